Source: an optimization exercise on an open RTL-to-GDS flow (aim: small area). Production flows keep margins and buffers that such runs may drop. RTL that was checked went through simulation tests only; none was proved equivalent to the original. The runs stand in the order in which they began. Some may have run side by side, so a run need not build on the results above it, and the first need not be the original design. Not every run is shown, and edits may drop behaviour that the tests do not exercise. Only the layout flow was run in runs 3 to 6 and 17; the RTL was not checked for function there. The clock input has no modelled driver; a real chip could not lean on it and would need a root buffer or a full tree. Power and IR drop assume default switching activity.

$ cat run.sh
#!/bin/bash
# synth_recipe.tcl (not shown) runs the flow's synth.tcl, then flattens the netlist and writes it again
# the make line also repeats each setting of config.mk as NAME=value (left out here)
make -C /OpenROAD-flow-scripts/flow DESIGN_CONFIG=/design/flow/config.mk WORK_HOME=/design/flow/orfs CLKGATE_MAP_FILE= SYNTH_SCRIPT=/design/flow/synth_recipe.tcl finish
$ cat config.mk
export PLATFORM = sky130hd
export DESIGN_NAME = aFinalP
export DESIGN_NICKNAME = aFinalP
export VERILOG_FILES = /design/flow/design.v
export SDC_FILE = /design/flow/constraint.sdc
export NUM_CORES = 4
export LEC_CHECK = 0
export ABC_AREA = 1
export CAP_MARGIN = 20
export CORE_MARGIN = 2
export CORE_UTILIZATION = 40
export SLEW_MARGIN = 20
$ cat constraint.sdc
create_clock -name core_clock -period 8.0 [get_ports {clk}]
set_input_delay 1.6000 -clock core_clock [delete_from_list [all_inputs] [get_ports {clk}]]
set_output_delay 1.6000 -clock core_clock [all_outputs]
set_load 0.01 [all_outputs]
$ cat design.v
module aFinalP(
    output [7:0] dr, dg,
    output [7:0] db,
    output [3:0] comm,
    input clk,
    input rst,  
    input [3:0] btn,
    output [7:0] seg,
    output [7:0] score_out
);
    reg [9:0] e;
    reg [5:0] flag;
    reg [7:0] score;
    reg [3:0] pressed;
    reg [3:0] deb;  
    wire pre = &flag;
    wire tick1 = &e[3:0];
    wire [2:0] row = e[6:4];
    reg [3:0] lit;
    always @(*) begin
        case ({flag, row})
        9'd7: lit = 4'd1;
        9'd14: lit = 4'd1;
        9'd21: lit = 4'd1;
        9'd23: lit = 4'd2;
        9'd28: lit = 4'd1;
        9'd30: lit = 4'd2;
        9'd35: lit = 4'd1;
        9'd37: lit = 4'd2;
        9'd39: lit = 4'd4;
        9'd42: lit = 4'd1;
        9'd44: lit = 4'd2;
        9'd46: lit = 4'd4;
        9'd49: lit = 4'd1;
        9'd51: lit = 4'd2;
        9'd53: lit = 4'd4;
        9'd55: lit = 4'd8;
        9'd56: lit = 4'd1;
        9'd58: lit = 4'd2;
        9'd60: lit = 4'd4;
        9'd62: lit = 4'd8;
        9'd65: lit = 4'd2;
        9'd67: lit = 4'd4;
        9'd69: lit = 4'd8;
        9'd72: lit = 4'd2;
        9'd74: lit = 4'd4;
        9'd76: lit = 4'd8;
        9'd81: lit = 4'd4;
        9'd83: lit = 4'd8;
        9'd87: lit = 4'd4;
        9'd88: lit = 4'd4;
        9'd90: lit = 4'd8;
        9'd94: lit = 4'd4;
        9'd97: lit = 4'd8;
        9'd101: lit = 4'd4;
        9'd103: lit = 4'd1;
        9'd104: lit = 4'd8;
        9'd108: lit = 4'd4;
        9'd110: lit = 4'd1;
        9'd115: lit = 4'd4;
        9'd117: lit = 4'd1;
        9'd119: lit = 4'd2;
        9'd122: lit = 4'd4;
        9'd124: lit = 4'd1;
        9'd126: lit = 4'd2;
        9'd129: lit = 4'd4;
        9'd131: lit = 4'd1;
        9'd133: lit = 4'd2;
        9'd135: lit = 4'd8;
        9'd136: lit = 4'd4;
        9'd138: lit = 4'd1;
        9'd140: lit = 4'd2;
        9'd142: lit = 4'd8;
        9'd145: lit = 4'd1;
        9'd147: lit = 4'd2;
        9'd149: lit = 4'd8;
        9'd151: lit = 4'd4;
        9'd152: lit = 4'd1;
        9'd154: lit = 4'd2;
        9'd156: lit = 4'd8;
        9'd158: lit = 4'd4;
        9'd161: lit = 4'd2;
        9'd163: lit = 4'd8;
        9'd165: lit = 4'd4;
        9'd167: lit = 4'd4;
        9'd168: lit = 4'd2;
        9'd170: lit = 4'd8;
        9'd172: lit = 4'd4;
        9'd174: lit = 4'd4;
        9'd175: lit = 4'd8;
        9'd177: lit = 4'd8;
        9'd179: lit = 4'd4;
        9'd181: lit = 4'd4;
        9'd182: lit = 4'd8;
        9'd183: lit = 4'd2;
        9'd184: lit = 4'd8;
        9'd186: lit = 4'd4;
        9'd188: lit = 4'd4;
        9'd189: lit = 4'd8;
        9'd190: lit = 4'd2;
        9'd191: lit = 4'd1;
        9'd193: lit = 4'd4;
        9'd195: lit = 4'd4;
        9'd196: lit = 4'd8;
        9'd197: lit = 4'd2;
        9'd198: lit = 4'd1;
        9'd199: lit = 4'd2;
        9'd200: lit = 4'd4;
        9'd202: lit = 4'd4;
        9'd203: lit = 4'd8;
        9'd204: lit = 4'd2;
        9'd205: lit = 4'd1;
        9'd207: lit = 4'd2;
        9'd209: lit = 4'd4;
        9'd210: lit = 4'd8;
        9'd211: lit = 4'd2;
        9'd212: lit = 4'd1;
        9'd214: lit = 4'd2;
        9'd215: lit = 4'd4;
        9'd216: lit = 4'd4;
        9'd217: lit = 4'd8;
        9'd218: lit = 4'd2;
        9'd219: lit = 4'd1;
        9'd221: lit = 4'd2;
        9'd222: lit = 4'd4;
        9'd223: lit = 4'd1;
        9'd224: lit = 4'd8;
        9'd225: lit = 4'd2;
        9'd226: lit = 4'd1;
        9'd228: lit = 4'd2;
        9'd229: lit = 4'd4;
        9'd230: lit = 4'd1;
        9'd231: lit = 4'd8;
        9'd232: lit = 4'd2;
        9'd233: lit = 4'd1;
        9'd235: lit = 4'd2;
        9'd236: lit = 4'd4;
        9'd237: lit = 4'd1;
        9'd238: lit = 4'd8;
        9'd240: lit = 4'd1;
        9'd242: lit = 4'd2;
        9'd243: lit = 4'd4;
        9'd244: lit = 4'd1;
        9'd245: lit = 4'd8;
        9'd249: lit = 4'd2;
        9'd250: lit = 4'd4;
        9'd251: lit = 4'd1;
        9'd252: lit = 4'd8;
        9'd255: lit = 4'd1;
        9'd256: lit = 4'd2;
        9'd257: lit = 4'd4;
        9'd258: lit = 4'd1;
        9'd259: lit = 4'd8;
        9'd262: lit = 4'd1;
        9'd263: lit = 4'd2;
        9'd264: lit = 4'd4;
        9'd265: lit = 4'd1;
        9'd266: lit = 4'd8;
        9'd269: lit = 4'd1;
        9'd270: lit = 4'd2;
        9'd272: lit = 4'd1;
        9'd273: lit = 4'd8;
        9'd276: lit = 4'd1;
        9'd277: lit = 4'd2;
        9'd279: lit = 4'd4;
        9'd280: lit = 4'd8;
        9'd283: lit = 4'd1;
        9'd284: lit = 4'd2;
        9'd286: lit = 4'd4;
        9'd287: lit = 4'd8;
        9'd290: lit = 4'd1;
        9'd291: lit = 4'd2;
        9'd293: lit = 4'd4;
        9'd294: lit = 4'd8;
        9'd297: lit = 4'd1;
        9'd298: lit = 4'd2;
        9'd300: lit = 4'd4;
        9'd301: lit = 4'd8;
        9'd303: lit = 4'd2;
        9'd304: lit = 4'd1;
        9'd305: lit = 4'd2;
        9'd307: lit = 4'd4;
        9'd308: lit = 4'd8;
        9'd310: lit = 4'd2;
        9'd312: lit = 4'd2;
        9'd314: lit = 4'd4;
        9'd315: lit = 4'd8;
        9'd317: lit = 4'd2;
        9'd319: lit = 4'd1;
        9'd321: lit = 4'd4;
        9'd322: lit = 4'd8;
        9'd324: lit = 4'd2;
        9'd326: lit = 4'd1;
        9'd327: lit = 4'd8;
        9'd328: lit = 4'd4;
        9'd329: lit = 4'd8;
        9'd331: lit = 4'd2;
        9'd333: lit = 4'd1;
        9'd334: lit = 4'd8;
        9'd336: lit = 4'd8;
        9'd338: lit = 4'd2;
        9'd340: lit = 4'd1;
        9'd341: lit = 4'd8;
        9'd345: lit = 4'd2;
        9'd347: lit = 4'd1;
        9'd348: lit = 4'd8;
        9'd352: lit = 4'd2;
        9'd354: lit = 4'd1;
        9'd355: lit = 4'd8;
        9'd359: lit = 4'd2;
        9'd361: lit = 4'd1;
        9'd362: lit = 4'd8;
        9'd366: lit = 4'd2;
        9'd368: lit = 4'd1;
        9'd369: lit = 4'd8;
        9'd373: lit = 4'd2;
        9'd376: lit = 4'd8;
        9'd381: lit = 4'd2;
        9'd388: lit = 4'd2;
        9'd395: lit = 4'd2;
        9'd402: lit = 4'd2;
        9'd409: lit = 4'd2;
        9'd416: lit = 4'd2;
        default: lit = 4'd0;
        endcase
    end
    reg [7:0] endpic;
    always @(*) begin
        case ({flag[1:0], row})
        5'd16: endpic = 8'b11000011;
        5'd17: endpic = 8'b10111101;
        5'd18: endpic = 8'b01111110;
        5'd19: endpic = 8'b01111110;
        5'd20: endpic = 8'b01111110;
        5'd21: endpic = 8'b01111110;
        5'd22: endpic = 8'b10111101;
        5'd23: endpic = 8'b11000011;
        5'd24: endpic = 8'b11000011;
        5'd25: endpic = 8'b10111101;
        5'd26: endpic = 8'b01011010;
        5'd27: endpic = 8'b01101110;
        5'd28: endpic = 8'b01101110;
        5'd29: endpic = 8'b01011010;
        5'd30: endpic = 8'b10111101;
        5'd31: endpic = 8'b11000011;
        5'd0: endpic = 8'b11000011;
        5'd1: endpic = 8'b10111101;
        5'd2: endpic = 8'b01101010;
        5'd3: endpic = 8'b01011110;
        5'd4: endpic = 8'b01011110;
        5'd5: endpic = 8'b01101010;
        5'd6: endpic = 8'b10111101;
        5'd7: endpic = 8'b11000011;
        default: endpic = 8'hFF;
        endcase
    end
    wire chart = (flag <= 6'd53);
    wire [7:0] chart_dr = ~{lit[0], lit[0], lit[1], lit[1], lit[2], lit[2], lit[3], lit[3]};
    assign dr = chart ? chart_dr : (flag == 6'd55 || flag == 6'd56) ? endpic : 8'hFF;
    assign dg = (flag == 6'd54 || flag == 6'd56) ? endpic : 8'hFF;
    assign comm = {1'b1, row & {3{~pre}}};
    assign db = 8'hFF;
    assign score_out = score;
    reg [6:0] segments;
    always @(*) begin
        if (score <= 8'd4) segments = 7'b1000110;        
        else if (score <= 8'd14) segments = 7'b0000011;  
        else if (score <= 8'd20) segments = 7'b0001000;  
        else if (score <= 8'd25) segments = 7'b0010010;  
        else segments = 7'b1111111;
    end
    assign seg = {1'b0, segments};
    reg [3:0] act;
    always @(*) begin
        act[0] = (flag == 6'd8 || flag == 6'd20 || flag == 6'd30 || flag == 6'd15 ||
                  flag == 6'd35 || flag == 6'd39 || flag == 6'd47);
        act[1] = (flag == 6'd10 || flag == 6'd22 || flag == 6'd28 || flag == 6'd33 ||
                  flag == 6'd40 || flag == 6'd45 || flag == 6'd53);
        act[2] = (flag == 6'd12 || flag == 6'd18 || flag == 6'd26 || flag == 6'd28 ||
                  flag == 6'd34 || flag == 6'd42);
        act[3] = (flag == 6'd14 || flag == 6'd24 || flag == 6'd29 || flag == 6'd36 ||
                  flag == 6'd43 || flag == 6'd48);
    end
    always @(posedge clk) begin
        if (rst) begin
            e <= 10'd1016;
            flag <= 6'd63;
            score <= 8'd0;
            pressed <= 4'd0;
            deb <= 4'd0;
        end else begin
            e <= e + 10'd1;
            if (pre) begin
                if (tick1) flag <= 6'd0;
            end else if (e == 10'd511) begin
                if (flag == 6'd53) begin
                    if (score >= 8'd21 && score <= 8'd25) flag <= 6'd56;
                    else if (score >= 8'd15 && score <= 8'd20) flag <= 6'd54;
                    else if (score <= 8'd14) flag <= 6'd55;
                end else if (flag < 6'd53)
                    flag <= flag + 6'd1;
            end
            if (e[6:0] == 7'd92) deb <= btn;
            if (e[6:0] == 7'd93) deb <= deb & btn;
            if (e[6:0] == 7'd111) begin
                if (|(deb & ~pressed & act)) score <= score + 8'd1;
                pressed <= deb & (pressed | act);
            end
        end
    end
endmodule
==> qor.txt, run 1 <==
Util after Layout: 47.03%
crit-path max FO: 22
DP HPWL: 7743 µm
CP Launch Type: flip-flop
critical path's slowest cell: dfxtp_1
Area Growth Syn to Fin: 13.24%
multi-input logic area: 0.002425 mm²
Diodes inserted: 0
Synth area leaders: nand2_1 20%, dfxtp_1 19%, nand3_1 9.8%
largest net degree at the start of global routing: 27
clock-pin slew on the worst setup and hold paths: 0.07 ns
Buffers on Ports: 39
met1 layer usage reported by global route: 30.64%
Hold Violations, Final: 0
Worst Hold Class: reg2reg
Post-Syn Area: 0.003430 mm²
GR Util met3: 2.793%
Post-synth EDFFs: 0
post-cts resize count: 0
CTS Buf Count: 5
crit path time final: 5.153 ns
required time of the worst setup path: 6.40 ns
CP max stage delay: 0.78 ns
routability cong.: 1.072
Die Area: 0.009331 mm²
share of the synthesized area in the top cell type: 19.70%
DRT antenna net count: 0
Die Y: 96.60 µm
outcome: no timing/DRC/antenna violations
Most used DFF post-synth: dfxtp_1
Setup CP Type: reg2out
Post-Syn Instances: 571
CTS tree: yes
Avg Inst Size Synth: 6.006 µm²
vias in the first global route: 3341
Rel. slew slack: 35.59%
Max clock buf depth: 2
global-route wire length before repair: 16060 µm
drt total wl: 9972 µm
drt pass-1 iters: 4
Post-CTS Setup Bufs: 0
grt met2 use: 34.78%
crit path cell chain: clkinv_1, ha_1, nand3_2, nor2_1, a31oi_1, o21ai_0, nand2_1, clkdlybuf4s50_1
Critical Path AT: 3.55 ns
Row Count: 33
most used routing layer in global routing: met2
largest area contributor in the netlist: nand2_1
Reg area: 640.6 µm²
DRC: 0
Yosys reg bits: 32
Worst setup EP type: output port
layout cells sized above 1: 9.244%
Tot Pwr: 326.4 µW
hold_buf cts: 0
H-tree level count: 2
initial drt markers: 304
Max Cap Viol: 0
IO Pins: 50
GRT overflow: 0
Core Area: 0.008258 mm²
WL/cell: 14.25 µm
detailed-route via count: 3722
static leakage: 1.855 nW
initial antenna violation count: 0
number of fill cells: 906
yosys synthesis warning count: 1
VDD IR max: 100.5 µV
Setup TNS: 0 ns
RSZ-0062 raised after global routing: no
share of the clock period used by the worst path: 64.41%
nets@finish: 623
Chip Width: 96.60 µm
async set-reset flop share out of synthesis: 0%
measured slew at the worst slew-check pin: 0.9632 ns
pwr dens: 84.05 mW/mm²
CTS root buffer: clkbuf_8
Final Skew: 0.01135 ns
# clock sinks: 32
final-report setup violation count: 0
Peak Freq: 194.1 MHz
Slew Limit Fails: 0
sequential-to-total area share from yosys stat: 18.68%
worst-skew pair later-pin latency: 0.28 ns
Total Routing Usage GR: 21.87%
Netlist cell types: 43
starting density of the core: 41.53%
DR vias/cell: 5.317
## metrics by stage
stage                     instance area [µm²]  setup slack [ns]  std cells  hold slack, ns
final                                    3884             2.847        700          0.4764
after floorplan                          3460             4.531        579          0.4449
after CTS                                3884             2.839        700          0.4745
after global routing                     3884             2.503        700          0.4982
after detailed placement                 3794             3.158        692          0.4705
after global placement                   3794             3.253        692          0.4630
## logic make-up after synthesis
kind of cell / share of synthesized area, %
simple gates: 42.50
compound gates: 16.16
flops: 18.68
other cells: 0.2190
xor+xnor: 2.554
fa+ha+maj: 8.391
buf+inv: 11.49
## final cells by class
class                      instances  share of cell area, %
multi-input combinational        461                  62.44
inverter                          55                  5.316
sequential                        32                  16.49
clock buffer                       8                  2.320
timing repair buffer              39                  10.05
tap                              105                  3.383
## cells in the mapped netlist, types with 5 or more instances
cell / number
buf_2: 6
a21oi_1: 25
o21ai_0: 34
dfxtp_1: 32
buf_4: 15
a31oi_1: 5
nand4_1: 7
ha_1: 23
inv_2: 12
a21oi_2: 9
clkbuf_1: 5
nand2_1: 180
inv_1: 42
nand2_2: 12
nor2_1: 40
nand3_1: 67
xor2_1: 8
## worst paths after layout
check	startpoint	cells past startpoint	slack (ns)	end
setup / recovery	flag[1]	8	2.85	dr[7]
hold / removal	pressed[2]	2	0.48	pressed[2]
setup reg to reg	flag[1]	11	4.86	score[6]
hold reg to reg	pressed[2]	2	0.48	pressed[2]
## state kept, by name, indices dropped and copies added (netlist names)
name / cells
pressed: 4
score: 8
deb: 4
e: 10
flag: 6
## power by group
part	internal [mW]	switching, mW
combinational	0.0122	0.0216
sequential	0.161	0.00309
clock	0.0702	0.0582
## worst max-delay path, delay by kind of cell, from the launching register on
kind / cells / cell delay, ns
flip-flops: 1 / 0.78
buffers and inverters: 2 / 1.17
adder cells (fa/ha/maj): 1 / 0.48
AO/OA/AOI/OAI: 2 / 0.56
AND/OR/NAND/NOR: 3 / 0.29
## cell usage in the layout, fill, tap and decap left out, types with 4 or more instances in the layout
cell,Yosys,routed
a21oi_2,9,9
o221a_2,4,4
clkdlybuf4s50_1,0,39
conb_1,2,10
xor2_1,8,8
o21ai_0,34,34
dfxtp_1,32,32
inv_1,42,42
ha_1,23,23
nand3_2,4,4
nor3_1,4,4
nand2_1,180,180
inv_2,12,12
nand4_1,7,7
a21oi_1,25,25
a211oi_1,4,4
nand2_2,12,12
nand3_1,67,67
clkbuf_8,0,6
nor2_1,40,40
a31oi_1,5,5
## per-layer routing
metal,vias to the layer above,share of wire [%]
met5,-,0
li1,1897,-
met3,21,5.3
met4,0,2.2
met1,1676,48
met2,128,44
==> run 2, diff against run 1 <==
==> design.v (replaced) <==
module aFinalP(
    output [7:0] dr, dg,
    output [7:0] db,
    output [3:0] comm,
    input clk,
    input rst,  
    input [3:0] btn,
    output [7:0] seg,
    output [7:0] score_out
);
    reg [9:0] e;
    reg [5:0] flag;
    reg [7:0] score;
    reg [3:0] pressed;
    reg [3:0] deb;  
    wire pre = &flag;
    wire tick1 = &e[3:0];
    wire [2:0] row = e[6:4];
    wire [5:0] s = flag + row;
    reg [3:0] seq;
    always @(*) begin
        case (s)
        6'd7: seq = 4'd1;
        6'd9: seq = 4'd2;
        6'd11: seq = 4'd4;
        6'd13: seq = 4'd8;
        6'd17: seq = 4'd4;
        6'd19: seq = 4'd1;
        6'd21: seq = 4'd2;
        6'd23: seq = 4'd8;
        6'd25: seq = 4'd4;
        6'd27: seq = 4'd4;
        6'd28: seq = 4'd8;
        6'd29: seq = 4'd2;
        6'd30: seq = 4'd1;
        6'd32: seq = 4'd2;
        6'd33: seq = 4'd4;
        6'd34: seq = 4'd1;
        6'd35: seq = 4'd8;
        6'd38: seq = 4'd1;
        6'd39: seq = 4'd2;
        6'd41: seq = 4'd4;
        6'd42: seq = 4'd8;
        6'd44: seq = 4'd2;
        6'd46: seq = 4'd1;
        6'd47: seq = 4'd8;
        default: seq = 4'd0;
        endcase
    end
    wire lane1 = seq[1] | (flag == 6'd24 && row == 3'd7) |
                 (s == 6'd51 && flag < 6'd47) | (s == 6'd52 && flag >= 6'd47);
    wire [3:0] lit = {seq[3:2], lane1, seq[0]};
    reg [7:0] endpic;
    always @(*) begin
        case ({flag[1:0], row})
        5'd16: endpic = 8'b11000011;
        5'd17: endpic = 8'b10111101;
        5'd18: endpic = 8'b01111110;
        5'd19: endpic = 8'b01111110;
        5'd20: endpic = 8'b01111110;
        5'd21: endpic = 8'b01111110;
        5'd22: endpic = 8'b10111101;
        5'd23: endpic = 8'b11000011;
        5'd24: endpic = 8'b11000011;
        5'd25: endpic = 8'b10111101;
        5'd26: endpic = 8'b01011010;
        5'd27: endpic = 8'b01101110;
        5'd28: endpic = 8'b01101110;
        5'd29: endpic = 8'b01011010;
        5'd30: endpic = 8'b10111101;
        5'd31: endpic = 8'b11000011;
        5'd0: endpic = 8'b11000011;
        5'd1: endpic = 8'b10111101;
        5'd2: endpic = 8'b01101010;
        5'd3: endpic = 8'b01011110;
        5'd4: endpic = 8'b01011110;
        5'd5: endpic = 8'b01101010;
        5'd6: endpic = 8'b10111101;
        5'd7: endpic = 8'b11000011;
        default: endpic = 8'hFF;
        endcase
    end
    wire chart = (flag <= 6'd53);
    wire [7:0] chart_dr = ~{lit[0], lit[0], lit[1], lit[1], lit[2], lit[2], lit[3], lit[3]};
    assign dr = chart ? chart_dr : (flag == 6'd55 || flag == 6'd56) ? endpic : 8'hFF;
    assign dg = (flag == 6'd54 || flag == 6'd56) ? endpic : 8'hFF;
    assign comm = {1'b1, row & {3{~pre}}};
    assign db = 8'hFF;
    assign score_out = score;
    reg [6:0] segments;
    always @(*) begin
        if (score <= 8'd4) segments = 7'b1000110;        
        else if (score <= 8'd14) segments = 7'b0000011;  
        else if (score <= 8'd20) segments = 7'b0001000;  
        else if (score <= 8'd25) segments = 7'b0010010;  
        else segments = 7'b1111111;
    end
    assign seg = {1'b0, segments};
    reg [3:0] act;
    always @(*) begin
        act[0] = (flag == 6'd8 || flag == 6'd20 || flag == 6'd30 || flag == 6'd15 ||
                  flag == 6'd35 || flag == 6'd39 || flag == 6'd47);
        act[1] = (flag == 6'd10 || flag == 6'd22 || flag == 6'd28 || flag == 6'd33 ||
                  flag == 6'd40 || flag == 6'd45 || flag == 6'd53);
        act[2] = (flag == 6'd12 || flag == 6'd18 || flag == 6'd26 || flag == 6'd28 ||
                  flag == 6'd34 || flag == 6'd42);
        act[3] = (flag == 6'd14 || flag == 6'd24 || flag == 6'd29 || flag == 6'd36 ||
                  flag == 6'd43 || flag == 6'd48);
    end
    always @(posedge clk) begin
        if (e[6:0] == 7'd92) deb <= btn;
        if (e[6:0] == 7'd93) deb <= deb & btn;
    end
    always @(posedge clk) begin
        if (rst) begin
            e <= 10'd1016;
            flag <= 6'd63;
            score <= 8'd0;
            pressed <= 4'd0;
        end else begin
            e <= e + 10'd1;
            if (pre) begin
                if (tick1) flag <= 6'd0;
            end else if (e == 10'd511) begin
                if (flag == 6'd53) begin
                    if (score >= 8'd21 && score <= 8'd25) flag <= 6'd56;
                    else if (score >= 8'd15 && score <= 8'd20) flag <= 6'd54;
                    else if (score <= 8'd14) flag <= 6'd55;
                end else if (flag < 6'd53)
                    flag <= flag + 6'd1;
            end
            if (e[6:0] == 7'd111) begin
                if (|(deb & ~pressed & act)) score <= score + 8'd1;
                pressed <= deb & (pressed | act);
            end
        end
    end
endmodule
==> run 2 against run 1 <==
  * Still clean on timing, DRC and antenna
  * Worst setup slack improved by 0.39 ns
  * Hold slack better by 0.0058 ns
  * Die area fell by 15%
  * Fmax rose by 8.3%
  * Register-to-register slack improved by 0.83 ns
  * Sequential cell count unchanged
  * Largest cell class unchanged
==> qor.txt, run 2 <==
outcome: no timing/DRC/antenna violations (unchanged)
Diodes inserted: 0 (unchanged)
nets@finish: 514 (was 623)
Hold Violations, Final: 0 (unchanged)
Rel. slew slack: 47.32% (was 35.59%)
Slew Limit Fails: 0 (unchanged)
CP Launch Type: flip-flop (unchanged)
largest reg by FF count: e (unchanged)
most used routing layer in global routing: met2 (unchanged)
routability cong.: 0.9546 (was 1.072)
Core Area: 0.007137 mm² (was 0.008258 mm²)
async set-reset flop share out of synthesis: 0% (unchanged)
VDD IR max: 88.42 µV (was 100.5 µV)
CTS Buf Count: 5 (unchanged)
sw frac: 24.30% (was 25.40%)
CP max stage delay: 0.53 ns (was 0.78 ns)
CP Launch Point: e[5] (was flag[1])
largest area contributor in the netlist: dfxtp_1 (was nand2_1)
grt met2 use: 30.12% (was 34.78%)
Netlist cell types: 40 (was 43)
starting density of the core: 40.57% (was 41.53%)
Most used DFF post-synth: dfxtp_1 (unchanged)
Power Internal: 235.9 µW (was 243.5 µW)
Row Count: 31 (was 33)
r2r endpoint: flag[5] (was score[6])
Worst Hold End: e[0] (was pressed[2])
Tot Pwr: 311.6 µW (was 326.4 µW)
sequential-to-total area share from yosys stat: 23.51% (was 18.68%)
Peak Freq: 210.1 MHz (was 194.1 MHz)
number of fill cells: 763 (was 906)
share of the synthesized area in the top cell type: 19.36% (was 19.70%)
Avg Inst Size Synth: 6.363 µm² (was 6.006 µm²)
Clk network pwr share: 37.4% (was 39.3%)
crit path time final: 4.760 ns (was 5.153 ns)
DRT antenna net count: 0 (unchanged)
Post-Syn Area: 0.002895 mm² (was 0.003430 mm²)
global-route wire length before repair: 11740 µm (was 16060 µm)
DP HPWL: 5628 µm (was 7743 µm)
Synth area leaders: dfxtp_1 19%, nand2_1 14%, nand3_1 10% (was nand2_1 20%, dfxtp_1 19%, nand3_1 9.8%)
placed inst area: 0.003284 mm² (was 0.003794 mm²)
post-route cell area: 0.003366 mm² (was 0.003884 mm²)
Switch Pwr: 75.73 µW (was 82.91 µW)
CTS root buffer: clkbuf_8 (unchanged)
Total Routing Usage GR: 18.57% (was 21.87%)
top-count cell post-synth: nand2_1 (unchanged)
Worst setup EP type: output port (unchanged)
CTS tree: yes (unchanged)
Post-Syn Instances: 455 (was 571)
drt total wl: 7063 µm (was 9972 µm)
worst min-delay path startpoint: e[0] (was pressed[2])
Largest register FFs: 10 (unchanged)
Final Skew: 0.007400 ns (was 0.01135 ns)
met1 layer usage reported by global route: 25.90% (was 30.64%)
Post-synth EDFFs: 4 (was 0)
DR vias/cell: 4.896 (was 5.317)
most frequent cells in the layout: 107 x nand2_1, 59 x nand3_1, 56 x inv_1, 42 x nor2_1, 39 x clkdlybuf4s50_1 (was 180 x nand2_1, 67 x nand3_1, 42 x inv_1, 40 x nor2_1, 39 x clkdlybuf4s50_1)
Reg power frac: 53.4% (was 50.3%)
hold_buf cts: 0 (unchanged)
GR Util met3: 2.770% (was 2.793%)
H-tree level count: 2 (unchanged)
R2R Path Start: flag[1] (unchanged)
Setup TNS: 0 ns (unchanged)
most common cell after layout, fill and taps aside: nand2_1 (unchanged)
Area Growth Syn to Fin: 16.25% (was 13.24%)
delay-heaviest family, CP: buffers and inverters (unchanged)
final-report setup violation count: 0 (unchanged)
IO Pins: 50 (unchanged)
clock-pin slew on the worst setup and hold paths: 0.06 ns (was 0.07 ns)
Buffers on Ports: 39 (unchanged)
Max clock buf depth: 2 (unchanged)
DRC: 0 (unchanged)
Yosys reg bits: 32 (unchanged)
Crit path top cell by count: nand2_1
initial antenna violation count: 0 (unchanged)
Chip Width: 89.08 µm (was 96.60 µm)
Critical path buffers and inverters: 4 (was 2)
slack of the worst reg-to-reg path: 5.69 ns (was 4.86 ns)
Critical Path AT: 3.16 ns (was 3.55 ns)
measured slew at the worst slew-check pin: 0.7878 ns (was 0.9632 ns)
static leakage: 1.621 nW (was 1.855 nW)
Max Cap Viol: 0 (unchanged)
drt pass-1 iters: 4 (unchanged)
initial drt markers: 158 (was 304)
Setup CP Type: reg2out (unchanged)
detailed-route via count: 2869 (was 3722)
yosys synthesis warning count: 1 (unchanged)
vias in the first global route: 2546 (was 3341)
WL/cell: 12.05 µm (was 14.25 µm)
worst-skew pair later-pin latency: 0.28 ns (about the same)
most frequent cells after synthesis: 107 x nand2_1, 59 x nand3_1, 56 x inv_1 (was 180 x nand2_1, 67 x nand3_1, 42 x inv_1)
layout cells sized above 1: 4.312% (was 9.244%)
Post-CTS Setup Bufs: 0 (unchanged)
Worst Hold Class: reg2reg (unchanged)
r2r worst-path depth: 10 (was 11)
Die Area: 0.007934 mm² (was 0.009331 mm²)
# clock sinks: 32 (unchanged)
required time of the worst setup path: 6.40 ns (about the same)
post-cts resize count: 0 (unchanged)
share of the clock period used by the worst path: 59.50% (was 64.41%)
Min-Delay Path Depth: 1 (was 2)
Top Registers: e (10), score (8), flag (6) (unchanged)
Logic pwr share: 9.2% (was 10.4%)
Die Y: 89.08 µm (was 96.60 µm)
GRT overflow: 0 (unchanged)
crit path cell chain: inv_1, fa_1, inv_1, nand2_1, a21oi_1, xor2_1, inv_1, a21oi_1, nand2_1, nand2_1, nand2_1, nand2_1, clkdlybuf4s50_1 (was clkinv_1, ha_1, nand3_2, nor2_1, a31oi_1, o21ai_0, nand2_1, clkdlybuf4s50_1)
RSZ-0062 raised after global routing: no (unchanged)
largest net degree at the start of global routing: 21 (was 27)
crit-path max FO: 8 (was 22)
critical path's slowest cell: clkdlybuf4s50_1 (was dfxtp_1)
pwr dens: 92.59 mW/mm² (was 84.05 mW/mm²)
## run 2: layout make-up
cell class / instances / area (µm²) / area share, %
Clock buffer: 7 / 76.32 / 2.268
Inverter: 60 / 225.2 / 6.691
Clock inverter: 1 / 5.005 / 0.1487
Multi-Input combinational cell: 348 / 1864 / 55.39
Sequential cell: 32 / 680.7 / 20.22
Timing Repair Buffer: 39 / 390.4 / 11.60
Tap cell: 99 / 123.9 / 3.680
## run 2: worst max path at each step
stage	slack, ns	end	cells after the start
after floorplan	4.32	dr[6]	12
after global placement	3.65	dr[0]	13
after detailed placement	3.55	dr[1]	13
after CTS	3.23	dr[1]	13
after global routing	2.97	dr[1]	13
final	3.24	dr[1]	13
## run 2: worst reg2reg max path, cell delays in order (launching register included)
cell and delay (ns):
dfxtp_1 0.39, inv_1 0.20, ha_1 0.27, nand3_2 0.13, nor2_4 0.22, or2_1 0.30, nand2_2 0.12, a21oi_4 0.24
nand2_2 0.14, nand2_1 0.10, nand3_1 0.07
## run 2: kinds of logic (layout without fill, tap and decap cells)
family | Yosys count | count (layout) | synth area share, %
AOI/OAI and AO/OA | 73 | 73 | 15.17
xor gates and xnor gates | 11 | 11 | 3.327
adders and majority gates | 22 | 22 | 9.767
buffers and inverters | 83 | 107 | 13.14
DFF | 32 | 32 | 23.51
other | 2 | 10 | 0.2594
and+or+nand+nor | 232 | 232 | 34.83
## run 2: per-layer routing
metal / share of wire (%) / up-vias
li1: - / 1523
met2: 47 / 68
met3: 4.3 / 2
met1: 48 / 1276
met5: 0 / -
met4: 0.41 / 0
## run 2: power by group through the flow
stage | registers [mW] | logic, mW | clock network, mW
final | 0.166 | 0.0287 | 0.117
after global routing | 0.167 | 0.0326 | 0.128
after CTS | 0.166 | 0.0287 | 0.122
after detailed placement | 0.170 | 0.0286 | 0
after global placement | 0.170 | 0.0286 | 0
after floorplan | 0.169 | 0.0236 | 0
## run 2: stage by stage
stage / hold WS, ns / worst slack [ns] / std cells / utilization, %
floorplan: 0.4449 / 4.322 / 463 / -
global placement: 0.4676 / 3.647 / 578 / 46.02
detailed placement: 0.4745 / 3.548 / 578 / 46.02
CTS: 0.4886 / 3.233 / 586 / 47.16
global route: 0.5130 / 2.965 / 586 / 47.16
finish: 0.4821 / 3.240 / 586 / 47.16
==> run 3, diff against run 2 <==
--- a/design.v
+++ b/design.v
@@ -15,4 +15,3 @@
     reg [3:0] deb;  
-    wire pre = &flag;
-    wire tick1 = &e[3:0];
+    wire pre = (flag == 6'd0) && !e[9];
     wire [2:0] row = e[6:4];
@@ -51,3 +50,3 @@
                  (s == 6'd51 && flag < 6'd47) | (s == 6'd52 && flag >= 6'd47);
-    wire [3:0] lit = {seq[3:2], lane1, seq[0]};
+    wire [3:0] lit = {seq[3:2], lane1, seq[0]} & {4{~pre}};
     reg [7:0] endpic;
@@ -113,6 +112,7 @@
     end
+    wire [16:0] k = {1'b0, flag, e} + 17'd1;
     always @(posedge clk) begin
         if (rst) begin
-            e <= 10'd1016;
-            flag <= 6'd63;
+            e <= 10'd504;
+            flag <= 6'd0;
             score <= 8'd0;
@@ -120,12 +120,9 @@
         end else begin
-            e <= e + 10'd1;
-            if (pre) begin
-                if (tick1) flag <= 6'd0;
-            end else if (e == 10'd511) begin
-                if (flag == 6'd53) begin
-                    if (score >= 8'd21 && score <= 8'd25) flag <= 6'd56;
-                    else if (score >= 8'd15 && score <= 8'd20) flag <= 6'd54;
-                    else if (score <= 8'd14) flag <= 6'd55;
-                end else if (flag < 6'd53)
-                    flag <= flag + 6'd1;
+            e <= k[9:0];
+            if (flag < 6'd53)
+                flag <= k[15:10];
+            else if (flag == 6'd53 && &e) begin
+                if (score >= 8'd21 && score <= 8'd25) flag <= 6'd56;
+                else if (score >= 8'd15 && score <= 8'd20) flag <= 6'd54;
+                else if (score <= 8'd14) flag <= 6'd55;
             end
==> flow/run.sh (new file) <==
#!/bin/bash
# Standard ORFS layout, with two changes: ABC maps the logic for area only
# (flow/area.abc, no buffering or upsizing for a 8 ps target), and the port
# buffers are the smallest buffer cell.
set -euo pipefail
here=$(pwd)
cat > "$here/mysynth.tcl" <<EOT
rename abc my_orig_abc
proc abc {args} {
  set i [lsearch -exact \$args -script]
  if {\$i >= 0} { lset args [expr {\$i + 1}] $here/flow/area.abc }
  my_orig_abc {*}\$args
}
source $here/synth_recipe.tcl
EOT
bash standard.sh SYNTH_SCRIPT="$here/mysynth.tcl" \
  "BUFFER_PORTS_ARGS=-buffer_cell sky130_fd_sc_hd__buf_1" finish > "$here/standard.log" 2>&1
==> flow/area.abc (new file) <==
strash
dch
map -a
topo
==> standard.sh (new file) <==
#!/bin/bash
# synth_recipe.tcl (not shown) runs the flow's synth.tcl, then flattens the netlist and writes it again
# the make line also repeats each setting of config.mk as NAME=value (left out here)
make -C /OpenROAD-flow-scripts/flow DESIGN_CONFIG=/design/flow/config.mk WORK_HOME=/design/flow/orfs CLKGATE_MAP_FILE= SYNTH_SCRIPT=/design/flow/synth_recipe.tcl "${@:-finish}"
--- a/config.mk
+++ b/config.mk
@@ -7,3 +7,2 @@
 export LEC_CHECK = 0
-export ABC_AREA = 1
 export CAP_MARGIN = 20
removed: run.sh
==> run 3 against run 2 <==
  * The run now fails in synthesis
==> qor.txt, run 3 <==
outcome: stopped before the end (was no timing/DRC/antenna violations)
yosys synthesis warning count: 1 (unchanged)
Stopped at: synthesis
Error: ERROR: TCL interpreter returned an error: can't rename "abc": command doesn't exist
==> run 4, diff against run 3 <==
--- a/flow/run.sh
+++ b/flow/run.sh
@@ -7,2 +7,3 @@
 cat > "$here/mysynth.tcl" <<EOT
+yosys -import
 rename abc my_orig_abc
==> run 4 against run 3 <==
  * Now clean on timing, DRC and antenna
==> qor.txt, run 4 <==
Peak Freq: 200.8 MHz
Power Internal: 237.2 µW
Netlist cell types: 31
nets@finish: 461
GRT overflow: 0
crit-path max FO: 8
r2r endpoint: score[7]
Rel. slew slack: 45.28%
Die Y: 84.06 µm
Tot Pwr: 309.7 µW
VDD IR max: 107.1 µV
yosys synthesis warning count: 1 (unchanged)
Largest register FFs: 10
RSZ-0062 raised after global routing: no
Chip Width: 84.06 µm
Diodes inserted: 0
Reg area: 680.7 µm²
Slew Limit Fails: 0
Logic pwr share: 5.0%
pwr dens: 109.2 mW/mm²
CP Launch Point: e[5]
Clk network pwr share: 41.6%
Synth area leaders: dfxtp_1 22%, clkinv_1 10%, nor2_1 8.8%
Top Registers: e (10), score (8), flag (6)
largest net degree at the start of global routing: 23
final worst slack: 3.021 ns
share of the synthesized area in the top cell type: 21.86%
Die Area: 0.007065 mm²
r2r worst-path depth: 12
Area Growth Syn to Fin: 10.59%
worst-skew pair later-pin latency: 0.28 ns
CTS tree: yes
DR vias/cell: 5.243
crit path time final: 4.979 ns
drt total wl: 6734 µm
WL/cell: 13.08 µm
R2R Path Start: flag[1]
Switch Pwr: 72.44 µW
most frequent cells in the layout: 69 x clkinv_1, 60 x nor2_1, 53 x nand2_1, 39 x buf_1, 38 x a21oi_1
DRT antenna net count: 0
initial drt markers: 101
Avg Inst Size Synth: 6.474 µm²
drt pass-1 iters: 5
static leakage: 1.052 nW
Worst Hold Class: reg2reg
top-count cell post-synth: clkinv_1
Buffers on Ports: 39
layout cells sized above 1: 2.740%
DP HPWL: 5387 µm
Max Cap Viol: 0
CP Launch Type: flip-flop
Post-Syn Area: 0.002564 mm²
number of fill cells: 684
Hold Violations, Final: 0
measured slew at the worst slew-check pin: 0.8105 ns
IO Pins: 50
DRC: 0
routability cong.: 0.8762
outcome: no timing/DRC/antenna violations (was stopped before the end)
sw frac: 23.39%
sequential-to-total area share from yosys stat: 26.55%
Worst setup EP type: output port
final-report setup violation count: 0
clock-pin slew on the worst setup and hold paths: 0.07 ns
# clock sinks: 32
hold_buf cts: 0
Post-synth EDFFs: 4
Max clock buf depth: 2
largest area contributor in the netlist: dfxtp_1
Post-Syn Instances: 396
share of the clock period used by the worst path: 62.24%
Final Skew: 0.003482 ns
Most used DFF post-synth: dfxtp_1
H-tree level count: 2
CTS Buf Count: 5
required time of the worst setup path: 6.40 ns
CTS root buffer: clkbuf_8
initial antenna violation count: 0
multi-input logic area: 0.001553 mm²
detailed-route via count: 2700
async set-reset flop share out of synthesis: 0%
vias in the first global route: 2342
Total Routing Usage GR: 19.30%
post-cts resize count: 0
largest reg by FF count: e
Post-Place Setup Slack: 3.339 ns
Row Count: 29
Setup CP Type: reg2out
Worst Setup EP: dr[6]
most common cell after layout, fill and taps aside: clkinv_1
Core Area: 0.006277 mm²
Critical Path AT: 3.38 ns
starting density of the core: 40.84%
Reg power frac: 53.3%
Yosys reg bits: 32
most frequent cells after synthesis: 69 x clkinv_1, 60 x nor2_1, 53 x nand2_1
Setup TNS: 0 ns
slack of the worst reg-to-reg path: 4.70 ns
Post-CTS Setup Bufs: 0
global-route wire length before repair: 11150 µm
run 4: worst min-delay path by stage:
stage	startpoint	end	slack [ns]	cells past startpoint
after detailed placement	e[0]	e[0]	0.47	1
after global routing	e[0]	e[0]	0.52	1
after global placement	e[0]	e[0]	0.46	1
after floorplan	e[0]	e[0]	0.44	1
final	e[0]	e[0]	0.48	1
after CTS	e[0]	e[0]	0.49	1
run 4: critical path, stage by stage (launching register included):
cell and delay, ns:
dfxtp_1 0.43, clkinv_1 0.29, fa_1 0.52, nor2_1 0.16
o21ai_0 0.16, or2_2 0.31, nand2_1 0.21, clkinv_1 0.17
nand2_1 0.11, a21oi_1 0.07, o41ai_1 0.42, nand2_1 0.10
buf_1 0.14
run 4: metrics by stage:
step	hold WS (ns)	cells	area [µm²]	utilization (%)
floorplan	0.4366	404	2594	-
global placement	0.4559	507	2743	43.69
detailed placement	0.4695	507	2743	43.69
CTS	0.4856	515	2835	45.17
global route	0.5155	515	2835	45.17
finish	0.4765	515	2835	45.17
run 4: cell type report:
type	count	area share [%]
tap	77	3.398
inverter	69	9.135
sequential	32	24.01
clock inverter	2	0.3530
multi-input combinational	289	54.77
clock buffer	6	2.913
timing repair buffer	40	5.428
run 4: power groups by stage:
stage	Combinational (mW)	Clock, mW	Sequential (mW)
3_5_place_dp	0.0155	0	0.169
4_1_cts	0.0157	0.133	0.165
6_report	0.0156	0.129	0.165
3_3_place_gp	0.0156	0	0.169
5_1_grt	0.0180	0.140	0.165
2_1_floorplan	0.0141	0	0.169
run 4: per-layer routing:
metal  GRT usage (%)  up-vias  share of wire, %  wire length (µm)
li1                -     1399                 -                 -
met4           8.504        0               2.7               182
met2           30.95       87                46              3129
met5               0        -                 0                 0
met3           3.264       11               4.8               325
met1           25.33     1203                46              3097
run 4: kinds of logic after synthesis:
family                   count (synthesis)  synth area share, %
AND/OR/NAND/NOR                        152                24.50
AO/OA/AOI/OAI                          105                24.16
buffers and inverters                   83                14.06
flip-flops                              32                26.55
adder cells (fa/ha/maj)                 18                9.077
XOR/XNOR                                 4                1.366
other                                    2               0.2929
==> run 5, diff against run 4 <==
--- a/design.v
+++ b/design.v
@@ -51,2 +51,3 @@
     wire [3:0] lit = {seq[3:2], lane1, seq[0]} & {4{~pre}};
+    wire fin = &flag[5:3];  
     reg [7:0] endpic;
@@ -62,18 +63,18 @@
         5'd23: endpic = 8'b11000011;
+        5'd8: endpic = 8'b11000011;
+        5'd9: endpic = 8'b10111101;
+        5'd10: endpic = 8'b01011010;
+        5'd11: endpic = 8'b01101110;
+        5'd12: endpic = 8'b01101110;
+        5'd13: endpic = 8'b01011010;
+        5'd14: endpic = 8'b10111101;
+        5'd15: endpic = 8'b11000011;
         5'd24: endpic = 8'b11000011;
         5'd25: endpic = 8'b10111101;
-        5'd26: endpic = 8'b01011010;
-        5'd27: endpic = 8'b01101110;
-        5'd28: endpic = 8'b01101110;
-        5'd29: endpic = 8'b01011010;
+        5'd26: endpic = 8'b01101010;
+        5'd27: endpic = 8'b01011110;
+        5'd28: endpic = 8'b01011110;
+        5'd29: endpic = 8'b01101010;
         5'd30: endpic = 8'b10111101;
         5'd31: endpic = 8'b11000011;
-        5'd0: endpic = 8'b11000011;
-        5'd1: endpic = 8'b10111101;
-        5'd2: endpic = 8'b01101010;
-        5'd3: endpic = 8'b01011110;
-        5'd4: endpic = 8'b01011110;
-        5'd5: endpic = 8'b01101010;
-        5'd6: endpic = 8'b10111101;
-        5'd7: endpic = 8'b11000011;
         default: endpic = 8'hFF;
@@ -81,6 +82,5 @@
     end
-    wire chart = (flag <= 6'd53);
     wire [7:0] chart_dr = ~{lit[0], lit[0], lit[1], lit[1], lit[2], lit[2], lit[3], lit[3]};
-    assign dr = chart ? chart_dr : (flag == 6'd55 || flag == 6'd56) ? endpic : 8'hFF;
-    assign dg = (flag == 6'd54 || flag == 6'd56) ? endpic : 8'hFF;
+    assign dr = !fin ? chart_dr : flag[0] ? endpic : 8'hFF;
+    assign dg = (fin && flag[1]) ? endpic : 8'hFF;
     assign comm = {1'b1, row & {3{~pre}}};
@@ -121,9 +121,10 @@
             e <= k[9:0];
-            if (flag < 6'd53)
+            if (flag == 6'd53) begin
+                if (&e) begin
+                    if (score >= 8'd21 && score <= 8'd25) flag <= 6'd59;
+                    else if (score >= 8'd15 && score <= 8'd20) flag <= 6'd58;
+                    else if (score <= 8'd14) flag <= 6'd57;
+                end
+            end else if (!fin)
                 flag <= k[15:10];
-            else if (flag == 6'd53 && &e) begin
-                if (score >= 8'd21 && score <= 8'd25) flag <= 6'd56;
-                else if (score >= 8'd15 && score <= 8'd20) flag <= 6'd54;
-                else if (score <= 8'd14) flag <= 6'd55;
-            end
             if (e[6:0] == 7'd111) begin
--- a/flow/run.sh
+++ b/flow/run.sh
@@ -17,2 +17,2 @@
 bash standard.sh SYNTH_SCRIPT="$here/mysynth.tcl" \
-  "BUFFER_PORTS_ARGS=-buffer_cell sky130_fd_sc_hd__buf_1" finish > "$here/standard.log" 2>&1
+  "BUFFER_PORTS_ARGS=-buffer_cell sky130_fd_sc_hd__buf_1" ADDER_MAP_FILE= finish > "$here/standard.log" 2>&1
==> flow/area.abc (replaced) <==
strash
 dch -f
 amap
 topo
==> run 5 against run 4 <==
  * Still clean
  * Synthesized cell count down 19%
  * Critical path depth is 4 higher
  * Worst setup slack worse by 0.37 ns
  * Critical endpoint is now dr[4]
  * Largest cell class unchanged
  * Largest power group unchanged
==> qor.txt, run 5 <==
slack of the worst reg-to-reg path: 4.19 ns (was 4.70 ns)
top-count cell post-synth: nor2_1 (was clkinv_1)
Post-Syn Area: 0.002166 mm² (was 0.002564 mm²)
CTS tree: yes (unchanged)
crit-path max FO: 11 (was 8)
Worst Hold End: e[0] (unchanged)
Buffers on Ports: 39 (unchanged)
RSZ-0062 raised after global routing: no (unchanged)
Min-Delay Path Depth: 1 (unchanged)
drt total wl: 5653 µm (was 6734 µm)
Most used DFF post-synth: dfxtp_1 (unchanged)
R2R Path Start: flag[0] (was flag[1])
WL/cell: 13.12 µm (was 13.08 µm)
Avg Inst Size Synth: 6.789 µm² (was 6.474 µm²)
starting density of the core: 41.87% (was 40.84%)
Yosys reg bits: 32 (unchanged)
Diodes inserted: 0 (unchanged)
Synth area leaders: dfxtp_1 26%, nor2_1 12%, clkinv_1 6.2% (was dfxtp_1 22%, clkinv_1 10%, nor2_1 8.8%)
Die Y: 77.59 µm (was 84.06 µm)
largest net degree at the start of global routing: 22 (was 23)
required time of the worst setup path: 6.40 ns (about the same)
Cells after DPL: 423 (was 507)
worst min-delay path startpoint: e[0] (unchanged)
Rel. slew slack: 47.93% (was 45.28%)
# clock sinks: 32 (unchanged)
CTS root buffer: clkbuf_8 (unchanged)
async set-reset flop share out of synthesis: 0% (unchanged)
Final Skew: 0.005273 ns (was 0.003482 ns)
Worst setup EP type: output port (unchanged)
final-report setup violation count: 0 (unchanged)
Netlist cell types: 41 (was 31)
Hold Violations, Final: 0 (unchanged)
global-route wire length before repair: 9839 µm (was 11150 µm)
initial antenna violation count: 0 (unchanged)
GRT overflow: 0 (unchanged)
pwr dens: 124.0 mW/mm² (was 109.2 mW/mm²)
most common cell after layout, fill and taps aside: nor2_1 (was clkinv_1)
vias in the first global route: 2181 (was 2342)
detailed-route via count: 2363 (was 2700)
Setup CP Type: reg2out (unchanged)
fin cells: 431 (was 515)
layout cells sized above 1: 2.770% (was 2.740%)
Core Area: 0.005172 mm² (was 0.006277 mm²)
post-cts resize count: 0 (unchanged)
Post-CTS Setup Bufs: 0 (unchanged)
Critical Path AT: 3.75 ns (was 3.38 ns)
share of the clock period used by the worst path: 66.91% (was 62.24%)
Area Growth Syn to Fin: 12.19% (was 10.59%)
Chip Width: 77.59 µm (was 84.06 µm)
Top Registers: e (10), score (8), flag (6) (unchanged)
largest area contributor in the netlist: dfxtp_1 (unchanged)
DR vias/cell: 5.483 (was 5.243)
number of fill cells: 539 (was 684)
DRC: 0 (unchanged)
initial drt markers: 202 (was 101)
routability cong.: 0.8994 (was 0.8762)
Worst Hold Class: reg2reg (unchanged)
CP Launch Type: flip-flop (unchanged)
H-tree level count: 2 (unchanged)
Total Routing Usage GR: 19.67% (was 19.30%)
multi-input logic area: 0.001285 mm² (was 0.001553 mm²)
crit path time final: 5.353 ns (was 4.979 ns)
most frequent cells in the layout: 67 x nor2_1, 39 x buf_1, 36 x clkinv_1, 29 x nand2_1, 28 x dfxtp_1 (was 69 x clkinv_1, 60 x nor2_1, 53 x nand2_1, 39 x buf_1, 38 x a21oi_1)
worst-skew pair later-pin latency: 0.29 ns (was 0.28 ns)
Max clock buf depth: 2 (unchanged)
hold_buf cts: 0 (unchanged)
drt pass-1 iters: 4 (was 5)
Max Cap Viol: 0 (unchanged)
yosys synthesis warning count: 1 (unchanged)
IO Pins: 50 (unchanged)
Slew Limit Fails: 0 (unchanged)
Row Count: 26 (was 29)
static leakage: 0.7627 nW (was 1.052 nW)
sequential-to-total area share from yosys stat: 31.43% (was 26.55%)
DRT antenna net count: 0 (unchanged)
Reg area: 680.7 µm² (unchanged)
largest reg by FF count: e (unchanged)
outcome: no timing/DRC/antenna violations (unchanged)
Post-synth EDFFs: 4 (unchanged)
Post-Syn Instances: 319 (was 396)
CTS Buf Count: 5 (unchanged)
measured slew at the worst slew-check pin: 0.7614 ns (was 0.8105 ns)
share of the synthesized area in the top cell type: 25.88% (was 21.86%)
VDD IR max: 103.4 µV (was 107.1 µV)
r2r worst-path depth: 11 (was 12)
DP HPWL: 4317 µm (was 5387 µm)
r2r endpoint: score[7] (unchanged)
nets@finish: 366 (was 461)
most frequent cells after synthesis: 67 x nor2_1, 36 x clkinv_1, 29 x nand2_1 (was 69 x clkinv_1, 60 x nor2_1, 53 x nand2_1)
Peak Freq: 186.8 MHz (was 200.8 MHz)
Largest register FFs: 10 (unchanged)
clock-pin slew on the worst setup and hold paths: 0.07 ns (about the same)
Setup TNS: 0 ns (unchanged)
Die Area: 0.006019 mm² (was 0.007065 mm²)
-- run 5: power by group --
part	leakage, nW	switching [mW]	internal [mW]
logic	0.452	0.00773	0.00330
clock network	0.0479	0.0644	0.0606
registers	0.262	0.00160	0.164
total	0.763	0.0737	0.228
-- run 5: worst max-delay path by stage --
| stage | from | to | cells past startpoint | slack (ns) |
|---|---|---|---|---|
| finish | flag[1] | dr[4] | 16 | 2.65 |
| global placement | flag[1] | dr[4] | 16 | 3.13 |
| global route | flag[1] | dr[4] | 17 | 2.13 |
| floorplan | flag[1] | dr[4] | 16 | 3.58 |
| detailed placement | flag[1] | dr[4] | 16 | 3.01 |
| CTS | flag[1] | dr[4] | 16 | 2.69 |
-- run 5: through the flow --
step / hold WS (ns) / total power [mW] / setup WS, ns / area (µm²) / utilization (%)
floorplan: 0.4305 / 0.1788 / 3.577 / 2196 / -
global placement: 0.4483 / 0.1795 / 3.130 / 2336 / 45.16
finish: 0.4964 / 0.3013 / 2.647 / 2430 / 46.98
detailed placement: 0.4810 / 0.1797 / 3.014 / 2336 / 45.16
CTS: 0.4988 / 0.3043 / 2.695 / 2424 / 46.86
global route: 0.5291 / 0.3116 / 2.125 / 2430 / 46.98
-- run 5: cell type report --
cell class | instances | area share [%]
Clock buffer | 5 | 2.832
Multi-Input combinational cell | 245 | 52.88
Inverter | 36 | 5.561
Sequential cell | 32 | 28.01
Timing Repair Buffer | 40 | 6.334
Clock inverter | 3 | 0.7724
Tap cell | 70 | 3.605
-- run 5: kinds of logic (layout without fill, tap and decap cells) --
group / Yosys count / in the layout / synth area share [%]
AOI/OAI and AO/OA: 91 / 91 / 27.85
other: 2 / 10 / 0.3467
DFF: 32 / 32 / 31.43
buffers and inverters: 50 / 84 / 10.92
and+or+nand+nor: 144 / 144 / 29.46
-- run 5: worst max-delay path, cell delays in order, from the launching register on --
cell and delay, ns:
dfxtp_1 0.51, clkinv_1 0.29, nor2_1 0.21, clkinv_1 0.09, nand2_1 0.06, nor2_1 0.04, a21oi_1 0.21, nand2_1 0.12
nor2_1 0.14, nor2_1 0.06, a21oi_1 0.39, clkinv_1 0.27, a311oi_1 0.33, a31oi_1 0.07, a311oi_1 0.34, o21bai_1 0.16
buf_1 0.17
-- run 5: routing by layer --
| metal | GRT usage [%] | share of wire (%) | vias to the layer above |
|---|---|---|---|
| met5 | 0 | 0 | - |
| met4 | 5.357 | 0.83 | 0 |
| met3 | 3.721 | 4.5 | 8 |
| met2 | 33.02 | 47 | 71 |
| met1 | 25.72 | 47 | 1071 |
| li1 | - | - | 1213 |
==> run 6, diff against run 5 <==
--- a/config.mk
+++ b/config.mk
@@ -10,2 +10,3 @@
 export CORE_UTILIZATION = 40
+export CTS_BUF_LIST = sky130_fd_sc_hd__clkbuf_2 sky130_fd_sc_hd__clkbuf_4
 export SLEW_MARGIN = 20
==> run 6 against run 5 <==
  * Count of clock-buffer cells in the layout is the same
  * Clock skew rose by 0.0017 ns
  * Worst setup slack got worse by 0.072 ns
  * Wire length shrank 0.27%
  * Largest power group unchanged
  * Global-route usage increased by 0.15 points
  * Cell count did not move
==> qor.txt, run 6 <==
outcome: no timing/DRC/antenna violations (unchanged)
CTS root buffer: clkbuf_4 (was clkbuf_8)
Post-synth EDFFs: 4 (unchanged)
drt total wl: 5638 µm (was 5653 µm)
Max Cap Viol: 0 (unchanged)
Hold Violations, Final: 0 (unchanged)
crit path time final: 5.425 ns (was 5.353 ns)
Final Skew: 0.006967 ns (was 0.005273 ns)
most frequent cells after synthesis: 67 x nor2_1, 36 x clkinv_1, 29 x nand2_1 (unchanged)
post-cts resize count: 0 (unchanged)
Crit path top cell by count: nor2_1 (unchanged)
final-report setup violation count: 0 (unchanged)
DRC: 0 (unchanged)
Rel. slew slack: 48.69% (was 47.93%)
Slew Limit Fails: 0 (unchanged)
Top Registers: e (10), score (8), flag (6) (unchanged)
initial antenna violation count: 0 (unchanged)
Yosys reg bits: 32 (unchanged)
static leakage: 0.7497 nW (was 0.7627 nW)
crit path cell chain: clkinv_1, nor2_1, clkinv_1, nand2_1, nor2_1, a21oi_1, nand2_1, nor2_1, nor2_1, a21oi_1, clkinv_1, a311oi_1, a31oi_1, a311oi_1, o21bai_1, buf_1 (unchanged)
Critical Path AT: 3.82 ns (was 3.75 ns)
critical path's slowest cell: dfxtp_1 (unchanged)
vias in the first global route: 2181 (unchanged)
hold_buf cts: 0 (unchanged)
most used routing layer in global routing: met2 (unchanged)
Die Y: 77.59 µm (unchanged)
Worst Hold Class: reg2reg (unchanged)
Core Area: 0.005172 mm² (unchanged)
GRT overflow: 0 (unchanged)
Critical path buffers and inverters: 4 (unchanged)
worst-skew pair later-pin latency: 0.34 ns (was 0.29 ns)
Die Area: 0.006019 mm² (unchanged)
CP max stage delay: 0.52 ns (was 0.51 ns)
measured slew at the worst slew-check pin: 0.7503 ns (was 0.7614 ns)
Setup CP Type: reg2out (unchanged)
Peak Freq: 184.3 MHz (was 186.8 MHz)
Largest register FFs: 10 (unchanged)
pwr dens: 113.1 mW/mm² (was 124.0 mW/mm²)
WL/cell: 13.08 µm (was 13.12 µm)
Diodes inserted: 0 (unchanged)
Worst setup EP type: output port (unchanged)
initial drt markers: 210 (was 202)
met1 layer usage reported by global route: 25.65% (was 25.72%)
IO Pins: 50 (unchanged)
drt pass-1 iters: 4 (unchanged)
CTS tree: yes (unchanged)
Setup TNS: 0 ns (unchanged)
Row Count: 26 (unchanged)
Total Routing Usage GR: 19.82% (was 19.67%)
layout cells sized above 1: 2.770% (unchanged)
CP Launch Type: flip-flop (unchanged)
sequential-to-total area share from yosys stat: 31.43% (unchanged)
detailed-route via count: 2383 (was 2363)
DRT antenna net count: 0 (unchanged)
Most used DFF post-synth: dfxtp_1 (unchanged)
CTS Buf Count: 5 (unchanged)
Netlist cell types: 41 (unchanged)
Post-Syn Instances: 319 (unchanged)
largest net degree at the start of global routing: 22 (unchanged)
grt met2 use: 32.84% (was 33.02%)
DP HPWL: 4317 µm (unchanged)
GR Util met3: 5.116% (was 3.721%)
most common cell after layout, fill and taps aside: nor2_1 (unchanged)
H-tree level count: 2 (unchanged)
Avg Inst Size Synth: 6.789 µm² (unchanged)
most frequent cells in the layout: 67 x nor2_1, 39 x buf_1, 36 x clkinv_1, 29 x nand2_1, 28 x dfxtp_1 (unchanged)
yosys synthesis warning count: 1 (unchanged)
delay-heaviest family, CP: compound AO/OA/AOI/OAI gates (unchanged)
clock-pin slew on the worst setup and hold paths: 0.11 ns (was 0.07 ns)
top-count cell post-synth: nor2_1 (unchanged)
VDD IR max: 99.98 µV (was 103.4 µV)
crit-path max FO: 11 (unchanged)
nets@finish: 366 (unchanged)
largest area contributor in the netlist: dfxtp_1 (unchanged)
Post-Syn Area: 0.002166 mm² (unchanged)
async set-reset flop share out of synthesis: 0% (unchanged)
Chip Width: 77.59 µm (unchanged)
Post-CTS Setup Bufs: 0 (unchanged)
largest reg by FF count: e (unchanged)
required time of the worst setup path: 6.40 ns (about the same)
share of the clock period used by the worst path: 67.81% (was 66.91%)
Util after Layout: 46.37% (was 46.98%)
RSZ-0062 raised after global routing: no (unchanged)
# clock sinks: 32 (unchanged)
Synth area leaders: dfxtp_1 26%, nor2_1 12%, clkinv_1 6.2% (unchanged)
starting density of the core: 41.87% (unchanged)
Buffers on Ports: 39 (unchanged)
Area Growth Syn to Fin: 10.75% (was 12.19%)
share of the synthesized area in the top cell type: 25.88% (unchanged)
DR vias/cell: 5.529 (was 5.483)
routability cong.: 0.8994 (unchanged)
global-route wire length before repair: 9832 µm (was 9839 µm)
Max clock buf depth: 2 (unchanged)
## run 6: final timing paths
kind,from,endpoint,slack [ns],cells after the start
max,flag[1],dr[4],2.58,16
min,score[7],score[7],0.51,1
max reg2reg,flag[0],score[7],4.17,11
min reg2reg,score[7],score[7],0.51,1
## run 6: where the power goes
group / internal [mW] / switching, mW / leakage [nW]
Clock: 0.0337 / 0.0613 / 0.0349
Combinational: 0.00330 / 0.00766 / 0.452
Sequential: 0.164 / 0.00160 / 0.262
## run 6: layout make-up
class,instances,area (µm²)
repair buffers,40,153.9
inverters,36,135.1
flip-flops and latches,32,680.7
clock inverters,3,18.77
fillers,543,2774
well taps,70,87.58
clock buffers,5,37.54
multi-input cells,245,1285
## run 6: per-layer routing
metal,vias up,routed length [µm]
met5,-,0
met4,0,44
met3,8,294
met2,86,2656
met1,1072,2643
li1,1217,-
## run 6: per-stage QoR
step | cell area (µm²) | worst slack, ns | hold WS, ns | power [mW] | cells
6_report | 2399 | 2.575 | 0.5054 | 0.2713 | 431
2_1_floorplan | 2196 | 3.577 | 0.4305 | 0.1788 | 327
3_3_place_gp | 2336 | 3.130 | 0.4483 | 0.1795 | 423
3_5_place_dp | 2336 | 3.014 | 0.4810 | 0.1797 | 423
4_1_cts | 2392 | 2.619 | 0.5085 | 0.2742 | 431
5_1_grt | 2399 | 2.037 | 0.5392 | 0.2826 | 431
## run 6: cell families after synthesis
family	count (synthesis)	synth area share, %
simple gates	144	29.46
compound gates	91	27.85
buf+inv	50	10.92
flops	32	31.43
other cells	2	0.3467
==> run 7, diff against run 6 <==
--- a/design.v
+++ b/design.v
@@ -83,3 +83,3 @@
     wire [7:0] chart_dr = ~{lit[0], lit[0], lit[1], lit[1], lit[2], lit[2], lit[3], lit[3]};
-    assign dr = !fin ? chart_dr : flag[0] ? endpic : 8'hFF;
+    assign dr = chart_dr & ((fin && flag[0]) ? endpic : 8'hFF);
     assign dg = (fin && flag[1]) ? endpic : 8'hFF;
--- a/flow/run.sh
+++ b/flow/run.sh
@@ -1,5 +1,8 @@
 #!/bin/bash
-# Standard ORFS layout, with two changes: ABC maps the logic for area only
-# (flow/area.abc, no buffering or upsizing for a 8 ps target), and the port
-# buffers are the smallest buffer cell.
+# The standard ORFS layout (standard.sh), with three changes:
+# - ABC maps the logic with flow/area.abc (AIG optimisation, then area-only
+#   mapping, no buffering or upsizing) instead of abc_area/abc_speed;
+# - no half/full adder cells from ADDER_MAP_FILE: adders are left to ABC;
+# - the port buffers are the smallest buffer cell, buf_1.
+# Every tool's output is in standard.log and ORFS's own logs under orfs/logs.
 set -euo pipefail
==> flow/area.abc (replaced) <==
strash
&get -n
&deepsyn -I 2 -J 20
&put
dch -f
amap
topo
--- a/config.mk
+++ b/config.mk
@@ -10,3 +10,3 @@
 export CORE_UTILIZATION = 40
-export CTS_BUF_LIST = sky130_fd_sc_hd__clkbuf_2 sky130_fd_sc_hd__clkbuf_4
+export CTS_BUF_LIST = sky130_fd_sc_hd__clkbuf_4
 export SLEW_MARGIN = 20
==> run 7 against run 6 <==
  * Critical path depth stayed put
  * Hold slack worse by 0.033 ns
  * Cell area is 8.1% lower
  * Area after synthesis is 7.6% lower
  * Via count is 11% lower
  * Register-to-register slack better by 0.79 ns
  * First-iteration DRC count is 30% lower
  * Sequential cell count stayed put
  * Fmax is 8.4% higher
  * Sequential share of layout area is 2.5 points higher
  * Synthesized cell count is 6.6% lower
  * Sequential power hardly changed
==> qor.txt, run 7 <==
outcome: no timing/DRC/antenna violations (unchanged)
Post-synth EDFFs: 4 (unchanged)
DR vias/cell: 5.227 (was 5.529)
Chip Width: 74.72 µm (was 77.59 µm)
Netlist cell types: 33 (was 41)
yosys synthesis warning count: 1 (unchanged)
vias in the first global route: 1813 (was 2181)
static leakage: 0.7151 nW (was 0.7497 nW)
largest family of logic cells by synthesized area: simple AND/OR/NAND/NOR gates (unchanged)
share of the synthesized area in the top cell type: 28.02% (was 25.88%)
Synth Area in Adders: 0% (unchanged)
Top Registers: e (10), score (8), flag (6) (unchanged)
# clock sinks: 32 (unchanged)
post-cts resize count: 0 (unchanged)
routability cong.: 0.9168 (was 0.8994)
final-report setup violation count: 0 (unchanged)
Clk network pwr share: 31.1% (was 35.0%)
measured slew at the worst slew-check pin: 0.9483 ns (was 0.7503 ns)
Max clock buf depth: 2 (unchanged)
Die Y: 74.72 µm (was 77.59 µm)
largest area contributor in the netlist: dfxtp_1 (unchanged)
share of the clock period used by the worst path: 62.56% (was 67.81%)
Post-CTS Setup Bufs: 0 (unchanged)
Avg Inst Size Synth: 6.714 µm² (was 6.789 µm²)
Reg power frac: 61.6% (was 60.9%)
clock-pin slew on the worst setup and hold paths: 0.10 ns (was 0.11 ns)
Yosys reg bits: 32 (unchanged)
layout cells sized above 1: 1.479% (was 2.770%)
Setup TNS: 0 ns (unchanged)
Most used DFF post-synth: dfxtp_1 (unchanged)
Switch Pwr: 68.98 µW (was 70.60 µW)
sw frac: 25.59% (was 26.02%)
simple-gate share of the synthesized area: 29.14% (was 29.46%)
CTS tree: yes (unchanged)
DP HPWL: 3923 µm (was 4317 µm)
worst-skew pair later-pin latency: 0.33 ns (was 0.34 ns)
Worst setup EP type: output port (unchanged)
top-count cell post-synth: nor2_1 (unchanged)
post-route cell area: 0.002205 mm² (was 0.002399 mm²)
async set-reset flop share out of synthesis: 0% (unchanged)
DRT antenna net count: 0 (unchanged)
drt total wl: 5161 µm (was 5638 µm)
Peak Freq: 199.8 MHz (was 184.3 MHz)
number of fill cells: 524 (was 543)
global-route wire length before repair: 8342 µm (was 9832 µm)
Setup CP Type: reg2out (unchanged)
placed inst area: 0.002160 mm² (was 0.002336 mm²)
initial drt markers: 147 (was 210)
required time of the worst setup path: 6.40 ns (about the same)
Total Routing Usage GR: 19.40% (was 19.82%)
IO Pins: 50 (unchanged)
slack of the worst reg-to-reg path: 4.96 ns (was 4.17 ns)
Worst Hold Slack: 0.4726 ns (was 0.5054 ns)
CP Launch Type: flip-flop (unchanged)
most frequent cells after synthesis: 64 x nor2_1, 34 x clkinv_1, 30 x nand2_1 (was 67 x nor2_1, 36 x clkinv_1, 29 x nand2_1)
crit-path max FO: 11 (unchanged)
Final Skew: 0.007264 ns (was 0.006967 ns)
GRT overflow: 0 (unchanged)
Core Area: 0.004786 mm² (was 0.005172 mm²)
Power Internal: 200.6 µW (was 200.7 µW)
Synth area leaders: dfxtp_1 28%, nor2_1 12%, o21ai_0 6.8% (was dfxtp_1 26%, nor2_1 12%, clkinv_1 6.2%)
detailed-route via count: 2117 (was 2383)
VDD IR max: 80.08 µV (was 99.98 µV)
CTS Buf Count: 5 (unchanged)
initial antenna violation count: 0 (unchanged)
Critical Path AT: 3.41 ns (was 3.82 ns)
Die Area: 0.005583 mm² (was 0.006019 mm²)
most common cell after layout, fill and taps aside: nor2_1 (unchanged)
drt pass-1 iters: 4 (unchanged)
Max Cap Viol: 0 (unchanged)
largest reg by FF count: e (unchanged)
starting density of the core: 41.80% (was 41.87%)
Largest register FFs: 10 (unchanged)
DRC: 0 (unchanged)
RSZ-0062 raised after global routing: no (unchanged)
post-synthesis compound-gate area fraction: 25.02% (was 27.85%)
pwr dens: 122.3 mW/mm² (was 113.1 mW/mm²)
Rel. slew slack: 35.89% (was 48.69%)
mux contribution to synthesized area: 0% (unchanged)
WL/cell: 12.74 µm (was 13.08 µm)
hold_buf cts: 0 (unchanged)
most frequent cells in the layout: 64 x nor2_1, 39 x buf_1, 36 x clkinv_1, 30 x nand2_1, 28 x dfxtp_1 (was 67 x nor2_1, 39 x buf_1, 36 x clkinv_1, 29 x nand2_1, 28 x dfxtp_1)
Buffers on Ports: 39 (unchanged)
Synth Area in XOR/XNOR: 0% (unchanged)
Post-Syn Area: 0.002001 mm² (was 0.002166 mm²)
largest net degree at the start of global routing: 17 (was 22)
Area Growth Syn to Fin: 10.19% (was 10.75%)
Post-Syn Instances: 298 (was 319)
sequential-to-total area share from yosys stat: 34.02% (was 31.43%)
H-tree level count: 2 (unchanged)
crit path time final: 5.005 ns (was 5.425 ns)
Worst Hold Class: reg2reg (unchanged)
CTS root buffer: clkbuf_4 (unchanged)
Row Count: 25 (was 26)
nets@finish: 344 (was 366)
Hold Violations, Final: 0 (unchanged)
Logic pwr share: 7.4% (was 4.0%)
Slew Limit Fails: 0 (unchanged)
Diodes inserted: 0 (unchanged)
run 7: worst max-delay path, cell delays in order, from the launching register on:
cell	delay (ns)
dfxtp_1	0.42
clkinv_1	0.28
nor2_1	0.21
nor2_1	0.06
a21oi_1	0.15
nand2_1	0.09
o21ai_0	0.10
nand2_1	0.10
o21ai_0	0.16
clkinv_1	0.23
o21ai_0	0.26
o22ai_1	0.14
nor2_1	0.11
a31oi_1	0.04
a2111oi_0	0.46
nor2_1	0.11
buf_1	0.15
run 7: layout make-up:
cell class	count	area [µm²]	share of cell area [%]
multi-input cells	226	1121	50.85
well taps	67	83.83	3.803
clock inverters	2	7.507	0.3405
repair buffers	39	146.4	6.640
flip-flops and latches	32	680.7	30.87
clock buffers	5	37.54	1.703
inverters	34	127.6	5.789
run 7: cells by family (layout without fill, tap and decap cells):
| kind of cell | count (synthesis) | in the layout |
|---|---|---|
| simple gates | 135 | 135 |
| compound gates | 81 | 81 |
| buf+inv | 48 | 80 |
| flops | 32 | 32 |
| other cells | 2 | 10 |
run 7: power by group through the flow:
stage                     clock [mW]  sequential (mW)  combinational (mW)
after floorplan                    0            0.169              0.0171
after global placement             0            0.170              0.0198
after detailed placement           0            0.170              0.0196
after CTS                     0.0874            0.166              0.0198
after global routing          0.0944            0.166              0.0227
final                         0.0837            0.166              0.0199
run 7: final timing paths:
| path | endpoint | cells past startpoint | startpoint |
|---|---|---|---|
| max | dr[7] | 16 | flag[1] |
| max reg2reg | score[7] | 12 | flag[4] |
| min | e[2] | 2 | e[2] |
| min reg2reg | e[2] | 2 | e[2] |
run 7: metal layers:
layer / part of all wire [%] / vias up / routed length, µm / GRT usage (%)
li1: - / 1111 / - / -
met5: 0 / - / 0 / 0
met4: 1.9 / 0 / 99 / 8.135
met2: 43 / 68 / 2211 / 28.91
met1: 49 / 927 / 2526 / 27.42
met3: 6.3 / 11 / 324 / 3.882
run 7: through the flow:
stage / util [%] / power, mW / setup slack, ns / std cells
3_5_place_dp: 45.12 / 0.1892 / 3.406 / 398
2_1_floorplan: - / 0.1862 / 3.888 / 306
6_report: 46.07 / 0.2696 / 2.995 / 405
4_1_cts: 46.07 / 0.2731 / 2.997 / 405
5_1_grt: 46.07 / 0.2834 / 2.596 / 405
3_3_place_gp: 45.12 / 0.1894 / 3.535 / 398
==> run 8, diff against run 7 <==
--- a/config.mk
+++ b/config.mk
@@ -10,3 +10,5 @@
 export CORE_UTILIZATION = 40
-export CTS_BUF_LIST = sky130_fd_sc_hd__clkbuf_4
+export CTS_BUF_LIST = sky130_fd_sc_hd__clkbuf_8
+export CTS_CLUSTER_DIAMETER = 100
+export CTS_CLUSTER_SIZE = 40
 export SLEW_MARGIN = 20
==> run 8 against run 7 <==
  * Still clean on timing, DRC and antenna
  * Wire length is 0.52% higher
  * First-iteration DRC count is 12% higher
  * Worst setup slack better by 0.044 ns
  * Sequential share of layout area is 0.70 points lower
  * Fmax is 0.88% higher
  * Core utilization is 1.1 points higher
  * Sequential power hardly changed
  * Critical path type unchanged
  * Largest cell class unchanged
==> qor.txt, run 8 <==
WL/cell: 12.81 µm (was 12.74 µm)
share of the synthesized area in the top cell type: 28.02% (unchanged)
Rel. slew slack: 41.37% (was 35.89%)
starting density of the core: 41.80% (unchanged)
post-cts resize count: 0 (unchanged)
Min-Delay Path Depth: 2 (unchanged)
CP Launch Type: flip-flop (unchanged)
Largest register FFs: 10 (unchanged)
Post-Syn Area: 0.002001 mm² (unchanged)
Total Routing Usage GR: 19.38% (was 19.40%)
routability cong.: 0.9168 (unchanged)
nets@finish: 344 (unchanged)
detailed-route via count: 2135 (was 2117)
Worst Hold End: e[2] (unchanged)
Setup TNS: 0 ns (unchanged)
DRC: 0 (unchanged)
Critical Path AT: 3.36 ns (was 3.41 ns)
Worst setup EP type: output port (unchanged)
number of fill cells: 522 (was 524)
measured slew at the worst slew-check pin: 0.8673 ns (was 0.9483 ns)
largest family of logic cells by synthesized area: simple AND/OR/NAND/NOR gates (unchanged)
outcome: no timing/DRC/antenna violations (unchanged)
Synth Area in Adders: 0% (unchanged)
most frequent cells in the layout: 64 x nor2_1, 39 x buf_1, 34 x clkinv_1, 30 x nand2_1, 28 x dfxtp_1 (was 64 x nor2_1, 39 x buf_1, 36 x clkinv_1, 30 x nand2_1, 28 x dfxtp_1)
most common cell after layout, fill and taps aside: nor2_1 (unchanged)
Core Area: 0.004786 mm² (unchanged)
r2r worst-path depth: 14 (was 12)
drt total wl: 5188 µm (was 5161 µm)
Netlist cell types: 33 (unchanged)
Die Area: 0.005583 mm² (unchanged)
share of the clock period used by the worst path: 62.02% (was 62.56%)
Max Cap Viol: 0 (unchanged)
GRT overflow: 0 (unchanged)
layout cells sized above 1: 2.071% (was 1.479%)
Most used DFF post-synth: dfxtp_1 (unchanged)
# clock sinks: 32 (unchanged)
yosys synthesis warning count: 1 (unchanged)
Post-synth EDFFs: 4 (unchanged)
Util after Layout: 47.14% (was 46.07%)
post-synthesis compound-gate area fraction: 25.02% (unchanged)
worst min-delay path startpoint: e[2] (unchanged)
CTS tree: yes (unchanged)
crit-path max FO: 8 (was 11)
crit path time final: 4.961 ns (was 5.005 ns)
Top Registers: e (10), score (8), flag (6) (unchanged)
worst-skew pair later-pin latency: 0.28 ns (was 0.33 ns)
CTS root buffer: clkbuf_8 (was clkbuf_4)
Final Skew: 0.003657 ns (was 0.007264 ns)
clock-pin slew on the worst setup and hold paths: 0.07 ns (was 0.10 ns)
DRT antenna net count: 0 (unchanged)
R2R Path Start: flag[2] (was flag[4])
largest net degree at the start of global routing: 17 (unchanged)
Chip Width: 74.72 µm (unchanged)
Reg area: 680.7 µm² (unchanged)
slack of the worst reg-to-reg path: 4.96 ns (about the same)
r2r endpoint: score[7] (unchanged)
hold_buf cts: 0 (unchanged)
Synth Area in XOR/XNOR: 0% (unchanged)
required time of the worst setup path: 6.40 ns (about the same)
vias in the first global route: 1809 (was 1813)
H-tree level count: 2 (unchanged)
Max clock buf depth: 2 (unchanged)
most frequent cells after synthesis: 64 x nor2_1, 34 x clkinv_1, 30 x nand2_1 (unchanged)
Yosys reg bits: 32 (unchanged)
Worst Hold Class: reg2reg (unchanged)
multi-input logic area: 0.001121 mm² (unchanged)
largest area contributor in the netlist: dfxtp_1 (unchanged)
global-route wire length before repair: 8355 µm (was 8342 µm)
IO Pins: 50 (unchanged)
Die Y: 74.72 µm (unchanged)
Synth area leaders: dfxtp_1 28%, nor2_1 12%, o21ai_0 6.8% (unchanged)
Diodes inserted: 0 (unchanged)
RSZ-0062 raised after global routing: no (unchanged)
Setup CP Type: reg2out (unchanged)
Area Growth Syn to Fin: 12.76% (was 10.19%)
Slew Limit Fails: 0 (unchanged)
Hold Violations, Final: 0 (unchanged)
initial antenna violation count: 0 (unchanged)
top-count cell post-synth: nor2_1 (unchanged)
async set-reset flop share out of synthesis: 0% (unchanged)
DP HPWL: 3923 µm (unchanged)
simple-gate share of the synthesized area: 29.14% (unchanged)
CTS Buf Count: 5 (unchanged)
Row Count: 25 (unchanged)
final-report setup violation count: 0 (unchanged)
static leakage: 0.7393 nW (was 0.7151 nW)
pwr dens: 142.1 mW/mm² (was 122.3 mW/mm²)
Post-CTS Setup Bufs: 0 (unchanged)
Peak Freq: 201.6 MHz (was 199.8 MHz)
DR vias/cell: 5.272 (was 5.227)
sequential-to-total area share from yosys stat: 34.02% (unchanged)
Post-Syn Instances: 298 (unchanged)
Avg Inst Size Synth: 6.714 µm² (unchanged)
VDD IR max: 118.1 µV (was 80.08 µV)
Buffers on Ports: 39 (unchanged)
largest reg by FF count: e (unchanged)
mux contribution to synthesized area: 0% (unchanged)
drt pass-1 iters: 4 (unchanged)
initial drt markers: 164 (was 147)
## run 8: cell count changes in the layout (fill, tap and decap cells not counted), sizes merged
cell	before	now
clkbuf	5	7
clkinv	36	34
## run 8: worst max path at each step
stage | from | endpoint | slack, ns | cells after the start
after floorplan | flag[1] | dr[6] | 3.89 | 15
after global placement | flag[1] | dr[6] | 3.53 | 16
after detailed placement | flag[1] | dr[7] | 3.41 | 16
after CTS | flag[1] | dr[7] | 3.07 | 16
after global routing | flag[0] | dr[7] | 2.68 | 16
final | flag[0] | dr[7] | 3.04 | 16
## run 8: area by class of cell
type	instances	share of cell area [%]
clock buffers	7	4.271
inverters	34	5.657
multi-input cells	226	49.70
flip-flops and latches	32	30.17
well taps	67	3.716
repair buffers	39	6.489
## run 8: power breakdown
part	internal, mW	switching, mW
sequential	0.164	0.00192
clock	0.0765	0.0580
combinational	0.00594	0.0140
## run 8: stage by stage
| stage | worst slack [ns] | hold WS (ns) | std cells | cell area [µm²] | power [mW] |
|---|---|---|---|---|---|
| 2_1_floorplan | 3.888 | 0.4349 | 306 | 2031 | 0.1862 |
| 3_3_place_gp | 3.535 | 0.4548 | 398 | 2160 | 0.1894 |
| 3_5_place_dp | 3.406 | 0.4599 | 398 | 2160 | 0.1892 |
| 4_1_cts | 3.067 | 0.4705 | 405 | 2256 | 0.3249 |
| 5_1_grt | 2.677 | 0.4917 | 405 | 2256 | 0.3334 |
| 6_report | 3.039 | 0.4676 | 405 | 2256 | 0.3206 |
## run 8: worst max-delay path: stages (launching register included)
cell       delay, ns
dfxtp_1         0.47
clkinv_1        0.20
nor2_1          0.23
nor2_1          0.06
a21oi_1         0.15
nand2_1         0.09
o21ai_0         0.10
nand2_1         0.10
o21ai_0         0.17
clkinv_1        0.23
o21ai_0         0.26
o22ai_1         0.14
nor2_1          0.11
a31oi_1         0.04
a2111oi_0       0.47
nor2_1          0.11
buf_1           0.15
## run 8: per-layer routing
layer  track usage (%)  part of all wire (%)  routed length, µm
met4             7.937                   1.4                 74
met5                 0                     0                  0
met3             3.481                   5.4                278
met2             28.91                    44               2290
met1             27.66                    49               2544
## run 8: logic make-up (layout without fill, tap and decap cells)
family | after synthesis | after routing
AOI/OAI and AO/OA | 81 | 81
buffers and inverters | 48 | 80
DFF | 32 | 32
other | 2 | 10
and+or+nand+nor | 135 | 135
==> run 9, diff against run 8 <==
--- a/config.mk
+++ b/config.mk
@@ -10,3 +10,3 @@
 export CORE_UTILIZATION = 40
-export CTS_BUF_LIST = sky130_fd_sc_hd__clkbuf_8
+export CTS_BUF_LIST = sky130_fd_sc_hd__clkbuf_4
 export CTS_CLUSTER_DIAMETER = 100
==> run 9 against run 8 <==
  * Cell count unchanged
  * Critical path depth unchanged
  * Global-route usage about the same
  * Worst setup slack got worse by 0.044 ns
  * First-iteration DRC count decreased by 10%
  * Combinational power about the same
  * Clock skew increased by 0.0036 ns
  * Largest cell class unchanged
  * Highest routed layer unchanged
==> qor.txt, run 9 <==
CP Launch Point: flag[1] (was flag[0])
H-tree level count: 2 (unchanged)
Max Cap Viol: 0 (unchanged)
yosys synthesis warning count: 1 (unchanged)
GR Util met3: 3.882% (was 3.481%)
Die Area: 0.005583 mm² (unchanged)
CP Launch Type: flip-flop (unchanged)
Post-Syn Instances: 298 (unchanged)
RSZ-0062 raised after global routing: no (unchanged)
share of the clock period used by the worst path: 62.56% (was 62.02%)
drt total wl: 5161 µm (was 5188 µm)
Max clock buf depth: 2 (unchanged)
IO Pins: 50 (unchanged)
Slew Limit Fails: 0 (unchanged)
DR vias/cell: 5.227 (was 5.272)
measured slew at the worst slew-check pin: 0.9483 ns (was 0.8673 ns)
Largest register FFs: 10 (unchanged)
Area Growth Syn to Fin: 10.19% (was 12.76%)
number of fill cells: 524 (was 522)
DRT antenna net count: 0 (unchanged)
most frequent cells after synthesis: 64 x nor2_1, 34 x clkinv_1, 30 x nand2_1 (unchanged)
final-report setup violation count: 0 (unchanged)
r2r worst-path depth: 12 (was 14)
GRT overflow: 0 (unchanged)
starting density of the core: 41.80% (unchanged)
drt pass-1 iters: 4 (unchanged)
vias in the first global route: 1813 (was 1809)
worst-skew pair later-pin latency: 0.33 ns (was 0.28 ns)
Total Routing Usage GR: 19.40% (was 19.38%)
fin cells: 405 (unchanged)
DRC: 0 (unchanged)
Die Y: 74.72 µm (unchanged)
largest reg by FF count: e (unchanged)
met1 layer usage reported by global route: 27.42% (was 27.66%)
largest area contributor in the netlist: dfxtp_1 (unchanged)
grt met2 use: 28.91% (unchanged)
Synth area leaders: dfxtp_1 28%, nor2_1 12%, o21ai_0 6.8% (unchanged)
R2R Path Start: flag[4] (was flag[2])
pwr dens: 122.3 mW/mm² (was 142.1 mW/mm²)
post-route cell area: 0.002205 mm² (was 0.002256 mm²)
CTS root buffer: clkbuf_4 (was clkbuf_8)
Setup TNS: 0 ns (unchanged)
r2r endpoint: score[7] (unchanged)
crit path time final: 5.005 ns (was 4.961 ns)
Critical Path AT: 3.41 ns (was 3.36 ns)
required time of the worst setup path: 6.40 ns (about the same)
nets@finish: 344 (unchanged)
# clock sinks: 32 (unchanged)
largest net degree at the start of global routing: 17 (unchanged)
Netlist cell types: 33 (unchanged)
Worst Hold Class: reg2reg (unchanged)
layout cells sized above 1: 1.479% (was 2.071%)
global-route wire length before repair: 8342 µm (was 8355 µm)
Worst Setup EP: dr[7] (unchanged)
static leakage: 0.7151 nW (was 0.7393 nW)
CTS tree: yes (unchanged)
Post-synth EDFFs: 4 (unchanged)
outcome: no timing/DRC/antenna violations (unchanged)
Min-Delay Path Depth: 2 (unchanged)
Row Count: 25 (unchanged)
routability cong.: 0.9168 (unchanged)
initial drt markers: 147 (was 164)
Post-CTS Setup Bufs: 0 (unchanged)
Buffers on Ports: 39 (unchanged)
most used routing layer in global routing: met2 (unchanged)
hold_buf cts: 0 (unchanged)
Cells after DPL: 398 (unchanged)
sequential-to-total area share from yosys stat: 34.02% (unchanged)
Rel. slew slack: 35.89% (was 41.37%)
Avg Inst Size Synth: 6.714 µm² (unchanged)
initial antenna violation count: 0 (unchanged)
placed inst area: 0.002160 mm² (unchanged)
Diodes inserted: 0 (unchanged)
most frequent cells in the layout: 64 x nor2_1, 39 x buf_1, 36 x clkinv_1, 30 x nand2_1, 28 x dfxtp_1 (was 64 x nor2_1, 39 x buf_1, 34 x clkinv_1, 30 x nand2_1, 28 x dfxtp_1)
most common cell after layout, fill and taps aside: nor2_1 (unchanged)
Peak Freq: 199.8 MHz (was 201.6 MHz)
VDD IR max: 80.08 µV (was 118.1 µV)
CTS Buf Count: 5 (unchanged)
Setup CP Type: reg2out (unchanged)
async set-reset flop share out of synthesis: 0% (unchanged)
share of the synthesized area in the top cell type: 28.02% (unchanged)
Hold Violations, Final: 0 (unchanged)
Post-Syn Area: 0.002001 mm² (unchanged)
Final Skew: 0.007264 ns (was 0.003657 ns)
detailed-route via count: 2117 (was 2135)
Yosys reg bits: 32 (unchanged)
clock-pin slew on the worst setup and hold paths: 0.10 ns (was 0.07 ns)
Top Registers: e (10), score (8), flag (6) (unchanged)
Core Area: 0.004786 mm² (unchanged)
slack of the worst reg-to-reg path: 4.96 ns (about the same)
top-count cell post-synth: nor2_1 (unchanged)
WL/cell: 12.74 µm (was 12.81 µm)
Chip Width: 74.72 µm (unchanged)
crit-path max FO: 11 (was 8)
Worst setup EP type: output port (unchanged)
Most used DFF post-synth: dfxtp_1 (unchanged)
post-cts resize count: 0 (unchanged)
DP HPWL: 3923 µm (unchanged)
==> run 9: changes by cell type in the layout (fill, tap and decap cells not counted), sizes merged <==
cell	before	now
clkbuf	7	5
clkinv	34	36
==> run 9: layout make-up <==
cell class                      count  area, µm²  share of cell area, %
Clock buffer                        5      37.54                  1.703
Clock inverter                      2      7.507                 0.3405
Tap cell                           67      83.83                  3.803
Timing Repair Buffer               39      146.4                  6.640
Multi-Input combinational cell    226       1121                  50.85
Inverter                           34      127.6                  5.789
Sequential cell                    32      680.7                  30.87
==> run 9: routing by layer <==
metal | part of all wire [%] | vias to the layer above
li1 | - | 1111
met1 | 49 | 927
met2 | 43 | 68
met3 | 6.3 | 11
met4 | 1.9 | 0
met5 | 0 | -
==> run 9: worst min-delay path by stage <==
| stage | from | endpoint | slack, ns |
|---|---|---|---|
| final | e[2] | e[2] | 0.47 |
| after floorplan | e[0] | e[0] | 0.43 |
| after global routing | e[2] | e[2] | 0.50 |
| after CTS | e[2] | e[2] | 0.48 |
| after global placement | e[2] | e[2] | 0.45 |
| after detailed placement | e[2] | e[2] | 0.46 |
==> run 9: logic make-up after synthesis <==
family	count (synthesis)	share of synthesized area (%)
DFF	32	34.02
AOI/OAI and AO/OA	81	25.02
other	2	0.3754
and+or+nand+nor	135	29.14
buffers and inverters	48	11.44
==> run 9: power by group <==
group	switching [mW]	total, mW	internal [mW]
Sequential	0.00193	0.166	0.164
Combinational	0.0139	0.0199	0.00594
Clock	0.0531	0.0837	0.0306
Total	0.0690	0.270	0.201
==> run 9: critical path, cell delays in order (launching register included) <==
cell and delay [ns]:
dfxtp_1 0.42, clkinv_1 0.28, nor2_1 0.21, nor2_1 0.06, a21oi_1 0.15, nand2_1 0.09, o21ai_0 0.10, nand2_1 0.10
o21ai_0 0.16, clkinv_1 0.23, o21ai_0 0.26, o22ai_1 0.14, nor2_1 0.11, a31oi_1 0.04, a2111oi_0 0.46, nor2_1 0.11
buf_1 0.15
==> run 9: stage by stage <==
| stage | hold WS [ns] | utilization [%] | setup WS, ns | power (mW) |
|---|---|---|---|---|
| 2_1_floorplan | 0.4349 | - | 3.888 | 0.1862 |
| 3_3_place_gp | 0.4548 | 45.12 | 3.535 | 0.1894 |
| 3_5_place_dp | 0.4599 | 45.12 | 3.406 | 0.1892 |
| 4_1_cts | 0.4754 | 46.07 | 2.997 | 0.2731 |
| 5_1_grt | 0.4973 | 46.07 | 2.596 | 0.2834 |
| 6_report | 0.4726 | 46.07 | 2.995 | 0.2696 |
==> run 10, diff against run 9 <==
--- a/design.v
+++ b/design.v
@@ -52,35 +52,13 @@
     wire fin = &flag[5:3];  
-    reg [7:0] endpic;
-    always @(*) begin
-        case ({flag[1:0], row})
-        5'd16: endpic = 8'b11000011;
-        5'd17: endpic = 8'b10111101;
-        5'd18: endpic = 8'b01111110;
-        5'd19: endpic = 8'b01111110;
-        5'd20: endpic = 8'b01111110;
-        5'd21: endpic = 8'b01111110;
-        5'd22: endpic = 8'b10111101;
-        5'd23: endpic = 8'b11000011;
-        5'd8: endpic = 8'b11000011;
-        5'd9: endpic = 8'b10111101;
-        5'd10: endpic = 8'b01011010;
-        5'd11: endpic = 8'b01101110;
-        5'd12: endpic = 8'b01101110;
-        5'd13: endpic = 8'b01011010;
-        5'd14: endpic = 8'b10111101;
-        5'd15: endpic = 8'b11000011;
-        5'd24: endpic = 8'b11000011;
-        5'd25: endpic = 8'b10111101;
-        5'd26: endpic = 8'b01101010;
-        5'd27: endpic = 8'b01011110;
-        5'd28: endpic = 8'b01011110;
-        5'd29: endpic = 8'b01101010;
-        5'd30: endpic = 8'b10111101;
-        5'd31: endpic = 8'b11000011;
-        default: endpic = 8'hFF;
-        endcase
-    end
+    wire f1 = row[1] ^ row[2], f0 = row[0] ^ row[2];
+    wire e_edge = ~f1;        
+    wire e_ring = f1 | ~f0;   
+    wire e_b3 = f1 | f0;
+    wire [7:0] end_r = {e_edge, e_ring, f0 ^ (f1 & flag[1]), f0 ^ (f1 & ~flag[1]),
+                        e_b3, f0, e_ring, e_edge};
+    wire [7:0] end_g = {e_edge, e_ring, f1 ? ~(f0 & flag[0]) : f0, f1 ? (f0 | ~flag[0]) : f0,
+                        e_b3, f1 ? (f0 | ~flag[0]) : f0, e_ring, e_edge};
     wire [7:0] chart_dr = ~{lit[0], lit[0], lit[1], lit[1], lit[2], lit[2], lit[3], lit[3]};
-    assign dr = chart_dr & ((fin && flag[0]) ? endpic : 8'hFF);
-    assign dg = (fin && flag[1]) ? endpic : 8'hFF;
+    assign dr = chart_dr & ((fin && flag[0]) ? end_r : 8'hFF);
+    assign dg = (fin && flag[1]) ? end_g : 8'hFF;
     assign comm = {1'b1, row & {3{~pre}}};
==> flow/run.sh (replaced) <==
#!/bin/bash
# The standard ORFS layout (standard.sh), with these changes:
# - ABC maps the logic with flow/multi_abc.tcl (best of several &deepsyn
#   seeds, area-only mapping, no buffering or upsizing) instead of
#   abc_area/abc_speed;
# - no half/full adder cells from ADDER_MAP_FILE: adders are left to ABC;
# - the port buffers are the smallest buffer cell, buf_1;
# - the constant outputs share the synthesis's tie cell instead of one tie
#   cell per output.
# Every tool's output is in standard.log and ORFS's own logs under orfs/logs.
set -euo pipefail
here=$(pwd)
mkdir -p "$here/abc_runs"
export MULTI_ABC_DIR="$here/abc_runs" MULTI_ABC_N=8
cat > "$here/mysynth.tcl" <<EOT
source $here/flow/multi_abc.tcl
source $here/synth_recipe.tcl
EOT
bash standard.sh SYNTH_SCRIPT="$here/mysynth.tcl" \
  "BUFFER_PORTS_ARGS=-buffer_cell sky130_fd_sc_hd__buf_1" ADDER_MAP_FILE= \
  SKIP_REPAIR_TIE_FANOUT=1 finish > "$here/standard.log" 2>&1
==> flow/multi_abc.tcl (new file) <==
# Sourced by flow/run.sh's synthesis script before synth_recipe.tcl. It wraps
# yosys's abc command: the technology mapping is run with several ABC scripts
# (AIG optimisation by &deepsyn with different seeds, then area-only mapping,
# no buffering or upsizing) and the smallest result is kept.
yosys -import
rename abc my_orig_abc
proc abc {args} {
  set i [lsearch -exact $args -script]
  if {$i < 0} { return [my_orig_abc {*}$args] }
  set li [lsearch -exact $args -liberty]
  set lib [lindex $args [expr {$li + 1}]]
  set dir $::env(MULTI_ABC_DIR)
  design -save multiabc_pre
  set best -1
  set bestarea 1e18
  for {set s 0} {$s < $::env(MULTI_ABC_N)} {incr s} {
    design -load multiabc_pre
    set f [open $dir/abc_$s.script w]
    puts $f "strash\n&get -n\n&deepsyn -I 2 -J 20 -S [expr {2 * $s}]\n&put\ndch -f\namap\ntopo"
    close $f
    lset args [expr {$i + 1}] $dir/abc_$s.script
    my_orig_abc {*}$args
    tee -q -o $dir/abc_$s.stat stat -liberty $lib
    set fh [open $dir/abc_$s.stat r]
    set txt [read $fh]
    close $fh
    regexp {Chip area for module[^:]*:\s*([0-9.]+)} $txt -> area
    puts "MULTIABC seed $s area $area"
    if {$area < $bestarea} {
      set bestarea $area
      set best $s
      design -save multiabc_best
    }
  }
  design -load multiabc_best
  puts "MULTIABC best seed $best area $bestarea"
}
--- a/config.mk
+++ b/config.mk
@@ -11,4 +11,2 @@
 export CTS_BUF_LIST = sky130_fd_sc_hd__clkbuf_4
-export CTS_CLUSTER_DIAMETER = 100
-export CTS_CLUSTER_SIZE = 40
 export SLEW_MARGIN = 20
removed: flow/area.abc
==> run 10 against run 9 <==
  * Critical path type unchanged
  * Synthesized cell count down 1.3%
  * Largest cell class unchanged
  * Non-clock buffer count unchanged
  * Via count down 1.9%
  * Area after synthesis up 0.63%
  * Sequential power about the same
  * Global-route usage down 0.43 points
  * Fmax down 8.1%
  * Still clean on timing, DRC and antenna
  * Combinational power down 48%
  * Die area up 0.60%
  * Register-to-register slack worse by 0.12 ns
==> qor.txt, run 10 <==
outcome: no timing/DRC/antenna violations (unchanged)
Clk network pwr share: 34.5% (was 31.1%)
largest area contributor in the netlist: dfxtp_1 (unchanged)
global-route wire length before repair: 8252 µm (was 8342 µm)
share of the clock period used by the worst path: 68.08% (was 62.56%)
Util after Layout: 45.86% (was 46.07%)
sw frac: 22.63% (was 25.59%)
yosys synthesis warning count: 1 (unchanged)
Post-synth EDFFs: 4 (unchanged)
Reg power frac: 61.6% (about the same)
slack of the worst reg-to-reg path: 4.84 ns (was 4.96 ns)
final-report setup violation count: 0 (unchanged)
Tot Pwr: 267.7 µW (was 269.6 µW)
Min-Delay Path Depth: 1 (was 2)
Max Cap Viol: 0 (unchanged)
Row Count: 25 (unchanged)
clock-pin slew on the worst setup and hold paths: 0.09 ns (was 0.10 ns)
Buffers on Ports: 39 (unchanged)
layout cells sized above 1: 2.141% (was 1.479%)
Worst Hold Class: reg2reg (unchanged)
Yosys reg bits: 32 (unchanged)
CTS Buf Count: 5 (unchanged)
crit-path max FO: 15 (was 11)
WL/cell: 12.67 µm (was 12.74 µm)
Critical Path AT: 3.85 ns (was 3.41 ns)
Avg Inst Size Synth: 6.848 µm² (was 6.714 µm²)
Power Internal: 207.1 µW (was 200.6 µW)
Final Skew: 0.009777 ns (was 0.007264 ns)
DR vias/cell: 5.269 (was 5.227)
Largest register FFs: 10 (unchanged)
VDD IR max: 91.34 µV (was 80.08 µV)
most frequent cells in the layout: 63 x nor2_1, 39 x buf_1, 35 x clkinv_1, 28 x nand2_1, 28 x dfxtp_1 (was 64 x nor2_1, 39 x buf_1, 36 x clkinv_1, 30 x nand2_1, 28 x dfxtp_1)
measured slew at the worst slew-check pin: 0.7197 ns (was 0.9483 ns)
drt pass-1 iters: 6 (was 4)
Max clock buf depth: 2 (unchanged)
Most used DFF post-synth: dfxtp_1 (unchanged)
vias in the first global route: 1760 (was 1813)
drt total wl: 4992 µm (was 5161 µm)
GRT overflow: 0 (unchanged)
Die Y: 74.95 µm (was 74.72 µm)
static leakage: 0.7411 nW (was 0.7151 nW)
Die Area: 0.005617 mm² (was 0.005583 mm²)
placed inst area: 0.002138 mm² (was 0.002160 mm²)
CTS tree: yes (unchanged)
worst min-delay path startpoint: e[0] (was e[2])
initial drt markers: 102 (was 147)
# clock sinks: 32 (unchanged)
Worst Hold End: e[0] (was e[2])
DRC: 0 (unchanged)
Post-CTS Setup Bufs: 0 (unchanged)
Worst setup EP type: output port (unchanged)
Setup TNS: 0 ns (unchanged)
DRT antenna net count: 0 (unchanged)
Chip Width: 74.95 µm (was 74.72 µm)
Worst Hold Slack: 0.4791 ns (was 0.4726 ns)
largest net degree at the start of global routing: 17 (unchanged)
async set-reset flop share out of synthesis: 0% (unchanged)
r2r endpoint: score[7] (unchanged)
Peak Freq: 183.6 MHz (was 199.8 MHz)
R2R Path Start: flag[0] (was flag[4])
most frequent cells after synthesis: 63 x nor2_1, 34 x clkinv_1, 28 x dfxtp_1, 28 x nand2_1, 27 x o21ai_0 (was 64 x nor2_1, 34 x clkinv_1, 30 x nand2_1)
required time of the worst setup path: 6.40 ns (about the same)
Total Routing Usage GR: 18.97% (was 19.40%)
Diodes inserted: 0 (unchanged)
post-cts resize count: 0 (unchanged)
number of fill cells: 501 (was 524)
routability cong.: 0.9083 (was 0.9168)
Setup CP Type: reg2out (unchanged)
H-tree level count: 2 (unchanged)
crit path time final: 5.446 ns (was 5.005 ns)
worst-skew pair later-pin latency: 0.33 ns (about the same)
Netlist cell types: 37 (was 33)
Rel. slew slack: 51.51% (was 35.89%)
CTS root buffer: clkbuf_4 (unchanged)
share of the synthesized area in the top cell type: 27.84% (was 28.02%)
Slew Limit Fails: 0 (unchanged)
Switch Pwr: 60.58 µW (was 68.98 µW)
Top Registers: e (10), score (8), flag (6) (unchanged)
top-count cell post-synth: nor2_1 (unchanged)
starting density of the core: 42.07% (was 41.80%)
initial antenna violation count: 0 (unchanged)
Synth area leaders: dfxtp_1 28%, nor2_1 12%, o21ai_0 6.7% (was dfxtp_1 28%, nor2_1 12%, o21ai_0 6.8%)
sequential-to-total area share from yosys stat: 33.81% (was 34.02%)
Hold Violations, Final: 0 (unchanged)
Post-Syn Area: 0.002013 mm² (was 0.002001 mm²)
nets@finish: 332 (was 344)
Logic pwr share: 3.9% (was 7.4%)
detailed-route via count: 2076 (was 2117)
RSZ-0062 raised after global routing: no (unchanged)
Post-Syn Instances: 294 (was 298)
pwr dens: 122.0 mW/mm² (was 122.3 mW/mm²)
most common cell after layout, fill and taps aside: nor2_1 (unchanged)
CP Launch Type: flip-flop (unchanged)
hold_buf cts: 0 (unchanged)
DP HPWL: 3854 µm (was 3923 µm)
largest reg by FF count: e (unchanged)
post-route cell area: 0.002195 mm² (was 0.002205 mm²)
r2r worst-path depth: 14 (was 12)
IO Pins: 50 (unchanged)
Area Growth Syn to Fin: 9.012% (was 10.19%)
Core Area: 0.004786 mm² (unchanged)
==> run 10: cells by family (layout without fill, tap and decap cells) <==
logic type      Yosys count  count (layout)  synth area share (%)
buf+inv                  48              81                 11.56
simple gates            130             130                 27.91
compound gates           82              82                 26.35
other cells               2               2                0.3730
flops                    32              32                 33.81
==> run 10: final cells by class <==
cell class / count / area, µm² / share of cell area (%)
clock inverters: 1 / 3.754 / 0.1710
repair buffers: 39 / 146.4 / 6.670
well taps: 67 / 83.83 / 3.820
clock buffers: 7 / 52.55 / 2.395
inverters: 34 / 127.6 / 5.815
flip-flops and latches: 32 / 680.7 / 31.01
multi-input cells: 214 / 1100 / 50.11
==> run 10: how the worst max path moves through the flow <==
| stage | from | to | slack [ns] | cells after the start |
|---|---|---|---|---|
| final | flag[1] | dg[5] | 2.55 | 19 |
| after global routing | flag[1] | dg[5] | 2.08 | 19 |
| after CTS | flag[1] | dg[5] | 2.56 | 19 |
| after detailed placement | flag[1] | dg[5] | 2.93 | 19 |
| after global placement | flag[1] | dg[5] | 3.05 | 19 |
| after floorplan | flag[1] | dg[5] | 3.37 | 18 |
==> run 10: metal layers <==
| metal | part of all wire [%] | wire length, µm | global-route usage, % | vias to the layer above |
|---|---|---|---|---|
| met1 | 48 | 2399 | 26.28 | 903 |
| li1 | - | - | - | 1096 |
| met5 | 0 | 0 | 0 | - |
| met3 | 6.7 | 332 | 3.882 | 7 |
| met2 | 44 | 2213 | 29.14 | 70 |
| met4 | 0.92 | 46 | 7.143 | 0 |
==> run 10: stage by stage <==
| stage | instances | worst slack (ns) |
|---|---|---|
| after floorplan | 294 | 3.367 |
| after global placement | 386 | 3.050 |
| after global routing | 394 | 2.084 |
| final | 394 | 2.554 |
| after detailed placement | 386 | 2.932 |
| after CTS | 394 | 2.565 |
==> run 10: power by group through the flow <==
| stage | Clock [mW] | Sequential, mW | Combinational (mW) |
|---|---|---|---|
| global placement | 0 | 0.169 | 0.0102 |
| detailed placement | 0 | 0.169 | 0.0103 |
| CTS | 0.0969 | 0.165 | 0.0103 |
| floorplan | 0 | 0.168 | 0.0107 |
| global route | 0.103 | 0.165 | 0.0119 |
| finish | 0.0923 | 0.165 | 0.0104 |
==> run 10: critical path: stages, from the launching register on <==
cell and delay [ns]:
dfxtp_1 0.63, clkinv_1 0.37, nor2_1 0.21, nor2_1 0.06, a21oi_1 0.15, nand2_1 0.08
o21ai_0 0.10, nand2_1 0.12, o21ai_0 0.21, nor2b_1 0.22, nor2_1 0.07, a21oi_1 0.14
nor2_1 0.07, and3_1 0.17, a2111oi_0 0.28, o31ai_1 0.16, nor2_1 0.17, nor2_1 0.06
nor2_1 0.09, buf_1 0.16
==> run 11, diff against run 10 <==
--- a/flow/run.sh
+++ b/flow/run.sh
@@ -20,2 +20,3 @@
   "BUFFER_PORTS_ARGS=-buffer_cell sky130_fd_sc_hd__buf_1" ADDER_MAP_FILE= \
-  SKIP_REPAIR_TIE_FANOUT=1 finish > "$here/standard.log" 2>&1
+  SKIP_REPAIR_TIE_FANOUT=1 \
+  "CTS_ARGS=-sink_clustering_enable -repair_clock_nets -buf_list sky130_fd_sc_hd__clkbuf_4 -dont_use_dummy_load" finish > "$here/standard.log" 2>&1
==> run 11 against run 10 <==
  * Total power is 5.4% lower
  * Critical path type unchanged
  * Still clean
  * Global-route usage decreased by 0.056 points
  * Wire length rose by 0.22%
  * Count of clock-buffer cells in the layout down 2
  * Highest routed layer unchanged
==> qor.txt, run 11 <==
outcome: no timing/DRC/antenna violations (unchanged)
share of the synthesized area in the top cell type: 27.84% (unchanged)
Critical Path AT: 3.83 ns (was 3.85 ns)
post-synthesis compound-gate area fraction: 26.35% (unchanged)
WL/cell: 12.80 µm (was 12.67 µm)
post-cts resize count: 0 (unchanged)
Post-Syn Area: 0.002013 mm² (unchanged)
Largest register FFs: 10 (unchanged)
Die Y: 74.95 µm (unchanged)
Synth Area in XOR/XNOR: 0% (unchanged)
most common cell after layout, fill and taps aside: nor2_1 (unchanged)
final-report setup violation count: 0 (unchanged)
mux contribution to synthesized area: 0% (unchanged)
CTS Buf Count: 5 (unchanged)
Setup CP Type: reg2out (unchanged)
Core Area: 0.004786 mm² (unchanged)
vias in the first global route: 1774 (was 1760)
worst-skew pair later-pin latency: 0.33 ns (about the same)
async set-reset flop share out of synthesis: 0% (unchanged)
Hold Violations, Final: 0 (unchanged)
Row Count: 25 (unchanged)
share of the clock period used by the worst path: 67.87% (was 68.08%)
clock-pin slew on the worst setup and hold paths: 0.08 ns (was 0.09 ns)
drt pass-1 iters: 6 (unchanged)
Final Skew: 0.01699 ns (was 0.009777 ns)
pwr dens: 116.3 mW/mm² (was 122.0 mW/mm²)
Worst Setup EP: dg[5] (unchanged)
required time of the worst setup path: 6.40 ns (about the same)
CTS root buffer: clkbuf_4 (unchanged)
Max clock buf depth: 2 (unchanged)
r2r worst-path depth: 14 (unchanged)
Avg Inst Size Synth: 6.848 µm² (unchanged)
Worst Hold Class: reg2reg (unchanged)
# clock sinks: 32 (unchanged)
top-count cell post-synth: nor2_1 (unchanged)
yosys synthesis warning count: 1 (unchanged)
Setup TNS: 0 ns (unchanged)
Post-Syn Instances: 294 (unchanged)
Area Growth Syn to Fin: 8.080% (was 9.012%)
DR vias/cell: 5.335 (was 5.269)
layout cells sized above 1: 1.543% (was 2.141%)
DRC: 0 (unchanged)
CP Launch Type: flip-flop (unchanged)
crit path time final: 5.430 ns (was 5.446 ns)
global-route wire length before repair: 8252 µm (unchanged)
Max Cap Viol: 0 (unchanged)
routability cong.: 0.9083 (unchanged)
most frequent cells after synthesis: 63 x nor2_1, 34 x clkinv_1, 28 x dfxtp_1, 28 x nand2_1, 27 x o21ai_0 (unchanged)
starting density of the core: 42.07% (unchanged)
Top Registers: e (10), score (8), flag (6) (unchanged)
R2R Path Start: flag[0] (unchanged)
Total Routing Usage GR: 18.92% (was 18.97%)
nets@finish: 332 (unchanged)
Peak Freq: 184.2 MHz (was 183.6 MHz)
CP Launch Point: flag[1] (unchanged)
H-tree level count: 2 (unchanged)
drt total wl: 5003 µm (was 4992 µm)
Yosys reg bits: 32 (unchanged)
largest area contributor in the netlist: dfxtp_1 (unchanged)
measured slew at the worst slew-check pin: 0.7177 ns (was 0.7197 ns)
VDD IR max: 86.28 µV (was 91.34 µV)
static leakage: 0.7303 nW (was 0.7411 nW)
Synth area leaders: dfxtp_1 28%, nor2_1 12%, o21ai_0 6.7% (unchanged)
GRT overflow: 0 (unchanged)
Chip Width: 74.95 µm (unchanged)
Die Area: 0.005617 mm² (unchanged)
Rel. slew slack: 51.78% (was 51.51%)
Worst setup EP type: output port (unchanged)
Diodes inserted: 0 (unchanged)
Slew Limit Fails: 0 (unchanged)
largest family of logic cells by synthesized area: simple AND/OR/NAND/NOR gates (unchanged)
Tot Pwr: 253.1 µW (was 267.7 µW)
simple-gate share of the synthesized area: 27.91% (unchanged)
IO Pins: 50 (unchanged)
sequential-to-total area share from yosys stat: 33.81% (unchanged)
CTS tree: yes (unchanged)
DP HPWL: 3854 µm (unchanged)
largest net degree at the start of global routing: 17 (unchanged)
Most used DFF post-synth: dfxtp_1 (unchanged)
Netlist cell types: 37 (unchanged)
crit-path max FO: 15 (unchanged)
Buffers on Ports: 39 (unchanged)
detailed-route via count: 2086 (was 2076)
largest reg by FF count: e (unchanged)
DRT antenna net count: 0 (unchanged)
Post-CTS Setup Bufs: 0 (unchanged)
r2r endpoint: score[7] (unchanged)
most frequent cells in the layout: 63 x nor2_1, 39 x buf_1, 34 x clkinv_1, 28 x nand2_1, 28 x dfxtp_1 (was 63 x nor2_1, 39 x buf_1, 35 x clkinv_1, 28 x nand2_1, 28 x dfxtp_1)
Util after Layout: 45.46% (was 45.86%)
RSZ-0062 raised after global routing: no (unchanged)
Post-synth EDFFs: 4 (unchanged)
slack of the worst reg-to-reg path: 4.87 ns (was 4.84 ns)
initial drt markers: 133 (was 102)
hold_buf cts: 0 (unchanged)
Synth Area in Adders: 0% (unchanged)
initial antenna violation count: 0 (unchanged)
## run 11: final cells by class
type	count	area, µm²
Multi-Input combinational cell	214	1100
Fill cell	504	2610
Clock buffer	5	37.54
Timing Repair Buffer	39	146.4
Inverter	34	127.6
Tap cell	67	83.83
Sequential cell	32	680.7
## run 11: worst min-delay path by stage
| stage | startpoint | endpoint | slack (ns) | depth (start not counted) |
|---|---|---|---|---|
| 3_5_place_dp | e[0] | e[0] | 0.46 | 1 |
| 5_1_grt | e[0] | e[0] | 0.50 | 1 |
| 6_report | e[0] | e[0] | 0.48 | 1 |
| 3_3_place_gp | e[0] | e[0] | 0.45 | 1 |
| 2_1_floorplan | e[0] | e[0] | 0.43 | 1 |
| 4_1_cts | e[0] | e[0] | 0.48 | 1 |
## run 11: layer usage
layer | wire (µm) | share of wire [%] | GRT usage, %
met1 | 2423 | 48 | 26.20
met2 | 2222 | 44 | 29.34
met3 | 305 | 6.1 | 3.882
met4 | 51 | 1.0 | 6.548
met5 | 0 | 0 | 0
## run 11: where the power goes
part | switching, mW | internal [mW]
Combinational | 0.00749 | 0.00294
Clock | 0.0484 | 0.0293
Sequential | 0.00134 | 0.164
## run 11: worst max-delay path, stage by stage (launching register included)
cell and delay (ns):
dfxtp_1 0.63, clkinv_1 0.36, nor2_1 0.21, nor2_1 0.06, a21oi_1 0.15, nand2_1 0.08
o21ai_0 0.10, nand2_1 0.12, o21ai_0 0.21, nor2b_1 0.22, nor2_1 0.06, a21oi_1 0.14
nor2_1 0.07, and3_1 0.18, a2111oi_0 0.28, o31ai_1 0.16, nor2_1 0.17, nor2_1 0.06
nor2_1 0.09, buf_1 0.16
## run 11: stage by stage
step	hold slack (ns)	setup WS, ns	area, µm²	cells
floorplan	0.4302	3.367	2013	294
global placement	0.4499	3.050	2138	386
detailed placement	0.4601	2.932	2138	386
CTS	0.4792	2.574	2176	391
global route	0.5027	2.096	2176	391
finish	0.4769	2.570	2176	391
## run 11: kinds of logic after synthesis
group / Yosys count
other: 2
AND/OR/NAND/NOR: 130
buffers and inverters: 48
AO/OA/AOI/OAI: 82
flip-flops: 32
==> run 12, diff against run 11 <==
--- a/flow/run.sh
+++ b/flow/run.sh
@@ -21,2 +21,2 @@
   SKIP_REPAIR_TIE_FANOUT=1 \
-  "CTS_ARGS=-sink_clustering_enable -repair_clock_nets -buf_list sky130_fd_sc_hd__clkbuf_4 -dont_use_dummy_load" finish > "$here/standard.log" 2>&1
+  "CTS_ARGS=-sink_clustering_enable -repair_clock_nets -buf_list sky130_fd_sc_hd__clkbuf_4 -dont_use_dummy_load -sink_clustering_size 16 -sink_clustering_max_diameter 200" finish > "$here/standard.log" 2>&1
==> run 12 against run 11 <==
  * Count of clock-buffer cells in the layout did not move
  * Combinational power barely moved
  * Critical path type unchanged
  * Worst setup slack did not move
  * Fmax did not move
  * Clock power barely moved
  * Largest cell class unchanged
  * Cell area did not move
  * Highest routed layer unchanged
  * Total power did not move
==> qor.txt, run 12 <==
most frequent cells in the layout: 63 x nor2_1, 39 x buf_1, 34 x clkinv_1, 28 x nand2_1, 28 x dfxtp_1 (unchanged)
global-route wire length before repair: 8252 µm (unchanged)
DRC: 0 (unchanged)
number of fill cells: 504 (unchanged)
Setup TNS: 0 ns (unchanged)
largest reg by FF count: e (unchanged)
fin cells: 391 (unchanged)
CP max stage delay: 0.63 ns (about the same)
most frequent cells after synthesis: 63 x nor2_1, 34 x clkinv_1, 28 x dfxtp_1, 28 x nand2_1, 27 x o21ai_0 (unchanged)
# clock sinks: 32 (unchanged)
Critical path buffers and inverters: 2 (unchanged)
crit path cell chain: clkinv_1, nor2_1, nor2_1, a21oi_1, nand2_1, o21ai_0, nand2_1, o21ai_0, nor2b_1, nor2_1, a21oi_1, nor2_1, and3_1, a2111oi_0, o31ai_1, nor2_1, nor2_1, nor2_1, buf_1 (unchanged)
post-route cell area: 0.002176 mm² (unchanged)
nets@finish: 332 (unchanged)
Netlist cell types: 37 (unchanged)
Max clock buf depth: 2 (unchanged)
Die Area: 0.005617 mm² (unchanged)
initial drt markers: 133 (unchanged)
Row Count: 25 (unchanged)
Die Y: 74.95 µm (unchanged)
Tot Pwr: 253.1 µW (unchanged)
Post-CTS Setup Bufs: 0 (unchanged)
mux contribution to synthesized area: 0% (unchanged)
drt pass-1 iters: 6 (unchanged)
Post-Syn Instances: 294 (unchanged)
yosys synthesis warning count: 1 (unchanged)
RSZ-0062 raised after global routing: no (unchanged)
layout cells sized above 1: 1.543% (unchanged)
DR vias/cell: 5.335 (unchanged)
share of the clock period used by the worst path: 67.87% (unchanged)
CTS root buffer: clkbuf_4 (unchanged)
share of the synthesized area in the top cell type: 27.84% (unchanged)
Avg Inst Size Synth: 6.848 µm² (unchanged)
Total Routing Usage GR: 18.92% (unchanged)
worst-skew pair later-pin latency: 0.33 ns (about the same)
delay-heaviest family, CP: simple AND/OR/NAND/NOR gates (unchanged)
Post-synth EDFFs: 4 (unchanged)
final-report setup violation count: 0 (unchanged)
hold_buf cts: 0 (unchanged)
Synth Area in Adders: 0% (unchanged)
sequential-to-total area share from yosys stat: 33.81% (unchanged)
Buffers on Ports: 39 (unchanged)
pwr dens: 116.3 mW/mm² (unchanged)
drt total wl: 5003 µm (unchanged)
largest family of logic cells by synthesized area: simple AND/OR/NAND/NOR gates (unchanged)
Cells after DPL: 386 (unchanged)
Most used DFF post-synth: dfxtp_1 (unchanged)
largest net degree at the start of global routing: 17 (unchanged)
Worst Hold Class: reg2reg (unchanged)
static leakage: 0.7303 nW (unchanged)
Core Area: 0.004786 mm² (unchanged)
crit path time final: 5.430 ns (unchanged)
Worst setup EP type: output port (unchanged)
Slew Limit Fails: 0 (unchanged)
Yosys reg bits: 32 (unchanged)
DRT antenna net count: 0 (unchanged)
Max Cap Viol: 0 (unchanged)
Critical Path AT: 3.83 ns (about the same)
Chip Width: 74.95 µm (unchanged)
CP Launch Type: flip-flop (unchanged)
IO Pins: 50 (unchanged)
initial antenna violation count: 0 (unchanged)
Largest register FFs: 10 (unchanged)
vias in the first global route: 1774 (unchanged)
most common cell after layout, fill and taps aside: nor2_1 (unchanged)
Crit path top cell by count: nor2_1 (unchanged)
placed inst area: 0.002138 mm² (unchanged)
Hold Violations, Final: 0 (unchanged)
Area Growth Syn to Fin: 8.080% (unchanged)
Synth area leaders: dfxtp_1 28%, nor2_1 12%, o21ai_0 6.7% (unchanged)
Peak Freq: 184.2 MHz (unchanged)
Rel. slew slack: 51.78% (unchanged)
largest area contributor in the netlist: dfxtp_1 (unchanged)
required time of the worst setup path: 6.40 ns (about the same)
H-tree level count: 2 (unchanged)
post-synthesis compound-gate area fraction: 26.35% (unchanged)
routability cong.: 0.9083 (unchanged)
async set-reset flop share out of synthesis: 0% (unchanged)
CTS tree: yes (unchanged)
GRT overflow: 0 (unchanged)
Synth Area in XOR/XNOR: 0% (unchanged)
detailed-route via count: 2086 (unchanged)
measured slew at the worst slew-check pin: 0.7177 ns (unchanged)
CTS Buf Count: 5 (unchanged)
Final Skew: 0.01699 ns (unchanged)
critical path's slowest cell: dfxtp_1 (unchanged)
Top Registers: e (10), score (8), flag (6) (unchanged)
Setup CP Type: reg2out (unchanged)
simple-gate share of the synthesized area: 27.91% (unchanged)
WL/cell: 12.80 µm (unchanged)
VDD IR max: 86.28 µV (unchanged)
DP HPWL: 3854 µm (unchanged)
starting density of the core: 42.07% (unchanged)
crit-path max FO: 15 (unchanged)
post-cts resize count: 0 (unchanged)
Diodes inserted: 0 (unchanged)
outcome: no timing/DRC/antenna violations (unchanged)
top-count cell post-synth: nor2_1 (unchanged)
clock-pin slew on the worst setup and hold paths: 0.08 ns (about the same)
Post-Syn Area: 0.002013 mm² (unchanged)
-- run 12: per-layer routing --
metal,global-route usage (%),vias to the layer above,wire (µm)
met3,3.882,9,305
li1,-,1091,-
met4,6.548,0,51
met2,29.34,69,2222
met1,26.20,917,2423
met5,0,-,0
-- run 12: power by group --
part	internal [mW]	leakage, nW	switching [mW]	total (mW)
logic	0.00294	0.445	0.00749	0.0104
registers	0.164	0.262	0.00134	0.165
clock network	0.0293	0.0230	0.0484	0.0777
-- run 12: area by class of cell --
type,instances,area [µm²],share of cell area [%]
Clock buffer,5,37.54,1.725
Tap cell,67,83.83,3.853
Multi-Input combinational cell,214,1100,50.55
Inverter,34,127.6,5.865
Sequential cell,32,680.7,31.28
Timing Repair Buffer,39,146.4,6.728
-- run 12: per-stage QoR --
stage	util [%]	setup slack (ns)	hold WS, ns
2_1_floorplan	-	3.367	0.4302
3_3_place_gp	44.68	3.050	0.4499
3_5_place_dp	44.68	2.932	0.4601
4_1_cts	45.46	2.574	0.4792
5_1_grt	45.46	2.096	0.5027
6_report	45.46	2.570	0.4769
-- run 12: final timing paths --
| kind | slack (ns) | end | from | cells past startpoint |
|---|---|---|---|---|
| worst max-delay path | 2.57 | dg[5] | flag[1] | 19 |
| worst min-delay path | 0.48 | e[0] | e[0] | 1 |
| worst max register to register | 4.87 | score[7] | flag[0] | 14 |
| worst min register to register | 0.48 | e[0] | e[0] | 1 |
-- run 12: cell families after synthesis --
| logic type | count (synthesis) |
|---|---|
| other cells | 2 |
| compound gates | 82 |
| buf+inv | 48 |
| flops | 32 |
| simple gates | 130 |
==> run 13, diff against run 12 <==
--- a/flow/run.sh
+++ b/flow/run.sh
@@ -8,3 +8,4 @@
 # - the constant outputs share the synthesis's tie cell instead of one tie
-#   cell per output.
+#   cell per output;
+# - clock tree synthesis adds no dummy load cells (-dont_use_dummy_load).
 # Every tool's output is in standard.log and ORFS's own logs under orfs/logs.
@@ -21,2 +22,2 @@
   SKIP_REPAIR_TIE_FANOUT=1 \
-  "CTS_ARGS=-sink_clustering_enable -repair_clock_nets -buf_list sky130_fd_sc_hd__clkbuf_4 -dont_use_dummy_load -sink_clustering_size 16 -sink_clustering_max_diameter 200" finish > "$here/standard.log" 2>&1
+  "CTS_ARGS=-sink_clustering_enable -repair_clock_nets -buf_list sky130_fd_sc_hd__clkbuf_4 -dont_use_dummy_load" finish > "$here/standard.log" 2>&1
==> run 13 against run 12 <==
  * Largest power group unchanged
  * First-iteration DRC count stayed put
  * Die area stayed put
  * Sequential cell count stayed put
  * Still clean
  * Total power is the same
  * Synthesized cell count unchanged
  * Core utilization unchanged
  * Count of clock-buffer cells in the layout unchanged
  * Sequential power about the same
  * Register-to-register slack hardly changed
  * Clock power is essentially flat
  * Cell count unchanged
==> qor.txt, run 13 <==
async set-reset flop share out of synthesis: 0% (unchanged)
r2r worst-path depth: 14 (unchanged)
Max Cap Viol: 0 (unchanged)
Slew Limit Fails: 0 (unchanged)
CTS root buffer: clkbuf_4 (unchanged)
hold_buf cts: 0 (unchanged)
Min-Delay Path Depth: 1 (unchanged)
Post-Syn Instances: 294 (unchanged)
Most used DFF post-synth: dfxtp_1 (unchanged)
Total Routing Usage GR: 18.92% (unchanged)
global-route wire length before repair: 8252 µm (unchanged)
most common cell after layout, fill and taps aside: nor2_1 (unchanged)
Post-CTS Setup Bufs: 0 (unchanged)
Diodes inserted: 0 (unchanged)
R2R Path Start: flag[0] (unchanged)
Yosys reg bits: 32 (unchanged)
post-cts resize count: 0 (unchanged)
Largest register FFs: 10 (unchanged)
Buffers on Ports: 39 (unchanged)
CP Launch Type: flip-flop (unchanged)
sw frac: 22.62% (unchanged)
DRC: 0 (unchanged)
RSZ-0062 raised after global routing: no (unchanged)
initial antenna violation count: 0 (unchanged)
static leakage: 0.7303 nW (unchanged)
IO Pins: 50 (unchanged)
Chip Width: 74.95 µm (unchanged)
DR vias/cell: 5.335 (unchanged)
DRT antenna net count: 0 (unchanged)
top-count cell post-synth: nor2_1 (unchanged)
Max clock buf depth: 2 (unchanged)
final-report setup violation count: 0 (unchanged)
Setup TNS: 0 ns (unchanged)
Util after Layout: 45.46% (unchanged)
slack of the worst reg-to-reg path: 4.87 ns (about the same)
worst-skew pair later-pin latency: 0.33 ns (about the same)
layout cells sized above 1: 1.543% (unchanged)
r2r endpoint: score[7] (unchanged)
crit path time final: 5.430 ns (unchanged)
number of fill cells: 504 (unchanged)
Core Area: 0.004786 mm² (unchanged)
outcome: no timing/DRC/antenna violations (unchanged)
Worst Hold Slack: 0.4769 ns (unchanged)
GRT overflow: 0 (unchanged)
VDD IR max: 86.28 µV (unchanged)
Area Growth Syn to Fin: 8.080% (unchanged)
required time of the worst setup path: 6.40 ns (about the same)
crit-path max FO: 15 (unchanged)
starting density of the core: 42.07% (unchanged)
Worst Hold End: e[0] (unchanged)
measured slew at the worst slew-check pin: 0.7177 ns (unchanged)
share of the synthesized area in the top cell type: 27.84% (unchanged)
# clock sinks: 32 (unchanged)
Netlist cell types: 37 (unchanged)
DP HPWL: 3854 µm (unchanged)
Rel. slew slack: 51.78% (unchanged)
CTS Buf Count: 5 (unchanged)
Final Skew: 0.01699 ns (unchanged)
vias in the first global route: 1774 (unchanged)
nets@finish: 332 (unchanged)
largest reg by FF count: e (unchanged)
Die Y: 74.95 µm (unchanged)
drt pass-1 iters: 6 (unchanged)
Avg Inst Size Synth: 6.848 µm² (unchanged)
most frequent cells after synthesis: 63 x nor2_1, 34 x clkinv_1, 28 x dfxtp_1, 28 x nand2_1, 27 x o21ai_0 (unchanged)
share of the clock period used by the worst path: 67.87% (unchanged)
yosys synthesis warning count: 1 (unchanged)
pwr dens: 116.3 mW/mm² (unchanged)
Clk network pwr share: 30.7% (about the same)
Worst setup EP type: output port (unchanged)
largest area contributor in the netlist: dfxtp_1 (unchanged)
routability cong.: 0.9083 (unchanged)
largest net degree at the start of global routing: 17 (unchanged)
Row Count: 25 (unchanged)
clock-pin slew on the worst setup and hold paths: 0.08 ns (about the same)
most frequent cells in the layout: 63 x nor2_1, 39 x buf_1, 34 x clkinv_1, 28 x nand2_1, 28 x dfxtp_1 (unchanged)
WL/cell: 12.80 µm (unchanged)
initial drt markers: 133 (unchanged)
drt total wl: 5003 µm (unchanged)
Worst Hold Class: reg2reg (unchanged)
Switch Pwr: 57.26 µW (unchanged)
Synth area leaders: dfxtp_1 28%, nor2_1 12%, o21ai_0 6.7% (unchanged)
H-tree level count: 2 (unchanged)
Power Internal: 195.9 µW (unchanged)
Setup CP Type: reg2out (unchanged)
CTS tree: yes (unchanged)
Hold Violations, Final: 0 (unchanged)
Post-synth EDFFs: 4 (unchanged)
Post-Syn Area: 0.002013 mm² (unchanged)
detailed-route via count: 2086 (unchanged)
Peak Freq: 184.2 MHz (unchanged)
Reg power frac: 65.2% (about the same)
Top Registers: e (10), score (8), flag (6) (unchanged)
Critical Path AT: 3.83 ns (about the same)
worst min-delay path startpoint: e[0] (unchanged)
sequential-to-total area share from yosys stat: 33.81% (unchanged)
Die Area: 0.005617 mm² (unchanged)
Logic pwr share: 4.1% (about the same)
run 13: worst max-delay path by stage:
stage | cells past startpoint | slack [ns] | start | to
after floorplan | 18 | 3.37 | flag[1] | dg[5]
after global placement | 19 | 3.05 | flag[1] | dg[5]
after detailed placement | 19 | 2.93 | flag[1] | dg[5]
after CTS | 19 | 2.57 | flag[1] | dg[5]
after global routing | 19 | 2.10 | flag[1] | dg[5]
final | 19 | 2.57 | flag[1] | dg[5]
run 13: kinds of logic (layout without fill, tap and decap cells):
family | Yosys count | count (layout) | synth area share [%]
other cells | 2 | 2 | 0.3730
buf+inv | 48 | 78 | 11.56
simple gates | 130 | 130 | 27.91
flops | 32 | 32 | 33.81
compound gates | 82 | 82 | 26.35
run 13: area by class of cell:
cell class	instances	area [µm²]	share of cell area, %
clock buffer	5	37.54	1.725
tap	67	83.83	3.853
sequential	32	680.7	31.28
timing repair buffer	39	146.4	6.728
inverter	34	127.6	5.865
multi-input combinational	214	1100	50.55
run 13: power groups by stage:
stage | clock network, mW | logic (mW) | registers, mW
global placement | 0 | 0.0102 | 0.169
finish | 0.0777 | 0.0104 | 0.165
global route | 0.0866 | 0.0119 | 0.165
CTS | 0.0821 | 0.0103 | 0.165
detailed placement | 0 | 0.0103 | 0.169
floorplan | 0 | 0.0107 | 0.168
run 13: critical path, stage by stage, from the launching register on:
cell       delay, ns
dfxtp_1         0.63
clkinv_1        0.36
nor2_1          0.21
nor2_1          0.06
a21oi_1         0.15
nand2_1         0.08
o21ai_0         0.10
nand2_1         0.12
o21ai_0         0.21
nor2b_1         0.22
nor2_1          0.06
a21oi_1         0.14
nor2_1          0.07
and3_1          0.18
a2111oi_0       0.28
o31ai_1         0.16
nor2_1          0.17
nor2_1          0.06
nor2_1          0.09
buf_1           0.16
run 13: stage by stage:
stage,area (µm²),power (mW),setup slack (ns),std cells
global placement,2138,0.1788,3.050,386
CTS,2176,0.2574,2.574,391
detailed placement,2138,0.1791,2.932,386
finish,2176,0.2531,2.570,391
global route,2176,0.2638,2.096,391
floorplan,2013,0.1790,3.367,294
run 13: per-layer routing:
| layer | GRT usage, % | up-vias | part of all wire [%] |
|---|---|---|---|
| met2 | 29.34 | 69 | 44 |
| met3 | 3.882 | 9 | 6.1 |
| met4 | 6.548 | 0 | 1.0 |
| li1 | - | 1091 | - |
| met1 | 26.20 | 917 | 48 |
| met5 | 0 | - | 0 |
==> run 14, diff against run 13 <==
--- a/design.v
+++ b/design.v
@@ -66,10 +66,6 @@
     assign score_out = score;
-    reg [6:0] segments;
-    always @(*) begin
-        if (score <= 8'd4) segments = 7'b1000110;        
-        else if (score <= 8'd14) segments = 7'b0000011;  
-        else if (score <= 8'd20) segments = 7'b0001000;  
-        else if (score <= 8'd25) segments = 7'b0010010;  
-        else segments = 7'b1111111;
-    end
+    wire ge5 = score >= 8'd5, ge15 = score >= 8'd15, ge21 = score >= 8'd21, ge26 = score >= 8'd26;
+    wire gA = ge15 & ~ge21;
+    wire [6:0] segments = {~ge5 | ge26, ge26, ge21, gA | ge26, ~ge5 | ge26, ~gA,
+                           (ge5 & ~ge15) | ge26};
     assign seg = {1'b0, segments};
@@ -87,4 +83,3 @@
     always @(posedge clk) begin
-        if (e[6:0] == 7'd92) deb <= btn;
-        if (e[6:0] == 7'd93) deb <= deb & btn;
+        if (e[6:1] == 6'd46) deb <= btn & (deb | {4{~e[0]}});
     end
@@ -101,5 +96,3 @@
                 if (&e) begin
-                    if (score >= 8'd21 && score <= 8'd25) flag <= 6'd59;
-                    else if (score >= 8'd15 && score <= 8'd20) flag <= 6'd58;
-                    else if (score <= 8'd14) flag <= 6'd57;
+                    if (!ge26) flag <= {4'b1110, ge15, ~gA};
                 end
==> run 14 against run 13 <==
  * Worst setup slack worse by 0.13 ns
  * Fmax down 2.3%
  * Global-route usage up 0.95 points
  * Non-clock buffer count unchanged
  * Core utilization down 0.29 points
==> qor.txt, run 14 <==
drt total wl: 5246 µm (was 5003 µm)
vias in the first global route: 1811 (was 1774)
initial drt markers: 93 (was 133)
CTS Buf Count: 5 (unchanged)
Row Count: 25 (unchanged)
Hold Violations, Final: 0 (unchanged)
VDD IR max: 110.5 µV (was 86.28 µV)
worst-skew pair later-pin latency: 0.33 ns (about the same)
Slew Limit Fails: 0 (unchanged)
most frequent cells after synthesis: 79 x nor2_1, 33 x clkinv_1, 28 x dfxtp_1 (was 63 x nor2_1, 34 x clkinv_1, 28 x dfxtp_1, 28 x nand2_1, 27 x o21ai_0)
IO Pins: 50 (unchanged)
DRT antenna net count: 0 (unchanged)
global-route wire length before repair: 8487 µm (was 8252 µm)
Chip Width: 74.97 µm (was 74.95 µm)
largest area contributor in the netlist: dfxtp_1 (unchanged)
Top Registers: e (10), score (8), flag (6) (unchanged)
Post-synth EDFFs: 4 (unchanged)
final worst slack: 2.441 ns (was 2.570 ns)
Setup CP Type: reg2out (unchanged)
DRC: 0 (unchanged)
outcome: no timing/DRC/antenna violations (unchanged)
CTS tree: yes (unchanged)
Yosys reg bits: 32 (unchanged)
final-report setup violation count: 0 (unchanged)
CP Launch Type: flip-flop (unchanged)
Diodes inserted: 0 (unchanged)
share of the synthesized area in the top cell type: 27.83% (was 27.84%)
Critical Path AT: 3.96 ns (was 3.83 ns)
CTS root buffer: clkbuf_4 (unchanged)
drt pass-1 iters: 4 (was 6)
detailed-route via count: 2117 (was 2086)
# clock sinks: 32 (unchanged)
WL/cell: 13.45 µm (was 12.80 µm)
crit path time final: 5.559 ns (was 5.430 ns)
Avg Inst Size Synth: 6.829 µm² (was 6.848 µm²)
hold_buf cts: 0 (unchanged)
largest net degree at the start of global routing: 18 (was 17)
placed inst area: 0.002125 mm² (was 0.002138 mm²)
Setup TNS: 0 ns (unchanged)
Synth area leaders: dfxtp_1 28%, nor2_1 15%, o21ai_0 6.7% (was dfxtp_1 28%, nor2_1 12%, o21ai_0 6.7%)
Util after Layout: 45.18% (was 45.46%)
Peak Freq: 179.9 MHz (was 184.2 MHz)
async set-reset flop share out of synthesis: 0% (unchanged)
layout cells sized above 1: 1.548% (was 1.543%)
Total Routing Usage GR: 19.87% (was 18.92%)
Post-CTS Setup Bufs: 0 (unchanged)
multi-input logic area: 0.001090 mm² (was 0.001100 mm²)
most common cell after layout, fill and taps aside: nor2_1 (unchanged)
crit-path max FO: 13 (was 15)
Core Area: 0.004786 mm² (unchanged)
DP HPWL: 4161 µm (was 3854 µm)
routability cong.: 0.9181 (was 0.9083)
Final Skew: 0.01498 ns (was 0.01699 ns)
Post-Syn Instances: 295 (was 294)
top-count cell post-synth: nor2_1 (unchanged)
Reg area: 680.7 µm² (unchanged)
required time of the worst setup path: 6.40 ns (about the same)
yosys synthesis warning count: 1 (unchanged)
post-route cell area: 0.002162 mm² (was 0.002176 mm²)
measured slew at the worst slew-check pin: 0.8195 ns (was 0.7177 ns)
Most used DFF post-synth: dfxtp_1 (unchanged)
share of the clock period used by the worst path: 69.49% (was 67.87%)
Die Area: 0.005620 mm² (was 0.005617 mm²)
H-tree level count: 2 (unchanged)
GRT overflow: 0 (unchanged)
sequential-to-total area share from yosys stat: 33.79% (was 33.81%)
static leakage: 0.7390 nW (was 0.7303 nW)
Post-Syn Area: 0.002014 mm² (was 0.002013 mm²)
clock-pin slew on the worst setup and hold paths: 0.10 ns (was 0.08 ns)
Buffers on Ports: 39 (unchanged)
Area Growth Syn to Fin: 7.329% (was 8.080%)
post-cts resize count: 0 (unchanged)
Largest register FFs: 10 (unchanged)
pwr dens: 118.5 mW/mm² (was 116.3 mW/mm²)
largest reg by FF count: e (unchanged)
RSZ-0062 raised after global routing: no (unchanged)
Worst Hold Class: reg2reg (unchanged)
Worst setup EP type: output port (unchanged)
Max clock buf depth: 2 (unchanged)
starting density of the core: 42.09% (was 42.07%)
Max Cap Viol: 0 (unchanged)
DR vias/cell: 5.428 (was 5.335)
nets@finish: 331 (was 332)
most frequent cells in the layout: 79 x nor2_1, 39 x buf_1, 33 x clkinv_1, 28 x dfxtp_1, 27 x o21ai_0 (was 63 x nor2_1, 39 x buf_1, 34 x clkinv_1, 28 x nand2_1, 28 x dfxtp_1)
number of fill cells: 527 (was 504)
Post-Place Setup Slack: 2.873 ns (was 2.932 ns)
Netlist cell types: 34 (was 37)
initial antenna violation count: 0 (unchanged)
Die Y: 74.97 µm (was 74.95 µm)
Rel. slew slack: 45.36% (was 51.78%)
run 14: critical path: stages, from the launching register on:
cell and delay, ns:
dfxtp_1 0.57, clkinv_1 0.43, nor2_1 0.34, o22ai_1 0.17
nand2_1 0.10, o21ai_0 0.13, nor2_1 0.16, nor2_1 0.08
nor2_1 0.20, clkinv_1 0.14, nand2_1 0.12, o21ai_0 0.12
clkinv_1 0.08, nor2_1 0.05, o221a_1 0.25, o22a_1 0.20
nor4_1 0.26, nor2_1 0.09, buf_1 0.14
run 14: worst paths after layout:
check	startpoint	end	slack (ns)	cells past startpoint
worst min-delay path	e[2]	e[2]	0.47	2
worst min register to register	e[2]	e[2]	0.47	2
worst max-delay path	flag[1]	dr[6]	2.44	18
worst max register to register	flag[1]	score[3]	3.75	20
run 14: final cells by class:
cell class	count	share of cell area, %
Multi-Input combinational cell	214	50.41
Sequential cell	32	31.48
Inverter	33	5.729
Timing Repair Buffer	39	6.771
Tap cell	67	3.877
Clock buffer	5	1.736
run 14: power by group:
| group | leakage [nW] | switching, mW | total (mW) | internal (mW) |
|---|---|---|---|---|
| sequential | 0.263 | 0.00137 | 0.165 | 0.164 |
| combinational | 0.453 | 0.00829 | 0.0117 | 0.00337 |
| clock | 0.0230 | 0.0501 | 0.0795 | 0.0293 |
| total | 0.739 | 0.0598 | 0.256 | 0.196 |
run 14: per-layer routing:
layer	global-route usage (%)	part of all wire (%)	vias up
met5	0	0	-
met4	7.937	1.9	0
met3	3.481	4.7	10
met2	33.72	46	58
met1	24.98	47	965
li1	-	-	1084
run 14: kinds of logic (layout without fill, tap and decap cells):
logic type / Yosys count / count (layout) / share of synthesized area [%]
simple gates: 135 / 135 / 28.32
compound gates: 77 / 77 / 25.40
buf+inv: 49 / 77 / 12.11
flops: 32 / 32 / 33.79
other cells: 2 / 2 / 0.3728
run 14: metrics by stage:
step	instances	hold WS (ns)	total power, mW
final	390	0.4695	0.2562
after global routing	390	0.4994	0.2671
after CTS	390	0.4701	0.2595
after detailed placement	385	0.4575	0.1805
after global placement	385	0.4528	0.1804
after floorplan	295	0.4361	0.1798
==> run 15, diff against run 14 <==
--- a/flow/run.sh
+++ b/flow/run.sh
@@ -9,3 +9,5 @@
 #   cell per output;
-# - clock tree synthesis adds no dummy load cells (-dont_use_dummy_load).
+# - clock tree synthesis adds no dummy load cells (-dont_use_dummy_load);
+# - before global routing, flow/drop_root.tcl removes the root clock buffer
+#   so the clock port drives the four leaf clock buffers directly.
 # Every tool's output is in standard.log and ORFS's own logs under orfs/logs.
@@ -22,2 +24,3 @@
   SKIP_REPAIR_TIE_FANOUT=1 \
-  "CTS_ARGS=-sink_clustering_enable -repair_clock_nets -buf_list sky130_fd_sc_hd__clkbuf_4 -dont_use_dummy_load" finish > "$here/standard.log" 2>&1
+  "CTS_ARGS=-sink_clustering_enable -repair_clock_nets -buf_list sky130_fd_sc_hd__clkbuf_4 -dont_use_dummy_load" \
+  PRE_GLOBAL_ROUTE_TCL="$here/flow/drop_root.tcl" finish > "$here/standard.log" 2>&1
==> flow/drop_root.tcl (new file) <==
proc drop_clock_root_buffer {} {
  set block [ord::get_db_block]
  set root [$block findInst clkbuf_0_clk]
  if { $root == "NULL" } { puts "DROPROOT: no root buffer"; return }
  set in_net [[$root findITerm A] getNet]
  set out_net [[$root findITerm X] getNet]
  set loads {}
  foreach it [$out_net getITerms] {
    if { [$it getInst] != $root } { lappend loads $it }
  }
  if { [llength $loads] > 4 || [llength [$out_net getBTerms]] > 0 } {
    puts "DROPROOT: [llength $loads] loads, root buffer kept"
    return
  }
  foreach it $loads {
    $it disconnect
    $it connect $in_net
  }
  [$root findITerm A] disconnect
  [$root findITerm X] disconnect
  odb::dbInst_destroy $root
  odb::dbNet_destroy $out_net
  puts "DROPROOT: removed [$in_net getName] root buffer, [llength $loads] leaf buffers on the port"
}
drop_clock_root_buffer
==> run 15 against run 14 <==
  * First-iteration DRC count down 5.4%
  * Highest routed layer unchanged
  * Critical path type unchanged
  * Cell area down 0.35%
  * Area after synthesis unchanged
  * Cell count down 0.26%
==> qor.txt, run 15 <==
CP Launch Type: flip-flop (unchanged)
post-cts resize count: 0 (unchanged)
largest net degree at the start of global routing: 18 (unchanged)
starting density of the core: 42.09% (unchanged)
Buffers on Ports: 39 (unchanged)
Post-synth EDFFs: 4 (unchanged)
outcome: no timing/DRC/antenna violations (unchanged)
GRT overflow: 0 (unchanged)
Post-Place Setup Slack: 2.873 ns (unchanged)
detailed-route via count: 2104 (was 2117)
r2r worst-path depth: 19 (was 20)
Netlist cell types: 34 (unchanged)
Top Registers: e (10), score (8), flag (6) (unchanged)
crit path time final: 5.368 ns (was 5.559 ns)
sequential-to-total area share from yosys stat: 33.79% (unchanged)
DRC: 0 (unchanged)
drt pass-1 iters: 4 (unchanged)
Die Y: 74.97 µm (unchanged)
RSZ-0062 raised after global routing: no (unchanged)
worst-skew pair later-pin latency: 0.16 ns (was 0.33 ns)
CP Launch Point: flag[1] (unchanged)
IO Pins: 50 (unchanged)
Reg area: 680.7 µm² (unchanged)
R2R Path Start: flag[1] (unchanged)
Most used DFF post-synth: dfxtp_1 (unchanged)
Rel. slew slack: 44.97% (was 45.36%)
number of fill cells: 526 (was 527)
Worst Setup EP: dr[6] (unchanged)
most frequent cells in the layout: 79 x nor2_1, 39 x buf_1, 33 x clkinv_1, 28 x dfxtp_1, 27 x o21ai_0 (unchanged)
yosys synthesis warning count: 1 (unchanged)
static leakage: 0.7344 nW (was 0.7390 nW)
DP HPWL: 4161 µm (unchanged)
Chip Width: 74.97 µm (unchanged)
final worst slack: 2.632 ns (was 2.441 ns)
Worst Hold Class: reg2reg (unchanged)
nets@finish: 330 (was 331)
vias in the first global route: 1802 (was 1811)
measured slew at the worst slew-check pin: 0.8255 ns (was 0.8195 ns)
routability cong.: 0.9181 (unchanged)
# clock sinks: 32 (unchanged)
global-route wire length before repair: 8438 µm (was 8487 µm)
slack of the worst reg-to-reg path: 3.77 ns (was 3.75 ns)
initial antenna violation count: 0 (unchanged)
VDD IR max: 110.3 µV (was 110.5 µV)
async set-reset flop share out of synthesis: 0% (unchanged)
WL/cell: 13.38 µm (was 13.45 µm)
Core Area: 0.004786 mm² (unchanged)
initial drt markers: 88 (was 93)
Yosys reg bits: 32 (unchanged)
Hold Violations, Final: 0 (unchanged)
Row Count: 25 (unchanged)
multi-input logic area: 0.001090 mm² (unchanged)
drt total wl: 5204 µm (was 5246 µm)
Slew Limit Fails: 0 (unchanged)
Avg Inst Size Synth: 6.829 µm² (unchanged)
r2r endpoint: score[7] (was score[3])
Diodes inserted: 0 (unchanged)
Peak Freq: 186.3 MHz (was 179.9 MHz)
Critical Path AT: 3.77 ns (was 3.96 ns)
Area Growth Syn to Fin: 6.957% (was 7.329%)
Largest register FFs: 10 (unchanged)
top-count cell post-synth: nor2_1 (unchanged)
Die Area: 0.005620 mm² (unchanged)
hold_buf cts: 0 (unchanged)
DRT antenna net count: 0 (unchanged)
Setup CP Type: reg2out (unchanged)
Setup TNS: 0 ns (unchanged)
share of the clock period used by the worst path: 67.10% (was 69.49%)
required time of the worst setup path: 6.40 ns (about the same)
Worst setup EP type: output port (unchanged)
Final Skew: 0.01484 ns (was 0.01498 ns)
pwr dens: 112.1 mW/mm² (was 118.5 mW/mm²)
Synth area leaders: dfxtp_1 28%, nor2_1 15%, o21ai_0 6.7% (unchanged)
Post-CTS Setup Bufs: 0 (unchanged)
Total Routing Usage GR: 19.45% (was 19.87%)
largest reg by FF count: e (unchanged)
Post-Syn Area: 0.002014 mm² (unchanged)
crit-path max FO: 13 (unchanged)
Post-Syn Instances: 295 (unchanged)
share of the synthesized area in the top cell type: 27.83% (unchanged)
largest area contributor in the netlist: dfxtp_1 (unchanged)
DR vias/cell: 5.409 (was 5.428)
most common cell after layout, fill and taps aside: nor2_1 (unchanged)
layout cells sized above 1: 1.242% (was 1.548%)
final-report setup violation count: 0 (unchanged)
most frequent cells after synthesis: 79 x nor2_1, 33 x clkinv_1, 28 x dfxtp_1 (unchanged)
clock-pin slew on the worst setup and hold paths: 0.10 ns (about the same)
Max Cap Viol: 0 (unchanged)
[run 15: worst max-delay path, cell delays in order, from the launching register on]
cell	delay (ns)
dfxtp_1	0.57
clkinv_1	0.43
nor2_1	0.34
o22ai_1	0.17
nand2_1	0.10
o21ai_0	0.12
nor2_1	0.15
nor2_1	0.08
nor2_1	0.20
clkinv_1	0.13
nand2_1	0.12
o21ai_0	0.12
clkinv_1	0.08
nor2_1	0.05
o221a_1	0.25
o22a_1	0.20
nor4_1	0.26
nor2_1	0.09
buf_1	0.14
[run 15: metal layers]
| layer | global-route usage, % | part of all wire [%] | routed length [µm] | vias to the layer above |
|---|---|---|---|---|
| li1 | - | - | - | 1081 |
| met1 | 24.98 | 47 | 2458 | 964 |
| met2 | 33.72 | 47 | 2434 | 52 |
| met3 | 3.079 | 4.5 | 233 | 7 |
| met4 | 5.556 | 1.5 | 78 | 0 |
| met5 | 0 | 0 | 0 | - |
[run 15: cell families after synthesis]
| family | share of synthesized area, % |
|---|---|
| compound gates | 25.40 |
| flops | 33.79 |
| simple gates | 28.32 |
| other cells | 0.3728 |
| buf+inv | 12.11 |
[run 15: where the power goes]
| group | internal (mW) | leakage, nW | switching (mW) | total, mW |
|---|---|---|---|---|
| Clock | 0.0239 | 0.0184 | 0.0409 | 0.0648 |
| Combinational | 0.00337 | 0.453 | 0.00827 | 0.0116 |
| Sequential | 0.164 | 0.263 | 0.00138 | 0.165 |
| Total | 0.191 | 0.734 | 0.0506 | 0.242 |
[run 15: layout make-up]
| class | instances | share of cell area (%) |
|---|---|---|
| Sequential cell | 32 | 31.59 |
| Inverter | 33 | 5.749 |
| Clock buffer | 4 | 1.394 |
| Multi-Input combinational cell | 214 | 50.58 |
| Tap cell | 67 | 3.891 |
| Timing Repair Buffer | 39 | 6.794 |
[run 15: worst min path at each step]
stage,startpoint,to,slack (ns),cells past startpoint
after floorplan,e[2],e[2],0.44,2
after global placement,e[1],e[1],0.45,1
after detailed placement,e[2],e[2],0.46,2
after CTS,e[2],e[2],0.47,2
after global routing,e[0],e[0],0.50,1
final,e[2],e[2],0.47,2
[run 15: per-stage QoR]
step                      power, mW  hold slack, ns  instances  util, %  cell area, µm²
final                        0.2416          0.4695        389    45.02            2155
after global routing         0.2509          0.4994        389    45.02            2155
after CTS                    0.2595          0.4701        390    45.18            2162
after detailed placement     0.1805          0.4575        385    44.39            2125
after global placement       0.1804          0.4528        385    44.39            2125
after floorplan              0.1798          0.4361        295        -            2014
==> run 16, diff against run 15 <==
--- a/design.v
+++ b/design.v
@@ -18,32 +18,27 @@
     wire [5:0] s = flag + row;
-    reg [3:0] seq;
-    always @(*) begin
-        case (s)
-        6'd7: seq = 4'd1;
-        6'd9: seq = 4'd2;
-        6'd11: seq = 4'd4;
-        6'd13: seq = 4'd8;
-        6'd17: seq = 4'd4;
-        6'd19: seq = 4'd1;
-        6'd21: seq = 4'd2;
-        6'd23: seq = 4'd8;
-        6'd25: seq = 4'd4;
-        6'd27: seq = 4'd4;
-        6'd28: seq = 4'd8;
-        6'd29: seq = 4'd2;
-        6'd30: seq = 4'd1;
-        6'd32: seq = 4'd2;
-        6'd33: seq = 4'd4;
-        6'd34: seq = 4'd1;
-        6'd35: seq = 4'd8;
-        6'd38: seq = 4'd1;
-        6'd39: seq = 4'd2;
-        6'd41: seq = 4'd4;
-        6'd42: seq = 4'd8;
-        6'd44: seq = 4'd2;
-        6'd46: seq = 4'd1;
-        6'd47: seq = 4'd8;
-        default: seq = 4'd0;
-        endcase
-    end
+    wire [3:0] seq;
+    assign seq[0] = (s == 6'd7) |
+                    (s == 6'd19) |
+                    (s == 6'd30) |
+                    (s == 6'd34) |
+                    (s == 6'd38) |
+                    (s == 6'd46);
+    assign seq[1] = (s == 6'd9) |
+                    (s == 6'd21) |
+                    (s == 6'd29) |
+                    (s == 6'd32) |
+                    (s == 6'd39) |
+                    (s == 6'd44);
+    assign seq[2] = (s == 6'd11) |
+                    (s == 6'd17) |
+                    (s == 6'd25) |
+                    (s == 6'd27) |
+                    (s == 6'd33) |
+                    (s == 6'd41);
+    assign seq[3] = (s == 6'd13) |
+                    (s == 6'd23) |
+                    (s == 6'd28) |
+                    (s == 6'd35) |
+                    (s == 6'd42) |
+                    (s == 6'd47);
     wire lane1 = seq[1] | (flag == 6'd24 && row == 3'd7) |
--- a/flow/run.sh
+++ b/flow/run.sh
@@ -16,3 +16,3 @@
 mkdir -p "$here/abc_runs"
-export MULTI_ABC_DIR="$here/abc_runs" MULTI_ABC_N=8
+export MULTI_ABC_DIR="$here/abc_runs" MULTI_ABC_N=12
 cat > "$here/mysynth.tcl" <<EOT
--- a/flow/multi_abc.tcl
+++ b/flow/multi_abc.tcl
@@ -2,4 +2,4 @@
 # yosys's abc command: the technology mapping is run with several ABC scripts
-# (AIG optimisation by &deepsyn with different seeds, then area-only mapping,
-# no buffering or upsizing) and the smallest result is kept.
+# (AIG optimisation by &deepsyn with different seeds, then area-only mapping
+# by amap or map -a, no buffering or upsizing) and the smallest result is kept.
 yosys -import
@@ -15,6 +15,13 @@
   set bestarea 1e18
+  set scripts {}
   for {set s 0} {$s < $::env(MULTI_ABC_N)} {incr s} {
+    foreach mapper {amap {map -a}} {
+      lappend scripts "strash\n&get -n\n&deepsyn -I 2 -J 20 -S [expr {2 * $s}]\n&put\ndch -f\n$mapper\ntopo"
+    }
+  }
+  set s 0
+  foreach body $scripts {
     design -load multiabc_pre
     set f [open $dir/abc_$s.script w]
-    puts $f "strash\n&get -n\n&deepsyn -I 2 -J 20 -S [expr {2 * $s}]\n&put\ndch -f\namap\ntopo"
+    puts $f $body
     close $f
@@ -27,3 +34,3 @@
     regexp {Chip area for module[^:]*:\s*([0-9.]+)} $txt -> area
-    puts "MULTIABC seed $s area $area"
+    puts "MULTIABC script $s area $area"
     if {$area < $bestarea} {
@@ -33,5 +40,6 @@
     }
+    incr s
   }
   design -load multiabc_best
-  puts "MULTIABC best seed $best area $bestarea"
+  puts "MULTIABC best script $best area $bestarea"
 }
==> run 16 against run 15 <==
  * Still clean on timing, DRC and antenna
  * Clock power is 3.7% lower
  * Synthesized cell count shrank 0.68%
  * Critical path depth shrank 2
  * Clock skew grew 0.0054 ns
  * Sequential power about the same
  * Total power is 0.90% lower
  * Count of clock-buffer cells in the layout did not move
  * Cell area shrank 0.87%
  * First-iteration DRC count grew 130%
  * Fmax grew 14%
  * Critical endpoint is now dr[1]
==> qor.txt, run 16 <==
Worst setup EP type: output port (unchanged)
Setup TNS: 0 ns (unchanged)
Top Registers: e (10), score (8), flag (6) (unchanged)
static leakage: 0.7124 nW (was 0.7344 nW)
Netlist cell types: 35 (was 34)
initial antenna violation count: 0 (unchanged)
Power Internal: 191.0 µW (about the same)
Synth area leaders: dfxtp_1 28%, nor2_1 14%, o21ai_0 6.5% (was dfxtp_1 28%, nor2_1 15%, o21ai_0 6.7%)
most common cell after layout, fill and taps aside: nor2_1 (unchanged)
most frequent cells in the layout: 74 x nor2_1, 39 x buf_1, 28 x clkinv_1, 28 x dfxtp_1, 26 x o21ai_0 (was 79 x nor2_1, 39 x buf_1, 33 x clkinv_1, 28 x dfxtp_1, 27 x o21ai_0)
Hold Violations, Final: 0 (unchanged)
Max Cap Viol: 0 (unchanged)
Largest register FFs: 10 (unchanged)
Final Skew: 0.02026 ns (was 0.01484 ns)
Post-Syn Instances: 293 (was 295)
outcome: no timing/DRC/antenna violations (unchanged)
sequential-to-total area share from yosys stat: 34.11% (was 33.79%)
Core Area: 0.004755 mm² (was 0.004786 mm²)
required time of the worst setup path: 6.40 ns (about the same)
slack of the worst reg-to-reg path: 4.94 ns (was 3.77 ns)
critical path's slowest cell: dfxtp_1 (unchanged)
post-cts resize count: 0 (unchanged)
routability cong.: 0.9064 (was 0.9181)
Switch Pwr: 48.40 µW (was 50.58 µW)
# clock sinks: 32 (unchanged)
initial drt markers: 203 (was 88)
top-count cell post-synth: nor2_1 (unchanged)
detailed-route via count: 2043 (was 2104)
Chip Width: 74.64 µm (was 74.97 µm)
VDD IR max: 96.81 µV (was 110.3 µV)
Setup CP Type: reg2out (unchanged)
DRT antenna net count: 0 (unchanged)
largest reg by FF count: e (unchanged)
Slew Limit Fails: 0 (unchanged)
RSZ-0062 raised after global routing: no (unchanged)
number of fill cells: 513 (was 526)
crit path time final: 4.693 ns (was 5.368 ns)
multi-input logic area: 0.001090 mm² (unchanged)
largest net degree at the start of global routing: 16 (was 18)
Area Growth Syn to Fin: 7.022% (was 6.957%)
worst-skew pair later-pin latency: 0.16 ns (about the same)
pwr dens: 112.1 mW/mm² (about the same)
async set-reset flop share out of synthesis: 0% (unchanged)
Clk network pwr share: 26.1% (was 26.8%)
CP max stage delay: 0.46 ns (was 0.57 ns)
vias in the first global route: 1751 (was 1802)
global-route wire length before repair: 7838 µm (was 8438 µm)
crit-path max FO: 12 (was 13)
Rel. slew slack: 44.03% (was 44.97%)
starting density of the core: 41.97% (was 42.09%)
share of the clock period used by the worst path: 58.67% (was 67.10%)
drt total wl: 4772 µm (was 5204 µm)
share of the synthesized area in the top cell type: 28.09% (was 27.83%)
final-report setup violation count: 0 (unchanged)
GRT overflow: 0 (unchanged)
Total Routing Usage GR: 17.89% (was 19.45%)
Reg area: 680.7 µm² (unchanged)
clock-pin slew on the worst setup and hold paths: 0.10 ns (about the same)
Row Count: 25 (unchanged)
CP Launch Type: flip-flop (unchanged)
Post-synth EDFFs: 4 (unchanged)
Avg Inst Size Synth: 6.811 µm² (was 6.829 µm²)
Most used DFF post-synth: dfxtp_1 (unchanged)
drt pass-1 iters: 4 (unchanged)
placed inst area: 0.002106 mm² (was 0.002125 mm²)
Worst Hold Slack: 0.4783 ns (was 0.4695 ns)
nets@finish: 328 (was 330)
largest area contributor in the netlist: dfxtp_1 (unchanged)
yosys synthesis warning count: 1 (unchanged)
Post-CTS Setup Bufs: 0 (unchanged)
DR vias/cell: 5.279 (was 5.409)
Yosys reg bits: 32 (unchanged)
Post-Syn Area: 0.001996 mm² (was 0.002014 mm²)
Crit path top cell by count: nor2_1 (unchanged)
layout cells sized above 1: 1.250% (was 1.242%)
crit path cell chain: clkinv_1, nor2_1, nor2_1, a21oi_1, nand2_1, o21ai_0, nand2_1, o21ai_0, or2_0, nand2_1, o22a_1, nor2_1, nor2_1, o32ai_1, nor2_1, buf_1 (was clkinv_1, nor2_1, o22ai_1, nand2_1, o21ai_0, nor2_1, nor2_1, nor2_1, clkinv_1, nand2_1, o21ai_0, clkinv_1, nor2_1, o221a_1, o22a_1, nor4_1, nor2_1, buf_1)
fin cells: 387 (was 389)
hold_buf cts: 0 (unchanged)
DP HPWL: 3751 µm (was 4161 µm)
Reg power frac: 69.0% (was 68.3%)
DRC: 0 (unchanged)
Die Area: 0.005570 mm² (was 0.005620 mm²)
Worst Hold Class: reg2reg (unchanged)
delay-heaviest family, CP: simple AND/OR/NAND/NOR gates (unchanged)
Critical Path AT: 3.09 ns (was 3.77 ns)
Peak Freq: 213.1 MHz (was 186.3 MHz)
Diodes inserted: 0 (unchanged)
IO Pins: 50 (unchanged)
Cells after DPL: 383 (was 385)
Logic pwr share: 4.9% (was 4.8%)
most frequent cells after synthesis: 74 x nor2_1, 28 x clkinv_1, 28 x dfxtp_1 (was 79 x nor2_1, 33 x clkinv_1, 28 x dfxtp_1)
WL/cell: 12.33 µm (was 13.38 µm)
Critical path buffers and inverters: 2 (was 4)
Util after Layout: 44.92% (was 45.02%)
measured slew at the worst slew-check pin: 0.8318 ns (was 0.8255 ns)
sw frac: 20.22% (was 20.94%)
post-route cell area: 0.002136 mm² (was 0.002155 mm²)
Die Y: 74.64 µm (was 74.97 µm)
Buffers on Ports: 39 (unchanged)
==> run 16: cell types whose count changed after synthesis, moves of 5 or more <==
cell / change
nor2_1: -5
clkinv_1: -5
nand3_1: +5
o211ai_1: +6
==> run 16: area by class of cell <==
cell class	count	share of cell area [%]
Clock buffer	4	1.406
Tap cell	67	3.925
Sequential cell	32	31.87
Inverter	28	4.921
Timing Repair Buffer	39	6.854
Multi-Input combinational cell	217	51.03
==> run 16: logic make-up (layout without fill, tap and decap cells) <==
logic type / after synthesis / count (layout) / share of synthesized area (%)
flip-flops: 32 / 32 / 34.11
buffers and inverters: 44 / 71 / 11.29
AND/OR/NAND/NOR: 139 / 139 / 29.72
AO/OA/AOI/OAI: 76 / 76 / 24.51
other: 2 / 2 / 0.3763
==> run 16: tightest hold or removal path, cell delays in order (launching register included) <==
cell,delay [ns]
dfxtp_1,0.32
clkinv_1,0.05
a211oi_1,0.06
==> run 16: per-stage QoR <==
stage | setup slack, ns | power [mW]
floorplan | 3.985 | 0.1804
global placement | 3.671 | 0.1807
detailed placement | 3.534 | 0.1809
CTS | 3.157 | 0.2581
global route | 2.935 | 0.2502
finish | 3.307 | 0.2394
==> run 16: power by group through the flow <==
stage / registers (mW) / logic (mW) / clock network, mW
2_1_floorplan: 0.169 / 0.0119 / 0
3_3_place_gp: 0.169 / 0.0118 / 0
3_5_place_dp: 0.169 / 0.0120 / 0
4_1_cts: 0.165 / 0.0120 / 0.0810
5_1_grt: 0.165 / 0.0136 / 0.0712
6_report: 0.165 / 0.0118 / 0.0624
==> run 16: final timing paths <==
kind | startpoint | end | cells after the start
min reg2reg | e[2] | e[2] | 2
min | e[2] | e[2] | 2
max | flag[1] | dr[1] | 16
max reg2reg | flag[3] | score[7] | 15
==> run 16: layer usage <==
metal / vias up / GRT usage (%) / part of all wire [%]
met5: - / 0 / 0
met4: 0 / 6.548 / 1.8
met3: 10 / 3.481 / 3.9
met2: 47 / 28.02 / 47
met1: 907 / 24.65 / 47
li1: 1079 / - / -
==> run 17, diff against run 16 <==
--- a/design.v
+++ b/design.v
@@ -80,3 +80,2 @@
     end
-    wire [16:0] k = {1'b0, flag, e} + 17'd1;
     always @(posedge clk) begin
@@ -88,3 +87,3 @@
         end else begin
-            e <= k[9:0];
+            e <= e + 10'd1;
             if (flag == 6'd53) begin
@@ -94,3 +93,3 @@
             end else if (!fin)
-                flag <= k[15:10];
+                flag <= flag + {5'd0, &e};
             if (e[6:0] == 7'd111) begin
==> run 17 against run 16 <==
  * Critical endpoint is now dr[6]
  * Sequential power barely moved
  * Cell count rose by 0.52%
  * Cell area barely moved
  * Via count rose by 1.6%
==> qor.txt, run 17 <==
worst-skew pair later-pin latency: 0.16 ns (about the same)
Post-Syn Instances: 295 (was 293)
Top Registers: e (10), score (8), flag (6) (unchanged)
routability cong.: 0.9001 (was 0.9064)
Post-CTS Setup Bufs: 0 (unchanged)
sequential-to-total area share from yosys stat: 34.13% (was 34.11%)
required time of the worst setup path: 6.40 ns (about the same)
Diodes inserted: 0 (unchanged)
IO Pins: 50 (unchanged)
starting density of the core: 41.95% (was 41.97%)
Worst Hold End: e[2] (unchanged)
CP Launch Type: flip-flop (unchanged)
Chip Width: 74.61 µm (was 74.64 µm)
Max Cap Viol: 0 (unchanged)
r2r worst-path depth: 14 (was 15)
slack of the worst reg-to-reg path: 4.96 ns (was 4.94 ns)
Most used DFF post-synth: dfxtp_1 (unchanged)
share of the synthesized area in the top cell type: 28.11% (was 28.09%)
VDD IR max: 73.65 µV (was 96.81 µV)
Critical Path AT: 3.07 ns (was 3.09 ns)
Worst setup EP type: output port (unchanged)
drt pass-1 iters: 4 (unchanged)
detailed-route via count: 2076 (was 2043)
final-report setup violation count: 0 (unchanged)
RSZ-0062 raised after global routing: no (unchanged)
worst min-delay path startpoint: e[2] (unchanged)
Rel. slew slack: 43.13% (was 44.03%)
Cells after DPL: 385 (was 383)
Buffers on Ports: 39 (unchanged)
yosys synthesis warning count: 1 (unchanged)
async set-reset flop share out of synthesis: 0% (unchanged)
Synth Area in Adders: 0% (unchanged)
most common cell after layout, fill and taps aside: nor2_1 (unchanged)
initial drt markers: 118 (was 203)
Min-Delay Path Depth: 2 (unchanged)
Largest register FFs: 10 (unchanged)
DP HPWL: 3947 µm (was 3751 µm)
layout cells sized above 1: 1.242% (was 1.250%)
Setup TNS: 0 ns (unchanged)
Die Y: 74.61 µm (was 74.64 µm)
hold_buf cts: 0 (unchanged)
crit path time final: 4.674 ns (was 4.693 ns)
Total Routing Usage GR: 18.93% (was 17.89%)
Setup CP Type: reg2out (unchanged)
Netlist cell types: 35 (unchanged)
measured slew at the worst slew-check pin: 0.8453 ns (was 0.8318 ns)
# clock sinks: 32 (unchanged)
WL/cell: 12.77 µm (was 12.33 µm)
Worst Hold Class: reg2reg (unchanged)
largest net degree at the start of global routing: 18 (was 16)
clock-pin slew on the worst setup and hold paths: 0.09 ns (was 0.10 ns)
Area Growth Syn to Fin: 7.026% (was 7.022%)
simple-gate share of the synthesized area: 28.54% (was 29.72%)
Hold Violations, Final: 0 (unchanged)
fin cells: 389 (was 387)
drt total wl: 4969 µm (was 4772 µm)
DR vias/cell: 5.337 (was 5.279)
Post-Place Setup Slack: 3.531 ns (was 3.534 ns)
Synth Area in XOR/XNOR: 0% (unchanged)
DRC: 0 (unchanged)
post-cts resize count: 0 (unchanged)
final worst slack: 3.326 ns (was 3.307 ns)
Row Count: 25 (unchanged)
Tot Pwr: 239.9 µW (was 239.4 µW)
outcome: no timing/DRC/antenna violations (unchanged)
most frequent cells in the layout: 71 x nor2_1, 39 x buf_1, 31 x clkinv_1, 31 x nand2_1, 30 x o21ai_0 (was 74 x nor2_1, 39 x buf_1, 28 x clkinv_1, 28 x dfxtp_1, 26 x o21ai_0)
Slew Limit Fails: 0 (unchanged)
Core Area: 0.004755 mm² (unchanged)
post-synthesis compound-gate area fraction: 25.09% (was 24.51%)
GRT overflow: 0 (unchanged)
largest reg by FF count: e (unchanged)
Post-synth EDFFs: 4 (unchanged)
share of the clock period used by the worst path: 58.42% (was 58.67%)
Post-Syn Area: 0.001994 mm² (was 0.001996 mm²)
Avg Inst Size Synth: 6.761 µm² (was 6.811 µm²)
top-count cell post-synth: nor2_1 (unchanged)
pwr dens: 112.4 mW/mm² (was 112.1 mW/mm²)
R2R Path Start: flag[3] (unchanged)
crit-path max FO: 12 (unchanged)
largest family of logic cells by synthesized area: simple AND/OR/NAND/NOR gates (unchanged)
nets@finish: 330 (was 328)
vias in the first global route: 1783 (was 1751)
Peak Freq: 214.0 MHz (was 213.1 MHz)
Final Skew: 0.01472 ns (was 0.02026 ns)
Synth area leaders: dfxtp_1 28%, nor2_1 13%, o21ai_0 7.5% (was dfxtp_1 28%, nor2_1 14%, o21ai_0 6.5%)
largest area contributor in the netlist: dfxtp_1 (unchanged)
Die Area: 0.005567 mm² (was 0.005570 mm²)
DRT antenna net count: 0 (unchanged)
global-route wire length before repair: 8114 µm (was 7838 µm)
mux contribution to synthesized area: 0% (unchanged)
most frequent cells after synthesis: 71 x nor2_1, 31 x clkinv_1, 31 x nand2_1 (was 74 x nor2_1, 28 x clkinv_1, 28 x dfxtp_1)
r2r endpoint: score[7] (unchanged)
static leakage: 0.7312 nW (was 0.7124 nW)
Util after Layout: 44.89% (was 44.92%)
Yosys reg bits: 32 (unchanged)
initial antenna violation count: 0 (unchanged)
[run 17: cell count changes after synthesis, moves of 2 or more]
cell,previous run,this run
nand3_1,7,4
nand2_1,25,31
nor2_1,74,71
o211ai_1,7,5
a22oi_1,3,1
nor2b_1,2,0
or3_1,1,4
o21ai_0,26,30
o32a_1,0,2
nor3_1,17,13
clkinv_1,28,31
o32ai_1,3,1
[run 17: logic make-up (layout without fill, tap and decap cells)]
group	Yosys count	in the layout
flip-flops	32	32
buffers and inverters	47	74
AND/OR/NAND/NOR	135	135
other	2	2
AO/OA/AOI/OAI	79	79
[run 17: worst max-delay path, cell delays in order (launching register included)]
cell and delay (ns):
dfxtp_1 0.48, clkinv_1 0.33, nor2_1 0.22, nor2_1 0.06
a21oi_1 0.15, nand2_1 0.08, o21ai_0 0.11, nand2_1 0.12
o22ai_1 0.24, o21ai_0 0.20, clkinv_1 0.09, o21ai_0 0.10
or3_1 0.33, a31oi_1 0.21, nor2_1 0.07, buf_1 0.13
[run 17: layer usage]
metal  routed length, µm  track usage, %
met1                2392           26.39
met4                  48           4.365
met3                 295           3.213
met5                   0               0
met2                2233           30.88
[run 17: worst max path at each step]
stage	startpoint	end	slack, ns	depth (start not counted)
floorplan	flag[1]	dr[5]	3.96	14
global placement	flag[1]	dr[6]	3.63	15
detailed placement	flag[1]	dr[6]	3.53	15
CTS	flag[1]	dr[6]	3.19	15
global route	flag[1]	dr[7]	2.96	15
finish	flag[1]	dr[6]	3.33	15
[run 17: cell type report]
cell class / instances / area [µm²]
fill: 518 / 2620
tap: 67 / 83.83
sequential: 32 / 680.7
inverter: 31 / 116.4
timing repair buffer: 39 / 146.4
clock buffer: 4 / 30.03
multi-input combinational: 216 / 1077
[run 17: power breakdown]
group          switching (mW)  internal (mW)
registers             0.00135          0.164
logic                 0.00777        0.00291
clock network          0.0403         0.0239
[run 17: per-stage QoR]
stage / hold WS (ns) / area (µm²)
after floorplan: 0.4365 / 1994
after global placement: 0.4554 / 2105
after detailed placement: 0.4569 / 2105
after CTS: 0.4716 / 2142
after global routing: 0.5168 / 2135
final: 0.4681 / 2135
==> run 18, diff against run 17 <==
--- a/design.v
+++ b/design.v
@@ -80,2 +80,3 @@
     end
+    wire [16:0] k = {1'b0, flag, e} + 17'd1;
     always @(posedge clk) begin
@@ -87,3 +88,3 @@
         end else begin
-            e <= e + 10'd1;
+            e <= k[9:0];
             if (flag == 6'd53) begin
@@ -93,3 +94,3 @@
             end else if (!fin)
-                flag <= flag + {5'd0, &e};
+                flag <= k[15:10];
             if (e[6:0] == 7'd111) begin
--- a/flow/run.sh
+++ b/flow/run.sh
@@ -10,4 +10,5 @@
 # - clock tree synthesis adds no dummy load cells (-dont_use_dummy_load);
-# - before global routing, flow/drop_root.tcl removes the root clock buffer
-#   so the clock port drives the four leaf clock buffers directly.
+# - before global routing (flow/pre_grt.tcl), drop_root.tcl removes the root
+#   clock buffer so the clock port drives the four leaf clock buffers
+#   directly, and merge_ties.tcl drives both constant nets from one tie cell.
 # Every tool's output is in standard.log and ORFS's own logs under orfs/logs.
@@ -25,2 +26,2 @@
   "CTS_ARGS=-sink_clustering_enable -repair_clock_nets -buf_list sky130_fd_sc_hd__clkbuf_4 -dont_use_dummy_load" \
-  PRE_GLOBAL_ROUTE_TCL="$here/flow/drop_root.tcl" finish > "$here/standard.log" 2>&1
+  PRE_GLOBAL_ROUTE_TCL="$here/flow/pre_grt.tcl" finish > "$here/standard.log" 2>&1
==> flow/merge_ties.tcl (new file) <==
# PRE_GLOBAL_ROUTE hook: the constant outputs are driven by two tie cells,
# one using only its HI pin and one only its LO pin; drive both nets from
# the first cell's HI and LO pins and remove the second.
proc merge_tie_cells {} {
  set block [ord::get_db_block]
  set hi_only {}
  set lo_only {}
  foreach inst [$block getInsts] {
    if { [[$inst getMaster] getName] != "sky130_fd_sc_hd__conb_1" } { continue }
    set hn [[$inst findITerm HI] getNet]
    set ln [[$inst findITerm LO] getNet]
    if { $hn != "NULL" && $ln == "NULL" } { lappend hi_only $inst }
    if { $hn == "NULL" && $ln != "NULL" } { lappend lo_only $inst }
  }
  if { [llength $hi_only] != 1 || [llength $lo_only] != 1 } {
    puts "MERGETIES: [llength $hi_only] HI-only and [llength $lo_only] LO-only tie cells, left as they are"
    return
  }
  set keep [lindex $hi_only 0]
  set drop [lindex $lo_only 0]
  set net [[$drop findITerm LO] getNet]
  [$drop findITerm LO] disconnect
  [$keep findITerm LO] connect $net
  odb::dbInst_destroy $drop
  puts "MERGETIES: [$net getName] moved to [$keep getName], [$drop getName] removed"
}
merge_tie_cells
==> flow/pre_grt.tcl (new file) <==
# PRE_GLOBAL_ROUTE hook (flow/run.sh): edits to the placed, clock-tree-built
# design before global routing.
set flow_dir [file dirname [info script]]
source $flow_dir/drop_root.tcl
source $flow_dir/merge_ties.tcl
==> run 18 against run 17 <==
  * Sequential power about the same
  * Via count fell by 0.96%
  * First-iteration DRC count increased by 97%
  * Fmax fell by 0.79%
  * Clock skew rose by 0.0070 ns
  * Cell area shrank 0.12%
  * Hold slack better by 0.010 ns
  * Total power is 0.11% lower
  * Critical path type unchanged
==> qor.txt, run 18 <==
outcome: no timing/DRC/antenna violations (unchanged)
most frequent cells in the layout: 74 x nor2_1, 39 x buf_1, 28 x clkinv_1, 28 x dfxtp_1, 26 x o21ai_0 (was 71 x nor2_1, 39 x buf_1, 31 x clkinv_1, 31 x nand2_1, 30 x o21ai_0)
hold_buf cts: 0 (unchanged)
vias in the first global route: 1754 (was 1783)
most common cell after layout, fill and taps aside: nor2_1 (unchanged)
initial drt markers: 232 (was 118)
DR vias/cell: 5.326 (was 5.337)
placed inst area: 0.002106 mm² (was 0.002105 mm²)
Rel. slew slack: 43.88% (was 43.13%)
share of the synthesized area in the top cell type: 28.09% (was 28.11%)
Yosys reg bits: 32 (unchanged)
routability cong.: 0.9064 (was 0.9001)
slack of the worst reg-to-reg path: 4.95 ns (was 4.96 ns)
Post-Syn Instances: 293 (was 295)
top-count cell post-synth: nor2_1 (unchanged)
Buffers on Ports: 39 (unchanged)
IO Pins: 50 (unchanged)
drt pass-1 iters: 4 (unchanged)
drt total wl: 4818 µm (was 4969 µm)
largest net degree at the start of global routing: 16 (was 18)
measured slew at the worst slew-check pin: 0.8341 ns (was 0.8453 ns)
post-cts resize count: 0 (unchanged)
worst-skew pair later-pin latency: 0.16 ns (about the same)
Avg Inst Size Synth: 6.811 µm² (was 6.761 µm²)
DP HPWL: 3751 µm (was 3947 µm)
DRT antenna net count: 0 (unchanged)
crit path time final: 4.711 ns (was 4.674 ns)
Area Growth Syn to Fin: 6.834% (was 7.026%)
Core Area: 0.004755 mm² (unchanged)
post-route cell area: 0.002132 mm² (was 0.002135 mm²)
CP Launch Type: flip-flop (unchanged)
sequential-to-total area share from yosys stat: 34.11% (was 34.13%)
Critical path buffers and inverters: 2 (was 3)
CP max stage delay: 0.47 ns (was 0.48 ns)
layout cells sized above 1: 1.254% (was 1.242%)
Die Y: 74.64 µm (was 74.61 µm)
required time of the worst setup path: 6.40 ns (about the same)
Final Skew: 0.02170 ns (was 0.01472 ns)
pwr dens: 112.4 mW/mm² (about the same)
largest area contributor in the netlist: dfxtp_1 (unchanged)
Post-CTS Setup Bufs: 0 (unchanged)
starting density of the core: 41.97% (was 41.95%)
static leakage: 0.7091 nW (was 0.7312 nW)
detailed-route via count: 2056 (was 2076)
Setup TNS: 0 ns (unchanged)
share of the clock period used by the worst path: 58.89% (was 58.42%)
Crit path top cell by count: nor2_1
GRT overflow: 0 (unchanged)
WL/cell: 12.48 µm (was 12.77 µm)
Cells after DPL: 383 (was 385)
DRC: 0 (unchanged)
Row Count: 25 (unchanged)
fin cells: 386 (was 389)
Chip Width: 74.64 µm (was 74.61 µm)
Util after Layout: 44.84% (was 44.89%)
crit-path max FO: 12 (unchanged)
clock-pin slew on the worst setup and hold paths: 0.10 ns (was 0.09 ns)
# clock sinks: 32 (unchanged)
Max Cap Viol: 0 (unchanged)
Most used DFF post-synth: dfxtp_1 (unchanged)
global-route wire length before repair: 7859 µm (was 8114 µm)
Die Area: 0.005570 mm² (was 0.005567 mm²)
Post-Syn Area: 0.001996 mm² (was 0.001994 mm²)
RSZ-0062 raised after global routing: no (unchanged)
async set-reset flop share out of synthesis: 0% (unchanged)
nets@finish: 328 (was 330)
crit path cell chain: clkinv_1, nor2_1, nor2_1, a21oi_1, nand2_1, o21ai_0, nand2_1, o21ai_0, or2_0, nand2_1, o22a_1, nor2_1, nor2_1, o32ai_1, nor2_1, buf_1 (was clkinv_1, nor2_1, nor2_1, a21oi_1, nand2_1, o21ai_0, nand2_1, o22ai_1, o21ai_0, clkinv_1, o21ai_0, or3_1, a31oi_1, nor2_1, buf_1)
Slew Limit Fails: 0 (unchanged)
initial antenna violation count: 0 (unchanged)
delay-heaviest family, CP: simple AND/OR/NAND/NOR gates (was compound AO/OA/AOI/OAI gates)
final-report setup violation count: 0 (unchanged)
Peak Freq: 212.3 MHz (was 214.0 MHz)
Total Routing Usage GR: 17.95% (was 18.93%)
Top Registers: e (10), score (8), flag (6) (unchanged)
Critical Path AT: 3.11 ns (was 3.07 ns)
Synth area leaders: dfxtp_1 28%, nor2_1 14%, o21ai_0 6.5% (was dfxtp_1 28%, nor2_1 13%, o21ai_0 7.5%)
VDD IR max: 97.68 µV (was 73.65 µV)
Hold Violations, Final: 0 (unchanged)
Post-synth EDFFs: 4 (unchanged)
critical path's slowest cell: dfxtp_1 (unchanged)
largest reg by FF count: e (unchanged)
Diodes inserted: 0 (unchanged)
Netlist cell types: 35 (unchanged)
Worst Hold Class: reg2reg (unchanged)
Worst setup EP type: output port (unchanged)
yosys synthesis warning count: 1 (unchanged)
Largest register FFs: 10 (unchanged)
Setup CP Type: reg2out (unchanged)
most frequent cells after synthesis: 74 x nor2_1, 28 x clkinv_1, 28 x dfxtp_1 (was 71 x nor2_1, 31 x clkinv_1, 31 x nand2_1)
run 18: final timing paths:
kind,start,endpoint,depth (start not counted)
setup / recovery,flag[1],dr[1],16
hold / removal,e[2],e[2],2
setup reg to reg,flag[3],score[7],15
hold reg to reg,e[2],e[2],2
run 18: stage by stage:
stage | power, mW | hold WS [ns] | worst slack (ns)
after floorplan | 0.1804 | 0.4365 | 3.985
after global placement | 0.1807 | 0.4549 | 3.671
after detailed placement | 0.1809 | 0.4629 | 3.534
after CTS | 0.2581 | 0.4819 | 3.157
after global routing | 0.2503 | 0.5087 | 2.935
final | 0.2397 | 0.4786 | 3.289
run 18: logic make-up after synthesis:
family | after synthesis | share of synthesized area, %
other cells | 2 | 0.3763
flops | 32 | 34.11
buf+inv | 44 | 11.29
compound gates | 76 | 24.51
simple gates | 139 | 29.72
run 18: metal layers:
layer	vias to the layer above	GRT usage (%)	routed length, µm
met2	53	28.22	2243
li1	1081	-	-
met5	-	0	0
met1	912	24.65	2270
met3	10	3.481	219
met4	0	6.548	84
run 18: worst register-to-register path, stage by stage, from the launching register on:
cell,delay [ns]
dfxtp_1,0.56
clkinv_1,0.20
nor2_1,0.24
nand2_1,0.11
nor2_1,0.09
a41oi_1,0.07
o2111ai_1,0.38
nand2_1,0.12
nor2_1,0.10
nor3_1,0.06
nor2_1,0.24
nand2_1,0.11
nor2_1,0.22
and3_1,0.23
nor2_1,0.05
a211oi_1,0.19
run 18: area by class of cell:
| cell class | instances | area (µm²) |
|---|---|---|
| well taps | 67 | 83.83 |
| fillers | 515 | 2623 |
| inverters | 28 | 105.1 |
| multi-input cells | 216 | 1086 |
| flip-flops and latches | 32 | 680.7 |
| clock buffers | 4 | 30.03 |
| repair buffers | 39 | 146.4 |
run 18: power by group:
group	switching, mW	internal [mW]	total (mW)
Combinational	0.00849	0.00337	0.0119
Sequential	0.00144	0.164	0.165
Clock	0.0388	0.0239	0.0627
==> run 19, diff against run 18 <==
--- a/flow/run.sh
+++ b/flow/run.sh
@@ -25,3 +25,3 @@
   SKIP_REPAIR_TIE_FANOUT=1 \
-  "CTS_ARGS=-sink_clustering_enable -repair_clock_nets -buf_list sky130_fd_sc_hd__clkbuf_4 -dont_use_dummy_load" \
+  "CTS_ARGS=-sink_clustering_enable -repair_clock_nets -buf_list sky130_fd_sc_hd__clkbuf_8 -dont_use_dummy_load" \
   PRE_GLOBAL_ROUTE_TCL="$here/flow/pre_grt.tcl" finish > "$here/standard.log" 2>&1
==> run 19 against run 18 <==
  * Still clean
  * Sequential power hardly changed
  * Clock power is 35% higher
  * Count of clock-buffer cells in the layout stayed put
  * Sequential share of layout area is 0.37 points lower
  * Cell area is 1.2% higher
  * Cell count stayed put
  * Highest routed layer unchanged
==> qor.txt, run 19 <==
CP Launch Type: flip-flop (unchanged)
Post-Syn Area: 0.001996 mm² (unchanged)
WL/cell: 12.42 µm (was 12.48 µm)
met3 routed WL: 194 µm (was 219 µm)
Hold Violations, Final: 0 (unchanged)
Top Registers: e (10), score (8), flag (6) (unchanged)
Synth area leaders: dfxtp_1 28%, nor2_1 14%, o21ai_0 6.5% (unchanged)
drt total wl: 4796 µm (was 4818 µm)
share of the clock period used by the worst path: 58.45% (was 58.89%)
Max Cap Viol: 0 (unchanged)
Critical path buffers and inverters: 2 (unchanged)
sequential-to-total area share from yosys stat: 34.11% (unchanged)
Area Growth Syn to Fin: 8.088% (was 6.834%)
critical path's slowest cell: dfxtp_1 (unchanged)
static leakage: 0.7195 nW (was 0.7091 nW)
initial antenna violation count: 0 (unchanged)
delay-heaviest family, CP: simple AND/OR/NAND/NOR gates (unchanged)
Total Routing Usage GR: 17.98% (was 17.95%)
largest net degree at the start of global routing: 16 (unchanged)
DP HPWL: 3751 µm (unchanged)
Post-Place Setup Slack: 3.534 ns (unchanged)
Diodes inserted: 0 (unchanged)
# clock sinks: 32 (unchanged)
hold_buf cts: 0 (unchanged)
Worst setup EP type: output port (unchanged)
Post-CTS Setup Bufs: 0 (unchanged)
number of fill cells: 517 (was 515)
Chip Width: 74.64 µm (unchanged)
crit path cell chain: clkinv_1, nor2_1, nor2_1, a21oi_1, nand2_1, o21ai_0, nand2_1, o21ai_0, or2_0, nand2_1, o22a_1, nor2_1, nor2_1, o32ai_1, nor2_1, buf_1 (unchanged)
vias in the first global route: 1759 (was 1754)
Setup CP Type: reg2out (unchanged)
Post-Syn Instances: 293 (unchanged)
final-report setup violation count: 0 (unchanged)
Netlist cell types: 35 (unchanged)
Buffers on Ports: 39 (unchanged)
pwr dens: 121.5 mW/mm² (was 112.4 mW/mm²)
Critical Path AT: 3.08 ns (was 3.11 ns)
top-count cell post-synth: nor2_1 (unchanged)
Final Skew: 0.01660 ns (was 0.02170 ns)
measured slew at the worst slew-check pin: 0.8293 ns (was 0.8341 ns)
crit path time final: 4.676 ns (was 4.711 ns)
DR vias/cell: 5.269 (was 5.326)
drt pass-1 iters: 4 (unchanged)
RSZ-0062 raised after global routing: no (unchanged)
layout cells sized above 1: 1.254% (unchanged)
Crit path top cell by count: nor2_1 (unchanged)
Row Count: 25 (unchanged)
global-route wire length before repair: 7866 µm (was 7859 µm)
post-cts resize count: 0 (unchanged)
Max Used Layer: met4 (unchanged)
Setup TNS: 0 ns (unchanged)
most frequent cells in the layout: 74 x nor2_1, 39 x buf_1, 28 x clkinv_1, 28 x dfxtp_1, 26 x o21ai_0 (unchanged)
GRT overflow: 0 (unchanged)
detailed-route via count: 2034 (was 2056)
most frequent cells after synthesis: 74 x nor2_1, 28 x clkinv_1, 28 x dfxtp_1 (unchanged)
nets@finish: 328 (unchanged)
DRT antenna net count: 0 (unchanged)
Die Y: 74.64 µm (unchanged)
Core Area: 0.004755 mm² (unchanged)
met2 routed WL: 2243 µm (unchanged)
outcome: no timing/DRC/antenna violations (unchanged)
Most used DFF post-synth: dfxtp_1 (unchanged)
largest area contributor in the netlist: dfxtp_1 (unchanged)
share of the synthesized area in the top cell type: 28.09% (unchanged)
wire length on met1: 2273 µm (was 2270 µm)
Die Area: 0.005570 mm² (unchanged)
Yosys reg bits: 32 (unchanged)
Slew Limit Fails: 0 (unchanged)
IO Pins: 50 (unchanged)
Largest register FFs: 10 (unchanged)
Post-synth EDFFs: 4 (unchanged)
largest reg by FF count: e (unchanged)
final worst slack: 3.324 ns (was 3.289 ns)
CP max stage delay: 0.46 ns (was 0.47 ns)
clock-pin slew on the worst setup and hold paths: 0.07 ns (was 0.10 ns)
Worst Hold Class: reg2reg (unchanged)
worst-skew pair later-pin latency: 0.13 ns (was 0.16 ns)
crit-path max FO: 12 (unchanged)
required time of the worst setup path: 6.40 ns (about the same)
Avg Inst Size Synth: 6.811 µm² (unchanged)
DRC: 0 (unchanged)
Rel. slew slack: 44.20% (was 43.88%)
starting density of the core: 41.97% (unchanged)
VDD IR max: 85.69 µV (was 97.68 µV)
Tot Pwr: 262.0 µW (was 239.7 µW)
Peak Freq: 213.9 MHz (was 212.3 MHz)
yosys synthesis warning count: 1 (unchanged)
routability cong.: 0.9064 (unchanged)
most common cell after layout, fill and taps aside: nor2_1 (unchanged)
async set-reset flop share out of synthesis: 0% (unchanged)
initial drt markers: 185 (was 232)
-- run 19: cell counts after synthesis --
No cell type changed its count.
-- run 19: final timing paths --
| kind | startpoint | to | cells past startpoint | slack, ns |
|---|---|---|---|---|
| worst max-delay path | flag[1] | dr[1] | 16 | 3.32 |
| worst min-delay path | e[2] | e[2] | 2 | 0.47 |
| worst max register to register | flag[3] | score[7] | 15 | 4.95 |
| worst min register to register | e[2] | e[2] | 2 | 0.47 |
-- run 19: layer usage --
metal / vias up / track usage, %
met2: 51 / 28.52
met1: 897 / 24.48
met4: 0 / 6.548
met5: - / 0
met3: 10 / 3.481
li1: 1076 / -
-- run 19: cell type report --
class	count	area, µm²	share of cell area, %
well taps	67	83.83	3.886
flip-flops and latches	32	680.7	31.55
repair buffers	39	146.4	6.787
inverters	28	105.1	4.872
multi-input cells	216	1086	50.35
clock buffers	4	55.05	2.552
-- run 19: through the flow --
step           cell area [µm²]  util [%]  hold slack (ns)  cells
5_1_grt                   2157     45.37           0.4989    386
2_1_floorplan             1996         -           0.4365    293
3_3_place_gp              2106     44.29           0.4549    383
6_report                  2157     45.37           0.4737    386
4_1_cts                   2175     45.74           0.4766    388
3_5_place_dp              2106     44.29           0.4629    383
-- run 19: cells by family after synthesis --
logic type	synth area share (%)
compound gates	24.51
buf+inv	11.29
flops	34.11
other cells	0.3763
simple gates	29.72
-- run 19: report_power, final --
part / switching (mW) / leakage (nW) / internal [mW]
sequential: 0.00143 / 0.263 / 0.164
clock: 0.0396 / 0.0288 / 0.0451
combinational: 0.00850 / 0.428 / 0.00337
total: 0.0495 / 0.719 / 0.213
-- run 19: tightest hold or removal path, stage by stage (launching register included) --
cell	delay (ns)
dfxtp_1	0.31
clkinv_1	0.05
a211oi_1	0.06

## separate check: timing with driven ports
In the flow no input, the clock included, has a driving cell. The finished layouts below were timed again as built, in two steps. Step 1 assumes that a clkbuf_16 drives the clock port and a buf_2 every other input. Step 2, shift: input delay + t, output delay - t, t = (earliest + latest rising clock arrival at the registers) / 2. This alone moves slack from input paths to output paths. Slacks: no drivers / after step 1 / after step 2; pairs: no drivers / after step 1.
| run | t, ns | setup WS [ns] | worst slew at a driven data input, ns |
|---|---|---|---|
| run 1 | 0.300 | 2.847 / 2.818 / 3.118 | 0.03 |
| run 2 | 0.299 | 3.240 / 3.216 / 3.515 | 0.03 |
| run 4 | 0.312 | 3.021 / 2.991 / 3.303 | 0.03 |
| run 5 | 0.307 | 2.647 / 2.623 / 2.930 | 0.03 |
| run 6 | 0.359 | 2.575 / 2.553 / 2.912 | 0.03 |
| run 7 | 0.349 | 2.995 / 2.973 / 3.322 | 0.03 |
| run 8 | 0.307 | 3.039 / 3.014 / 3.321 | 0.03 |
| run 9 | 0.349 | 2.995 / 2.973 / 3.322 | 0.03 |
| run 10 | 0.348 | 2.554 / 2.531 / 2.879 | 0.03 |
| run 11 | 0.346 | 2.570 / 2.547 / 2.893 | 0.03 |
| run 12 | 0.346 | 2.570 / 2.547 / 2.893 | 0.03 |
| run 13 | 0.346 | 2.570 / 2.547 / 2.893 | 0.03 |
| run 14 | 0.347 | 2.441 / 2.419 / 2.765 | 0.03 |
| run 15 | 0.193 | 2.632 / 2.591 / 2.783 | 0.03 |
| run 16 | 0.189 | 3.307 / 3.266 / 3.455 | 0.03 |
| run 17 | 0.196 | 3.326 / 3.281 / 3.477 | 0.03 |
| run 18 | 0.189 | 3.289 / 3.249 / 3.438 | 0.03 |
| run 19 | 0.171 | 3.324 / 3.275 / 3.447 | 0.03 |
After both steps every run listed still meets setup and hold.
